Context: an optimization exercise on an open-source flow, tuned for small area and a short achievable clock period. The choices shown serve that exercise and are no tape-out recipe.
In this exercise RTL edits were held to simulation tests only and were not proved equivalent to the original.
Order is by start time. A run may have started before the one above it ended, and the first run may already hold edits.
Not every run is shown, and edits may drop behaviour that the tests do not exercise.
No activity file was given, so power comes from the tool's default toggle rates.

$ cat design/flow/config.mk
export PLATFORM = sky130hd
export DESIGN_NAME = RISC_V
export DESIGN_NICKNAME = RISC_V
export VERILOG_FILES = /design/flow/design.v
export SDC_FILE = /design/flow/constraint.sdc
export NUM_CORES = 4
export LEC_CHECK = 0
export CAP_MARGIN = 20
export CORE_MARGIN = 2
export CORE_UTILIZATION = 40
export SETUP_SLACK_MARGIN = 0.6
export SLEW_MARGIN = 20
$ cat design/flow/constraint.sdc
create_clock -name core_clock -period 18.0 [get_ports {clock}]
set_input_delay 3.6000 -clock core_clock [delete_from_list [all_inputs] [get_ports {clock}]]
set_output_delay 3.6000 -clock core_clock [all_outputs]
set_load 0.01 [all_outputs]
$ cat design/flow/design.v
module programCounter #(parameter LENGTH = 32)(
	input clock,reset,enable,
	input [LENGTH-1:0]D,
	output reg [LENGTH-1:0]Q
	);
always @(posedge clock, posedge reset) 
	begin
		if(reset) 
            Q <= 'h400000;
        else
			if(enable)
				Q <= D;
				else
					Q <= Q;
	end
endmodule
module ImmediateDecode (
    input [31:0] instruction,
	 input [2:0] sel,
    output reg [31:0] immediate
    );
localparam I_TYPE			= 3'b000;
localparam S_TYPE			= 3'b001;
localparam B_TYPE			= 3'b010;
localparam U_TYPE			= 3'b011;
localparam J_TYPE			= 3'b100;
localparam U_TYPE_SLL	= 3'b101;
    always @*
    begin
        case(sel)
        I_TYPE:
           immediate <= {{20{instruction[31]}},instruction[31:20]};
        S_TYPE:
           immediate <= {20'h0,instruction[31:25],instruction[11:7]};
        B_TYPE:
           immediate <= {{19{instruction[31]}},instruction[31],instruction[7],instruction[30:25],instruction[11:8],1'b0};
        U_TYPE:
           immediate <= {12'h0,instruction[31:12]};
        J_TYPE:
           immediate <= {{11{instruction[31]}},instruction[31],instruction[19:12],instruction[20],instruction[30:21],1'b0};
        U_TYPE_SLL:
           immediate <= ({12'h0,instruction[31:12]} << 'hC);
        default: 
           immediate <= {19'h0,instruction[31],instruction[7],instruction[30:25],instruction[11:8],1'b0} - 3'h4;
        endcase
    end
endmodule
module Adder_param #(parameter LENGTH = 32)(
	input [LENGTH-1:0]A,
	input [LENGTH-1:0]B,
	output reg [LENGTH-1:0]Q
	);
always @*
				Q <= A + B;
endmodule
module Mux_2in_1out #(parameter LENGTH = 32)(
    input clk, rst, enable,
    input [LENGTH-1:0]A, 
    input [LENGTH-1:0]B,
    input sel,
    output reg [LENGTH-1:0]Q
    );
localparam A_TO_OUT = 1'b0;
localparam B_TO_OUT = 1'b1;
always @*
begin
			case (sel)
			A_TO_OUT: Q <= A;
			B_TO_OUT: Q <= B;
			default: Q <= A;
			endcase
end
endmodule
module Mux_4in_1out #(parameter LENGTH = 32)(
input clk, rst, enable,
input [LENGTH-1:0]A, B, C, D,
input [1:0] sel,
output reg [LENGTH-1:0]Q
);
localparam A_TO_OUT = 2'b00;
localparam B_TO_OUT = 2'b01;
localparam C_TO_OUT = 2'b10;
localparam D_TO_OUT = 2'b11;
always @*
begin
			case (sel)
			A_TO_OUT: Q <= A;
			B_TO_OUT: Q <= B;
			C_TO_OUT: Q <= C;
			D_TO_OUT: Q <= D;
			endcase
end
endmodule
module RegisterFile #(parameter DATA_WIDTH=32, parameter ADDR_WIDTH=5)(
	input [(ADDR_WIDTH-1):0] A1, A2, A3,     
	input [(DATA_WIDTH-1):0] WD3,            
	input WE3,                               
	input clk,reset,
	output [(DATA_WIDTH-1):0] RD1,RD2    
	);
	reg [DATA_WIDTH-1:0] ram[2**ADDR_WIDTH-1:0];
	integer i;
always @ (posedge clk)
  begin
	 if(reset)
		for (i = 0; i < 2**ADDR_WIDTH; i = i + 1)
			ram[i] <= (i == 2) ? 'h7FFFEFFC : 'h0;
	 else
    if (WE3) 
        ram[A3] <= WD3;
  end
assign RD1 = ram[A1];
assign RD2 = ram[A2];
endmodule
module ALU_Control (
	input rst,
	input [2:0] ALUOp,
	input [2:0] funct,
	input [6:0] funct7,
	input [6:0] opCode,
	output reg [2:0] ALUControl
);
localparam R_Type = 7'b0110011;
localparam ADD_FN	= 3'b000;
localparam SUB_FN	= 3'b100;
localparam AND_FN	= 3'b111;
localparam OR_FN	= 3'b110;
localparam SLL_FN	= 3'b001;
localparam SRL_FN	= 3'b101;
localparam SLT_FN	= 3'b010;
localparam SLTU_FN = 3'b011;
reg [2:0] ALUFunctions_o;
always @*
    begin
        if(rst)
            ALUFunctions_o <= 3'b000;       
        else
            case (funct)
					ADD_FN:
						if((funct7 == 6'h01) & (opCode == R_Type))
                    ALUFunctions_o <= 3'b101;
						 else
                    ALUFunctions_o <= 3'b010;
					SUB_FN:
                    ALUFunctions_o <= 3'b110;
					AND_FN:
                    ALUFunctions_o <= 3'b000;
					OR_FN:
                    ALUFunctions_o <= 3'b001;
					SLL_FN:
                    ALUFunctions_o <= 3'b111;
					SRL_FN:
                    ALUFunctions_o <= 3'b011;
					SLT_FN:
                    ALUFunctions_o <= 3'b100;
					SLTU_FN:
                    ALUFunctions_o <= 3'b100;
                default: 
                    ALUFunctions_o <= 3'b010;
            endcase
    end
always @*
    begin
        case (ALUOp)
            3'b000:
                ALUControl = 3'b010;
            3'b001:
                ALUControl = 3'b110;
            3'b010:
                ALUControl = ALUFunctions_o;
            3'b011:
                ALUControl = 3'b011;
				default:
					 ALUControl = 3'b010;
        endcase
    end
endmodule
module ALU #(parameter LENGTH = 5)(
input clk,
input signed [LENGTH-1:0] A,B,                  
input [2:0] ALU_Sel,
input [4:0] shamt,
output reg [LENGTH-1:0] ALU_Out,
output reg zero
    );
localparam AND					= 3'b000;
localparam OR					= 3'b001;
localparam ADD					= 3'b010;
localparam SUB					= 3'b110;
localparam SHIFT_LEFT		= 3'b111;
localparam SHIFT_RIGHT		= 3'b011;
localparam SET_LESS_THAN	= 3'b100;
localparam MUL					= 3'b101;
    always @*
    begin
        case(ALU_Sel)
        AND:
           ALU_Out = A & B;
        OR:
           ALU_Out = A | B;
        ADD:
           ALU_Out = A + B;
        SUB:
           ALU_Out = A - B;
        SHIFT_LEFT:
           ALU_Out = A << B[4:0];
        SHIFT_RIGHT:
           ALU_Out = A >> B;
        SET_LESS_THAN:
           ALU_Out = A < B;
        MUL:
           ALU_Out = A * B;
        default: 
           ALU_Out = 'h0; 
        endcase
			zero = (ALU_Out == 0)? 1:0;
    end
endmodule
module ControlUnit (
    input clk, rst,
    input [6:0] opCode,
	 input [2:0] funct,
	 output reg BranchEQ,
	 output reg BranchNE,
	 output reg MemRead,
    output reg MemtoReg,
    output reg MemWrite,
	 output reg ALUSrcA,
	 output reg [1:0] ALUSrcB,
    output reg RegWrite,
	 output reg HADDR_Sel,
	 output reg RegDst,
	 output reg [2:0] immediateSel,
    output reg [2:0] ALUOp,
	 output reg JalFunct,
	 output reg PCMux
);
localparam B_Type = 7'b1100011;
localparam JAL = 7'b1101111;
localparam I_Type = 7'b0010011;
localparam S_Type = 7'b0100011;
localparam R_Type = 7'b0110011;
localparam BEQ = 3'b000;
localparam BNE = 3'b001;
localparam JALR = 7'b1100111;
localparam AUIPC = 7'b0010111;
localparam LW	= 7'b0000011;
localparam SW	=	3'b010;
always @*
	begin
		if (rst) 
					begin
						BranchEQ			=	1'b0;
						BranchNE			=	1'b0;
						MemRead			=	1'b0;
						MemtoReg			=	1'b0;
						MemWrite			=	1'b0;
						ALUSrcA			=	1'b0;
						ALUSrcB			=	2'b00;
						RegWrite			=	1'b0;
						HADDR_Sel		=	1'b0;
						RegDst			=	1'b0;
						immediateSel	=	3'b000;
						ALUOp				=	3'b000;
						JalFunct			=	1'b0;
						PCMux				=	1'b0;
					end
		else 
		case (opCode)
            R_Type:
					begin
						BranchEQ			=	1'b0;
						BranchNE			=	1'b0;
						MemRead			=	1'b0;  
						MemtoReg			=	1'b0;
						MemWrite			=	1'b0;
						ALUSrcA			=	1'b1;	 
						ALUSrcB			=	2'b00;	 
						RegWrite			=	1'b1;
						HADDR_Sel		=	1'b0;
						RegDst			=	1'b1;
						immediateSel	=	3'b000;
						ALUOp				=	3'b010;
						JalFunct			=	1'b0;
						PCMux				=	1'b0;
					end
            I_Type:
					begin
						BranchEQ			=	1'b0;
						BranchNE			=	1'b0;
						MemRead			=	1'b0;  
						MemtoReg			=	1'b0;
						MemWrite			=	1'b0;
						ALUSrcA			=	1'b1;		 
						ALUSrcB			=	2'b01;		 
						RegWrite			=	1'b1;
						HADDR_Sel		=	1'b0;
						RegDst			=	1'b1;
						immediateSel	=	3'b000;	 
						ALUOp				=	3'b010;	 
						JalFunct			=	1'b0;
						PCMux				=	1'b0;
					end
				AUIPC:
					begin
						BranchEQ			=	1'b0;
						BranchNE			=	1'b0;
						MemRead			=	1'b0;	 
						MemtoReg			=	1'b0;
						MemWrite			=	1'b0;
						ALUSrcA			=	1'b0;	 
						ALUSrcB			=	2'b01;	 
						RegWrite			=	1'b1;	 
						HADDR_Sel		=	1'b0;
						RegDst			=	1'b1;	 
						immediateSel	=	3'b101;	 
						ALUOp				=	3'b000;	 
						JalFunct			=	1'b0;
						PCMux				=	1'b0;
					end
				LW:
					begin
						BranchEQ			=	1'b0;
						BranchNE			=	1'b0;
						MemRead			=	1'b0;
						MemtoReg			=	1'b1;	 
						MemWrite			=	1'b0;
						ALUSrcA			=	1'b1;	 
						ALUSrcB			=	2'b01;	 
						RegWrite			=	1'b1;	 
						HADDR_Sel		=	1'b1;	 
						RegDst			=	1'b1;	 
						immediateSel	=	3'b000;	 
						ALUOp				=	3'b000;	 
						JalFunct			=	1'b0;
						PCMux				=	1'b0;
					end
				B_Type:
					if(funct == BEQ)
					begin
						BranchEQ			=	1'b1;	 
						BranchNE			=	1'b0;
						MemRead			=	1'b0;
						MemtoReg			=	1'b0;
						MemWrite			=	1'b0;
						ALUSrcA			=	1'b1;	 
						ALUSrcB			=	2'b00;	 
						RegWrite			=	1'b0;
						HADDR_Sel		=	1'b0;
						RegDst			=	1'b0;
						immediateSel	=	3'b010;	 
						ALUOp				=	3'b001;	 
						JalFunct			=	1'b0;
						PCMux				=	1'b0;
					end
					else if(funct == BNE)
					begin
						BranchEQ			=	1'b0;
						BranchNE			=	1'b1;	 
						MemRead			=	1'b0;
						MemtoReg			=	1'b0;
						MemWrite			=	1'b0;
						ALUSrcA			=	1'b1;	 
						ALUSrcB			=	2'b00;	 
						RegWrite			=	1'b0;
						HADDR_Sel		=	1'b0;
						RegDst			=	1'b0;
						immediateSel	=	3'b010;	 
						ALUOp				=	3'b001;	 
						JalFunct			=	1'b0;
						PCMux				=	1'b0;
					end
					else
					begin
						BranchEQ			=	1'b0;
						BranchNE			=	1'b0;
						MemRead			=	1'b0;
						MemtoReg			=	1'b0;
						MemWrite			=	1'b0;
						ALUSrcA			=	1'b0;
						ALUSrcB			=	2'b00;
						RegWrite			=	1'b0;
						HADDR_Sel		=	1'b0;
						RegDst			=	1'b0;
						immediateSel	=	3'b000;
						ALUOp				=	3'b000;
						JalFunct			=	1'b0;
						PCMux				=	1'b0;
					end
				JAL:
					begin
						BranchEQ			=	1'b0;
						BranchNE			=	1'b0;
						MemRead			=	1'b0;
						MemtoReg			=	1'b0;
						MemWrite			=	1'b0;
						ALUSrcA			=	1'b0;	 
						ALUSrcB			=	2'b10;	 
						RegWrite			=	1'b1;	 
						HADDR_Sel		=	1'b0;
						RegDst			=	1'b1;	 
						immediateSel	=	3'b100;	 
						ALUOp				=	3'b000;	 
						JalFunct			=	1'b1;		 
						PCMux				=	1'b0;
					end
				JALR:
					begin
						BranchEQ			=	1'b0;
						BranchNE			=	1'b0;
						MemRead			=	1'b0;
						MemtoReg			=	1'b0;
						MemWrite			=	1'b0;
						ALUSrcA			=	1'b0;	 
						ALUSrcB			=	2'b10;	 
						RegWrite			=	1'b1;	 
						HADDR_Sel		=	1'b0;
						RegDst			=	1'b1;	 
						immediateSel	=	3'b000;	 
						ALUOp				=	3'b000;	 
						JalFunct			=	1'b0;
						PCMux				=	1'b1;		 
					end
				S_Type:
					begin
						BranchEQ			=	1'b0;
						BranchNE			=	1'b0;
						MemRead			=	1'b0;
						MemtoReg			=	1'b0;
						MemWrite			=	1'b1;	 
						ALUSrcA			=	1'b1;	 
						ALUSrcB			=	2'b01;	 
						RegWrite			=	1'b0;
						HADDR_Sel		=	1'b1;	 
						RegDst			=	1'b0;
						immediateSel	=	3'b001;	 
						ALUOp				=	3'b000;	 
						JalFunct			=	1'b0;
						PCMux				=	1'b0;
					end
				default:
					begin
						BranchEQ			=	1'b0;
						BranchNE			=	1'b0;
						MemRead			=	1'b0;
						MemtoReg			=	1'b0;
						MemWrite			=	1'b0;
						ALUSrcA			=	1'b0;
						ALUSrcB			=	2'b00;
						RegWrite			=	1'b0;
						HADDR_Sel		=	1'b0;
						RegDst			=	1'b0;
						immediateSel	=	3'b000;
						ALUOp				=	3'b000;
						JalFunct			=	1'b0;
						PCMux				=	1'b0;
					end
	endcase	 
	end
endmodule
module RISC_V #(parameter LENGTH = 32)(
    input clock,reset,
	 input [LENGTH-1:0] HRDATA_Instr, HRDATA_Data,
	 output MemWrite,
	 output [LENGTH-1:0] RegisterFile_RD2_w, HADDR,
	 output [LENGTH-1:0] programCounter_Output
    );
wire [LENGTH-1:0] programCounter_Output_mux;
wire [LENGTH-1:0] programCounter_Output_mux2;
wire [LENGTH-1:0] programCounter_Output_normal;
wire [LENGTH-1:0] programCounter_Output_branch;
wire [LENGTH-1:0] programCounter_Output_JALR;
wire [LENGTH-1:0] immediate_w;
wire [LENGTH-1:0] ALU_Out;
wire [LENGTH-1:0] RegisterFile_RD1_w;
wire [LENGTH-1:0] RD2_Imm_mux_w;
wire [LENGTH-1:0] RD1_PC_mux_w;
wire [LENGTH-1:0] ALU_Result;
wire [LENGTH-1:0] ALU_DataMem_mux;
wire [2:0] immediateSel;
wire PCSrc;
wire HADDR_Sel;
wire ALUSrcA;
wire [1:0] ALUSrcB;
wire [2:0] ALUOp;
wire [2:0] ALUControl;
wire zero;
wire MemtoReg;
wire RegDst;
wire [4:0] RegisterFile_A3_w;
wire BranchEQ;
wire BranchNE;
wire MemRead;
wire RegWrite;
wire JalFunct;
wire PCMux;
programCounter  #(.LENGTH(LENGTH)) programCounter_TOP(  
    .clock(clock),
    .reset(reset),
    .enable(1'b1),
    .D(programCounter_Output_mux2),
    .Q(programCounter_Output)
    );
ImmediateDecode ImmediateDecode_TOP(  
    .sel(immediateSel),
    .instruction(HRDATA_Instr),
    .immediate(immediate_w)
    );
Adder_param #(.LENGTH(LENGTH)) Adder_param_PC(  
	.A(programCounter_Output),
	.B('h4),
	.Q(programCounter_Output_normal)
);
Adder_param #(.LENGTH(LENGTH)) Adder_param_Branch(  
	.A(programCounter_Output),
	.B(immediate_w),
	.Q(programCounter_Output_branch)
);
Adder_param #(.LENGTH(LENGTH)) Adder_param_JALR(  
	.A(RegisterFile_RD1_w),
	.B(immediate_w),
	.Q(programCounter_Output_JALR)
);
Mux_2in_1out #(.LENGTH(LENGTH)) Mux_2in_1out_1(        
    .clk(clock),
    .rst(reset),
    .enable(1'b1),
    .A(programCounter_Output_normal),
    .B(programCounter_Output_branch),
    .sel(PCSrc),
    .Q(programCounter_Output_mux)
    );
Mux_2in_1out #(.LENGTH(LENGTH)) Mux_2in_1out_7(        
    .clk(clock),
    .rst(reset),
    .enable(1'b1),
    .A(programCounter_Output_mux),
    .B(programCounter_Output_JALR),
    .sel(PCMux),
    .Q(programCounter_Output_mux2)
    );
Mux_2in_1out #(.LENGTH(LENGTH)) Mux_2in_1out_2(        
    .clk(clock),
    .rst(reset),
    .enable(1'b1),
    .A(programCounter_Output),
    .B(ALU_Result),
    .sel(HADDR_Sel),	 
    .Q(HADDR)
    );
Mux_2in_1out #(.LENGTH(5)) Mux_2in_1out_5(        
    .clk(clock),
    .rst(reset),
    .enable(1'b1),
    .A(HRDATA_Instr[19:15]),
    .B(HRDATA_Instr[11:7]),
    .sel(RegDst),
    .Q(RegisterFile_A3_w)
    );
RegisterFile #(.DATA_WIDTH(LENGTH), .ADDR_WIDTH(5)) RegisterFile_TOP(
    .clk(clock),
    .reset(reset),
    .A1(HRDATA_Instr[19:15]),
    .A2(HRDATA_Instr[24:20]),
    .A3(RegisterFile_A3_w),
    .WD3(ALU_DataMem_mux),				 
    .WE3(RegWrite),	 
    .RD1(RegisterFile_RD1_w),                     
    .RD2(RegisterFile_RD2_w)
    );
Mux_2in_1out #(.LENGTH(LENGTH)) Mux_2in_1out_6(        
    .clk(clock),
    .rst(reset),
    .enable(1'b1),
    .A(programCounter_Output),
    .B(RegisterFile_RD1_w),		 
    .sel(ALUSrcA),	 
    .Q(RD1_PC_mux_w)
    );
Mux_4in_1out #(.LENGTH(LENGTH)) Mux_4in_1out_1(        
    .clk(clock),
    .rst(reset),
    .enable(1'b1),
    .A(RegisterFile_RD2_w),
    .B(immediate_w),		 
	 .C('h4),
    .sel(ALUSrcB),	 
    .Q(RD2_Imm_mux_w)
    );
ALU_Control ALU_Control_TOP(
	.rst(reset),
	.ALUOp(ALUOp),		 
	.funct(HRDATA_Instr[14:12]),
	.funct7(HRDATA_Instr[31:25]),
	.opCode(HRDATA_Instr[6:0]),
	.ALUControl(ALUControl)
    );
ALU #(.LENGTH(LENGTH)) ALU_TOP(       
    .clk(clock),
    .ALU_Sel(ALUControl),
    .A(RD1_PC_mux_w),
    .B(RD2_Imm_mux_w),                         
    .shamt(HRDATA_Instr[10:6]),
    .ALU_Out(ALU_Result),
	 .zero(zero)
    );
Mux_2in_1out #(.LENGTH(LENGTH)) Mux_2in_1out_4(        
    .clk(clock),
    .rst(reset),
    .enable(1'b1),
    .A(ALU_Result),
    .B(HRDATA_Data),		 
    .sel(MemtoReg),	 
    .Q(ALU_DataMem_mux)
    );
ControlUnit ControlUnit(
    .clk(clock),
	 .rst(reset),
    .opCode(HRDATA_Instr[6:0]),
	 .funct(HRDATA_Instr[14:12]),
	 .BranchEQ(BranchEQ),
	 .BranchNE(BranchNE),
	 .MemRead(MemRead),
    .MemtoReg(MemtoReg),
    .MemWrite(MemWrite),
	 .ALUSrcA(ALUSrcA),
	 .ALUSrcB(ALUSrcB),
    .RegWrite(RegWrite),
	 .HADDR_Sel(HADDR_Sel),
	 .RegDst(RegDst),
	 .immediateSel(immediateSel),
    .ALUOp(ALUOp),
	 .JalFunct(JalFunct),
	 .PCMux(PCMux)
);
assign PCSrc = ((zero & BranchEQ) | (~zero & BranchNE)) | JalFunct;
endmodule
$ cat design/flow/run.sh
#!/bin/bash
# synth_recipe.tcl (not shown) runs the flow's synth.tcl, then flattens the netlist and writes it again
# the make line also repeats each setting of config.mk as NAME=value (left out here)
make -C /OpenROAD-flow-scripts/flow DESIGN_CONFIG=/design/flow/config.mk WORK_HOME=/design/flow/orfs CLKGATE_MAP_FILE= SYNTH_SCRIPT=/design/flow/synth_recipe.tcl finish
==> impl_metrics.ini, run 1 <==
[final_layout]
area_delta_synth_final_pct = 18.2
drive_gt1_frac = 0.183
fin_nets = 9384

[drt]
drc = 0
drt-initial-drc-count = 10500
dr.pass1.iters = 12
routed_via_density = 6.43
post_drt_wl_per_cell_um = 37.5
ant_nets = 0
routed-via-count = 73100
drt-total-wl_um = 427000

[floorplan]
rows = 166
die_area_mm2 = 0.210
start_util = 0.403
die_y_um = 458
core_mm2 = 0.205
die_w_um = 458
boundaryPins = 163

[cts]
ctsHoldBuffers = 0
cts.sinks = 1056
cts.path.max_buffers = 3
clk_latency_ns = 0.77
tritoncts = built
cts.clk_slew.worst_paths_ns = 0.06
numCtsBuffers = 107
htree_levels = 3
root_buffer = clkbuf_16

[worst_setup_path]
start_kind = input pin
crit_path_end_kind = primary output
slowest_delay_ns = 0.64
critPathRequiredTime_ns = 14.40
path_class = in -> out
path_max_fanout = 16
arrival_ns = 13.82
critPathSlowestCell = nor2_2
crit_top_cell = buf_4

[sta]
period_needed_ns = 17.42
tightest_slew_ns = 1.30
finalSetupViolations = 0
final_max_slew_viol_count = 0
fin_tns_setup_ns = 0
finClkSkew_ns = 0.0451
fmax_mhz = 57.4
final-hold-violation-count = 0
rsz0062_at_grt = yes
relSlewSlack = 0.136
fin_crit_sh = 0.968

[global_routing]
grt_pass1_vias = 73500
antenna_found_initial = 22
grt_use_total = 0.399
grt_pass1_wl_um = 583000
grt_max_degree = 95
gr-total-overflow = 0

[synth]
synth_edf_count = 1024
synth_ff_type = edfxtp_1
ys_top_cells_by_area = edfxtp_1 37%, mux2i_1 10%, fa_1 10%, nor2_1 7.0%, ha_1 4.7%
synthCells = 8037
avgSynthCellArea_um2 = 10.3
synth_commonest_cells = 1548 x nor2_1, 1024 x edfxtp_1, 842 x mux2i_1, 555 x inv_1, 489 x nand2_1
ys_seq_area_frac = 0.382
yosysUniqueCellTypes = 109
yosysMostFrequentCell = nor2_1
synth_top_cell_area_share = 0.373
yosysTopAreaCell = edfxtp_1
synth-warning-count = 42
ys_ff_latch = 1056
netlist_area_mm2 = 0.0825
async_flop_share = 0.0303

[place]
port_buffers = 162
dp_hpwl_um = 303000
gp_congestion = 1.03

[run_status]
status = no timing/DRC/antenna violations

[job]
cap_violations = 0

[worst_hold_path]
hold_path_class = reg -> reg
[cell type report]
class / instances / area, µm²
antenna: 9 / 22.5
clock buffer: 137 / 2810
clock inverter: 58 / 629
fill: 18900 / 107000
inverter: 573 / 2160
multi-input combinational: 5786 / 47300
sequential: 1056 / 31600
tap: 2688 / 3360
timing repair buffer: 1070 / 9770
[per-stage QoR]
step | hold WS, ns | std cells | area (µm²) | utilization | setup slack [ns]
after detailed placement | 0.651 | 11100 | 93000 | 0.454 | -0.525
after global placement | 0.633 | 11100 | 92900 | 0.453 | -0.648
after CTS | 0.664 | 11300 | 96800 | 0.473 | 0.440
final | 0.672 | 11400 | 97600 | 0.476 | 0.577
after global routing | 0.709 | 11400 | 97500 | 0.476 | 0.316
after floorplan | 0.617 | 8037 | 82500 | - | 0.651
[layer usage]
layer | up-vias | global-route usage | routed length (µm) | part of all wire
li1 | 29600 | - | - | -
met1 | 36400 | 0.463 | 145000 | 0.34
met2 | 5413 | 0.618 | 188000 | 0.44
met3 | 1685 | 0.0873 | 45300 | 0.11
met4 | 22 | 0.364 | 47900 | 0.11
met5 | - | 0 | 132 | 0.00031
[worst paths after layout]
check | slack [ns] | start | depth (start not counted) | end
worst max-delay path | 0.58 | HRDATA_Instr[23] | 42 | HADDR[30]
worst min-delay path | 0.67 | programCounter_TOP.Q[0]$_DFFE_PP0P_ | 2 | programCounter_TOP.Q[0]$_DFFE_PP0P_
worst max register to register | 5.29 | RegisterFile_TOP.ram[6][5]$_SDFFCE_PN0P_ | 44 | programCounter_TOP.Q[17]$_DFF_PP0_
worst min register to register | 0.67 | programCounter_TOP.Q[0]$_DFFE_PP0P_ | 2 | programCounter_TOP.Q[0]$_DFFE_PP0P_
max in group asynchronous | 14.09 | reset | 3 | programCounter_TOP.Q[17]$_DFF_PP0_
min in group asynchronous | 3.41 | reset | 3 | programCounter_TOP.Q[23]$_DFF_PP0_
[cells by family (layout without fill, tap and decap cells)]
group / count (synthesis) / after routing / synth area share
AOI/OAI and AO/OA: 1295 / 1295 / 0.105
adders and majority gates: 724 / 724 / 0.147
DFF: 1056 / 1056 / 0.382
muxes: 1085 / 1085 / 0.158
xor gates and xnor gates: 188 / 188 / 0.0201
other: 0 / 9 / 0
buffers and inverters: 1195 / 1838 / 0.0602
and+or+nand+nor: 2494 / 2494 / 0.127
[state kept, by name, summed over array words and instances, names as in the netlist]
name and count:
RegisterFile_TOP.ram 1024, programCounter_TOP.Q 32
[cell usage in the layout (no fill, tap or decap), types with 84 or more instances in the layout]
master           instances
nor2_1                1528
edfxtp_1              1024
mux2i_1                807
buf_4                  793
inv_1                  549
nand2_1                421
fa_1                   404
a22oi_1                346
a21oi_1                323
ha_1                   301
mux4_2                 165
clkdlybuf4s50_1        144
xnor2_1                140
o21ai_0                115
o22ai_1                109
clkbuf_16              109
nand3_1                 96
buf_12                  84
[repair_timing]
action | in CTS | in global routing
pin swaps | 20 | 42
buffers inserted | 17 | 15
gates resized for setup | 70 | 98
setup endpoints to repair | 18 | 14
[worst max-delay path, delay by kind of cell]
kind,cells,cell delay (ns)
compound gates,10,1.30
fa+ha+maj,9,4.23
simple gates,8,1.79
buf+inv,15,2.86
Power of run 1 is not shown: default switching activity piles up to over one toggle a cycle in this logic, so the estimate is an artifact.
==> run 2, diff against run 1 <==
==> design/flow/design.v (replaced) <==
module add32 (input [31:0] a, input [31:0] b, output [31:0] s);
assign s = a + b;
endmodule
module add32c (input [31:0] a, input [31:0] b, input ci, output [31:0] s);
wire [32:0] t = {a, 1'b1} + {b, ci};
assign s = t[32:1];
endmodule
module rf_read (input [1023:0] q, input [4:0] a, input [31:0] w, input hit, output reg [31:0] d);
wire [31:0] dec = 32'b1 << a;
integer k;
always @* begin
    d = w & {32{hit}};
    for (k = 0; k < 32; k = k + 1)
        d = d | (q[32*k +: 32] & {32{dec[k] & ~hit}});
end
endmodule
module mul_tree (input [31:0] a, input [31:0] b, output [31:0] s, output [31:0] c);
wire pp0_0;
wire pp0_1;
wire pp0_2;
wire pp0_3;
wire pp0_4;
wire pp0_5;
wire pp0_6;
wire pp0_7;
wire pp0_8;
wire pp0_9;
wire pp0_10;
wire pp0_11;
wire pp0_12;
wire pp0_13;
wire pp0_14;
wire pp0_15;
wire pp0_16;
wire pp0_17;
wire pp0_18;
wire pp0_19;
wire pp0_20;
wire pp0_21;
wire pp0_22;
wire pp0_23;
wire pp0_24;
wire pp0_25;
wire pp0_26;
wire pp0_27;
wire pp0_28;
wire pp0_29;
wire pp0_30;
wire pp0_31;
wire pp1_0;
wire pp1_1;
wire pp1_2;
wire pp1_3;
wire pp1_4;
wire pp1_5;
wire pp1_6;
wire pp1_7;
wire pp1_8;
wire pp1_9;
wire pp1_10;
wire pp1_11;
wire pp1_12;
wire pp1_13;
wire pp1_14;
wire pp1_15;
wire pp1_16;
wire pp1_17;
wire pp1_18;
wire pp1_19;
wire pp1_20;
wire pp1_21;
wire pp1_22;
wire pp1_23;
wire pp1_24;
wire pp1_25;
wire pp1_26;
wire pp1_27;
wire pp1_28;
wire pp1_29;
wire pp2_0;
wire pp2_1;
wire pp2_2;
wire pp2_3;
wire pp2_4;
wire pp2_5;
wire pp2_6;
wire pp2_7;
wire pp2_8;
wire pp2_9;
wire pp2_10;
wire pp2_11;
wire pp2_12;
wire pp2_13;
wire pp2_14;
wire pp2_15;
wire pp2_16;
wire pp2_17;
wire pp2_18;
wire pp2_19;
wire pp2_20;
wire pp2_21;
wire pp2_22;
wire pp2_23;
wire pp2_24;
wire pp2_25;
wire pp2_26;
wire pp2_27;
wire pp3_0;
wire pp3_1;
wire pp3_2;
wire pp3_3;
wire pp3_4;
wire pp3_5;
wire pp3_6;
wire pp3_7;
wire pp3_8;
wire pp3_9;
wire pp3_10;
wire pp3_11;
wire pp3_12;
wire pp3_13;
wire pp3_14;
wire pp3_15;
wire pp3_16;
wire pp3_17;
wire pp3_18;
wire pp3_19;
wire pp3_20;
wire pp3_21;
wire pp3_22;
wire pp3_23;
wire pp3_24;
wire pp3_25;
wire pp4_0;
wire pp4_1;
wire pp4_2;
wire pp4_3;
wire pp4_4;
wire pp4_5;
wire pp4_6;
wire pp4_7;
wire pp4_8;
wire pp4_9;
wire pp4_10;
wire pp4_11;
wire pp4_12;
wire pp4_13;
wire pp4_14;
wire pp4_15;
wire pp4_16;
wire pp4_17;
wire pp4_18;
wire pp4_19;
wire pp4_20;
wire pp4_21;
wire pp4_22;
wire pp4_23;
wire pp5_0;
wire pp5_1;
wire pp5_2;
wire pp5_3;
wire pp5_4;
wire pp5_5;
wire pp5_6;
wire pp5_7;
wire pp5_8;
wire pp5_9;
wire pp5_10;
wire pp5_11;
wire pp5_12;
wire pp5_13;
wire pp5_14;
wire pp5_15;
wire pp5_16;
wire pp5_17;
wire pp5_18;
wire pp5_19;
wire pp5_20;
wire pp5_21;
wire pp6_0;
wire pp6_1;
wire pp6_2;
wire pp6_3;
wire pp6_4;
wire pp6_5;
wire pp6_6;
wire pp6_7;
wire pp6_8;
wire pp6_9;
wire pp6_10;
wire pp6_11;
wire pp6_12;
wire pp6_13;
wire pp6_14;
wire pp6_15;
wire pp6_16;
wire pp6_17;
wire pp6_18;
wire pp6_19;
wire pp7_0;
wire pp7_1;
wire pp7_2;
wire pp7_3;
wire pp7_4;
wire pp7_5;
wire pp7_6;
wire pp7_7;
wire pp7_8;
wire pp7_9;
wire pp7_10;
wire pp7_11;
wire pp7_12;
wire pp7_13;
wire pp7_14;
wire pp7_15;
wire pp7_16;
wire pp7_17;
wire pp8_0;
wire pp8_1;
wire pp8_2;
wire pp8_3;
wire pp8_4;
wire pp8_5;
wire pp8_6;
wire pp8_7;
wire pp8_8;
wire pp8_9;
wire pp8_10;
wire pp8_11;
wire pp8_12;
wire pp8_13;
wire pp8_14;
wire pp8_15;
wire pp9_0;
wire pp9_1;
wire pp9_2;
wire pp9_3;
wire pp9_4;
wire pp9_5;
wire pp9_6;
wire pp9_7;
wire pp9_8;
wire pp9_9;
wire pp9_10;
wire pp9_11;
wire pp9_12;
wire pp9_13;
wire pp10_0;
wire pp10_1;
wire pp10_2;
wire pp10_3;
wire pp10_4;
wire pp10_5;
wire pp10_6;
wire pp10_7;
wire pp10_8;
wire pp10_9;
wire pp10_10;
wire pp10_11;
wire pp11_0;
wire pp11_1;
wire pp11_2;
wire pp11_3;
wire pp11_4;
wire pp11_5;
wire pp11_6;
wire pp11_7;
wire pp11_8;
wire pp11_9;
wire pp12_0;
wire pp12_1;
wire pp12_2;
wire pp12_3;
wire pp12_4;
wire pp12_5;
wire pp12_6;
wire pp12_7;
wire pp13_0;
wire pp13_1;
wire pp13_2;
wire pp13_3;
wire pp13_4;
wire pp13_5;
wire pp14_0;
wire pp14_1;
wire pp14_2;
wire pp14_3;
wire pp15_0;
wire pp15_1;
wire s1;
wire c2;
wire s3;
wire c4;
wire s5;
wire c6;
wire s7;
wire c8;
wire s9;
wire c10;
wire s11;
wire c12;
wire s13;
wire c14;
wire s15;
wire c16;
wire s17;
wire c18;
wire s19;
wire c20;
wire s21;
wire c22;
wire s23;
wire c24;
wire s25;
wire c26;
wire s27;
wire c28;
wire s29;
wire c30;
wire s31;
wire c32;
wire s33;
wire s34;
wire s35;
wire s36;
wire s37;
wire c38;
wire s39;
wire c40;
wire s41;
wire c42;
wire s43;
wire c44;
wire s45;
wire c46;
wire s47;
wire c48;
wire s49;
wire c50;
wire s51;
wire c52;
wire s53;
wire c54;
wire s55;
wire c56;
wire s57;
wire c58;
wire s59;
wire c60;
wire s61;
wire c62;
wire s63;
wire c64;
wire s65;
wire c66;
wire s67;
wire c68;
wire s69;
wire c70;
wire s71;
wire c72;
wire s73;
wire c74;
wire s75;
wire c76;
wire s77;
wire c78;
wire s79;
wire c80;
wire s81;
wire c82;
wire s83;
wire c84;
wire s85;
wire c86;
wire s87;
wire c88;
wire s89;
wire c90;
wire s91;
wire c92;
wire s93;
wire c94;
wire s95;
wire c96;
wire s97;
wire c98;
wire s99;
wire c100;
wire s101;
wire c102;
wire s103;
wire c104;
wire s105;
wire c106;
wire s107;
wire c108;
wire s109;
wire c110;
wire s111;
wire c112;
wire s113;
wire c114;
wire s115;
wire c116;
wire s117;
wire c118;
wire s119;
wire c120;
wire s121;
wire c122;
wire s123;
wire c124;
wire s125;
wire c126;
wire s127;
wire c128;
wire s129;
wire c130;
wire s131;
wire c132;
wire s133;
wire s134;
wire s135;
wire s136;
wire s137;
wire c138;
wire s139;
wire c140;
wire s141;
wire c142;
wire s143;
wire c144;
wire s145;
wire c146;
wire s147;
wire c148;
wire s149;
wire c150;
wire s151;
wire c152;
wire s153;
wire c154;
wire s155;
wire c156;
wire s157;
wire c158;
wire s159;
wire c160;
wire s161;
wire c162;
wire s163;
wire c164;
wire s165;
wire c166;
wire s167;
wire c168;
wire s169;
wire c170;
wire s171;
wire c172;
wire s173;
wire c174;
wire s175;
wire c176;
wire s177;
wire c178;
wire s179;
wire c180;
wire s181;
wire c182;
wire s183;
wire c184;
wire s185;
wire c186;
wire s187;
wire c188;
wire s189;
wire c190;
wire s191;
wire c192;
wire s193;
wire c194;
wire s195;
wire c196;
wire s197;
wire c198;
wire s199;
wire c200;
wire s201;
wire c202;
wire s203;
wire c204;
wire s205;
wire c206;
wire s207;
wire c208;
wire s209;
wire c210;
wire s211;
wire c212;
wire s213;
wire c214;
wire s215;
wire c216;
wire s217;
wire c218;
wire s219;
wire c220;
wire s221;
wire c222;
wire s223;
wire c224;
wire s225;
wire c226;
wire s227;
wire c228;
wire s229;
wire c230;
wire s231;
wire c232;
wire s233;
wire c234;
wire s235;
wire c236;
wire s237;
wire c238;
wire s239;
wire c240;
wire s241;
wire c242;
wire s243;
wire c244;
wire s245;
wire c246;
wire s247;
wire c248;
wire s249;
wire c250;
wire s251;
wire s252;
wire s253;
wire s254;
wire c255;
wire s256;
wire c257;
wire s258;
wire c259;
wire s260;
wire c261;
wire s262;
wire c263;
wire s264;
wire c265;
wire s266;
wire c267;
wire s268;
wire c269;
wire s270;
wire c271;
wire s272;
wire c273;
wire s274;
wire c275;
wire s276;
wire c277;
wire s278;
wire c279;
wire s280;
wire c281;
wire s282;
wire c283;
wire s284;
wire c285;
wire s286;
wire c287;
wire s288;
wire c289;
wire s290;
wire c291;
wire s292;
wire c293;
wire s294;
wire c295;
wire s296;
wire c297;
wire s298;
wire c299;
wire s300;
wire c301;
wire s302;
wire c303;
wire s304;
wire c305;
wire s306;
wire c307;
wire s308;
wire c309;
wire s310;
wire c311;
wire s312;
wire c313;
wire s314;
wire c315;
wire s316;
wire c317;
wire s318;
wire c319;
wire s320;
wire c321;
wire s322;
wire c323;
wire s324;
wire c325;
wire s326;
wire c327;
wire s328;
wire c329;
wire s330;
wire c331;
wire s332;
wire c333;
wire s334;
wire c335;
wire s336;
wire c337;
wire s338;
wire c339;
wire s340;
wire c341;
wire s342;
wire c343;
wire s344;
wire c345;
wire s346;
wire c347;
wire s348;
wire c349;
wire s350;
wire s351;
wire s352;
wire c353;
wire s354;
wire c355;
wire s356;
wire c357;
wire s358;
wire c359;
wire s360;
wire c361;
wire s362;
wire c363;
wire s364;
wire c365;
wire s366;
wire c367;
wire s368;
wire c369;
wire s370;
wire c371;
wire s372;
wire c373;
wire s374;
wire c375;
wire s376;
wire c377;
wire s378;
wire c379;
wire s380;
wire c381;
wire s382;
wire c383;
wire s384;
wire c385;
wire s386;
wire c387;
wire s388;
wire c389;
wire s390;
wire c391;
wire s392;
wire c393;
wire s394;
wire c395;
wire s396;
wire c397;
wire s398;
wire c399;
wire s400;
wire c401;
wire s402;
wire c403;
wire s404;
wire c405;
wire s406;
wire s407;
wire c408;
wire s409;
wire c410;
wire s411;
wire c412;
wire s413;
wire c414;
wire s415;
wire c416;
wire s417;
wire c418;
wire s419;
wire c420;
wire s421;
wire c422;
wire s423;
wire c424;
wire s425;
wire c426;
wire s427;
wire c428;
wire s429;
wire c430;
wire s431;
wire c432;
wire s433;
wire c434;
wire s435;
wire c436;
wire s437;
wire c438;
wire s439;
wire c440;
wire s441;
wire c442;
wire s443;
wire c444;
wire s445;
wire c446;
wire s447;
wire c448;
wire s449;
wire c450;
wire s451;
wire c452;
wire s453;
wire c454;
wire s455;
wire c456;
wire s457;
wire c458;
wire s459;
wire c460;
wire s461;
wire c462;
wire s463;
wire c464;
wire s465;
wire one0 = b[0] ^ 1'b0;
wire two0 = (b[1] & ~b[0] & ~1'b0) | (~b[1] & b[0] & 1'b0);
wire neg0 = b[1];
assign pp0_0 = ((one0 & a[0]) | (two0 & 1'b0)) ^ neg0;
assign pp0_1 = ((one0 & a[1]) | (two0 & a[0])) ^ neg0;
assign pp0_2 = ((one0 & a[2]) | (two0 & a[1])) ^ neg0;
assign pp0_3 = ((one0 & a[3]) | (two0 & a[2])) ^ neg0;
assign pp0_4 = ((one0 & a[4]) | (two0 & a[3])) ^ neg0;
assign pp0_5 = ((one0 & a[5]) | (two0 & a[4])) ^ neg0;
assign pp0_6 = ((one0 & a[6]) | (two0 & a[5])) ^ neg0;
assign pp0_7 = ((one0 & a[7]) | (two0 & a[6])) ^ neg0;
assign pp0_8 = ((one0 & a[8]) | (two0 & a[7])) ^ neg0;
assign pp0_9 = ((one0 & a[9]) | (two0 & a[8])) ^ neg0;
assign pp0_10 = ((one0 & a[10]) | (two0 & a[9])) ^ neg0;
assign pp0_11 = ((one0 & a[11]) | (two0 & a[10])) ^ neg0;
assign pp0_12 = ((one0 & a[12]) | (two0 & a[11])) ^ neg0;
assign pp0_13 = ((one0 & a[13]) | (two0 & a[12])) ^ neg0;
assign pp0_14 = ((one0 & a[14]) | (two0 & a[13])) ^ neg0;
assign pp0_15 = ((one0 & a[15]) | (two0 & a[14])) ^ neg0;
assign pp0_16 = ((one0 & a[16]) | (two0 & a[15])) ^ neg0;
assign pp0_17 = ((one0 & a[17]) | (two0 & a[16])) ^ neg0;
assign pp0_18 = ((one0 & a[18]) | (two0 & a[17])) ^ neg0;
assign pp0_19 = ((one0 & a[19]) | (two0 & a[18])) ^ neg0;
assign pp0_20 = ((one0 & a[20]) | (two0 & a[19])) ^ neg0;
assign pp0_21 = ((one0 & a[21]) | (two0 & a[20])) ^ neg0;
assign pp0_22 = ((one0 & a[22]) | (two0 & a[21])) ^ neg0;
assign pp0_23 = ((one0 & a[23]) | (two0 & a[22])) ^ neg0;
assign pp0_24 = ((one0 & a[24]) | (two0 & a[23])) ^ neg0;
assign pp0_25 = ((one0 & a[25]) | (two0 & a[24])) ^ neg0;
assign pp0_26 = ((one0 & a[26]) | (two0 & a[25])) ^ neg0;
assign pp0_27 = ((one0 & a[27]) | (two0 & a[26])) ^ neg0;
assign pp0_28 = ((one0 & a[28]) | (two0 & a[27])) ^ neg0;
assign pp0_29 = ((one0 & a[29]) | (two0 & a[28])) ^ neg0;
assign pp0_30 = ((one0 & a[30]) | (two0 & a[29])) ^ neg0;
assign pp0_31 = ((one0 & a[31]) | (two0 & a[30])) ^ neg0;
wire one1 = b[2] ^ b[1];
wire two1 = (b[3] & ~b[2] & ~b[1]) | (~b[3] & b[2] & b[1]);
wire neg1 = b[3];
assign pp1_0 = ((one1 & a[0]) | (two1 & 1'b0)) ^ neg1;
assign pp1_1 = ((one1 & a[1]) | (two1 & a[0])) ^ neg1;
assign pp1_2 = ((one1 & a[2]) | (two1 & a[1])) ^ neg1;
assign pp1_3 = ((one1 & a[3]) | (two1 & a[2])) ^ neg1;
assign pp1_4 = ((one1 & a[4]) | (two1 & a[3])) ^ neg1;
assign pp1_5 = ((one1 & a[5]) | (two1 & a[4])) ^ neg1;
assign pp1_6 = ((one1 & a[6]) | (two1 & a[5])) ^ neg1;
assign pp1_7 = ((one1 & a[7]) | (two1 & a[6])) ^ neg1;
assign pp1_8 = ((one1 & a[8]) | (two1 & a[7])) ^ neg1;
assign pp1_9 = ((one1 & a[9]) | (two1 & a[8])) ^ neg1;
assign pp1_10 = ((one1 & a[10]) | (two1 & a[9])) ^ neg1;
assign pp1_11 = ((one1 & a[11]) | (two1 & a[10])) ^ neg1;
assign pp1_12 = ((one1 & a[12]) | (two1 & a[11])) ^ neg1;
assign pp1_13 = ((one1 & a[13]) | (two1 & a[12])) ^ neg1;
assign pp1_14 = ((one1 & a[14]) | (two1 & a[13])) ^ neg1;
assign pp1_15 = ((one1 & a[15]) | (two1 & a[14])) ^ neg1;
assign pp1_16 = ((one1 & a[16]) | (two1 & a[15])) ^ neg1;
assign pp1_17 = ((one1 & a[17]) | (two1 & a[16])) ^ neg1;
assign pp1_18 = ((one1 & a[18]) | (two1 & a[17])) ^ neg1;
assign pp1_19 = ((one1 & a[19]) | (two1 & a[18])) ^ neg1;
assign pp1_20 = ((one1 & a[20]) | (two1 & a[19])) ^ neg1;
assign pp1_21 = ((one1 & a[21]) | (two1 & a[20])) ^ neg1;
assign pp1_22 = ((one1 & a[22]) | (two1 & a[21])) ^ neg1;
assign pp1_23 = ((one1 & a[23]) | (two1 & a[22])) ^ neg1;
assign pp1_24 = ((one1 & a[24]) | (two1 & a[23])) ^ neg1;
assign pp1_25 = ((one1 & a[25]) | (two1 & a[24])) ^ neg1;
assign pp1_26 = ((one1 & a[26]) | (two1 & a[25])) ^ neg1;
assign pp1_27 = ((one1 & a[27]) | (two1 & a[26])) ^ neg1;
assign pp1_28 = ((one1 & a[28]) | (two1 & a[27])) ^ neg1;
assign pp1_29 = ((one1 & a[29]) | (two1 & a[28])) ^ neg1;
wire one2 = b[4] ^ b[3];
wire two2 = (b[5] & ~b[4] & ~b[3]) | (~b[5] & b[4] & b[3]);
wire neg2 = b[5];
assign pp2_0 = ((one2 & a[0]) | (two2 & 1'b0)) ^ neg2;
assign pp2_1 = ((one2 & a[1]) | (two2 & a[0])) ^ neg2;
assign pp2_2 = ((one2 & a[2]) | (two2 & a[1])) ^ neg2;
assign pp2_3 = ((one2 & a[3]) | (two2 & a[2])) ^ neg2;
assign pp2_4 = ((one2 & a[4]) | (two2 & a[3])) ^ neg2;
assign pp2_5 = ((one2 & a[5]) | (two2 & a[4])) ^ neg2;
assign pp2_6 = ((one2 & a[6]) | (two2 & a[5])) ^ neg2;
assign pp2_7 = ((one2 & a[7]) | (two2 & a[6])) ^ neg2;
assign pp2_8 = ((one2 & a[8]) | (two2 & a[7])) ^ neg2;
assign pp2_9 = ((one2 & a[9]) | (two2 & a[8])) ^ neg2;
assign pp2_10 = ((one2 & a[10]) | (two2 & a[9])) ^ neg2;
assign pp2_11 = ((one2 & a[11]) | (two2 & a[10])) ^ neg2;
assign pp2_12 = ((one2 & a[12]) | (two2 & a[11])) ^ neg2;
assign pp2_13 = ((one2 & a[13]) | (two2 & a[12])) ^ neg2;
assign pp2_14 = ((one2 & a[14]) | (two2 & a[13])) ^ neg2;
assign pp2_15 = ((one2 & a[15]) | (two2 & a[14])) ^ neg2;
assign pp2_16 = ((one2 & a[16]) | (two2 & a[15])) ^ neg2;
assign pp2_17 = ((one2 & a[17]) | (two2 & a[16])) ^ neg2;
assign pp2_18 = ((one2 & a[18]) | (two2 & a[17])) ^ neg2;
assign pp2_19 = ((one2 & a[19]) | (two2 & a[18])) ^ neg2;
assign pp2_20 = ((one2 & a[20]) | (two2 & a[19])) ^ neg2;
assign pp2_21 = ((one2 & a[21]) | (two2 & a[20])) ^ neg2;
assign pp2_22 = ((one2 & a[22]) | (two2 & a[21])) ^ neg2;
assign pp2_23 = ((one2 & a[23]) | (two2 & a[22])) ^ neg2;
assign pp2_24 = ((one2 & a[24]) | (two2 & a[23])) ^ neg2;
assign pp2_25 = ((one2 & a[25]) | (two2 & a[24])) ^ neg2;
assign pp2_26 = ((one2 & a[26]) | (two2 & a[25])) ^ neg2;
assign pp2_27 = ((one2 & a[27]) | (two2 & a[26])) ^ neg2;
wire one3 = b[6] ^ b[5];
wire two3 = (b[7] & ~b[6] & ~b[5]) | (~b[7] & b[6] & b[5]);
wire neg3 = b[7];
assign pp3_0 = ((one3 & a[0]) | (two3 & 1'b0)) ^ neg3;
assign pp3_1 = ((one3 & a[1]) | (two3 & a[0])) ^ neg3;
assign pp3_2 = ((one3 & a[2]) | (two3 & a[1])) ^ neg3;
assign pp3_3 = ((one3 & a[3]) | (two3 & a[2])) ^ neg3;
assign pp3_4 = ((one3 & a[4]) | (two3 & a[3])) ^ neg3;
assign pp3_5 = ((one3 & a[5]) | (two3 & a[4])) ^ neg3;
assign pp3_6 = ((one3 & a[6]) | (two3 & a[5])) ^ neg3;
assign pp3_7 = ((one3 & a[7]) | (two3 & a[6])) ^ neg3;
assign pp3_8 = ((one3 & a[8]) | (two3 & a[7])) ^ neg3;
assign pp3_9 = ((one3 & a[9]) | (two3 & a[8])) ^ neg3;
assign pp3_10 = ((one3 & a[10]) | (two3 & a[9])) ^ neg3;
assign pp3_11 = ((one3 & a[11]) | (two3 & a[10])) ^ neg3;
assign pp3_12 = ((one3 & a[12]) | (two3 & a[11])) ^ neg3;
assign pp3_13 = ((one3 & a[13]) | (two3 & a[12])) ^ neg3;
assign pp3_14 = ((one3 & a[14]) | (two3 & a[13])) ^ neg3;
assign pp3_15 = ((one3 & a[15]) | (two3 & a[14])) ^ neg3;
assign pp3_16 = ((one3 & a[16]) | (two3 & a[15])) ^ neg3;
assign pp3_17 = ((one3 & a[17]) | (two3 & a[16])) ^ neg3;
assign pp3_18 = ((one3 & a[18]) | (two3 & a[17])) ^ neg3;
assign pp3_19 = ((one3 & a[19]) | (two3 & a[18])) ^ neg3;
assign pp3_20 = ((one3 & a[20]) | (two3 & a[19])) ^ neg3;
assign pp3_21 = ((one3 & a[21]) | (two3 & a[20])) ^ neg3;
assign pp3_22 = ((one3 & a[22]) | (two3 & a[21])) ^ neg3;
assign pp3_23 = ((one3 & a[23]) | (two3 & a[22])) ^ neg3;
assign pp3_24 = ((one3 & a[24]) | (two3 & a[23])) ^ neg3;
assign pp3_25 = ((one3 & a[25]) | (two3 & a[24])) ^ neg3;
wire one4 = b[8] ^ b[7];
wire two4 = (b[9] & ~b[8] & ~b[7]) | (~b[9] & b[8] & b[7]);
wire neg4 = b[9];
assign pp4_0 = ((one4 & a[0]) | (two4 & 1'b0)) ^ neg4;
assign pp4_1 = ((one4 & a[1]) | (two4 & a[0])) ^ neg4;
assign pp4_2 = ((one4 & a[2]) | (two4 & a[1])) ^ neg4;
assign pp4_3 = ((one4 & a[3]) | (two4 & a[2])) ^ neg4;
assign pp4_4 = ((one4 & a[4]) | (two4 & a[3])) ^ neg4;
assign pp4_5 = ((one4 & a[5]) | (two4 & a[4])) ^ neg4;
assign pp4_6 = ((one4 & a[6]) | (two4 & a[5])) ^ neg4;
assign pp4_7 = ((one4 & a[7]) | (two4 & a[6])) ^ neg4;
assign pp4_8 = ((one4 & a[8]) | (two4 & a[7])) ^ neg4;
assign pp4_9 = ((one4 & a[9]) | (two4 & a[8])) ^ neg4;
assign pp4_10 = ((one4 & a[10]) | (two4 & a[9])) ^ neg4;
assign pp4_11 = ((one4 & a[11]) | (two4 & a[10])) ^ neg4;
assign pp4_12 = ((one4 & a[12]) | (two4 & a[11])) ^ neg4;
assign pp4_13 = ((one4 & a[13]) | (two4 & a[12])) ^ neg4;
assign pp4_14 = ((one4 & a[14]) | (two4 & a[13])) ^ neg4;
assign pp4_15 = ((one4 & a[15]) | (two4 & a[14])) ^ neg4;
assign pp4_16 = ((one4 & a[16]) | (two4 & a[15])) ^ neg4;
assign pp4_17 = ((one4 & a[17]) | (two4 & a[16])) ^ neg4;
assign pp4_18 = ((one4 & a[18]) | (two4 & a[17])) ^ neg4;
assign pp4_19 = ((one4 & a[19]) | (two4 & a[18])) ^ neg4;
assign pp4_20 = ((one4 & a[20]) | (two4 & a[19])) ^ neg4;
assign pp4_21 = ((one4 & a[21]) | (two4 & a[20])) ^ neg4;
assign pp4_22 = ((one4 & a[22]) | (two4 & a[21])) ^ neg4;
assign pp4_23 = ((one4 & a[23]) | (two4 & a[22])) ^ neg4;
wire one5 = b[10] ^ b[9];
wire two5 = (b[11] & ~b[10] & ~b[9]) | (~b[11] & b[10] & b[9]);
wire neg5 = b[11];
assign pp5_0 = ((one5 & a[0]) | (two5 & 1'b0)) ^ neg5;
assign pp5_1 = ((one5 & a[1]) | (two5 & a[0])) ^ neg5;
assign pp5_2 = ((one5 & a[2]) | (two5 & a[1])) ^ neg5;
assign pp5_3 = ((one5 & a[3]) | (two5 & a[2])) ^ neg5;
assign pp5_4 = ((one5 & a[4]) | (two5 & a[3])) ^ neg5;
assign pp5_5 = ((one5 & a[5]) | (two5 & a[4])) ^ neg5;
assign pp5_6 = ((one5 & a[6]) | (two5 & a[5])) ^ neg5;
assign pp5_7 = ((one5 & a[7]) | (two5 & a[6])) ^ neg5;
assign pp5_8 = ((one5 & a[8]) | (two5 & a[7])) ^ neg5;
assign pp5_9 = ((one5 & a[9]) | (two5 & a[8])) ^ neg5;
assign pp5_10 = ((one5 & a[10]) | (two5 & a[9])) ^ neg5;
assign pp5_11 = ((one5 & a[11]) | (two5 & a[10])) ^ neg5;
assign pp5_12 = ((one5 & a[12]) | (two5 & a[11])) ^ neg5;
assign pp5_13 = ((one5 & a[13]) | (two5 & a[12])) ^ neg5;
assign pp5_14 = ((one5 & a[14]) | (two5 & a[13])) ^ neg5;
assign pp5_15 = ((one5 & a[15]) | (two5 & a[14])) ^ neg5;
assign pp5_16 = ((one5 & a[16]) | (two5 & a[15])) ^ neg5;
assign pp5_17 = ((one5 & a[17]) | (two5 & a[16])) ^ neg5;
assign pp5_18 = ((one5 & a[18]) | (two5 & a[17])) ^ neg5;
assign pp5_19 = ((one5 & a[19]) | (two5 & a[18])) ^ neg5;
assign pp5_20 = ((one5 & a[20]) | (two5 & a[19])) ^ neg5;
assign pp5_21 = ((one5 & a[21]) | (two5 & a[20])) ^ neg5;
wire one6 = b[12] ^ b[11];
wire two6 = (b[13] & ~b[12] & ~b[11]) | (~b[13] & b[12] & b[11]);
wire neg6 = b[13];
assign pp6_0 = ((one6 & a[0]) | (two6 & 1'b0)) ^ neg6;
assign pp6_1 = ((one6 & a[1]) | (two6 & a[0])) ^ neg6;
assign pp6_2 = ((one6 & a[2]) | (two6 & a[1])) ^ neg6;
assign pp6_3 = ((one6 & a[3]) | (two6 & a[2])) ^ neg6;
assign pp6_4 = ((one6 & a[4]) | (two6 & a[3])) ^ neg6;
assign pp6_5 = ((one6 & a[5]) | (two6 & a[4])) ^ neg6;
assign pp6_6 = ((one6 & a[6]) | (two6 & a[5])) ^ neg6;
assign pp6_7 = ((one6 & a[7]) | (two6 & a[6])) ^ neg6;
assign pp6_8 = ((one6 & a[8]) | (two6 & a[7])) ^ neg6;
assign pp6_9 = ((one6 & a[9]) | (two6 & a[8])) ^ neg6;
assign pp6_10 = ((one6 & a[10]) | (two6 & a[9])) ^ neg6;
assign pp6_11 = ((one6 & a[11]) | (two6 & a[10])) ^ neg6;
assign pp6_12 = ((one6 & a[12]) | (two6 & a[11])) ^ neg6;
assign pp6_13 = ((one6 & a[13]) | (two6 & a[12])) ^ neg6;
assign pp6_14 = ((one6 & a[14]) | (two6 & a[13])) ^ neg6;
assign pp6_15 = ((one6 & a[15]) | (two6 & a[14])) ^ neg6;
assign pp6_16 = ((one6 & a[16]) | (two6 & a[15])) ^ neg6;
assign pp6_17 = ((one6 & a[17]) | (two6 & a[16])) ^ neg6;
assign pp6_18 = ((one6 & a[18]) | (two6 & a[17])) ^ neg6;
assign pp6_19 = ((one6 & a[19]) | (two6 & a[18])) ^ neg6;
wire one7 = b[14] ^ b[13];
wire two7 = (b[15] & ~b[14] & ~b[13]) | (~b[15] & b[14] & b[13]);
wire neg7 = b[15];
assign pp7_0 = ((one7 & a[0]) | (two7 & 1'b0)) ^ neg7;
assign pp7_1 = ((one7 & a[1]) | (two7 & a[0])) ^ neg7;
assign pp7_2 = ((one7 & a[2]) | (two7 & a[1])) ^ neg7;
assign pp7_3 = ((one7 & a[3]) | (two7 & a[2])) ^ neg7;
assign pp7_4 = ((one7 & a[4]) | (two7 & a[3])) ^ neg7;
assign pp7_5 = ((one7 & a[5]) | (two7 & a[4])) ^ neg7;
assign pp7_6 = ((one7 & a[6]) | (two7 & a[5])) ^ neg7;
assign pp7_7 = ((one7 & a[7]) | (two7 & a[6])) ^ neg7;
assign pp7_8 = ((one7 & a[8]) | (two7 & a[7])) ^ neg7;
assign pp7_9 = ((one7 & a[9]) | (two7 & a[8])) ^ neg7;
assign pp7_10 = ((one7 & a[10]) | (two7 & a[9])) ^ neg7;
assign pp7_11 = ((one7 & a[11]) | (two7 & a[10])) ^ neg7;
assign pp7_12 = ((one7 & a[12]) | (two7 & a[11])) ^ neg7;
assign pp7_13 = ((one7 & a[13]) | (two7 & a[12])) ^ neg7;
assign pp7_14 = ((one7 & a[14]) | (two7 & a[13])) ^ neg7;
assign pp7_15 = ((one7 & a[15]) | (two7 & a[14])) ^ neg7;
assign pp7_16 = ((one7 & a[16]) | (two7 & a[15])) ^ neg7;
assign pp7_17 = ((one7 & a[17]) | (two7 & a[16])) ^ neg7;
wire one8 = b[16] ^ b[15];
wire two8 = (b[17] & ~b[16] & ~b[15]) | (~b[17] & b[16] & b[15]);
wire neg8 = b[17];
assign pp8_0 = ((one8 & a[0]) | (two8 & 1'b0)) ^ neg8;
assign pp8_1 = ((one8 & a[1]) | (two8 & a[0])) ^ neg8;
assign pp8_2 = ((one8 & a[2]) | (two8 & a[1])) ^ neg8;
assign pp8_3 = ((one8 & a[3]) | (two8 & a[2])) ^ neg8;
assign pp8_4 = ((one8 & a[4]) | (two8 & a[3])) ^ neg8;
assign pp8_5 = ((one8 & a[5]) | (two8 & a[4])) ^ neg8;
assign pp8_6 = ((one8 & a[6]) | (two8 & a[5])) ^ neg8;
assign pp8_7 = ((one8 & a[7]) | (two8 & a[6])) ^ neg8;
assign pp8_8 = ((one8 & a[8]) | (two8 & a[7])) ^ neg8;
assign pp8_9 = ((one8 & a[9]) | (two8 & a[8])) ^ neg8;
assign pp8_10 = ((one8 & a[10]) | (two8 & a[9])) ^ neg8;
assign pp8_11 = ((one8 & a[11]) | (two8 & a[10])) ^ neg8;
assign pp8_12 = ((one8 & a[12]) | (two8 & a[11])) ^ neg8;
assign pp8_13 = ((one8 & a[13]) | (two8 & a[12])) ^ neg8;
assign pp8_14 = ((one8 & a[14]) | (two8 & a[13])) ^ neg8;
assign pp8_15 = ((one8 & a[15]) | (two8 & a[14])) ^ neg8;
wire one9 = b[18] ^ b[17];
wire two9 = (b[19] & ~b[18] & ~b[17]) | (~b[19] & b[18] & b[17]);
wire neg9 = b[19];
assign pp9_0 = ((one9 & a[0]) | (two9 & 1'b0)) ^ neg9;
assign pp9_1 = ((one9 & a[1]) | (two9 & a[0])) ^ neg9;
assign pp9_2 = ((one9 & a[2]) | (two9 & a[1])) ^ neg9;
assign pp9_3 = ((one9 & a[3]) | (two9 & a[2])) ^ neg9;
assign pp9_4 = ((one9 & a[4]) | (two9 & a[3])) ^ neg9;
assign pp9_5 = ((one9 & a[5]) | (two9 & a[4])) ^ neg9;
assign pp9_6 = ((one9 & a[6]) | (two9 & a[5])) ^ neg9;
assign pp9_7 = ((one9 & a[7]) | (two9 & a[6])) ^ neg9;
assign pp9_8 = ((one9 & a[8]) | (two9 & a[7])) ^ neg9;
assign pp9_9 = ((one9 & a[9]) | (two9 & a[8])) ^ neg9;
assign pp9_10 = ((one9 & a[10]) | (two9 & a[9])) ^ neg9;
assign pp9_11 = ((one9 & a[11]) | (two9 & a[10])) ^ neg9;
assign pp9_12 = ((one9 & a[12]) | (two9 & a[11])) ^ neg9;
assign pp9_13 = ((one9 & a[13]) | (two9 & a[12])) ^ neg9;
wire one10 = b[20] ^ b[19];
wire two10 = (b[21] & ~b[20] & ~b[19]) | (~b[21] & b[20] & b[19]);
wire neg10 = b[21];
assign pp10_0 = ((one10 & a[0]) | (two10 & 1'b0)) ^ neg10;
assign pp10_1 = ((one10 & a[1]) | (two10 & a[0])) ^ neg10;
assign pp10_2 = ((one10 & a[2]) | (two10 & a[1])) ^ neg10;
assign pp10_3 = ((one10 & a[3]) | (two10 & a[2])) ^ neg10;
assign pp10_4 = ((one10 & a[4]) | (two10 & a[3])) ^ neg10;
assign pp10_5 = ((one10 & a[5]) | (two10 & a[4])) ^ neg10;
assign pp10_6 = ((one10 & a[6]) | (two10 & a[5])) ^ neg10;
assign pp10_7 = ((one10 & a[7]) | (two10 & a[6])) ^ neg10;
assign pp10_8 = ((one10 & a[8]) | (two10 & a[7])) ^ neg10;
assign pp10_9 = ((one10 & a[9]) | (two10 & a[8])) ^ neg10;
assign pp10_10 = ((one10 & a[10]) | (two10 & a[9])) ^ neg10;
assign pp10_11 = ((one10 & a[11]) | (two10 & a[10])) ^ neg10;
wire one11 = b[22] ^ b[21];
wire two11 = (b[23] & ~b[22] & ~b[21]) | (~b[23] & b[22] & b[21]);
wire neg11 = b[23];
assign pp11_0 = ((one11 & a[0]) | (two11 & 1'b0)) ^ neg11;
assign pp11_1 = ((one11 & a[1]) | (two11 & a[0])) ^ neg11;
assign pp11_2 = ((one11 & a[2]) | (two11 & a[1])) ^ neg11;
assign pp11_3 = ((one11 & a[3]) | (two11 & a[2])) ^ neg11;
assign pp11_4 = ((one11 & a[4]) | (two11 & a[3])) ^ neg11;
assign pp11_5 = ((one11 & a[5]) | (two11 & a[4])) ^ neg11;
assign pp11_6 = ((one11 & a[6]) | (two11 & a[5])) ^ neg11;
assign pp11_7 = ((one11 & a[7]) | (two11 & a[6])) ^ neg11;
assign pp11_8 = ((one11 & a[8]) | (two11 & a[7])) ^ neg11;
assign pp11_9 = ((one11 & a[9]) | (two11 & a[8])) ^ neg11;
wire one12 = b[24] ^ b[23];
wire two12 = (b[25] & ~b[24] & ~b[23]) | (~b[25] & b[24] & b[23]);
wire neg12 = b[25];
assign pp12_0 = ((one12 & a[0]) | (two12 & 1'b0)) ^ neg12;
assign pp12_1 = ((one12 & a[1]) | (two12 & a[0])) ^ neg12;
assign pp12_2 = ((one12 & a[2]) | (two12 & a[1])) ^ neg12;
assign pp12_3 = ((one12 & a[3]) | (two12 & a[2])) ^ neg12;
assign pp12_4 = ((one12 & a[4]) | (two12 & a[3])) ^ neg12;
assign pp12_5 = ((one12 & a[5]) | (two12 & a[4])) ^ neg12;
assign pp12_6 = ((one12 & a[6]) | (two12 & a[5])) ^ neg12;
assign pp12_7 = ((one12 & a[7]) | (two12 & a[6])) ^ neg12;
wire one13 = b[26] ^ b[25];
wire two13 = (b[27] & ~b[26] & ~b[25]) | (~b[27] & b[26] & b[25]);
wire neg13 = b[27];
assign pp13_0 = ((one13 & a[0]) | (two13 & 1'b0)) ^ neg13;
assign pp13_1 = ((one13 & a[1]) | (two13 & a[0])) ^ neg13;
assign pp13_2 = ((one13 & a[2]) | (two13 & a[1])) ^ neg13;
assign pp13_3 = ((one13 & a[3]) | (two13 & a[2])) ^ neg13;
assign pp13_4 = ((one13 & a[4]) | (two13 & a[3])) ^ neg13;
assign pp13_5 = ((one13 & a[5]) | (two13 & a[4])) ^ neg13;
wire one14 = b[28] ^ b[27];
wire two14 = (b[29] & ~b[28] & ~b[27]) | (~b[29] & b[28] & b[27]);
wire neg14 = b[29];
assign pp14_0 = ((one14 & a[0]) | (two14 & 1'b0)) ^ neg14;
assign pp14_1 = ((one14 & a[1]) | (two14 & a[0])) ^ neg14;
assign pp14_2 = ((one14 & a[2]) | (two14 & a[1])) ^ neg14;
assign pp14_3 = ((one14 & a[3]) | (two14 & a[2])) ^ neg14;
wire one15 = b[30] ^ b[29];
wire two15 = (b[31] & ~b[30] & ~b[29]) | (~b[31] & b[30] & b[29]);
wire neg15 = b[31];
assign pp15_0 = ((one15 & a[0]) | (two15 & 1'b0)) ^ neg15;
assign pp15_1 = ((one15 & a[1]) | (two15 & a[0])) ^ neg15;
mha h2 (.a(pp0_24), .b(pp1_22), .s(s1), .co(c2));
mha h4 (.a(pp0_25), .b(pp1_23), .s(s3), .co(c4));
mfa f6 (.a(pp0_26), .b(pp1_24), .c(pp2_22), .s(s5), .co(c6));
mha h8 (.a(pp3_20), .b(pp4_18), .s(s7), .co(c8));
mfa f10 (.a(pp0_27), .b(pp1_25), .c(pp2_23), .s(s9), .co(c10));
mha h12 (.a(pp3_21), .b(pp4_19), .s(s11), .co(c12));
mfa f14 (.a(pp0_28), .b(pp1_26), .c(pp2_24), .s(s13), .co(c14));
mfa f16 (.a(pp3_22), .b(pp4_20), .c(pp5_18), .s(s15), .co(c16));
mha h18 (.a(pp6_16), .b(pp7_14), .s(s17), .co(c18));
mfa f20 (.a(pp0_29), .b(pp1_27), .c(pp2_25), .s(s19), .co(c20));
mfa f22 (.a(pp3_23), .b(pp4_21), .c(pp5_19), .s(s21), .co(c22));
mha h24 (.a(pp6_17), .b(pp7_15), .s(s23), .co(c24));
mfa f26 (.a(pp0_30), .b(pp1_28), .c(pp2_26), .s(s25), .co(c26));
mfa f28 (.a(pp3_24), .b(pp4_22), .c(pp5_20), .s(s27), .co(c28));
mfa f30 (.a(pp6_18), .b(pp7_16), .c(pp8_14), .s(s29), .co(c30));
mha h32 (.a(pp9_12), .b(pp10_10), .s(s31), .co(c32));
mfa f33 (.a(pp0_31), .b(pp1_29), .c(pp2_27), .s(s33), .co());
mfa f34 (.a(pp3_25), .b(pp4_23), .c(pp5_21), .s(s34), .co());
mfa f35 (.a(pp6_19), .b(pp7_17), .c(pp8_15), .s(s35), .co());
assign s36 = pp9_13 ^ pp10_11;
mha h38 (.a(pp0_16), .b(pp1_14), .s(s37), .co(c38));
mha h40 (.a(pp0_17), .b(pp1_15), .s(s39), .co(c40));
mfa f42 (.a(pp0_18), .b(pp1_16), .c(pp2_14), .s(s41), .co(c42));
mha h44 (.a(pp3_12), .b(pp4_10), .s(s43), .co(c44));
mfa f46 (.a(pp0_19), .b(pp1_17), .c(pp2_15), .s(s45), .co(c46));
mha h48 (.a(pp3_13), .b(pp4_11), .s(s47), .co(c48));
mfa f50 (.a(pp0_20), .b(pp1_18), .c(pp2_16), .s(s49), .co(c50));
mfa f52 (.a(pp3_14), .b(pp4_12), .c(pp5_10), .s(s51), .co(c52));
mha h54 (.a(pp6_8), .b(pp7_6), .s(s53), .co(c54));
mfa f56 (.a(pp0_21), .b(pp1_19), .c(pp2_17), .s(s55), .co(c56));
mfa f58 (.a(pp3_15), .b(pp4_13), .c(pp5_11), .s(s57), .co(c58));
mha h60 (.a(pp6_9), .b(pp7_7), .s(s59), .co(c60));
mfa f62 (.a(pp0_22), .b(pp1_20), .c(pp2_18), .s(s61), .co(c62));
mfa f64 (.a(pp3_16), .b(pp4_14), .c(pp5_12), .s(s63), .co(c64));
mfa f66 (.a(pp6_10), .b(pp7_8), .c(pp8_6), .s(s65), .co(c66));
mha h68 (.a(pp9_4), .b(pp10_2), .s(s67), .co(c68));
mfa f70 (.a(pp0_23), .b(pp1_21), .c(pp2_19), .s(s69), .co(c70));
mfa f72 (.a(pp3_17), .b(pp4_15), .c(pp5_13), .s(s71), .co(c72));
mfa f74 (.a(pp6_11), .b(pp7_9), .c(pp8_7), .s(s73), .co(c74));
mha h76 (.a(pp9_5), .b(pp10_3), .s(s75), .co(c76));
mfa f78 (.a(pp2_20), .b(pp3_18), .c(pp4_16), .s(s77), .co(c78));
mfa f80 (.a(pp5_14), .b(pp6_12), .c(pp7_10), .s(s79), .co(c80));
mfa f82 (.a(pp8_8), .b(pp9_6), .c(pp10_4), .s(s81), .co(c82));
mfa f84 (.a(pp11_2), .b(pp12_0), .c(neg12), .s(s83), .co(c84));
mfa f86 (.a(pp2_21), .b(pp3_19), .c(pp4_17), .s(s85), .co(c86));
mfa f88 (.a(pp5_15), .b(pp6_13), .c(pp7_11), .s(s87), .co(c88));
mfa f90 (.a(pp8_9), .b(pp9_7), .c(pp10_5), .s(s89), .co(c90));
mfa f92 (.a(pp11_3), .b(pp12_1), .c(s3), .s(s91), .co(c92));
mfa f94 (.a(pp5_16), .b(pp6_14), .c(pp7_12), .s(s93), .co(c94));
mfa f96 (.a(pp8_10), .b(pp9_8), .c(pp10_6), .s(s95), .co(c96));
mfa f98 (.a(pp11_4), .b(pp12_2), .c(pp13_0), .s(s97), .co(c98));
mfa f100 (.a(neg13), .b(s5), .c(s7), .s(s99), .co(c100));
mfa f102 (.a(pp5_17), .b(pp6_15), .c(pp7_13), .s(s101), .co(c102));
mfa f104 (.a(pp8_11), .b(pp9_9), .c(pp10_7), .s(s103), .co(c104));
mfa f106 (.a(pp11_5), .b(pp12_3), .c(pp13_1), .s(s105), .co(c106));
mfa f108 (.a(s9), .b(s11), .c(c6), .s(s107), .co(c108));
mfa f110 (.a(pp8_12), .b(pp9_10), .c(pp10_8), .s(s109), .co(c110));
mfa f112 (.a(pp11_6), .b(pp12_4), .c(pp13_2), .s(s111), .co(c112));
mfa f114 (.a(pp14_0), .b(neg14), .c(s13), .s(s113), .co(c114));
mfa f116 (.a(s15), .b(s17), .c(c10), .s(s115), .co(c116));
mfa f118 (.a(pp8_13), .b(pp9_11), .c(pp10_9), .s(s117), .co(c118));
mfa f120 (.a(pp11_7), .b(pp12_5), .c(pp13_3), .s(s119), .co(c120));
mfa f122 (.a(pp14_1), .b(s19), .c(s21), .s(s121), .co(c122));
mfa f124 (.a(s23), .b(c14), .c(c16), .s(s123), .co(c124));
mfa f126 (.a(pp11_8), .b(pp12_6), .c(pp13_4), .s(s125), .co(c126));
mfa f128 (.a(pp14_2), .b(pp15_0), .c(neg15), .s(s127), .co(c128));
mfa f130 (.a(s25), .b(s27), .c(s29), .s(s129), .co(c130));
mfa f132 (.a(s31), .b(c20), .c(c22), .s(s131), .co(c132));
mfa f133 (.a(pp11_9), .b(pp12_7), .c(pp13_5), .s(s133), .co());
mfa f134 (.a(pp14_3), .b(pp15_1), .c(s33), .s(s134), .co());
mfa f135 (.a(s34), .b(s35), .c(s36), .s(s135), .co());
mfa f136 (.a(c26), .b(c28), .c(c30), .s(s136), .co());
mha h138 (.a(pp0_10), .b(pp1_8), .s(s137), .co(c138));
mha h140 (.a(pp0_11), .b(pp1_9), .s(s139), .co(c140));
mfa f142 (.a(pp0_12), .b(pp1_10), .c(pp2_8), .s(s141), .co(c142));
mha h144 (.a(pp3_6), .b(pp4_4), .s(s143), .co(c144));
mfa f146 (.a(pp0_13), .b(pp1_11), .c(pp2_9), .s(s145), .co(c146));
mha h148 (.a(pp3_7), .b(pp4_5), .s(s147), .co(c148));
mfa f150 (.a(pp0_14), .b(pp1_12), .c(pp2_10), .s(s149), .co(c150));
mfa f152 (.a(pp3_8), .b(pp4_6), .c(pp5_4), .s(s151), .co(c152));
mha h154 (.a(pp6_2), .b(pp7_0), .s(s153), .co(c154));
mfa f156 (.a(pp0_15), .b(pp1_13), .c(pp2_11), .s(s155), .co(c156));
mfa f158 (.a(pp3_9), .b(pp4_7), .c(pp5_5), .s(s157), .co(c158));
mha h160 (.a(pp6_3), .b(pp7_1), .s(s159), .co(c160));
mfa f162 (.a(pp2_12), .b(pp3_10), .c(pp4_8), .s(s161), .co(c162));
mfa f164 (.a(pp5_6), .b(pp6_4), .c(pp7_2), .s(s163), .co(c164));
mfa f166 (.a(pp8_0), .b(neg8), .c(s37), .s(s165), .co(c166));
mfa f168 (.a(pp2_13), .b(pp3_11), .c(pp4_9), .s(s167), .co(c168));
mfa f170 (.a(pp5_7), .b(pp6_5), .c(pp7_3), .s(s169), .co(c170));
mfa f172 (.a(pp8_1), .b(s39), .c(c38), .s(s171), .co(c172));
mfa f174 (.a(pp5_8), .b(pp6_6), .c(pp7_4), .s(s173), .co(c174));
mfa f176 (.a(pp8_2), .b(pp9_0), .c(neg9), .s(s175), .co(c176));
mfa f178 (.a(s41), .b(s43), .c(c40), .s(s177), .co(c178));
mfa f180 (.a(pp5_9), .b(pp6_7), .c(pp7_5), .s(s179), .co(c180));
mfa f182 (.a(pp8_3), .b(pp9_1), .c(s45), .s(s181), .co(c182));
mfa f184 (.a(s47), .b(c42), .c(c44), .s(s183), .co(c184));
mfa f186 (.a(pp8_4), .b(pp9_2), .c(pp10_0), .s(s185), .co(c186));
mfa f188 (.a(neg10), .b(s49), .c(s51), .s(s187), .co(c188));
mfa f190 (.a(s53), .b(c46), .c(c48), .s(s189), .co(c190));
mfa f192 (.a(pp8_5), .b(pp9_3), .c(pp10_1), .s(s191), .co(c192));
mfa f194 (.a(s55), .b(s57), .c(s59), .s(s193), .co(c194));
mfa f196 (.a(c50), .b(c52), .c(c54), .s(s195), .co(c196));
mfa f198 (.a(pp11_0), .b(neg11), .c(s61), .s(s197), .co(c198));
mfa f200 (.a(s63), .b(s65), .c(s67), .s(s199), .co(c200));
mfa f202 (.a(c56), .b(c58), .c(c60), .s(s201), .co(c202));
mfa f204 (.a(pp11_1), .b(s69), .c(s71), .s(s203), .co(c204));
mfa f206 (.a(s73), .b(s75), .c(c62), .s(s205), .co(c206));
mfa f208 (.a(c64), .b(c66), .c(c68), .s(s207), .co(c208));
mfa f210 (.a(s1), .b(s77), .c(s79), .s(s209), .co(c210));
mfa f212 (.a(s81), .b(s83), .c(c70), .s(s211), .co(c212));
mfa f214 (.a(c72), .b(c74), .c(c76), .s(s213), .co(c214));
mfa f216 (.a(c2), .b(s85), .c(s87), .s(s215), .co(c216));
mfa f218 (.a(s89), .b(s91), .c(c78), .s(s217), .co(c218));
mfa f220 (.a(c80), .b(c82), .c(c84), .s(s219), .co(c220));
mfa f222 (.a(c4), .b(s93), .c(s95), .s(s221), .co(c222));
mfa f224 (.a(s97), .b(s99), .c(c86), .s(s223), .co(c224));
mfa f226 (.a(c88), .b(c90), .c(c92), .s(s225), .co(c226));
mfa f228 (.a(c8), .b(s101), .c(s103), .s(s227), .co(c228));
mfa f230 (.a(s105), .b(s107), .c(c94), .s(s229), .co(c230));
mfa f232 (.a(c96), .b(c98), .c(c100), .s(s231), .co(c232));
mfa f234 (.a(c12), .b(s109), .c(s111), .s(s233), .co(c234));
mfa f236 (.a(s113), .b(s115), .c(c102), .s(s235), .co(c236));
mfa f238 (.a(c104), .b(c106), .c(c108), .s(s237), .co(c238));
mfa f240 (.a(c18), .b(s117), .c(s119), .s(s239), .co(c240));
mfa f242 (.a(s121), .b(s123), .c(c110), .s(s241), .co(c242));
mfa f244 (.a(c112), .b(c114), .c(c116), .s(s243), .co(c244));
mfa f246 (.a(c24), .b(s125), .c(s127), .s(s245), .co(c246));
mfa f248 (.a(s129), .b(s131), .c(c118), .s(s247), .co(c248));
mfa f250 (.a(c120), .b(c122), .c(c124), .s(s249), .co(c250));
mfa f251 (.a(c32), .b(s133), .c(s134), .s(s251), .co());
mfa f252 (.a(s135), .b(s136), .c(c126), .s(s252), .co());
mfa f253 (.a(c128), .b(c130), .c(c132), .s(s253), .co());
mha h255 (.a(pp0_6), .b(pp1_4), .s(s254), .co(c255));
mha h257 (.a(pp0_7), .b(pp1_5), .s(s256), .co(c257));
mfa f259 (.a(pp0_8), .b(pp1_6), .c(pp2_4), .s(s258), .co(c259));
mha h261 (.a(pp3_2), .b(pp4_0), .s(s260), .co(c261));
mfa f263 (.a(pp0_9), .b(pp1_7), .c(pp2_5), .s(s262), .co(c263));
mha h265 (.a(pp3_3), .b(pp4_1), .s(s264), .co(c265));
mfa f267 (.a(pp2_6), .b(pp3_4), .c(pp4_2), .s(s266), .co(c267));
mfa f269 (.a(pp5_0), .b(neg5), .c(s137), .s(s268), .co(c269));
mfa f271 (.a(pp2_7), .b(pp3_5), .c(pp4_3), .s(s270), .co(c271));
mfa f273 (.a(pp5_1), .b(s139), .c(c138), .s(s272), .co(c273));
mfa f275 (.a(pp5_2), .b(pp6_0), .c(neg6), .s(s274), .co(c275));
mfa f277 (.a(s141), .b(s143), .c(c140), .s(s276), .co(c277));
mfa f279 (.a(pp5_3), .b(pp6_1), .c(s145), .s(s278), .co(c279));
mfa f281 (.a(s147), .b(c142), .c(c144), .s(s280), .co(c281));
mfa f283 (.a(neg7), .b(s149), .c(s151), .s(s282), .co(c283));
mfa f285 (.a(s153), .b(c146), .c(c148), .s(s284), .co(c285));
mfa f287 (.a(s155), .b(s157), .c(s159), .s(s286), .co(c287));
mfa f289 (.a(c150), .b(c152), .c(c154), .s(s288), .co(c289));
mfa f291 (.a(s161), .b(s163), .c(s165), .s(s290), .co(c291));
mfa f293 (.a(c156), .b(c158), .c(c160), .s(s292), .co(c293));
mfa f295 (.a(s167), .b(s169), .c(s171), .s(s294), .co(c295));
mfa f297 (.a(c162), .b(c164), .c(c166), .s(s296), .co(c297));
mfa f299 (.a(s173), .b(s175), .c(s177), .s(s298), .co(c299));
mfa f301 (.a(c168), .b(c170), .c(c172), .s(s300), .co(c301));
mfa f303 (.a(s179), .b(s181), .c(s183), .s(s302), .co(c303));
mfa f305 (.a(c174), .b(c176), .c(c178), .s(s304), .co(c305));
mfa f307 (.a(s185), .b(s187), .c(s189), .s(s306), .co(c307));
mfa f309 (.a(c180), .b(c182), .c(c184), .s(s308), .co(c309));
mfa f311 (.a(s191), .b(s193), .c(s195), .s(s310), .co(c311));
mfa f313 (.a(c186), .b(c188), .c(c190), .s(s312), .co(c313));
mfa f315 (.a(s197), .b(s199), .c(s201), .s(s314), .co(c315));
mfa f317 (.a(c192), .b(c194), .c(c196), .s(s316), .co(c317));
mfa f319 (.a(s203), .b(s205), .c(s207), .s(s318), .co(c319));
mfa f321 (.a(c198), .b(c200), .c(c202), .s(s320), .co(c321));
mfa f323 (.a(s209), .b(s211), .c(s213), .s(s322), .co(c323));
mfa f325 (.a(c204), .b(c206), .c(c208), .s(s324), .co(c325));
mfa f327 (.a(s215), .b(s217), .c(s219), .s(s326), .co(c327));
mfa f329 (.a(c210), .b(c212), .c(c214), .s(s328), .co(c329));
mfa f331 (.a(s221), .b(s223), .c(s225), .s(s330), .co(c331));
mfa f333 (.a(c216), .b(c218), .c(c220), .s(s332), .co(c333));
mfa f335 (.a(s227), .b(s229), .c(s231), .s(s334), .co(c335));
mfa f337 (.a(c222), .b(c224), .c(c226), .s(s336), .co(c337));
mfa f339 (.a(s233), .b(s235), .c(s237), .s(s338), .co(c339));
mfa f341 (.a(c228), .b(c230), .c(c232), .s(s340), .co(c341));
mfa f343 (.a(s239), .b(s241), .c(s243), .s(s342), .co(c343));
mfa f345 (.a(c234), .b(c236), .c(c238), .s(s344), .co(c345));
mfa f347 (.a(s245), .b(s247), .c(s249), .s(s346), .co(c347));
mfa f349 (.a(c240), .b(c242), .c(c244), .s(s348), .co(c349));
mfa f350 (.a(s251), .b(s252), .c(s253), .s(s350), .co());
mfa f351 (.a(c246), .b(c248), .c(c250), .s(s351), .co());
mha h353 (.a(pp0_4), .b(pp1_2), .s(s352), .co(c353));
mha h355 (.a(pp0_5), .b(pp1_3), .s(s354), .co(c355));
mfa f357 (.a(pp2_2), .b(pp3_0), .c(neg3), .s(s356), .co(c357));
mfa f359 (.a(pp2_3), .b(pp3_1), .c(s256), .s(s358), .co(c359));
mfa f361 (.a(neg4), .b(s258), .c(s260), .s(s360), .co(c361));
mfa f363 (.a(s262), .b(s264), .c(c259), .s(s362), .co(c363));
mfa f365 (.a(s266), .b(s268), .c(c263), .s(s364), .co(c365));
mfa f367 (.a(s270), .b(s272), .c(c267), .s(s366), .co(c367));
mfa f369 (.a(s274), .b(s276), .c(c271), .s(s368), .co(c369));
mfa f371 (.a(s278), .b(s280), .c(c275), .s(s370), .co(c371));
mfa f373 (.a(s282), .b(s284), .c(c279), .s(s372), .co(c373));
mfa f375 (.a(s286), .b(s288), .c(c283), .s(s374), .co(c375));
mfa f377 (.a(s290), .b(s292), .c(c287), .s(s376), .co(c377));
mfa f379 (.a(s294), .b(s296), .c(c291), .s(s378), .co(c379));
mfa f381 (.a(s298), .b(s300), .c(c295), .s(s380), .co(c381));
mfa f383 (.a(s302), .b(s304), .c(c299), .s(s382), .co(c383));
mfa f385 (.a(s306), .b(s308), .c(c303), .s(s384), .co(c385));
mfa f387 (.a(s310), .b(s312), .c(c307), .s(s386), .co(c387));
mfa f389 (.a(s314), .b(s316), .c(c311), .s(s388), .co(c389));
mfa f391 (.a(s318), .b(s320), .c(c315), .s(s390), .co(c391));
mfa f393 (.a(s322), .b(s324), .c(c319), .s(s392), .co(c393));
mfa f395 (.a(s326), .b(s328), .c(c323), .s(s394), .co(c395));
mfa f397 (.a(s330), .b(s332), .c(c327), .s(s396), .co(c397));
mfa f399 (.a(s334), .b(s336), .c(c331), .s(s398), .co(c399));
mfa f401 (.a(s338), .b(s340), .c(c335), .s(s400), .co(c401));
mfa f403 (.a(s342), .b(s344), .c(c339), .s(s402), .co(c403));
mfa f405 (.a(s346), .b(s348), .c(c343), .s(s404), .co(c405));
mfa f406 (.a(s350), .b(s351), .c(c347), .s(s406), .co());
mha h408 (.a(pp0_2), .b(pp1_0), .s(s407), .co(c408));
mha h410 (.a(pp0_3), .b(pp1_1), .s(s409), .co(c410));
mfa f412 (.a(pp2_0), .b(neg2), .c(s352), .s(s411), .co(c412));
mfa f414 (.a(pp2_1), .b(s354), .c(c353), .s(s413), .co(c414));
mfa f416 (.a(s254), .b(s356), .c(c355), .s(s415), .co(c416));
mfa f418 (.a(c255), .b(s358), .c(c357), .s(s417), .co(c418));
mfa f420 (.a(c257), .b(s360), .c(c359), .s(s419), .co(c420));
mfa f422 (.a(c261), .b(s362), .c(c361), .s(s421), .co(c422));
mfa f424 (.a(c265), .b(s364), .c(c363), .s(s423), .co(c424));
mfa f426 (.a(c269), .b(s366), .c(c365), .s(s425), .co(c426));
mfa f428 (.a(c273), .b(s368), .c(c367), .s(s427), .co(c428));
mfa f430 (.a(c277), .b(s370), .c(c369), .s(s429), .co(c430));
mfa f432 (.a(c281), .b(s372), .c(c371), .s(s431), .co(c432));
mfa f434 (.a(c285), .b(s374), .c(c373), .s(s433), .co(c434));
mfa f436 (.a(c289), .b(s376), .c(c375), .s(s435), .co(c436));
mfa f438 (.a(c293), .b(s378), .c(c377), .s(s437), .co(c438));
mfa f440 (.a(c297), .b(s380), .c(c379), .s(s439), .co(c440));
mfa f442 (.a(c301), .b(s382), .c(c381), .s(s441), .co(c442));
mfa f444 (.a(c305), .b(s384), .c(c383), .s(s443), .co(c444));
mfa f446 (.a(c309), .b(s386), .c(c385), .s(s445), .co(c446));
mfa f448 (.a(c313), .b(s388), .c(c387), .s(s447), .co(c448));
mfa f450 (.a(c317), .b(s390), .c(c389), .s(s449), .co(c450));
mfa f452 (.a(c321), .b(s392), .c(c391), .s(s451), .co(c452));
mfa f454 (.a(c325), .b(s394), .c(c393), .s(s453), .co(c454));
mfa f456 (.a(c329), .b(s396), .c(c395), .s(s455), .co(c456));
mfa f458 (.a(c333), .b(s398), .c(c397), .s(s457), .co(c458));
mfa f460 (.a(c337), .b(s400), .c(c399), .s(s459), .co(c460));
mfa f462 (.a(c341), .b(s402), .c(c401), .s(s461), .co(c462));
mfa f464 (.a(c345), .b(s404), .c(c403), .s(s463), .co(c464));
mfa f465 (.a(c349), .b(s406), .c(c405), .s(s465), .co());
assign s[0] = pp0_0;
assign c[0] = neg0;
assign s[1] = pp0_1;
assign c[1] = 1'b0;
assign s[2] = neg1;
assign c[2] = s407;
assign s[3] = s409;
assign c[3] = c408;
assign s[4] = s411;
assign c[4] = c410;
assign s[5] = s413;
assign c[5] = c412;
assign s[6] = s415;
assign c[6] = c414;
assign s[7] = s417;
assign c[7] = c416;
assign s[8] = s419;
assign c[8] = c418;
assign s[9] = s421;
assign c[9] = c420;
assign s[10] = s423;
assign c[10] = c422;
assign s[11] = s425;
assign c[11] = c424;
assign s[12] = s427;
assign c[12] = c426;
assign s[13] = s429;
assign c[13] = c428;
assign s[14] = s431;
assign c[14] = c430;
assign s[15] = s433;
assign c[15] = c432;
assign s[16] = s435;
assign c[16] = c434;
assign s[17] = s437;
assign c[17] = c436;
assign s[18] = s439;
assign c[18] = c438;
assign s[19] = s441;
assign c[19] = c440;
assign s[20] = s443;
assign c[20] = c442;
assign s[21] = s445;
assign c[21] = c444;
assign s[22] = s447;
assign c[22] = c446;
assign s[23] = s449;
assign c[23] = c448;
assign s[24] = s451;
assign c[24] = c450;
assign s[25] = s453;
assign c[25] = c452;
assign s[26] = s455;
assign c[26] = c454;
assign s[27] = s457;
assign c[27] = c456;
assign s[28] = s459;
assign c[28] = c458;
assign s[29] = s461;
assign c[29] = c460;
assign s[30] = s463;
assign c[30] = c462;
assign s[31] = s465;
assign c[31] = c464;
endmodule
module mfa (input a, input b, input c, output s, output co);
assign s = a ^ b ^ c;
assign co = (a & b) | (a & c) | (b & c);
endmodule
module mha (input a, input b, output s, output co);
assign s = a ^ b;
assign co = a & b;
endmodule
module RISC_V #(parameter LENGTH = 32)(
    input clock,reset,
    input [LENGTH-1:0] HRDATA_Instr, HRDATA_Data,
    output MemWrite,
    output [LENGTH-1:0] RegisterFile_RD2_w, HADDR,
    output [LENGTH-1:0] programCounter_Output
    );
wire [31:0] ins = HRDATA_Instr;
wire [6:0] op = ins[6:0];
wire [2:0] f3 = ins[14:12];
wire [6:0] f7 = ins[31:25];
wire [4:0] rd  = ins[11:7];
wire [4:0] rs1 = ins[19:15];
wire [4:0] rs2 = ins[24:20];
wire is_r     = (op == 7'b0110011);
wire is_i     = (op == 7'b0010011);
wire is_auipc = (op == 7'b0010111);
wire is_ld    = (op == 7'b0000011);
wire is_st    = (op == 7'b0100011);
wire is_br    = (op == 7'b1100011);
wire is_jal   = (op == 7'b1101111);
wire is_jalr  = (op == 7'b1100111);
wire [31:0] immI = {{20{ins[31]}}, ins[31:20]};
wire [31:0] immS = {20'h0, ins[31:25], ins[11:7]};
wire [31:0] immB = {{19{ins[31]}}, ins[31], ins[7], ins[30:25], ins[11:8], 1'b0};
wire [31:0] immJ = {{11{ins[31]}}, ins[31], ins[19:12], ins[20], ins[30:21], 1'b0};
wire [31:0] immU = {ins[31:12], 12'h0};
reg [31:0] pc;
assign programCounter_Output = pc;
reg [31:0] p_s, p_c;      
reg        p_cin;
reg        p_slt;         
reg        p_we;
reg [4:0]  p_rd;
wire [31:0] p_sum;
add32c u_fin (.a(p_s), .b(p_c), .ci(p_cin), .s(p_sum));
wire p_lt = (p_s[31] == p_c[31]) ? p_s[31] : p_sum[31];
wire [31:0] w = p_slt ? {31'b0, p_lt} : p_sum;
reg [31:0] rf [0:31];
wire [1023:0] rfq;
genvar gq;
generate for (gq = 0; gq < 32; gq = gq + 1) begin : g_q
    assign rfq[32*gq +: 32] = rf[gq];
end endgenerate
wire hit1 = p_we & (p_rd == rs1);
wire hit2 = p_we & (p_rd == rs2);
wire [31:0] rs1v, rs2v;
rf_read u_rd1 (.q(rfq), .a(rs1), .w(w), .hit(hit1), .d(rs1v));
rf_read u_rd2 (.q(rfq), .a(rs2), .w(w), .hit(hit2), .d(rs2v));
assign RegisterFile_RD2_w = rs2v;
wire [31:0] w0 = w & {32{~reset}};
wire [31:0] w2 = (w & ~{32{reset}}) | (32'h7FFFEFFC & {32{reset}});
genvar gi;
generate for (gi = 0; gi < 32; gi = gi + 1) begin : g_rf
    always @(posedge clock)
        if (reset | (p_we & (p_rd == gi)))
            rf[gi] <= (gi == 2) ? w2 : w0;
end endgenerate
wire [31:0] A = rs1v;
wire [31:0] B = is_r ? rs2v : immI;
wire is_mul = is_r & (f7 == 7'b0000001) & (f3 == 3'b000);
wire is_alu = is_r | is_i;
wire [31:0] mul_s, mul_c;
mul_tree u_mul (.a(rs1v), .b(rs2v), .s(mul_s), .c(mul_c));
reg [31:0] x, y;
reg cin, slt;
always @* begin
    x = 32'b0; y = 32'b0; cin = 1'b0; slt = 1'b0;
    if (is_alu) begin
        case (f3)
        3'b000: begin x = A; y = B; end
        3'b100: begin x = A; y = ~B; cin = 1'b1; end
        3'b111: x = A & B;
        3'b110: x = A | B;
        3'b001: x = A << B[4:0];
        3'b101: x = A >> B;
        default: begin x = A; y = ~B; cin = 1'b1; slt = 1'b1; end
        endcase
        if (is_mul) begin x = mul_s; y = mul_c; cin = 1'b0; end
    end else if (is_ld) begin
        x = HRDATA_Data;
    end else if (is_auipc) begin
        x = pc; y = immU;
    end else begin
        x = pc; y = 32'd4;
    end
end
wire we = is_alu | is_ld | is_auipc | is_jal | is_jalr;
always @(posedge clock) begin
    p_s   <= x;
    p_c   <= y;
    p_cin <= cin;
    p_slt <= slt;
    p_rd  <= rd;
    p_we  <= we & ~reset;
end
wire [31:0] pc4  = pc + 32'd4;
wire [31:0] pcim;
add32 u_pcim (.a(pc), .b(is_jal ? immJ : immB), .s(pcim));
wire [31:0] agu;
add32 u_agu (.a(rs1v), .b(is_st ? immS : immI), .s(agu));
wire eq = (rs1v == rs2v);
wire take = is_jal | (is_br & ((f3 == 3'b000) & eq | (f3 == 3'b001) & ~eq));
wire [31:0] npc = is_jalr ? agu : take ? pcim : pc4;
always @(posedge clock, posedge reset)
    if (reset) pc <= 32'h00400000;
    else       pc <= npc;
assign HADDR = (is_ld | is_st) ? agu : pc;
assign MemWrite = is_st & ~reset;
endmodule
--- a/design/flow/config.mk
+++ b/design/flow/config.mk
@@ -12 +12,2 @@
 export SLEW_MARGIN = 20
+export SYNTH_HIERARCHICAL = 1
==> run 2 against run 1 <==
Compared with the run above: routed wire length is 3.1% higher; worst setup slack better by 1.8 ns; via count rose by 2.2%; critical endpoint is now HADDR[27].
==> impl_metrics.ini, run 2 <==
[floorplan]
die_y_um = 443
core_mm2 = 0.192
start_util = 0.401
rows = 161
die_area_mm2 = 0.196
boundaryPins = 163
die_w_um = 443

[cts]
post_cts_resize_count = 0
root_buffer = clkbuf_16
clk_latency_ns = 0.83
cts.sinks = 1128
cts.path.max_buffers = 3
tritoncts = built
htree_levels = 4
numCtsBuffers = 132
cts_setup_buffers = 0
ctsHoldBuffers = 0
cts.clk_slew.worst_paths_ns = 0.05

[global_routing]
grt_use_total = 0.432
antenna_found_initial = 51
grt_pass1_vias = 68600
grt_pass1_wl_um = 588000
gr-total-overflow = 0
grt_max_degree = 79

[place]
dp_hpwl_um = 283000
gp_congestion = 1.04
port_buffers = 162

[worst_setup_path]
arrival_ns = 11.99
critPathRequiredTime_ns = 14.40
path_class = in -> out
start_kind = input pin
crit_path_end_kind = primary output
r2r.worst_path.cells = 25
path_max_fanout = 46
r2r_start = p_rd[0]$_DFF_P_
reg2reg_slack_ns = 6.93
cp-startpoint = HRDATA_Instr[17]
rr_endpoint = p_s[31]$_DFF_P_

[worst_hold_path]
worstHoldPathCells = 2
whs_endpoint = pc[22]$_DFF_PP1_
hold_path_class = reg -> reg
hp-start = pc[22]$_DFF_PP1_

[drt]
ant_nets = 0
post_drt_wl_per_cell_um = 44.5
drc = 0
drt-initial-drc-count = 14700
dr.pass1.iters = 9
routed_via_density = 7.58
routed-via-count = 74800
drt-total-wl_um = 440000

[synth]
synth_ff_type = edfxtp_1
synth_top_cell_area_share = 0.399
synth_commonest_cells = 1024 x edfxtp_1, 703 x a22oi_1, 595 x a21oi_1, 478 x nand2_1, 336 x clkbuf_1
ys_top_cells_by_area = edfxtp_1 40%, a22oi_1 6.8%, fa_1 5.5%, a21oi_1 3.9%, mux2_2 3.0%
synth-warning-count = 9
synthCells = 7330
avgSynthCellArea_um2 = 10.5
netlist_area_mm2 = 0.0772
async_flop_share = 0.0284
yosysUniqueCellTypes = 125
synth_edf_count = 1024
ys_ff_latch = 1128
yosysMostFrequentCell = edfxtp_1
ys_seq_area_frac = 0.428
yosysTopAreaCell = edfxtp_1

[sta]
period_needed_ns = 15.59
relSlewSlack = 0.175
final_max_slew_viol_count = 0
rsz0062_at_grt = no
tightest_slew_ns = 1.24
finalSetupViolations = 0
finClkSkew_ns = 0.0774
final-hold-violation-count = 0
fin_crit_sh = 0.866
fin_tns_setup_ns = 0
fmax_mhz = 64.1

[final_layout]
layout_commonest_cell = edfxtp_1
mostFrequentLayoutCells = 1024 x edfxtp_1, 703 x a22oi_1, 593 x a21oi_1
multi_input_comb_area_mm2 = 0.0409
largest_register_ffs = 1024
fillers = 18000
max_flop_register = rf
area_delta_synth_final_pct = 11.4
drive_gt1_frac = 0.152
seq_area_mm2 = 0.0330
fin_nets = 7621

[job]
cap_violations = 0

[run_status]
status = no timing/DRC/antenna violations
run 2: through the flow:
step	utilization	std cells	setup slack, ns	cell area (µm²)	hold slack [ns]
2_1_floorplan	-	7330	6.51	77200	0.570
3_3_place_gp	0.423	9609	2.44	81400	0.648
3_5_place_dp	0.424	9611	2.44	81400	0.654
4_1_cts	0.447	9846	2.46	85900	0.661
5_1_grt	0.447	9849	2.49	85900	0.677
6_report	0.447	9869	2.41	86000	0.669
run 2: kinds of logic (layout without fill, tap and decap cells):
logic type	count (synthesis)	count (layout)	share of synthesized area
other	2	25	0.0000973
and+or+nand+nor	1955	1955	0.133
DFF	1128	1128	0.428
adders and majority gates	367	367	0.0792
muxes	398	398	0.0569
AOI/OAI and AO/OA	2428	2428	0.224
xor gates and xnor gates	223	223	0.0253
buffers and inverters	829	819	0.0539
run 2: cell type report:
cell class | count | area share
clock inverters | 77 | 0.0116
flip-flops and latches | 1128 | 0.384
well taps | 2526 | 0.0368
repair buffers | 499 | 0.0485
multi-input cells | 5373 | 0.475
clock buffers | 158 | 0.0398
diodes | 23 | 0.000669
inverters | 85 | 0.00374
run 2: worst max path at each step:
stage | end | slack [ns] | depth (start not counted)
finish | HADDR[27] | 2.41 | 23
global route | HADDR[27] | 2.49 | 23
CTS | HADDR[27] | 2.46 | 23
floorplan | HADDR[16] | 6.51 | 20
global placement | HADDR[27] | 2.44 | 23
detailed placement | HADDR[27] | 2.44 | 23
run 2: worst max-delay path, stage by stage:
cell             delay, ns
buf_2                 0.08
buf_4                 0.51
xor2_1                0.21
nor4_1                0.08
and3_2                0.24
buf_4                 0.37
nor4bb_4              0.86
nor2b_2               1.05
buf_4                 0.60
a22oi_1               0.16
nand4_1               0.13
or4_2                 0.22
buf_4                 0.62
ha_1                  0.41
a21oi_1               0.32
and2_1                0.19
o21ai_0               0.08
a21oi_1               0.16
o31a_1                0.41
nor3_1                0.11
nor4_1                0.58
mux2_2                0.27
clkdlybuf4s50_1       0.58
run 2: Yosys stat by module, one instance, submodules excluded:
module / flops+latches / cell area, µm²
rf_read: 0 / 7160
RISC_V: 1128 / 43300
add32: 0 / 1740
mha: 0 / 12.5
add32c: 0 / 1740
mul_tree: 0 / 9730
mfa: 0 / 20.0
run 2: routing by layer:
| metal | routed length, µm | vias up | global-route usage |
|---|---|---|---|
| li1 | - | 28600 | - |
| met1 | 152000 | 36800 | 0.522 |
| met2 | 178000 | 7272 | 0.611 |
| met3 | 65600 | 2061 | 0.174 |
| met4 | 42700 | 42 | 0.330 |
| met5 | 456 | - | 0.00537 |
Power of run 2 is not shown: the default activity estimate is doubtful for this run.
==> run 3, diff against run 2 <==
--- a/design/flow/design.v
+++ b/design/flow/design.v
@@ -3,14 +3,141 @@
 endmodule
-module add32c (input [31:0] a, input [31:0] b, input ci, output [31:0] s);
-wire [32:0] t = {a, 1'b1} + {b, ci};
-assign s = t[32:1];
+module add32bk (input [31:0] a, input [31:0] b, input ci, output [31:0] s);
+wire [31:0] p = a ^ b;
+wire [31:0] g0 = a & b;
+wire gc0 = g0[0] | (p[0] & ci);
+wire G1 = g0[1] | (p[1] & gc0);
+wire G2 = g0[3] | (p[3] & g0[2]);
+wire P2 = p[3] & p[2];
+wire G3 = g0[5] | (p[5] & g0[4]);
+wire P3 = p[5] & p[4];
+wire G4 = g0[7] | (p[7] & g0[6]);
+wire P4 = p[7] & p[6];
+wire G5 = g0[9] | (p[9] & g0[8]);
+wire P5 = p[9] & p[8];
+wire G6 = g0[11] | (p[11] & g0[10]);
+wire P6 = p[11] & p[10];
+wire G7 = g0[13] | (p[13] & g0[12]);
+wire P7 = p[13] & p[12];
+wire G8 = g0[15] | (p[15] & g0[14]);
+wire P8 = p[15] & p[14];
+wire G9 = g0[17] | (p[17] & g0[16]);
+wire P9 = p[17] & p[16];
+wire G10 = g0[19] | (p[19] & g0[18]);
+wire P10 = p[19] & p[18];
+wire G11 = g0[21] | (p[21] & g0[20]);
+wire P11 = p[21] & p[20];
+wire G12 = g0[23] | (p[23] & g0[22]);
+wire P12 = p[23] & p[22];
+wire G13 = g0[25] | (p[25] & g0[24]);
+wire P13 = p[25] & p[24];
+wire G14 = g0[27] | (p[27] & g0[26]);
+wire P14 = p[27] & p[26];
+wire G15 = g0[29] | (p[29] & g0[28]);
+wire P15 = p[29] & p[28];
+wire G16 = g0[31] | (p[31] & g0[30]);
+wire P16 = p[31] & p[30];
+wire G17 = G2 | (P2 & G1);
+wire G18 = G4 | (P4 & G3);
+wire P18 = P4 & P3;
+wire G19 = G6 | (P6 & G5);
+wire P19 = P6 & P5;
+wire G20 = G8 | (P8 & G7);
+wire P20 = P8 & P7;
+wire G21 = G10 | (P10 & G9);
+wire P21 = P10 & P9;
+wire G22 = G12 | (P12 & G11);
+wire P22 = P12 & P11;
+wire G23 = G14 | (P14 & G13);
+wire P23 = P14 & P13;
+wire G24 = G16 | (P16 & G15);
+wire P24 = P16 & P15;
+wire G25 = G18 | (P18 & G17);
+wire G26 = G20 | (P20 & G19);
+wire P26 = P20 & P19;
+wire G27 = G22 | (P22 & G21);
+wire P27 = P22 & P21;
+wire G28 = G24 | (P24 & G23);
+wire P28 = P24 & P23;
+wire G29 = G26 | (P26 & G25);
+wire G30 = G28 | (P28 & G27);
+wire P30 = P28 & P27;
+wire G31 = G30 | (P30 & G29);
+wire G32 = G27 | (P27 & G29);
+wire G33 = G19 | (P19 & G25);
+wire G34 = G21 | (P21 & G29);
+wire G35 = G23 | (P23 & G32);
+wire G36 = G3 | (P3 & G17);
+wire G37 = G5 | (P5 & G25);
+wire G38 = G7 | (P7 & G33);
+wire G39 = G9 | (P9 & G29);
+wire G40 = G11 | (P11 & G34);
+wire G41 = G13 | (P13 & G32);
+wire G42 = G15 | (P15 & G35);
+wire G43 = g0[2] | (p[2] & G1);
+wire G44 = g0[4] | (p[4] & G17);
+wire G45 = g0[6] | (p[6] & G36);
+wire G46 = g0[8] | (p[8] & G25);
+wire G47 = g0[10] | (p[10] & G37);
+wire G48 = g0[12] | (p[12] & G33);
+wire G49 = g0[14] | (p[14] & G38);
+wire G50 = g0[16] | (p[16] & G29);
+wire G51 = g0[18] | (p[18] & G39);
+wire G52 = g0[20] | (p[20] & G34);
+wire G53 = g0[22] | (p[22] & G40);
+wire G54 = g0[24] | (p[24] & G32);
+wire G55 = g0[26] | (p[26] & G41);
+wire G56 = g0[28] | (p[28] & G35);
+wire G57 = g0[30] | (p[30] & G42);
+assign s[0] = p[0] ^ ci;
+assign s[1] = p[1] ^ gc0;
+assign s[2] = p[2] ^ G1;
+assign s[3] = p[3] ^ G43;
+assign s[4] = p[4] ^ G17;
+assign s[5] = p[5] ^ G44;
+assign s[6] = p[6] ^ G36;
+assign s[7] = p[7] ^ G45;
+assign s[8] = p[8] ^ G25;
+assign s[9] = p[9] ^ G46;
+assign s[10] = p[10] ^ G37;
+assign s[11] = p[11] ^ G47;
+assign s[12] = p[12] ^ G33;
+assign s[13] = p[13] ^ G48;
+assign s[14] = p[14] ^ G38;
+assign s[15] = p[15] ^ G49;
+assign s[16] = p[16] ^ G29;
+assign s[17] = p[17] ^ G50;
+assign s[18] = p[18] ^ G39;
+assign s[19] = p[19] ^ G51;
+assign s[20] = p[20] ^ G34;
+assign s[21] = p[21] ^ G52;
+assign s[22] = p[22] ^ G40;
+assign s[23] = p[23] ^ G53;
+assign s[24] = p[24] ^ G32;
+assign s[25] = p[25] ^ G54;
+assign s[26] = p[26] ^ G41;
+assign s[27] = p[27] ^ G55;
+assign s[28] = p[28] ^ G35;
+assign s[29] = p[29] ^ G56;
+assign s[30] = p[30] ^ G42;
+assign s[31] = p[31] ^ G57;
 endmodule
-module rf_read (input [1023:0] q, input [4:0] a, input [31:0] w, input hit, output reg [31:0] d);
+module rf_read (input [1023:0] q, input [4:0] a, input [31:0] w, input hit, output [31:0] d);
 wire [31:0] dec = 32'b1 << a;
-integer k;
-always @* begin
-    d = w & {32{hit}};
-    for (k = 0; k < 32; k = k + 1)
-        d = d | (q[32*k +: 32] & {32{dec[k] & ~hit}});
-end
+wire [32:0] sel = {hit, dec & {32{~hit}}};
+genvar j, g;
+generate for (j = 0; j < 32; j = j + 1) begin : g_bit
+    wire [32:0] v = {w[j], q[j+992], q[j+960], q[j+928], q[j+896], q[j+864], q[j+832], q[j+800],
+                     q[j+768], q[j+736], q[j+704], q[j+672], q[j+640], q[j+608], q[j+576], q[j+544],
+                     q[j+512], q[j+480], q[j+448], q[j+416], q[j+384], q[j+352], q[j+320], q[j+288],
+                     q[j+256], q[j+224], q[j+192], q[j+160], q[j+128], q[j+96], q[j+64], q[j+32], q[j]};
+    wire [10:0] n;
+    for (g = 0; g < 11; g = g + 1) begin : g_grp
+        aoi222 u (.a1(v[3*g]), .b1(sel[3*g]), .a2(v[3*g+1]), .b2(sel[3*g+1]),
+                  .a3(v[3*g+2]), .b3(sel[3*g+2]), .y(n[g]));
+    end
+    assign d[j] = ~&n;
+end endgenerate
+endmodule
+module aoi222 (input a1, input b1, input a2, input b2, input a3, input b3, output y);
+assign y = ~((a1 & b1) | (a2 & b2) | (a3 & b3));
 endmodule
@@ -1419,2 +1546,3 @@
 reg        p_slt;         
+reg        p_rev;         
 reg        p_we;
@@ -1422,5 +1550,10 @@
 wire [31:0] p_sum;
-add32c u_fin (.a(p_s), .b(p_c), .ci(p_cin), .s(p_sum));
+add32bk u_fin (.a(p_s), .b(p_c), .ci(p_cin), .s(p_sum));
 wire p_lt = (p_s[31] == p_c[31]) ? p_s[31] : p_sum[31];
-wire [31:0] w = p_slt ? {31'b0, p_lt} : p_sum;
+wire [31:0] p_sum_r;
+genvar gr;
+generate for (gr = 0; gr < 32; gr = gr + 1) begin : g_rev
+    assign p_sum_r[gr] = p_sum[31-gr];
+end endgenerate
+wire [31:0] w = p_slt ? {31'b0, p_lt} : p_rev ? p_sum_r : p_sum;
 reg [31:0] rf [0:31];
@@ -1449,8 +1582,18 @@
 wire is_alu = is_r | is_i;
+wire is_sll = (f3 == 3'b001);
+wire is_srl = (f3 == 3'b101);
+wire [31:0] rs1r;
+generate for (gr = 0; gr < 32; gr = gr + 1) begin : g_rev1
+    assign rs1r[gr] = rs1v[31-gr];
+end endgenerate
+wire big = is_srl & (|B[31:5]);
+wire [31:0] oh = big ? 32'b0 : (32'b1 << B[4:0]);
+wire [31:0] ma = is_srl ? rs1r : rs1v;
+wire [31:0] mb = (is_sll | is_srl) ? oh : rs2v;
 wire [31:0] mul_s, mul_c;
-mul_tree u_mul (.a(rs1v), .b(rs2v), .s(mul_s), .c(mul_c));
+mul_tree u_mul (.a(ma), .b(mb), .s(mul_s), .c(mul_c));
 reg [31:0] x, y;
-reg cin, slt;
+reg cin, slt, rev;
 always @* begin
-    x = 32'b0; y = 32'b0; cin = 1'b0; slt = 1'b0;
+    x = 32'b0; y = 32'b0; cin = 1'b0; slt = 1'b0; rev = 1'b0;
     if (is_alu) begin
@@ -1461,4 +1604,4 @@
         3'b110: x = A | B;
-        3'b001: x = A << B[4:0];
-        3'b101: x = A >> B;
+        3'b001: begin x = mul_s; y = mul_c; end
+        3'b101: begin x = mul_s; y = mul_c; rev = 1'b1; end
         default: begin x = A; y = ~B; cin = 1'b1; slt = 1'b1; end
@@ -1480,2 +1623,3 @@
     p_slt <= slt;
+    p_rev <= rev;
     p_rd  <= rd;
@@ -1483,5 +1627,3 @@
 end
-wire [31:0] pc4  = pc + 32'd4;
 wire [31:0] pcim;
-add32 u_pcim (.a(pc), .b(is_jal ? immJ : immB), .s(pcim));
 wire [31:0] agu;
@@ -1490,3 +1632,4 @@
 wire take = is_jal | (is_br & ((f3 == 3'b000) & eq | (f3 == 3'b001) & ~eq));
-wire [31:0] npc = is_jalr ? agu : take ? pcim : pc4;
+add32bk u_pcim (.a(pc), .b(is_jal ? immJ : take ? immB : 32'd4), .ci(1'b0), .s(pcim));
+wire [31:0] npc = is_jalr ? agu : pcim;
 always @(posedge clock, posedge reset)
--- a/design/flow/config.mk
+++ b/design/flow/config.mk
@@ -10,2 +10,3 @@
 export CORE_UTILIZATION = 40
+export CTS_BUF_LIST = sky130_fd_sc_hd__clkbuf_8
 export SETUP_SLACK_MARGIN = 0.6
==> run 3 against run 2 <==
Compared with the run above: still clean; maximum frequency grew 4.6%; clock-buffer cell count grew 29; worst setup slack gained 0.69 ns; global-route usage shrank 9.9 points; register-to-register slack lost 1.8 ns; synthesized cell count shrank 26%; via count shrank 24%; routed wire length shrank 32%; critical path type unchanged; largest cell class unchanged.
==> impl_metrics.ini, run 3 <==
[sta]
final_max_slew_viol_count = 0
fmax_mhz = 67.1
tightest_slew_ns = 1.19
fin_tns_setup_ns = 0
relSlewSlack = 0.201
period_needed_ns = 14.90
fin_crit_sh = 0.828
final-hold-violation-count = 0
rsz0062_at_grt = no
finalSetupViolations = 0
finClkSkew_ns = 0.0724

[power]
power.total_w = 0.0153
power_density_mw_per_mm2 = 201
peakVddDrop_v = 0.000673
cellLeakagePower_nw = 27.6

[floorplan]
core_mm2 = 0.169
boundaryPins = 163
rows = 151
die_w_um = 416
die_y_um = 416
start_util = 0.402
die_area_mm2 = 0.173

[synth]
synth-warning-count = 8
netlist_area_mm2 = 0.0679
synthCells = 5409
yosysUniqueCellTypes = 97
avgSynthCellArea_um2 = 12.6
yosysTopAreaCell = edfxtp_1
ys_seq_area_frac = 0.486
async_flop_share = 0.0283
synth_top_cell_area_share = 0.453
ys_ff_latch = 1129
ys_top_cells_by_area = edfxtp_1 45%, a222oi_1 10%, fa_1 7.2%, mux2_2 3.3%, a21oi_1 2.7%
synth_commonest_cells = 1024 x edfxtp_1, 704 x a222oi_1, 363 x a21oi_1, 298 x nand2_1, 245 x fa_1
synth_ff_type = edfxtp_1
synth_edf_count = 1024
yosysMostFrequentCell = edfxtp_1

[final_layout]
layout_commonest_cell = edfxtp_1
final_cells = 7935
fin_nets = 5992
area_delta_synth_final_pct = 11.8
max_flop_register = rf
mostFrequentLayoutCells = 1024 x edfxtp_1, 704 x a222oi_1, 360 x a21oi_1
largest_register_ffs = 1024
drive_gt1_frac = 0.181

[worst_setup_path]
critPathSlowestCell = or3_1
start_kind = input pin
crit_top_cell = buf_4
path_class = in -> out
arrival_ns = 11.30
critPathRequiredTime_ns = 14.40
path_max_fanout = 32
slowest_delay_ns = 0.84
crit_path_end_kind = primary output
path_cells = clkdlybuf4s50_1, buf_4, xor2_1, nor4_1, and3_1, buf_4, nand4bb_1, nor2_2, buf_4, a222oi_1, nand4_1, or3_1, ha_1, nand4_1, nor4_2, and3_1, o21bai_1, or2_1, xor2_1, mux2_2, clkdlybuf4s50_1
reg2reg_slack_ns = 5.17

[worst_hold_path]
hold_path_class = reg -> reg

[place]
gp_congestion = 1.03
dpl.cell_count = 7600
port_buffers = 162
dp_hpwl_um = 197000

[global_routing]
grt_pass1_vias = 53300
grt_max_degree = 72
grt_use_total = 0.332
gr-total-overflow = 0
grt_pass1_wl_um = 410000
antenna_found_initial = 25

[cts]
cts.sinks = 1129
cts.clk_slew.worst_paths_ns = 0.07
htree_levels = 4
post_cts_resize_count = 0
root_buffer = clkbuf_8
cts_setup_buffers = 0
clk_latency_ns = 1.00
tritoncts = built
cts.path.max_buffers = 3
ctsHoldBuffers = 0
numCtsBuffers = 181

[job]
cap_violations = 0

[drt]
post_drt_wl_per_cell_um = 37.7
ant_nets = 0
drc = 0
drt-initial-drc-count = 13200
dr.pass1.iters = 14
drt-total-wl_um = 299000
routed_via_density = 7.16
routed-via-count = 56800

[run_status]
status = no timing/DRC/antenna violations
-- run 3: changes by cell type after synthesis, moves of 80 or more --
cell and delta:
a22oi_1 -693, and3_1 -230, buf_2 -84, mux2i_1 -103, nand3_1 -151, nand2_1 -180, a222oi_1 +677, xnor2_1 -80
clkbuf_1 -195, nor2_1 -81, a21oi_1 -232
-- run 3: cell type report --
cell class,instances,area [µm²]
clock inverter,134,778
fill,15300,93100
clock buffer,187,2570
inverter,71,269
timing repair buffer,400,3400
multi-input combinational,3782,33100
tap,2218,2780
antenna,14,35.0
sequential,1129,33000
-- run 3: path summary, 6_finish.rpt --
check / start / to / cells after the start
max in group asynchronous: reset / pc[25]$_DFF_PP0_ / 4
min reg2reg: p_slt$_SDFF_PP0_ / rf[2][8]$_DFFE_PP_ / 1
max: HRDATA_Instr[17] / HADDR[27] / 21
min: p_slt$_SDFF_PP0_ / rf[2][8]$_DFFE_PP_ / 1
max reg2reg: p_s[0]$_DFF_P_ / p_s[31]$_DFF_P_ / 32
min in group asynchronous: reset / pc[3]$_DFF_PP0_ / 4
-- run 3: layer usage --
layer / global-route usage / wire length, µm / up-vias
met4: 0.207 / 22700 / 14
met3: 0.111 / 41500 / 841
met2: 0.489 / 127000 / 4507
met5: 0 / 86 / -
li1: - / - / 23100
met1: 0.420 / 108000 / 28300
-- run 3: per-module statistics from Yosys (local to each module, per instance) --
module,area [µm²],times used,flops+latches,cells
RISC_V,39400,1,1129,2140
mul_tree,10400,1,0,1429
add32,1750,1,0,243
add32bk,1300,2,0,149
rf_read,1070,2,0,178
mfa,20.0,210,0,1
mha,12.5,29,0,1
aoi222,10.0,704,0,1
-- run 3: cell families (layout without fill, tap and decap cells) --
kind of cell,after synthesis,in the layout,share of synthesized area
xor+xnor,167,167,0.0215
simple gates,1066,1066,0.0797
buf+inv,499,792,0.0385
other cells,2,17,0.000111
compound gates,1845,1845,0.224
fa+ha+maj,390,390,0.0978
mux,311,311,0.0527
flops,1129,1129,0.486
-- run 3: report_power, final --
| group | switching [W] | internal [W] |
|---|---|---|
| clock network | 0.00110 | 0.00103 |
| logic | 0.00597 | 0.00322 |
| registers | 0.000351 | 0.00363 |
-- run 3: metrics by stage --
stage	area (µm²)	setup slack, ns	hold slack [ns]	utilization
3_3_place_gp	72600	3.33	0.688	0.429
6_report	76000	3.10	0.697	0.449
3_5_place_dp	72600	3.30	0.695	0.429
5_1_grt	75900	2.99	0.729	0.449
4_1_cts	75900	3.35	0.692	0.449
2_1_floorplan	67900	5.44	0.607	-
-- run 3: critical path: cells and delay by family --
| family | cells | cell delay [ns] |
|---|---|---|
| simple gates | 10 | 3.56 |
| buf+inv | 5 | 2.19 |
| compound gates | 2 | 0.61 |
| fa+ha+maj | 1 | 0.57 |
| xor+xnor | 2 | 0.45 |
| mux | 1 | 0.23 |
==> run 4, diff against run 3 <==
--- a/design/flow/config.mk
+++ b/design/flow/config.mk
@@ -11,3 +11,3 @@
 export CTS_BUF_LIST = sky130_fd_sc_hd__clkbuf_8
-export SETUP_SLACK_MARGIN = 0.6
+export SETUP_SLACK_MARGIN = 5
 export SLEW_MARGIN = 20
==> run 4 against run 3 <==
Compared with the run above: clock-buffer cell count is the same; non-clock buffer count is 84 higher; synthesized cell count unchanged; die area stayed put; critical endpoint is now HADDR[13]; highest routed layer unchanged.
==> impl_metrics.ini, run 4 <==
[run_status]
status = no timing/DRC/antenna violations

[power]
power_density_mw_per_mm2 = 198
power.share.sequential = 0.258
p_switching_w = 0.00746
power.total_w = 0.0154
pwr-share-clk = 0.139
p_sw_frac = 0.483
cellLeakagePower_nw = 28.5
combPwrFrac = 0.603
peakVddDrop_v = 0.000670
p_int_w = 0.00797

[place]
port_buffers = 162
dp_hpwl_um = 197000
gp_congestion = 1.03
place_area_mm2 = 0.0726
dpl.cell_count = 7600

[drt]
ant_nets = 0
drc = 0
routed_via_density = 7.19
drt-initial-drc-count = 13200
drt-total-wl_um = 306000
routed-via-count = 57700
dr.pass1.iters = 15
post_drt_wl_per_cell_um = 38.1

[synth]
synth_edf_count = 1024
yosysUniqueCellTypes = 97
synth_commonest_cells = 1024 x edfxtp_1, 704 x a222oi_1, 363 x a21oi_1, 298 x nand2_1, 245 x fa_1
avgSynthCellArea_um2 = 12.6
ys_top_cells_by_area = edfxtp_1 45%, a222oi_1 10%, fa_1 7.2%, mux2_2 3.3%, a21oi_1 2.7%
ys_seq_area_frac = 0.486
netlist_area_mm2 = 0.0679
async_flop_share = 0.0283
yosysMostFrequentCell = edfxtp_1
synth_ff_type = edfxtp_1
synthCells = 5409
synth_top_cell_area_share = 0.453
ys_ff_latch = 1129
yosysTopAreaCell = edfxtp_1
synth-warning-count = 8

[final_layout]
fin_nets = 6081
max_flop_register = rf
layout_commonest_cell = edfxtp_1
finalInstanceArea_mm2 = 0.0780
area_delta_synth_final_pct = 14.9
drive_gt1_frac = 0.216
mostFrequentLayoutCells = 1024 x edfxtp_1, 704 x a222oi_1, 354 x a21oi_1
largest_register_ffs = 1024
fillers = 15100
final_cells = 8024

[floorplan]
core_mm2 = 0.169
die_area_mm2 = 0.173
rows = 151
boundaryPins = 163
start_util = 0.402
die_w_um = 416
die_y_um = 416

[worst_hold_path]
hold_path_class = reg -> reg

[sta]
finalSetupViolations = 0
fmax_mhz = 76.4
period_needed_ns = 13.08
tightest_slew_ns = 1.13
fin_crit_sh = 0.727
finClkSkew_ns = 0.0831
fin_tns_setup_ns = 0
rsz0062_at_grt = yes
relSlewSlack = 0.227
final-hold-violation-count = 0
final_max_slew_viol_count = 0

[global_routing]
grt_use_total = 0.339
grt_max_degree = 72
gr-total-overflow = 0
antenna_found_initial = 19
grt_pass1_vias = 54000
grt_pass1_wl_um = 417000

[worst_setup_path]
critPathSlowestCell = or3_4
critPathRequiredTime_ns = 14.40
slowest_delay_ns = 0.56
path_max_fanout = 32
critical_path_buf_inv_count = 5
start_kind = input pin
path_cells = clkdlybuf4s50_1, buf_8, xnor2_1, and3_4, nand4b_1, buf_4, nor2_2, buf_6, a222oi_1, nand4_1, or3_4, ha_4, a211oi_2, nor2_2, o311ai_4, nor2b_2, o21ai_0, xor2_1, mux2_2, clkdlybuf4s50_1
path_class = in -> out
cp_top_family = simple AND/OR/NAND/NOR gates
crit_path_end_kind = primary output
arrival_ns = 9.48

[cts]
cts.path.max_buffers = 3
tritoncts = built
cts.sinks = 1129
numCtsBuffers = 181
root_buffer = clkbuf_8
clk_latency_ns = 0.98
cts.clk_slew.worst_paths_ns = 0.07
ctsHoldBuffers = 0
htree_levels = 4

[job]
cap_violations = 0
## run 4: cell counts after synthesis
Identical to the previous run, type by type.
## run 4: cell families after synthesis
| family | after synthesis | synth area share |
|---|---|---|
| DFF | 1129 | 0.486 |
| other | 2 | 0.000111 |
| adders and majority gates | 390 | 0.0978 |
| muxes | 311 | 0.0527 |
| AOI/OAI and AO/OA | 1845 | 0.224 |
| and+or+nand+nor | 1066 | 0.0797 |
| xor gates and xnor gates | 167 | 0.0215 |
| buffers and inverters | 499 | 0.0385 |
## run 4: tightest hold or removal path, cell delays in order (launching register included)
cell and delay (ns):
dfrtp_1 0.45, nand2_1 0.12, a31oi_1 0.08
## run 4: layer usage
layer	vias to the layer above	GRT usage	share of wire	wire length, µm
met5	-	0	0.00015	47
met4	8	0.213	0.075	22900
met3	919	0.124	0.14	43500
met2	4703	0.496	0.43	130000
met1	28800	0.423	0.36	109000
li1	23300	-	-	-
## run 4: cell type report
cell class              instances  area [µm²]  share of cell area
flip-flops and latches       1129       33000               0.423
clock buffers                 187        2570              0.0330
repair buffers                484        4550              0.0584
multi-input cells            3787       34000               0.436
inverters                      71         269             0.00345
well taps                    2218        2780              0.0356
clock inverters               134         778             0.00997
diodes                         14        35.0            0.000449
## run 4: per-module statistics from Yosys (local to each module, per instance), a selection
| module | copies in the design | area, µm² | flops+latches |
|---|---|---|---|
| aoi222 | 704 | 10.0 | 0 |
| add32 | 1 | 1750 | 0 |
| add32bk | 2 | 1300 | 0 |
| mfa | 210 | 20.0 | 0 |
| mul_tree | 1 | 10400 | 0 |
| mha | 29 | 12.5 | 0 |
| rf_read | 2 | 1070 | 0 |
## run 4: path summary, 6_finish.rpt
kind,endpoint,start,depth (start not counted),slack (ns)
setup / recovery,HADDR[13],HRDATA_Instr[15],20,4.92
hold / removal,p_s[7]$_DFF_P_,pc[7]$_DFF_PP0_,2,0.69
setup reg to reg,p_s[25]$_DFF_P_,p_s[0]$_DFF_P_,33,5.91
hold reg to reg,p_s[7]$_DFF_P_,pc[7]$_DFF_PP0_,2,0.69
max in group asynchronous,pc[28]$_DFF_PP0_,reset,4,14.14
min in group asynchronous,pc[3]$_DFF_PP0_,reset,4,3.43
## run 4: repair_timing
item | 4_1_cts | 5_1_grt
gates cloned | 8 | 4
setup buffers | 61 | 16
setup endpoints to repair | 58 | 54
resized for setup | 203 | 86
pin swaps | 80 | 58
## run 4: power groups by stage
stage	sequential [W]	combinational (W)	clock (W)
6_report	0.00398	0.00931	0.00214
5_1_grt	0.00404	0.00950	0.00225
4_1_cts	0.00397	0.00904	0.00214
3_5_place_dp	0.00402	0.00889	0
3_3_place_gp	0.00399	0.00880	0
2_1_floorplan	0.00392	0.00612	0
## run 4: through the flow
step	hold WS, ns	worst slack [ns]	utilization
6_report	0.687	4.92	0.462
5_1_grt	0.728	4.90	0.461
4_1_cts	0.692	5.00	0.458
3_5_place_dp	0.695	3.30	0.429
3_3_place_gp	0.688	3.33	0.429
2_1_floorplan	0.607	5.44	-
==> run 5, diff against run 4 <==
--- a/design/flow/design.v
+++ b/design/flow/design.v
@@ -123,5 +123,6 @@
 endmodule
-module rf_read (input [1023:0] q, input [4:0] a, input [31:0] w, input hit, output [31:0] d);
+module rf_read (input [1023:0] q, input [4:0] a, input [31:0] w, input hit, input [31:0] npend,
+                output [31:0] d);
 wire [31:0] dec = 32'b1 << a;
-wire [32:0] sel = {hit, dec & {32{~hit}}};
+wire [32:0] sel = {hit, dec & npend};
 genvar j, g;
@@ -1567,4 +1568,5 @@
 wire [31:0] rs1v, rs2v;
-rf_read u_rd1 (.q(rfq), .a(rs1), .w(w), .hit(hit1), .d(rs1v));
-rf_read u_rd2 (.q(rfq), .a(rs2), .w(w), .hit(hit2), .d(rs2v));
+wire [31:0] pend = {31'b0, p_we} << p_rd;
+rf_read u_rd1 (.q(rfq), .a(rs1), .w(w), .hit(hit1), .npend(~pend), .d(rs1v));
+rf_read u_rd2 (.q(rfq), .a(rs2), .w(w), .hit(hit2), .npend(~pend), .d(rs2v));
 assign RegisterFile_RD2_w = rs2v;
@@ -1575,3 +1577,3 @@
     always @(posedge clock)
-        if (reset | (p_we & (p_rd == gi)))
+        if (reset | pend[gi])
             rf[gi] <= (gi == 2) ? w2 : w0;
==> design/flow/flow/run.sh (new file) <==
#!/bin/bash
set -euo pipefail
MARGIN=$(cat flow/margin.txt)
bash standard.sh synth > synth.log 2>&1
bash standard.sh SETUP_SLACK_MARGIN="$MARGIN" finish > layout.log 2>&1
==> design/flow/flow/margin.txt (new file) <==
7.5
==> design/flow/standard.sh (new file) <==
#!/bin/bash
# synth_recipe.tcl (not shown) runs the flow's synth.tcl, then flattens the netlist and writes it again
# the make line also repeats each setting of config.mk as NAME=value (left out here)
make -C /OpenROAD-flow-scripts/flow DESIGN_CONFIG=/design/flow/config.mk WORK_HOME=/design/flow/orfs CLKGATE_MAP_FILE= SYNTH_SCRIPT=/design/flow/synth_recipe.tcl "${@:-finish}"
--- a/design/flow/config.mk
+++ b/design/flow/config.mk
@@ -11,3 +11,3 @@
 export CTS_BUF_LIST = sky130_fd_sc_hd__clkbuf_8
-export SETUP_SLACK_MARGIN = 5
+export SETUP_SLACK_MARGIN = 0.6
 export SLEW_MARGIN = 20
removed: design/flow/run.sh
==> run 5 against run 4 <==
Compared with the run above: register-to-register slack better by 0.90 ns; die area hardly changed; clock power grew 2%; flip-flop and latch count stayed put; total power decreased by 1.2%; combinational power decreased by 2.5%; clock-buffer cell count is 2 higher; global-route usage is 2.8 points higher; worst setup slack improved by 0.97 ns; clock skew shrank 0.0078 ns; core utilization grew 3.2 points; routed wire length up 9.7%; largest power group unchanged.
==> impl_metrics.ini, run 5 <==
[worst_hold_path]
hold_path_class = reg -> reg

[sta]
relSlewSlack = 0.169
tightest_slew_ns = 1.24
final_max_slew_viol_count = 0
final-hold-violation-count = 0
fin_tns_setup_ns = 0
rsz0062_at_grt = yes
setup_slack_ns = 5.89
fin_crit_sh = 0.673
fmax_mhz = 82.6
period_needed_ns = 12.11
finClkSkew_ns = 0.0753
finalSetupViolations = 0

[floorplan]
die_w_um = 416
rows = 151
die_y_um = 416
die_area_mm2 = 0.173
boundaryPins = 163
start_util = 0.402
core_mm2 = 0.169

[final_layout]
final_util = 0.493
finalInstanceArea_mm2 = 0.0834
max_flop_register = rf
area_delta_synth_final_pct = 22.8
fillers = 14500
largest_register_ffs = 1024
layout_commonest_cell = edfxtp_1
drive_gt1_frac = 0.302
mostFrequentLayoutCells = 1024 x edfxtp_1, 723 x a222oi_1, 395 x buf_4
fin_nets = 6286

[global_routing]
gr-total-overflow = 0
grt_use_total = 0.367
antenna_found_initial = 41
grt_pass1_vias = 55800
grt_max_degree = 67
grt_pass1_wl_um = 448000

[worst_setup_path]
path_class = in -> out
crit_path_end_kind = primary output
critPathSlowestCell = or3_4
critPathRequiredTime_ns = 14.40
path_cells = buf_12, buf_12, and3b_2, and3_4, a222oi_1, nand4_1, or3_4, buf_6, fa_2, a211oi_4, o21bai_2, a21oi_2, a21o_4, a211o_1, and3b_2, xnor2_2, mux2_4, buf_6
slowest_delay_ns = 0.76
path_max_fanout = 6
arrival_ns = 8.51
start_kind = input pin

[cts]
htree_levels = 4
cts.path.max_buffers = 3
root_buffer = clkbuf_8
numCtsBuffers = 180
tritoncts = built
cts.sinks = 1129
clk_latency_ns = 0.97
cts.clk_slew.worst_paths_ns = 0.06

[place]
dp_hpwl_um = 196000
port_buffers = 162
gp_congestion = 1.02
pre_cts_ws_ns = 3.63
place_area_mm2 = 0.0721

[synth]
ys_top_cells_by_area = edfxtp_1 45%, a222oi_1 11%, fa_1 7.2%, mux2_2 3.6%, a21oi_1 2.4%
yosysTopAreaCell = edfxtp_1
netlist_area_mm2 = 0.0680
synth_top_cell_area_share = 0.452
synth_edf_count = 1024
ys_seq_area_frac = 0.486
avgSynthCellArea_um2 = 12.7
synthCells = 5341
synth-warning-count = 8
async_flop_share = 0.0283
synth_commonest_cells = 1024 x edfxtp_1, 723 x a222oi_1, 328 x a21oi_1, 281 x nand2_1, 245 x fa_1
yosysMostFrequentCell = edfxtp_1
ys_ff_latch = 1129
yosysUniqueCellTypes = 95
synth_ff_type = edfxtp_1

[power]
cellLeakagePower_nw = 31.0
power_density_mw_per_mm2 = 183
peakVddDrop_v = 0.000389

[drt]
ant_nets = 0
routed_via_density = 7.49
drc = 0
drt-total-wl_um = 335000
routed-via-count = 61800
post_drt_wl_per_cell_um = 40.6
dr.pass1.iters = 22
drt-initial-drc-count = 15500

[job]
cap_violations = 0

[run_status]
status = no timing/DRC/antenna violations
==> run 5: cell count changes in the layout (fill, tap and decap cells not counted), sizes merged, moves of 35 or more <==
cell   previous run  this run
mux2i            59        98
o21ai           234       195
nor2            217       148
a21oi           395       360
and3             20       106
buf             315       554
==> run 5: area by class of cell <==
| class | instances | area (µm²) | area share |
|---|---|---|---|
| Antenna cell | 28 | 70.1 | 0.000840 |
| Clock buffer | 189 | 2600 | 0.0312 |
| Clock inverter | 140 | 841 | 0.0101 |
| Inverter | 86 | 325 | 0.00390 |
| Multi-Input combinational cell | 3754 | 36200 | 0.433 |
| Sequential cell | 1129 | 33000 | 0.396 |
| Tap cell | 2218 | 2780 | 0.0333 |
| Timing Repair Buffer | 708 | 7630 | 0.0915 |
==> run 5: worst max-delay path, delay by kind of cell <==
kind / cells / cell delay (ns)
xor gates and xnor gates: 1 / 0.11
buffers and inverters: 4 / 0.54
adders and majority gates: 1 / 0.41
muxes: 1 / 0.28
AOI/OAI and AO/OA: 6 / 1.29
and+or+nand+nor: 5 / 2.26
==> run 5: kinds of logic (layout without fill, tap and decap cells) <==
logic type | Yosys count | count (layout) | share of synthesized area
compound gates | 1763 | 1765 | 0.217
flops | 1129 | 1129 | 0.486
simple gates | 1022 | 1064 | 0.0780
buf+inv | 503 | 1123 | 0.0388
fa+ha+maj | 390 | 390 | 0.0978
mux | 365 | 365 | 0.0608
xor+xnor | 167 | 167 | 0.0215
other cells | 2 | 31 | 0.000111
==> run 5: Yosys stat by module (local to each module, per instance) <==
module    cells  flip-flops and latches
RISC_V     2091                    1129
add32       243                       0
add32bk     149                       0
aoi222        1                       0
mfa           1                       0
mha           1                       0
mul_tree   1422                       0
rf_read     172                       0
==> run 5: repair_timing <==
item,in CTS,in global routing
hold buffers,0,0
resized for setup,704,254
endpoints found under the setup margin,137,86
pin swaps,259,247
gates cloned,66,12
setup buffers,239,101
==> run 5: path summary, 6_finish.rpt <==
| check | start | to | slack (ns) | cells past startpoint |
|---|---|---|---|---|
| max | HRDATA_Instr[19] | HADDR[18] | 5.89 | 18 |
| min | p_slt$_SDFF_PP0_ | rf[2][19]$_DFFE_PP_ | 0.78 | 1 |
| max reg2reg | p_s[0]$_DFF_P_ | p_s[30]$_DFF_P_ | 6.81 | 38 |
| min reg2reg | p_slt$_SDFF_PP0_ | rf[2][19]$_DFFE_PP_ | 0.78 | 1 |
| max in group asynchronous | reset | pc[22]$_DFF_PP1_ | 13.26 | 5 |
| min in group asynchronous | reset | pc[3]$_DFF_PP0_ | 4.35 | 5 |
==> run 5: per-stage QoR <==
step | total power (W) | hold slack (ns) | std cells
after floorplan | 0.0101 | 0.623 | 5342
after global placement | 0.0115 | 0.754 | 7475
after detailed placement | 0.0117 | 0.763 | 7476
after CTS | 0.0144 | 0.772 | 8110
after global routing | 0.0157 | 0.822 | 8230
final | 0.0152 | 0.784 | 8252
==> run 5: power by group <==
| part | switching (W) | leakage, nW | internal (W) |
|---|---|---|---|
| Combinational | 0.00540 | 17.6 | 0.00368 |
| Clock | 0.00112 | 1.97 | 0.00107 |
| Sequential | 0.000356 | 11.4 | 0.00363 |
==> run 5: per-layer routing <==
metal  vias to the layer above  routed length [µm]  track usage
li1                      23800                   -            -
met1                     30400              117000        0.467
met2                      6191              130000        0.501
met3                      1450               61900        0.183
met4                        38               25700        0.204
met5                         -                 398      0.00556
==> run 6, diff against run 5 <==
--- a/design/flow/design.v
+++ b/design/flow/design.v
@@ -1,3 +1,210 @@
-module add32 (input [31:0] a, input [31:0] b, output [31:0] s);
-assign s = a + b;
+module add32sk (input [31:0] a, input [31:0] b, output [31:0] s);
+wire [31:0] p, g;
+genvar i;
+generate for (i = 0; i < 32; i = i + 1) begin : g_pg
+    pg_ha u (.a(a[i]), .b(b[i]), .p(p[i]), .g(g[i]));
+end endgenerate
+wire G1;
+pg_g u1 (.g1(g[1]), .p1(p[1]), .g0(g[0]), .g(G1));
+wire G2, P2;
+pg_gp u2 (.g1(g[3]), .p1(p[3]), .g0(g[2]), .p0(p[2]), .g(G2), .p(P2));
+wire G3, P3;
+pg_gp u3 (.g1(g[5]), .p1(p[5]), .g0(g[4]), .p0(p[4]), .g(G3), .p(P3));
+wire G4, P4;
+pg_gp u4 (.g1(g[7]), .p1(p[7]), .g0(g[6]), .p0(p[6]), .g(G4), .p(P4));
+wire G5, P5;
+pg_gp u5 (.g1(g[9]), .p1(p[9]), .g0(g[8]), .p0(p[8]), .g(G5), .p(P5));
+wire G6, P6;
+pg_gp u6 (.g1(g[11]), .p1(p[11]), .g0(g[10]), .p0(p[10]), .g(G6), .p(P6));
+wire G7, P7;
+pg_gp u7 (.g1(g[13]), .p1(p[13]), .g0(g[12]), .p0(p[12]), .g(G7), .p(P7));
+wire G8, P8;
+pg_gp u8 (.g1(g[15]), .p1(p[15]), .g0(g[14]), .p0(p[14]), .g(G8), .p(P8));
+wire G9, P9;
+pg_gp u9 (.g1(g[17]), .p1(p[17]), .g0(g[16]), .p0(p[16]), .g(G9), .p(P9));
+wire G10, P10;
+pg_gp u10 (.g1(g[19]), .p1(p[19]), .g0(g[18]), .p0(p[18]), .g(G10), .p(P10));
+wire G11, P11;
+pg_gp u11 (.g1(g[21]), .p1(p[21]), .g0(g[20]), .p0(p[20]), .g(G11), .p(P11));
+wire G12, P12;
+pg_gp u12 (.g1(g[23]), .p1(p[23]), .g0(g[22]), .p0(p[22]), .g(G12), .p(P12));
+wire G13, P13;
+pg_gp u13 (.g1(g[25]), .p1(p[25]), .g0(g[24]), .p0(p[24]), .g(G13), .p(P13));
+wire G14, P14;
+pg_gp u14 (.g1(g[27]), .p1(p[27]), .g0(g[26]), .p0(p[26]), .g(G14), .p(P14));
+wire G15, P15;
+pg_gp u15 (.g1(g[29]), .p1(p[29]), .g0(g[28]), .p0(p[28]), .g(G15), .p(P15));
+wire G16, P16;
+pg_gp u16 (.g1(g[31]), .p1(p[31]), .g0(g[30]), .p0(p[30]), .g(G16), .p(P16));
+wire G17;
+pg_g u17 (.g1(g[2]), .p1(p[2]), .g0(G1), .g(G17));
+wire G18;
+pg_g u18 (.g1(G2), .p1(P2), .g0(G1), .g(G18));
+wire G19, P19;
+pg_gp u19 (.g1(g[6]), .p1(p[6]), .g0(G3), .p0(P3), .g(G19), .p(P19));
+wire G20, P20;
+pg_gp u20 (.g1(G4), .p1(P4), .g0(G3), .p0(P3), .g(G20), .p(P20));
+wire G21, P21;
+pg_gp u21 (.g1(g[10]), .p1(p[10]), .g0(G5), .p0(P5), .g(G21), .p(P21));
+wire G22, P22;
+pg_gp u22 (.g1(G6), .p1(P6), .g0(G5), .p0(P5), .g(G22), .p(P22));
+wire G23, P23;
+pg_gp u23 (.g1(g[14]), .p1(p[14]), .g0(G7), .p0(P7), .g(G23), .p(P23));
+wire G24, P24;
+pg_gp u24 (.g1(G8), .p1(P8), .g0(G7), .p0(P7), .g(G24), .p(P24));
+wire G25, P25;
+pg_gp u25 (.g1(g[18]), .p1(p[18]), .g0(G9), .p0(P9), .g(G25), .p(P25));
+wire G26, P26;
+pg_gp u26 (.g1(G10), .p1(P10), .g0(G9), .p0(P9), .g(G26), .p(P26));
+wire G27, P27;
+pg_gp u27 (.g1(g[22]), .p1(p[22]), .g0(G11), .p0(P11), .g(G27), .p(P27));
+wire G28, P28;
+pg_gp u28 (.g1(G12), .p1(P12), .g0(G11), .p0(P11), .g(G28), .p(P28));
+wire G29, P29;
+pg_gp u29 (.g1(g[26]), .p1(p[26]), .g0(G13), .p0(P13), .g(G29), .p(P29));
+wire G30, P30;
+pg_gp u30 (.g1(G14), .p1(P14), .g0(G13), .p0(P13), .g(G30), .p(P30));
+wire G31, P31;
+pg_gp u31 (.g1(g[30]), .p1(p[30]), .g0(G15), .p0(P15), .g(G31), .p(P31));
+wire G32, P32;
+pg_gp u32 (.g1(G16), .p1(P16), .g0(G15), .p0(P15), .g(G32), .p(P32));
+wire G33;
+pg_g u33 (.g1(g[4]), .p1(p[4]), .g0(G18), .g(G33));
+wire G34;
+pg_g u34 (.g1(G3), .p1(P3), .g0(G18), .g(G34));
+wire G35;
+pg_g u35 (.g1(G19), .p1(P19), .g0(G18), .g(G35));
+wire G36;
+pg_g u36 (.g1(G20), .p1(P20), .g0(G18), .g(G36));
+wire G37, P37;
+pg_gp u37 (.g1(g[12]), .p1(p[12]), .g0(G22), .p0(P22), .g(G37), .p(P37));
+wire G38, P38;
+pg_gp u38 (.g1(G7), .p1(P7), .g0(G22), .p0(P22), .g(G38), .p(P38));
+wire G39, P39;
+pg_gp u39 (.g1(G23), .p1(P23), .g0(G22), .p0(P22), .g(G39), .p(P39));
+wire G40, P40;
+pg_gp u40 (.g1(G24), .p1(P24), .g0(G22), .p0(P22), .g(G40), .p(P40));
+wire G41, P41;
+pg_gp u41 (.g1(g[20]), .p1(p[20]), .g0(G26), .p0(P26), .g(G41), .p(P41));
+wire G42, P42;
+pg_gp u42 (.g1(G11), .p1(P11), .g0(G26), .p0(P26), .g(G42), .p(P42));
+wire G43, P43;
+pg_gp u43 (.g1(G27), .p1(P27), .g0(G26), .p0(P26), .g(G43), .p(P43));
+wire G44, P44;
+pg_gp u44 (.g1(G28), .p1(P28), .g0(G26), .p0(P26), .g(G44), .p(P44));
+wire G45, P45;
+pg_gp u45 (.g1(g[28]), .p1(p[28]), .g0(G30), .p0(P30), .g(G45), .p(P45));
+wire G46, P46;
+pg_gp u46 (.g1(G15), .p1(P15), .g0(G30), .p0(P30), .g(G46), .p(P46));
+wire G47, P47;
+pg_gp u47 (.g1(G31), .p1(P31), .g0(G30), .p0(P30), .g(G47), .p(P47));
+wire G48, P48;
+pg_gp u48 (.g1(G32), .p1(P32), .g0(G30), .p0(P30), .g(G48), .p(P48));
+wire G49;
+pg_g u49 (.g1(g[8]), .p1(p[8]), .g0(G36), .g(G49));
+wire G50;
+pg_g u50 (.g1(G5), .p1(P5), .g0(G36), .g(G50));
+wire G51;
+pg_g u51 (.g1(G21), .p1(P21), .g0(G36), .g(G51));
+wire G52;
+pg_g u52 (.g1(G22), .p1(P22), .g0(G36), .g(G52));
+wire G53;
+pg_g u53 (.g1(G37), .p1(P37), .g0(G36), .g(G53));
+wire G54;
+pg_g u54 (.g1(G38), .p1(P38), .g0(G36), .g(G54));
+wire G55;
+pg_g u55 (.g1(G39), .p1(P39), .g0(G36), .g(G55));
+wire G56;
+pg_g u56 (.g1(G40), .p1(P40), .g0(G36), .g(G56));
+wire G57, P57;
+pg_gp u57 (.g1(g[24]), .p1(p[24]), .g0(G44), .p0(P44), .g(G57), .p(P57));
+wire G58, P58;
+pg_gp u58 (.g1(G13), .p1(P13), .g0(G44), .p0(P44), .g(G58), .p(P58));
+wire G59, P59;
+pg_gp u59 (.g1(G29), .p1(P29), .g0(G44), .p0(P44), .g(G59), .p(P59));
+wire G60, P60;
+pg_gp u60 (.g1(G30), .p1(P30), .g0(G44), .p0(P44), .g(G60), .p(P60));
+wire G61, P61;
+pg_gp u61 (.g1(G45), .p1(P45), .g0(G44), .p0(P44), .g(G61), .p(P61));
+wire G62, P62;
+pg_gp u62 (.g1(G46), .p1(P46), .g0(G44), .p0(P44), .g(G62), .p(P62));
+wire G63, P63;
+pg_gp u63 (.g1(G47), .p1(P47), .g0(G44), .p0(P44), .g(G63), .p(P63));
+wire G64, P64;
+pg_gp u64 (.g1(G48), .p1(P48), .g0(G44), .p0(P44), .g(G64), .p(P64));
+wire G65;
+pg_g u65 (.g1(g[16]), .p1(p[16]), .g0(G56), .g(G65));
+wire G66;
+pg_g u66 (.g1(G9), .p1(P9), .g0(G56), .g(G66));
+wire G67;
+pg_g u67 (.g1(G25), .p1(P25), .g0(G56), .g(G67));
+wire G68;
+pg_g u68 (.g1(G26), .p1(P26), .g0(G56), .g(G68));
+wire G69;
+pg_g u69 (.g1(G41), .p1(P41), .g0(G56), .g(G69));
+wire G70;
+pg_g u70 (.g1(G42), .p1(P42), .g0(G56), .g(G70));
+wire G71;
+pg_g u71 (.g1(G43), .p1(P43), .g0(G56), .g(G71));
+wire G72;
+pg_g u72 (.g1(G44), .p1(P44), .g0(G56), .g(G72));
+wire G73;
+pg_g u73 (.g1(G57), .p1(P57), .g0(G56), .g(G73));
+wire G74;
+pg_g u74 (.g1(G58), .p1(P58), .g0(G56), .g(G74));
+wire G75;
+pg_g u75 (.g1(G59), .p1(P59), .g0(G56), .g(G75));
+wire G76;
+pg_g u76 (.g1(G60), .p1(P60), .g0(G56), .g(G76));
+wire G77;
+pg_g u77 (.g1(G61), .p1(P61), .g0(G56), .g(G77));
+wire G78;
+pg_g u78 (.g1(G62), .p1(P62), .g0(G56), .g(G78));
+wire G79;
+pg_g u79 (.g1(G63), .p1(P63), .g0(G56), .g(G79));
+wire G80;
+pg_g u80 (.g1(G64), .p1(P64), .g0(G56), .g(G80));
+assign s[0] = p[0];
+assign s[1] = p[1] ^ g[0];
+assign s[2] = p[2] ^ G1;
+assign s[3] = p[3] ^ G17;
+assign s[4] = p[4] ^ G18;
+assign s[5] = p[5] ^ G33;
+assign s[6] = p[6] ^ G34;
+assign s[7] = p[7] ^ G35;
+assign s[8] = p[8] ^ G36;
+assign s[9] = p[9] ^ G49;
+assign s[10] = p[10] ^ G50;
+assign s[11] = p[11] ^ G51;
+assign s[12] = p[12] ^ G52;
+assign s[13] = p[13] ^ G53;
+assign s[14] = p[14] ^ G54;
+assign s[15] = p[15] ^ G55;
+assign s[16] = p[16] ^ G56;
+assign s[17] = p[17] ^ G65;
+assign s[18] = p[18] ^ G66;
+assign s[19] = p[19] ^ G67;
+assign s[20] = p[20] ^ G68;
+assign s[21] = p[21] ^ G69;
+assign s[22] = p[22] ^ G70;
+assign s[23] = p[23] ^ G71;
+assign s[24] = p[24] ^ G72;
+assign s[25] = p[25] ^ G73;
+assign s[26] = p[26] ^ G74;
+assign s[27] = p[27] ^ G75;
+assign s[28] = p[28] ^ G76;
+assign s[29] = p[29] ^ G77;
+assign s[30] = p[30] ^ G78;
+assign s[31] = p[31] ^ G79;
+endmodule
+module pg_ha (input a, input b, output p, output g);
+assign p = a ^ b;
+assign g = a & b;
+endmodule
+module pg_gp (input g1, input p1, input g0, input p0, output g, output p);
+assign g = g1 | (p1 & g0);
+assign p = p1 & p0;
+endmodule
+module pg_g (input g1, input p1, input g0, output g);
+assign g = g1 | (p1 & g0);
 endmodule
@@ -144,3 +351,3 @@
 endmodule
-module mul_tree (input [31:0] a, input [31:0] b, output [31:0] s, output [31:0] c);
+module mul_tree (input [31:0] a, input [31:0] b, input sh, input [4:0] n, output [31:0] s, output [31:0] c);
 wire pp0_0;
@@ -882,5 +1089,6 @@
 wire s465;
-wire one0 = b[0] ^ 1'b0;
-wire two0 = (b[1] & ~b[0] & ~1'b0) | (~b[1] & b[0] & 1'b0);
-wire neg0 = b[1];
+wire hn0 = (n[4:1] == 4'd0);
+wire one0 = sh ? (hn0 & ~n[0]) : (b[0] ^ 1'b0);
+wire two0 = sh ? (hn0 & n[0]) : ((b[1] & ~b[0] & ~1'b0) | (~b[1] & b[0] & 1'b0));
+wire neg0 = ~sh & b[1];
 assign pp0_0 = ((one0 & a[0]) | (two0 & 1'b0)) ^ neg0;
@@ -917,5 +1125,6 @@
 assign pp0_31 = ((one0 & a[31]) | (two0 & a[30])) ^ neg0;
-wire one1 = b[2] ^ b[1];
-wire two1 = (b[3] & ~b[2] & ~b[1]) | (~b[3] & b[2] & b[1]);
-wire neg1 = b[3];
+wire hn1 = (n[4:1] == 4'd1);
+wire one1 = sh ? (hn1 & ~n[0]) : (b[2] ^ b[1]);
+wire two1 = sh ? (hn1 & n[0]) : ((b[3] & ~b[2] & ~b[1]) | (~b[3] & b[2] & b[1]));
+wire neg1 = ~sh & b[3];
 assign pp1_0 = ((one1 & a[0]) | (two1 & 1'b0)) ^ neg1;
@@ -950,5 +1159,6 @@
 assign pp1_29 = ((one1 & a[29]) | (two1 & a[28])) ^ neg1;
-wire one2 = b[4] ^ b[3];
-wire two2 = (b[5] & ~b[4] & ~b[3]) | (~b[5] & b[4] & b[3]);
-wire neg2 = b[5];
+wire hn2 = (n[4:1] == 4'd2);
+wire one2 = sh ? (hn2 & ~n[0]) : (b[4] ^ b[3]);
+wire two2 = sh ? (hn2 & n[0]) : ((b[5] & ~b[4] & ~b[3]) | (~b[5] & b[4] & b[3]));
+wire neg2 = ~sh & b[5];
 assign pp2_0 = ((one2 & a[0]) | (two2 & 1'b0)) ^ neg2;
@@ -981,5 +1191,6 @@
 assign pp2_27 = ((one2 & a[27]) | (two2 & a[26])) ^ neg2;
-wire one3 = b[6] ^ b[5];
-wire two3 = (b[7] & ~b[6] & ~b[5]) | (~b[7] & b[6] & b[5]);
-wire neg3 = b[7];
+wire hn3 = (n[4:1] == 4'd3);
+wire one3 = sh ? (hn3 & ~n[0]) : (b[6] ^ b[5]);
+wire two3 = sh ? (hn3 & n[0]) : ((b[7] & ~b[6] & ~b[5]) | (~b[7] & b[6] & b[5]));
+wire neg3 = ~sh & b[7];
 assign pp3_0 = ((one3 & a[0]) | (two3 & 1'b0)) ^ neg3;
@@ -1010,5 +1221,6 @@
 assign pp3_25 = ((one3 & a[25]) | (two3 & a[24])) ^ neg3;
-wire one4 = b[8] ^ b[7];
-wire two4 = (b[9] & ~b[8] & ~b[7]) | (~b[9] & b[8] & b[7]);
-wire neg4 = b[9];
+wire hn4 = (n[4:1] == 4'd4);
+wire one4 = sh ? (hn4 & ~n[0]) : (b[8] ^ b[7]);
+wire two4 = sh ? (hn4 & n[0]) : ((b[9] & ~b[8] & ~b[7]) | (~b[9] & b[8] & b[7]));
+wire neg4 = ~sh & b[9];
 assign pp4_0 = ((one4 & a[0]) | (two4 & 1'b0)) ^ neg4;
@@ -1037,5 +1249,6 @@
 assign pp4_23 = ((one4 & a[23]) | (two4 & a[22])) ^ neg4;
-wire one5 = b[10] ^ b[9];
-wire two5 = (b[11] & ~b[10] & ~b[9]) | (~b[11] & b[10] & b[9]);
-wire neg5 = b[11];
+wire hn5 = (n[4:1] == 4'd5);
+wire one5 = sh ? (hn5 & ~n[0]) : (b[10] ^ b[9]);
+wire two5 = sh ? (hn5 & n[0]) : ((b[11] & ~b[10] & ~b[9]) | (~b[11] & b[10] & b[9]));
+wire neg5 = ~sh & b[11];
 assign pp5_0 = ((one5 & a[0]) | (two5 & 1'b0)) ^ neg5;
@@ -1062,5 +1275,6 @@
 assign pp5_21 = ((one5 & a[21]) | (two5 & a[20])) ^ neg5;
-wire one6 = b[12] ^ b[11];
-wire two6 = (b[13] & ~b[12] & ~b[11]) | (~b[13] & b[12] & b[11]);
-wire neg6 = b[13];
+wire hn6 = (n[4:1] == 4'd6);
+wire one6 = sh ? (hn6 & ~n[0]) : (b[12] ^ b[11]);
+wire two6 = sh ? (hn6 & n[0]) : ((b[13] & ~b[12] & ~b[11]) | (~b[13] & b[12] & b[11]));
+wire neg6 = ~sh & b[13];
 assign pp6_0 = ((one6 & a[0]) | (two6 & 1'b0)) ^ neg6;
@@ -1085,5 +1299,6 @@
 assign pp6_19 = ((one6 & a[19]) | (two6 & a[18])) ^ neg6;
-wire one7 = b[14] ^ b[13];
-wire two7 = (b[15] & ~b[14] & ~b[13]) | (~b[15] & b[14] & b[13]);
-wire neg7 = b[15];
+wire hn7 = (n[4:1] == 4'd7);
+wire one7 = sh ? (hn7 & ~n[0]) : (b[14] ^ b[13]);
+wire two7 = sh ? (hn7 & n[0]) : ((b[15] & ~b[14] & ~b[13]) | (~b[15] & b[14] & b[13]));
+wire neg7 = ~sh & b[15];
 assign pp7_0 = ((one7 & a[0]) | (two7 & 1'b0)) ^ neg7;
@@ -1106,5 +1321,6 @@
 assign pp7_17 = ((one7 & a[17]) | (two7 & a[16])) ^ neg7;
-wire one8 = b[16] ^ b[15];
-wire two8 = (b[17] & ~b[16] & ~b[15]) | (~b[17] & b[16] & b[15]);
-wire neg8 = b[17];
+wire hn8 = (n[4:1] == 4'd8);
+wire one8 = sh ? (hn8 & ~n[0]) : (b[16] ^ b[15]);
+wire two8 = sh ? (hn8 & n[0]) : ((b[17] & ~b[16] & ~b[15]) | (~b[17] & b[16] & b[15]));
+wire neg8 = ~sh & b[17];
 assign pp8_0 = ((one8 & a[0]) | (two8 & 1'b0)) ^ neg8;
@@ -1125,5 +1341,6 @@
 assign pp8_15 = ((one8 & a[15]) | (two8 & a[14])) ^ neg8;
-wire one9 = b[18] ^ b[17];
-wire two9 = (b[19] & ~b[18] & ~b[17]) | (~b[19] & b[18] & b[17]);
-wire neg9 = b[19];
+wire hn9 = (n[4:1] == 4'd9);
+wire one9 = sh ? (hn9 & ~n[0]) : (b[18] ^ b[17]);
+wire two9 = sh ? (hn9 & n[0]) : ((b[19] & ~b[18] & ~b[17]) | (~b[19] & b[18] & b[17]));
+wire neg9 = ~sh & b[19];
 assign pp9_0 = ((one9 & a[0]) | (two9 & 1'b0)) ^ neg9;
@@ -1142,5 +1359,6 @@
 assign pp9_13 = ((one9 & a[13]) | (two9 & a[12])) ^ neg9;
-wire one10 = b[20] ^ b[19];
-wire two10 = (b[21] & ~b[20] & ~b[19]) | (~b[21] & b[20] & b[19]);
-wire neg10 = b[21];
+wire hn10 = (n[4:1] == 4'd10);
+wire one10 = sh ? (hn10 & ~n[0]) : (b[20] ^ b[19]);
+wire two10 = sh ? (hn10 & n[0]) : ((b[21] & ~b[20] & ~b[19]) | (~b[21] & b[20] & b[19]));
+wire neg10 = ~sh & b[21];
 assign pp10_0 = ((one10 & a[0]) | (two10 & 1'b0)) ^ neg10;
@@ -1157,5 +1375,6 @@
 assign pp10_11 = ((one10 & a[11]) | (two10 & a[10])) ^ neg10;
-wire one11 = b[22] ^ b[21];
-wire two11 = (b[23] & ~b[22] & ~b[21]) | (~b[23] & b[22] & b[21]);
-wire neg11 = b[23];
+wire hn11 = (n[4:1] == 4'd11);
+wire one11 = sh ? (hn11 & ~n[0]) : (b[22] ^ b[21]);
+wire two11 = sh ? (hn11 & n[0]) : ((b[23] & ~b[22] & ~b[21]) | (~b[23] & b[22] & b[21]));
+wire neg11 = ~sh & b[23];
 assign pp11_0 = ((one11 & a[0]) | (two11 & 1'b0)) ^ neg11;
@@ -1170,5 +1389,6 @@
 assign pp11_9 = ((one11 & a[9]) | (two11 & a[8])) ^ neg11;
-wire one12 = b[24] ^ b[23];
-wire two12 = (b[25] & ~b[24] & ~b[23]) | (~b[25] & b[24] & b[23]);
-wire neg12 = b[25];
+wire hn12 = (n[4:1] == 4'd12);
+wire one12 = sh ? (hn12 & ~n[0]) : (b[24] ^ b[23]);
+wire two12 = sh ? (hn12 & n[0]) : ((b[25] & ~b[24] & ~b[23]) | (~b[25] & b[24] & b[23]));
+wire neg12 = ~sh & b[25];
 assign pp12_0 = ((one12 & a[0]) | (two12 & 1'b0)) ^ neg12;
@@ -1181,5 +1401,6 @@
 assign pp12_7 = ((one12 & a[7]) | (two12 & a[6])) ^ neg12;
-wire one13 = b[26] ^ b[25];
-wire two13 = (b[27] & ~b[26] & ~b[25]) | (~b[27] & b[26] & b[25]);
-wire neg13 = b[27];
+wire hn13 = (n[4:1] == 4'd13);
+wire one13 = sh ? (hn13 & ~n[0]) : (b[26] ^ b[25]);
+wire two13 = sh ? (hn13 & n[0]) : ((b[27] & ~b[26] & ~b[25]) | (~b[27] & b[26] & b[25]));
+wire neg13 = ~sh & b[27];
 assign pp13_0 = ((one13 & a[0]) | (two13 & 1'b0)) ^ neg13;
@@ -1190,5 +1411,6 @@
 assign pp13_5 = ((one13 & a[5]) | (two13 & a[4])) ^ neg13;
-wire one14 = b[28] ^ b[27];
-wire two14 = (b[29] & ~b[28] & ~b[27]) | (~b[29] & b[28] & b[27]);
-wire neg14 = b[29];
+wire hn14 = (n[4:1] == 4'd14);
+wire one14 = sh ? (hn14 & ~n[0]) : (b[28] ^ b[27]);
+wire two14 = sh ? (hn14 & n[0]) : ((b[29] & ~b[28] & ~b[27]) | (~b[29] & b[28] & b[27]));
+wire neg14 = ~sh & b[29];
 assign pp14_0 = ((one14 & a[0]) | (two14 & 1'b0)) ^ neg14;
@@ -1197,5 +1419,6 @@
 assign pp14_3 = ((one14 & a[3]) | (two14 & a[2])) ^ neg14;
-wire one15 = b[30] ^ b[29];
-wire two15 = (b[31] & ~b[30] & ~b[29]) | (~b[31] & b[30] & b[29]);
-wire neg15 = b[31];
+wire hn15 = (n[4:1] == 4'd15);
+wire one15 = sh ? (hn15 & ~n[0]) : (b[30] ^ b[29]);
+wire two15 = sh ? (hn15 & n[0]) : ((b[31] & ~b[30] & ~b[29]) | (~b[31] & b[30] & b[29]));
+wire neg15 = ~sh & b[31];
 assign pp15_0 = ((one15 & a[0]) | (two15 & 1'b0)) ^ neg15;
@@ -1547,2 +1770,3 @@
 reg        p_slt;         
+reg        p_zero;        
 reg        p_rev;         
@@ -1558,3 +1782,3 @@
 end endgenerate
-wire [31:0] w = p_slt ? {31'b0, p_lt} : p_rev ? p_sum_r : p_sum;
+wire [31:0] w = p_zero ? 32'b0 : p_slt ? {31'b0, p_lt} : p_rev ? p_sum_r : p_sum;
 reg [31:0] rf [0:31];
@@ -1590,8 +1814,6 @@
 end endgenerate
-wire big = is_srl & (|B[31:5]);
-wire [31:0] oh = big ? 32'b0 : (32'b1 << B[4:0]);
+wire big = is_alu & is_srl & (|B[31:5]);
 wire [31:0] ma = is_srl ? rs1r : rs1v;
-wire [31:0] mb = (is_sll | is_srl) ? oh : rs2v;
 wire [31:0] mul_s, mul_c;
-mul_tree u_mul (.a(ma), .b(mb), .s(mul_s), .c(mul_c));
+mul_tree u_mul (.a(ma), .b(rs2v), .sh(is_sll | is_srl), .n(B[4:0]), .s(mul_s), .c(mul_c));
 reg [31:0] x, y;
@@ -1625,2 +1847,3 @@
     p_slt <= slt;
+    p_zero <= big;
     p_rev <= rev;
@@ -1631,3 +1854,3 @@
 wire [31:0] agu;
-add32 u_agu (.a(rs1v), .b(is_st ? immS : immI), .s(agu));
+add32sk u_agu (.a(rs1v), .b(is_st ? immS : immI), .s(agu));
 wire eq = (rs1v == rs2v);
==> design/flow/flow/run.sh (replaced) <==
#!/bin/bash
# Own layout flow: the standard synthesis and layout steps, with the port
# buffers that placement inserts made plain buffers (buf_2) instead of the
# delay cells buffer_ports picks by default. Each step's log is under
# orfs/logs; the two make runs log to synth.log and layout.log here.
set -euo pipefail
bash standard.sh synth > synth.log 2>&1
bash standard.sh "BUFFER_PORTS_ARGS=-buffer_cell sky130_fd_sc_hd__buf_2" finish > layout.log 2>&1
--- a/design/flow/config.mk
+++ b/design/flow/config.mk
@@ -11,3 +11,3 @@
 export CTS_BUF_LIST = sky130_fd_sc_hd__clkbuf_8
-export SETUP_SLACK_MARGIN = 0.6
+export SETUP_SLACK_MARGIN = 5
 export SLEW_MARGIN = 20
removed: design/flow/flow/margin.txt
==> run 6 against run 5 <==
Compared with the run above: sequential share of layout area is 7.2 points higher; maximum frequency fell by 5.7%; clock skew is 0.023 ns higher; clock-buffer cell count shrank 4; via count down 16%; synthesized area down 6.4%; routed wire length decreased by 16%; synthesized cell count fell by 10%; non-clock buffer count shrank 368; core utilization shrank 4.7 points; global-route usage fell by 2.8 points; hold slack worse by 0.12 ns; largest cell class is now flip-flops and latches.
==> impl_metrics.ini, run 6 <==
[sta]
period_needed_ns = 12.84
setup_slack_ns = 5.16
tightest_slew_ns = 1.24
fin_tns_setup_ns = 0
fmax_mhz = 77.9
fin_crit_sh = 0.713
whs_ns = 0.659
relSlewSlack = 0.173
final-hold-violation-count = 0
final_max_slew_viol_count = 0
finClkSkew_ns = 0.0984
finalSetupViolations = 0
rsz0062_at_grt = yes

[drt]
routed_via_density = 7.18
dr.pass1.iters = 15
post_drt_wl_per_cell_um = 39.2
drt-initial-drc-count = 12200
drt-total-wl_um = 283000
drc = 0
ant_nets = 0
routed-via-count = 51900

[synth]
synthCells = 4782
synth_commonest_cells = 1024 x edfxtp_1, 704 x a222oi_1, 303 x xnor2_1, 279 x a22oi_1, 244 x fa_1
ys_top_cells_by_area = edfxtp_1 48%, a222oi_1 11%, fa_1 7.7%, xnor2_1 4.2%, a22oi_1 3.3%
synth_ff_type = edfxtp_1
ys_seq_area_frac = 0.519
synth_top_cell_area_share = 0.483
yosysUniqueCellTypes = 83
ys_ff_latch = 1130
netlist_area_mm2 = 0.0636
yosysMostFrequentCell = edfxtp_1
async_flop_share = 0.0283
synth_edf_count = 1024
synth-warning-count = 8
avgSynthCellArea_um2 = 13.3
yosysTopAreaCell = edfxtp_1

[job]
cap_violations = 0

[worst_setup_path]
path_max_fanout = 16
r2r.worst_path.cells = 31
endpoint = HADDR[19]
start_kind = flip-flop
critPathRequiredTime_ns = 14.40
cp-startpoint = p_s[0]$_DFF_P_
path_class = reg -> out
r2r_start = p_s[0]$_DFF_P_
arrival_ns = 9.24
rr_endpoint = p_s[31]$_DFF_P_
crit_path_end_kind = primary output
reg2reg_slack_ns = 6.33

[floorplan]
boundaryPins = 163
core_mm2 = 0.158
rows = 146
die_area_mm2 = 0.162
start_util = 0.402
die_w_um = 403
die_y_um = 403

[final_layout]
seq_area_mm2 = 0.0330
max_flop_register = rf
fillers = 14500
mostFrequentLayoutCells = 1024 x edfxtp_1, 704 x a222oi_1, 303 x xnor2_1
area_delta_synth_final_pct = 11.0
fin_nets = 5435
multi_input_comb_area_mm2 = 0.0292
drive_gt1_frac = 0.163
layout_commonest_cell = edfxtp_1
largest_register_ffs = 1024

[cts]
post_cts_resize_count = 0
tritoncts = built
cts.clk_slew.worst_paths_ns = 0.07
root_buffer = clkbuf_8
htree_levels = 4
cts.sinks = 1130
ctsHoldBuffers = 0
clk_latency_ns = 0.94
numCtsBuffers = 182
cts_setup_buffers = 0
cts.path.max_buffers = 3

[place]
pre_cts_ws_ns = 5.41
gp_congestion = 1.01
dp_hpwl_um = 184000
port_buffers = 162

[global_routing]
grt_use_total = 0.339
gr-total-overflow = 0
grt_pass1_wl_um = 389000
grt_max_degree = 72
antenna_found_initial = 33
grt_pass1_vias = 49400

[worst_hold_path]
hold_path_class = reg -> reg
worstHoldPathCells = 2

[run_status]
status = no timing/DRC/antenna violations
-- run 6: cell count changes after synthesis, sizes merged, moves of 92 or more --
cell | before | now
a22oi | 11 | 280
xnor2 | 54 | 303
a21oi | 360 | 155
a221oi | 182 | 4
mux2 | 267 | 102
buf | 277 | 178
nand2 | 292 | 200
-- run 6: final cells by class --
class / instances / area share
clock buffer: 185 / 0.0360
sequential: 1130 / 0.468
inverter: 78 / 0.00418
tap: 2072 / 0.0367
clock inverter: 132 / 0.0113
multi-input combinational: 3276 / 0.413
antenna: 13 / 0.000460
timing repair buffer: 340 / 0.0310
-- run 6: kinds of logic (layout without fill, tap and decap cells) --
group                      Yosys count  count (layout)  synth area share
AOI/OAI and AO/OA                 1470            1470             0.194
xor gates and xnor gates           393             393            0.0543
adders and majority gates          362             362            0.0999
buffers and inverters              377             735            0.0292
DFF                               1130            1130             0.519
muxes                              173             173            0.0292
other                                2              16          0.000118
and+or+nand+nor                    875             875            0.0740
-- run 6: layer usage --
layer  track usage  vias to the layer above  part of all wire
met4         0.234                       22             0.084
met2         0.500                     4422              0.43
met1         0.417                    25900              0.35
li1              -                    20600                 -
met3         0.116                      900              0.14
met5             0                        -           0.00045
-- run 6: worst min-delay path by stage --
stage | startpoint | slack [ns] | to
5_1_grt | pc[21]$_DFF_PP0_ | 0.71 | p_s[21]$_DFF_P_
3_3_place_gp | pc[21]$_DFF_PP0_ | 0.65 | p_s[21]$_DFF_P_
2_1_floorplan | pc[13]$_DFF_PP0_ | 0.58 | p_s[13]$_DFF_P_
3_5_place_dp | pc[21]$_DFF_PP0_ | 0.66 | p_s[21]$_DFF_P_
6_report | pc[21]$_DFF_PP0_ | 0.66 | p_s[21]$_DFF_P_
4_1_cts | pc[21]$_DFF_PP0_ | 0.67 | p_s[21]$_DFF_P_
-- run 6: per-stage QoR --
| step | std cells | util | area [µm²] |
|---|---|---|---|
| floorplan | 4783 | - | 63600 |
| global placement | 6893 | 0.425 | 67200 |
| detailed placement | 6894 | 0.425 | 67200 |
| CTS | 7211 | 0.446 | 70600 |
| global route | 7218 | 0.446 | 70600 |
| finish | 7226 | 0.447 | 70700 |
-- run 6: critical path: stages, from the launching register on --
cell and delay [ns]:
dfxtp_1 0.31, inv_1 0.05, fa_1 0.43, fa_1 0.43
nand2b_1 0.18, a21oi_1 0.30, o21ai_1 0.18, a211oi_2 0.30
o31ai_2 0.15, fa_1 0.40, xnor2_1 0.17, mux2i_2 0.68
nor2_1 0.43, a222oi_1 0.50, nand4_1 0.40, or3_1 0.79
ha_1 0.49, and2_1 0.16, and2_1 0.13, a21o_1 0.34
a21o_1 0.53, a21o_1 0.20, xor2_1 0.37, mux2_2 0.28
buf_2 0.13
-- run 6: modules after synthesis, one instance, submodules excluded --
module,copies in the design,cells inside
mfa,210,1
add32bk,2,152
aoi222,704,1
RISC_V,1,2128
mha,29,1
pg_ha,32,1
add32sk,1,32
rf_read,2,172
mul_tree,1,879
pg_gp,45,2
pg_g,30,1
Power of run 6 is not shown: the default activity estimate is doubtful for this run.
==> run 7, diff against run 6 <==
==> design/flow/flow/run.sh (replaced) <==
#!/bin/bash
# Own layout flow: the standard synthesis and layout steps, with the port
# buffers that placement inserts made plain buffers (buf_2) instead of the
# delay cells buffer_ports picks by default, and timing repair aimed at the
# setup margin in flow/margin.txt (the SDC and clock period are unchanged).
# Each step's log is under orfs/logs; the two make runs log to synth.log and
# layout.log here.
set -euo pipefail
MARGIN=$(cat flow/margin.txt)
bash standard.sh synth > synth.log 2>&1
bash standard.sh "BUFFER_PORTS_ARGS=-buffer_cell sky130_fd_sc_hd__buf_2" SETUP_SLACK_MARGIN="$MARGIN" finish > layout.log 2>&1
==> design/flow/flow/margin.txt (new file) <==
6
==> run 7 against run 6 <==
Compared with the run above: clock skew is 0.0077 ns lower; clock-buffer cell count unchanged; via count down 0.18%; synthesized area is the same; core utilization up 0.23 points; routed wire length is essentially flat; worst setup slack better by 0.79 ns; flip-flop and latch count unchanged; first-iteration DRC count is 1.8% lower; register-to-register slack better by 0.06 ns; synthesized cell count is the same; critical path type is now in -> out; largest cell class unchanged.
==> impl_metrics.ini, run 7 <==
[worst_setup_path]
r2r_start = p_s[0]$_DFF_P_
critPathRequiredTime_ns = 14.40
reg2reg_slack_ns = 6.39
start_kind = input pin
rr_endpoint = p_s[31]$_DFF_P_
crit_path_end_kind = primary output
r2r.worst_path.cells = 33
path_max_fanout = 32
arrival_ns = 8.45
path_class = in -> out
cp-startpoint = HRDATA_Instr[19]

[worst_hold_path]
worstHoldPathCells = 2
hold_path_class = reg -> reg
hp-start = pc[21]$_DFF_PP0_
whs_endpoint = p_s[21]$_DFF_P_

[global_routing]
antenna_found_initial = 27
gr-total-overflow = 0
grt_pass1_wl_um = 389000
grt_max_degree = 72
grt_pass1_vias = 49300
grt_use_total = 0.339

[sta]
finalSetupViolations = 0
finClkSkew_ns = 0.0907
fin_tns_setup_ns = 0
tightest_slew_ns = 1.26
final-hold-violation-count = 0
period_needed_ns = 12.05
fmax_mhz = 83.0
setup_slack_ns = 5.95
final_max_slew_viol_count = 0
fin_crit_sh = 0.669
relSlewSlack = 0.160
rsz0062_at_grt = no

[final_layout]
drive_gt1_frac = 0.173
area_delta_synth_final_pct = 11.6
max_flop_register = rf
finalInstanceArea_mm2 = 0.0710
mostFrequentLayoutCells = 1024 x edfxtp_1, 704 x a222oi_1, 303 x xnor2_1
fin_nets = 5440
largest_register_ffs = 1024
final_cells = 7233
layout_commonest_cell = edfxtp_1

[floorplan]
start_util = 0.402
rows = 146
die_w_um = 403
die_y_um = 403
boundaryPins = 163
die_area_mm2 = 0.162
core_mm2 = 0.158

[drt]
drt-total-wl_um = 283000
post_drt_wl_per_cell_um = 39.2
drc = 0
routed-via-count = 51800
drt-initial-drc-count = 11900
routed_via_density = 7.16
ant_nets = 0
dr.pass1.iters = 14

[place]
place_area_mm2 = 0.0672
dp_hpwl_um = 184000
gp_congestion = 1.01
dpl.cell_count = 6894
pre_cts_ws_ns = 5.41
port_buffers = 162

[cts]
cts.sinks = 1130
numCtsBuffers = 182
tritoncts = built
ctsHoldBuffers = 0
cts.path.max_buffers = 3
htree_levels = 4
clk_latency_ns = 0.95
root_buffer = clkbuf_8
cts.clk_slew.worst_paths_ns = 0.07

[synth]
synth_ff_type = edfxtp_1
yosysTopAreaCell = edfxtp_1
async_flop_share = 0.0283
synth_edf_count = 1024
synthCells = 4782
yosysUniqueCellTypes = 83
synth-warning-count = 8
synth_commonest_cells = 1024 x edfxtp_1, 704 x a222oi_1, 303 x xnor2_1, 279 x a22oi_1, 244 x fa_1
ys_top_cells_by_area = edfxtp_1 48%, a222oi_1 11%, fa_1 7.7%, xnor2_1 4.2%, a22oi_1 3.3%
synth_top_cell_area_share = 0.483
ys_seq_area_frac = 0.519
netlist_area_mm2 = 0.0636
ys_ff_latch = 1130
avgSynthCellArea_um2 = 13.3
yosysMostFrequentCell = edfxtp_1

[job]
cap_violations = 0

[run_status]
status = no timing/DRC/antenna violations
==> run 7: timing repair <==
action	CTS	global route
endpoints found under the setup margin	20	24
hold endpoints to repair	0	0
gates resized for setup	32	40
pin swaps	5	16
buffers inserted	2	3
==> run 7: metal layers <==
metal,track usage,wire length (µm)
met1,0.419,99400
met5,0,101
met4,0.235,23200
met2,0.497,121000
met3,0.117,39300
==> run 7: modules after synthesis (local to each module, per instance), excerpt <==
| module | area [µm²] | copies in the design | flip-flops and latches |
|---|---|---|---|
| RISC_V | 39300 | 1 | 1130 |
| mul_tree | 6440 | 1 | 0 |
| add32bk | 1320 | 2 | 0 |
| rf_read | 1060 | 2 | 0 |
| add32sk | 279 | 1 | 0 |
| mfa | 20.0 | 210 | 0 |
| pg_gp | 13.8 | 45 | 0 |
| mha | 12.5 | 29 | 0 |
| aoi222 | 10.0 | 704 | 0 |
| pg_g | 7.51 | 30 | 0 |
==> run 7: metrics by stage <==
stage	hold slack [ns]	util
after floorplan	0.582	-
after global placement	0.650	0.425
after detailed placement	0.663	0.425
after CTS	0.669	0.447
after global routing	0.708	0.449
final	0.660	0.449
==> run 7: area by class of cell <==
class / instances / area (µm²)
well taps: 2072 / 2590
fillers: 14500 / 87200
clock inverters: 132 / 798
inverters: 78 / 295
diodes: 15 / 37.5
repair buffers: 345 / 2270
multi-input cells: 3276 / 29400
clock buffers: 185 / 2550
flip-flops and latches: 1130 / 33000
==> run 7: worst max-delay path by stage <==
stage | end | slack (ns)
after floorplan | HADDR[22] | 7.29
after global placement | p_s[31]$_DFF_P_ | 5.47
after CTS | HADDR[19] | 6.01
after detailed placement | p_s[31]$_DFF_P_ | 5.41
after global routing | HADDR[31] | 6.00
final | HADDR[31] | 5.95
==> run 7: critical path, cell delays in order <==
cell	delay (ns)
clkbuf_4	0.28
and3b_1	0.27
and3_1	0.20
buf_4	0.29
a222oi_1	0.51
nand4_1	0.40
or3_2	0.84
ha_1	0.44
and2_1	0.19
a21o_1	0.21
a21o_1	0.20
a21o_1	0.15
a21o_1	0.16
xor2_1	0.18
mux2_2	0.27
buf_2	0.19
==> run 7: cell families after synthesis <==
kind of cell    share of synthesized area
other cells                      0.000118
simple gates                       0.0740
flops                               0.519
fa+ha+maj                          0.0999
xor+xnor                           0.0543
buf+inv                            0.0292
mux                                0.0292
compound gates                      0.194
Power of run 7 is not shown: the default activity estimate is doubtful for this run.
==> run 8, diff against run 7 <==
--- a/design/flow/design.v
+++ b/design/flow/design.v
@@ -199,2 +199,203 @@
 endmodule
+module add32skc (input [31:0] a, input [31:0] b, input ci, output [31:0] s);
+wire [31:0] p, g;
+genvar i;
+generate for (i = 0; i < 32; i = i + 1) begin : g_pg
+    pg_ha u (.a(a[i]), .b(b[i]), .p(p[i]), .g(g[i]));
+end endgenerate
+wire gc0;
+pg_g u0 (.g1(g[0]), .p1(p[0]), .g0(ci), .g(gc0));
+wire G1;
+pg_g u1 (.g1(g[1]), .p1(p[1]), .g0(gc0), .g(G1));
+wire G2, P2;
+pg_gp u2 (.g1(g[3]), .p1(p[3]), .g0(g[2]), .p0(p[2]), .g(G2), .p(P2));
+wire G3, P3;
+pg_gp u3 (.g1(g[5]), .p1(p[5]), .g0(g[4]), .p0(p[4]), .g(G3), .p(P3));
+wire G4, P4;
+pg_gp u4 (.g1(g[7]), .p1(p[7]), .g0(g[6]), .p0(p[6]), .g(G4), .p(P4));
+wire G5, P5;
+pg_gp u5 (.g1(g[9]), .p1(p[9]), .g0(g[8]), .p0(p[8]), .g(G5), .p(P5));
+wire G6, P6;
+pg_gp u6 (.g1(g[11]), .p1(p[11]), .g0(g[10]), .p0(p[10]), .g(G6), .p(P6));
+wire G7, P7;
+pg_gp u7 (.g1(g[13]), .p1(p[13]), .g0(g[12]), .p0(p[12]), .g(G7), .p(P7));
+wire G8, P8;
+pg_gp u8 (.g1(g[15]), .p1(p[15]), .g0(g[14]), .p0(p[14]), .g(G8), .p(P8));
+wire G9, P9;
+pg_gp u9 (.g1(g[17]), .p1(p[17]), .g0(g[16]), .p0(p[16]), .g(G9), .p(P9));
+wire G10, P10;
+pg_gp u10 (.g1(g[19]), .p1(p[19]), .g0(g[18]), .p0(p[18]), .g(G10), .p(P10));
+wire G11, P11;
+pg_gp u11 (.g1(g[21]), .p1(p[21]), .g0(g[20]), .p0(p[20]), .g(G11), .p(P11));
+wire G12, P12;
+pg_gp u12 (.g1(g[23]), .p1(p[23]), .g0(g[22]), .p0(p[22]), .g(G12), .p(P12));
+wire G13, P13;
+pg_gp u13 (.g1(g[25]), .p1(p[25]), .g0(g[24]), .p0(p[24]), .g(G13), .p(P13));
+wire G14, P14;
+pg_gp u14 (.g1(g[27]), .p1(p[27]), .g0(g[26]), .p0(p[26]), .g(G14), .p(P14));
+wire G15, P15;
+pg_gp u15 (.g1(g[29]), .p1(p[29]), .g0(g[28]), .p0(p[28]), .g(G15), .p(P15));
+wire G16, P16;
+pg_gp u16 (.g1(g[31]), .p1(p[31]), .g0(g[30]), .p0(p[30]), .g(G16), .p(P16));
+wire G17;
+pg_g u17 (.g1(g[2]), .p1(p[2]), .g0(G1), .g(G17));
+wire G18;
+pg_g u18 (.g1(G2), .p1(P2), .g0(G1), .g(G18));
+wire G19, P19;
+pg_gp u19 (.g1(g[6]), .p1(p[6]), .g0(G3), .p0(P3), .g(G19), .p(P19));
+wire G20, P20;
+pg_gp u20 (.g1(G4), .p1(P4), .g0(G3), .p0(P3), .g(G20), .p(P20));
+wire G21, P21;
+pg_gp u21 (.g1(g[10]), .p1(p[10]), .g0(G5), .p0(P5), .g(G21), .p(P21));
+wire G22, P22;
+pg_gp u22 (.g1(G6), .p1(P6), .g0(G5), .p0(P5), .g(G22), .p(P22));
+wire G23, P23;
+pg_gp u23 (.g1(g[14]), .p1(p[14]), .g0(G7), .p0(P7), .g(G23), .p(P23));
+wire G24, P24;
+pg_gp u24 (.g1(G8), .p1(P8), .g0(G7), .p0(P7), .g(G24), .p(P24));
+wire G25, P25;
+pg_gp u25 (.g1(g[18]), .p1(p[18]), .g0(G9), .p0(P9), .g(G25), .p(P25));
+wire G26, P26;
+pg_gp u26 (.g1(G10), .p1(P10), .g0(G9), .p0(P9), .g(G26), .p(P26));
+wire G27, P27;
+pg_gp u27 (.g1(g[22]), .p1(p[22]), .g0(G11), .p0(P11), .g(G27), .p(P27));
+wire G28, P28;
+pg_gp u28 (.g1(G12), .p1(P12), .g0(G11), .p0(P11), .g(G28), .p(P28));
+wire G29, P29;
+pg_gp u29 (.g1(g[26]), .p1(p[26]), .g0(G13), .p0(P13), .g(G29), .p(P29));
+wire G30, P30;
+pg_gp u30 (.g1(G14), .p1(P14), .g0(G13), .p0(P13), .g(G30), .p(P30));
+wire G31, P31;
+pg_gp u31 (.g1(g[30]), .p1(p[30]), .g0(G15), .p0(P15), .g(G31), .p(P31));
+wire G32, P32;
+pg_gp u32 (.g1(G16), .p1(P16), .g0(G15), .p0(P15), .g(G32), .p(P32));
+wire G33;
+pg_g u33 (.g1(g[4]), .p1(p[4]), .g0(G18), .g(G33));
+wire G34;
+pg_g u34 (.g1(G3), .p1(P3), .g0(G18), .g(G34));
+wire G35;
+pg_g u35 (.g1(G19), .p1(P19), .g0(G18), .g(G35));
+wire G36;
+pg_g u36 (.g1(G20), .p1(P20), .g0(G18), .g(G36));
+wire G37, P37;
+pg_gp u37 (.g1(g[12]), .p1(p[12]), .g0(G22), .p0(P22), .g(G37), .p(P37));
+wire G38, P38;
+pg_gp u38 (.g1(G7), .p1(P7), .g0(G22), .p0(P22), .g(G38), .p(P38));
+wire G39, P39;
+pg_gp u39 (.g1(G23), .p1(P23), .g0(G22), .p0(P22), .g(G39), .p(P39));
+wire G40, P40;
+pg_gp u40 (.g1(G24), .p1(P24), .g0(G22), .p0(P22), .g(G40), .p(P40));
+wire G41, P41;
+pg_gp u41 (.g1(g[20]), .p1(p[20]), .g0(G26), .p0(P26), .g(G41), .p(P41));
+wire G42, P42;
+pg_gp u42 (.g1(G11), .p1(P11), .g0(G26), .p0(P26), .g(G42), .p(P42));
+wire G43, P43;
+pg_gp u43 (.g1(G27), .p1(P27), .g0(G26), .p0(P26), .g(G43), .p(P43));
+wire G44, P44;
+pg_gp u44 (.g1(G28), .p1(P28), .g0(G26), .p0(P26), .g(G44), .p(P44));
+wire G45, P45;
+pg_gp u45 (.g1(g[28]), .p1(p[28]), .g0(G30), .p0(P30), .g(G45), .p(P45));
+wire G46, P46;
+pg_gp u46 (.g1(G15), .p1(P15), .g0(G30), .p0(P30), .g(G46), .p(P46));
+wire G47, P47;
+pg_gp u47 (.g1(G31), .p1(P31), .g0(G30), .p0(P30), .g(G47), .p(P47));
+wire G48, P48;
+pg_gp u48 (.g1(G32), .p1(P32), .g0(G30), .p0(P30), .g(G48), .p(P48));
+wire G49;
+pg_g u49 (.g1(g[8]), .p1(p[8]), .g0(G36), .g(G49));
+wire G50;
+pg_g u50 (.g1(G5), .p1(P5), .g0(G36), .g(G50));
+wire G51;
+pg_g u51 (.g1(G21), .p1(P21), .g0(G36), .g(G51));
+wire G52;
+pg_g u52 (.g1(G22), .p1(P22), .g0(G36), .g(G52));
+wire G53;
+pg_g u53 (.g1(G37), .p1(P37), .g0(G36), .g(G53));
+wire G54;
+pg_g u54 (.g1(G38), .p1(P38), .g0(G36), .g(G54));
+wire G55;
+pg_g u55 (.g1(G39), .p1(P39), .g0(G36), .g(G55));
+wire G56;
+pg_g u56 (.g1(G40), .p1(P40), .g0(G36), .g(G56));
+wire G57, P57;
+pg_gp u57 (.g1(g[24]), .p1(p[24]), .g0(G44), .p0(P44), .g(G57), .p(P57));
+wire G58, P58;
+pg_gp u58 (.g1(G13), .p1(P13), .g0(G44), .p0(P44), .g(G58), .p(P58));
+wire G59, P59;
+pg_gp u59 (.g1(G29), .p1(P29), .g0(G44), .p0(P44), .g(G59), .p(P59));
+wire G60, P60;
+pg_gp u60 (.g1(G30), .p1(P30), .g0(G44), .p0(P44), .g(G60), .p(P60));
+wire G61, P61;
+pg_gp u61 (.g1(G45), .p1(P45), .g0(G44), .p0(P44), .g(G61), .p(P61));
+wire G62, P62;
+pg_gp u62 (.g1(G46), .p1(P46), .g0(G44), .p0(P44), .g(G62), .p(P62));
+wire G63, P63;
+pg_gp u63 (.g1(G47), .p1(P47), .g0(G44), .p0(P44), .g(G63), .p(P63));
+wire G64, P64;
+pg_gp u64 (.g1(G48), .p1(P48), .g0(G44), .p0(P44), .g(G64), .p(P64));
+wire G65;
+pg_g u65 (.g1(g[16]), .p1(p[16]), .g0(G56), .g(G65));
+wire G66;
+pg_g u66 (.g1(G9), .p1(P9), .g0(G56), .g(G66));
+wire G67;
+pg_g u67 (.g1(G25), .p1(P25), .g0(G56), .g(G67));
+wire G68;
+pg_g u68 (.g1(G26), .p1(P26), .g0(G56), .g(G68));
+wire G69;
+pg_g u69 (.g1(G41), .p1(P41), .g0(G56), .g(G69));
+wire G70;
+pg_g u70 (.g1(G42), .p1(P42), .g0(G56), .g(G70));
+wire G71;
+pg_g u71 (.g1(G43), .p1(P43), .g0(G56), .g(G71));
+wire G72;
+pg_g u72 (.g1(G44), .p1(P44), .g0(G56), .g(G72));
+wire G73;
+pg_g u73 (.g1(G57), .p1(P57), .g0(G56), .g(G73));
+wire G74;
+pg_g u74 (.g1(G58), .p1(P58), .g0(G56), .g(G74));
+wire G75;
+pg_g u75 (.g1(G59), .p1(P59), .g0(G56), .g(G75));
+wire G76;
+pg_g u76 (.g1(G60), .p1(P60), .g0(G56), .g(G76));
+wire G77;
+pg_g u77 (.g1(G61), .p1(P61), .g0(G56), .g(G77));
+wire G78;
+pg_g u78 (.g1(G62), .p1(P62), .g0(G56), .g(G78));
+wire G79;
+pg_g u79 (.g1(G63), .p1(P63), .g0(G56), .g(G79));
+wire G80;
+pg_g u80 (.g1(G64), .p1(P64), .g0(G56), .g(G80));
+assign s[0] = p[0] ^ ci;
+assign s[1] = p[1] ^ gc0;
+assign s[2] = p[2] ^ G1;
+assign s[3] = p[3] ^ G17;
+assign s[4] = p[4] ^ G18;
+assign s[5] = p[5] ^ G33;
+assign s[6] = p[6] ^ G34;
+assign s[7] = p[7] ^ G35;
+assign s[8] = p[8] ^ G36;
+assign s[9] = p[9] ^ G49;
+assign s[10] = p[10] ^ G50;
+assign s[11] = p[11] ^ G51;
+assign s[12] = p[12] ^ G52;
+assign s[13] = p[13] ^ G53;
+assign s[14] = p[14] ^ G54;
+assign s[15] = p[15] ^ G55;
+assign s[16] = p[16] ^ G56;
+assign s[17] = p[17] ^ G65;
+assign s[18] = p[18] ^ G66;
+assign s[19] = p[19] ^ G67;
+assign s[20] = p[20] ^ G68;
+assign s[21] = p[21] ^ G69;
+assign s[22] = p[22] ^ G70;
+assign s[23] = p[23] ^ G71;
+assign s[24] = p[24] ^ G72;
+assign s[25] = p[25] ^ G73;
+assign s[26] = p[26] ^ G74;
+assign s[27] = p[27] ^ G75;
+assign s[28] = p[28] ^ G76;
+assign s[29] = p[29] ^ G77;
+assign s[30] = p[30] ^ G78;
+assign s[31] = p[31] ^ G79;
+endmodule
 module pg_ha (input a, input b, output p, output g);
@@ -1774,11 +1975,4 @@
 reg [4:0]  p_rd;
-wire [31:0] p_sum;
-add32bk u_fin (.a(p_s), .b(p_c), .ci(p_cin), .s(p_sum));
-wire p_lt = (p_s[31] == p_c[31]) ? p_s[31] : p_sum[31];
-wire [31:0] p_sum_r;
-genvar gr;
-generate for (gr = 0; gr < 32; gr = gr + 1) begin : g_rev
-    assign p_sum_r[gr] = p_sum[31-gr];
-end endgenerate
-wire [31:0] w = p_zero ? 32'b0 : p_slt ? {31'b0, p_lt} : p_rev ? p_sum_r : p_sum;
+wire [31:0] w;
+fin32 u_fin (.s(p_s), .c(p_c), .cin(p_cin), .slt(p_slt), .rev(p_rev), .zero(p_zero), .w(w));
 reg [31:0] rf [0:31];
@@ -1810,2 +2004,3 @@
 wire is_srl = (f3 == 3'b101);
+genvar gr;
 wire [31:0] rs1r;
@@ -1865 +2060,13 @@
 endmodule
+module fin32 (input [31:0] s, input [31:0] c, input cin, input slt, input rev, input zero,
+              output [31:0] w);
+wire [31:0] sum;
+add32skc u_add (.a(s), .b(c), .ci(cin), .s(sum));
+wire lt = (s[31] == c[31]) ? s[31] : sum[31];
+wire [31:0] sum_r;
+genvar i;
+generate for (i = 0; i < 32; i = i + 1) begin : g_rev
+    assign sum_r[i] = sum[31-i];
+end endgenerate
+assign w = zero ? 32'b0 : slt ? {31'b0, lt} : rev ? sum_r : sum;
+endmodule
==> design/flow/flow/margin.txt (replaced) <==
6.5
==> run 8 against run 7 <==
Compared with the run above: still clean; global-route usage shrank 0.82 points; sequential share of layout area shrank 1.1 points; critical path depth grew 2; maximum frequency grew 3.2%; clock skew shrank 0.0080 ns; hold slack lost 0.018 ns; synthesized area grew 0.49%; flip-flop and latch count is the same; highest routed layer unchanged.
==> impl_metrics.ini, run 8 <==
[run_status]
status = no timing/DRC/antenna violations

[sta]
rsz0062_at_grt = yes
fin_tns_setup_ns = 0
finClkSkew_ns = 0.0826
final_max_slew_viol_count = 0
final-hold-violation-count = 0
relSlewSlack = 0.156
tightest_slew_ns = 1.27
period_needed_ns = 11.68
finalSetupViolations = 0
fin_crit_sh = 0.649
fmax_mhz = 85.6

[worst_setup_path]
path_cells = buf_16, and3b_2, and3_4, buf_4, clkbuf_16, a222oi_1, nand4_1, or3_1, buf_6, ha_4, and2_1, and2_1, a21o_4, a21o_1, a21o_1, xor2_2, mux2_4, buf_6
path_max_fanout = 8
arrival_ns = 8.08
rr_endpoint = p_s[31]$_DFF_P_
reg2reg_slack_ns = 7.38
cp_top_family = simple AND/OR/NAND/NOR gates
r2r_start = p_s[0]$_DFF_P_
path_class = in -> out
cp-startpoint = HRDATA_Instr[17]
slowest_delay_ns = 0.55
crit_cells = 18
critPathSlowestCell = nand4_1
start_kind = input pin
crit_path_end_kind = primary output
endpoint = HADDR[31]
r2r.worst_path.cells = 25
critPathRequiredTime_ns = 14.40
critical_path_buf_inv_count = 5

[synth]
ys_seq_area_frac = 0.517
ys_top_cells_by_area = edfxtp_1 48%, a222oi_1 11%, fa_1 7.1%, xnor2_1 4.1%, a22oi_1 3.3%
synth_edf_count = 1024
netlist_area_mm2 = 0.0639
synthCells = 4808
synth-warning-count = 8
async_flop_share = 0.0283
yosysTopAreaCell = edfxtp_1
synth_ff_type = edfxtp_1
synth_commonest_cells = 1024 x edfxtp_1, 704 x a222oi_1, 296 x xnor2_1, 279 x a22oi_1, 227 x fa_1
ys_ff_latch = 1130
yosysUniqueCellTypes = 83
yosysMostFrequentCell = edfxtp_1
synth_top_cell_area_share = 0.481
avgSynthCellArea_um2 = 13.3

[global_routing]
grt_max_degree = 43
grt_pass1_vias = 49800
grt_pass1_wl_um = 382000
antenna_found_initial = 31
gr-total-overflow = 0
grt_use_total = 0.331

[drt]
ant_nets = 0
routed-via-count = 52800
post_drt_wl_per_cell_um = 38.7
dr.pass1.iters = 15
routed_via_density = 7.20
drc = 0
drt-initial-drc-count = 12100
drt-total-wl_um = 284000

[final_layout]
final_cells = 7332
finalInstanceArea_mm2 = 0.0728
drive_gt1_frac = 0.191
area_delta_synth_final_pct = 13.8
fin_nets = 5514
mostFrequentLayoutCells = 1024 x edfxtp_1, 704 x a222oi_1, 296 x xnor2_1
largest_register_ffs = 1024
final_util = 0.459
max_flop_register = rf
layout_commonest_cell = edfxtp_1

[place]
place_area_mm2 = 0.0675
gp_congestion = 1.01
port_buffers = 162
dpl.cell_count = 6929
dp_hpwl_um = 178000

[job]
cap_violations = 0

[floorplan]
die_area_mm2 = 0.163
die_y_um = 404
boundaryPins = 163
start_util = 0.403
die_w_um = 404
core_mm2 = 0.159
rows = 146

[worst_hold_path]
hold_path_class = reg -> reg

[cts]
numCtsBuffers = 181
cts.clk_slew.worst_paths_ns = 0.06
htree_levels = 4
cts.sinks = 1130
tritoncts = built
cts.path.max_buffers = 3
root_buffer = clkbuf_8
clk_latency_ns = 0.98
[run 8: changes by cell type in the layout (fill, tap and decap cells not counted), sizes merged, moves of 16 or more]
cell and delta:
a21o +74, and2 +44, buf +44, o21ai -35, nor3 -32, nor2b +31, or2 +27, xor2 +23
fa -17, a21oi -16
[run 8: worst min-delay path: stages, from the launching register on]
cell     delay [ns]
dfrtp_1        0.42
a21oi_1        0.12
o21ai_1        0.07
[run 8: how the worst min path moves through the flow]
| stage | from | to | slack (ns) | cells after the start |
|---|---|---|---|---|
| after floorplan | pc[13]$_DFF_PP0_ | p_s[13]$_DFF_P_ | 0.58 | 2 |
| after global placement | pc[17]$_DFF_PP0_ | p_s[17]$_DFF_P_ | 0.62 | 2 |
| after detailed placement | pc[17]$_DFF_PP0_ | p_s[17]$_DFF_P_ | 0.62 | 2 |
| after CTS | pc[17]$_DFF_PP0_ | p_s[17]$_DFF_P_ | 0.64 | 2 |
| after global routing | pc[17]$_DFF_PP0_ | p_s[17]$_DFF_P_ | 0.70 | 2 |
| final | pc[17]$_DFF_PP0_ | p_s[17]$_DFF_P_ | 0.64 | 2 |
[run 8: timing repair]
action | CTS | global route
setup buffers | 4 | 43
hold buffers | 0 | 0
cloned | 2 | 8
setup endpoints to repair | 37 | 39
pin swaps | 44 | 88
endpoints found under the hold margin | 0 | 0
gates resized for setup | 102 | 148
[run 8: metal layers]
| layer | wire [µm] | vias up | part of all wire | global-route usage |
|---|---|---|---|---|
| li1 | - | 20900 | - | - |
| met1 | 98300 | 26200 | 0.35 | 0.410 |
| met2 | 120000 | 4730 | 0.42 | 0.485 |
| met3 | 41400 | 915 | 0.15 | 0.110 |
| met4 | 24000 | 24 | 0.084 | 0.234 |
| met5 | 163 | - | 0.00057 | 0 |
[run 8: cell families (layout without fill, tap and decap cells)]
group                      after synthesis  in the layout  share of synthesized area
adders and majority gates              348            348                     0.0948
muxes                                  173            173                     0.0291
buffers and inverters                  344            780                     0.0278
and+or+nand+nor                        919            919                     0.0794
AOI/OAI and AO/OA                     1483           1485                      0.196
other                                    2             16                   0.000117
DFF                                   1130           1130                      0.517
xor gates and xnor gates               409            409                     0.0562
[run 8: per-module statistics from Yosys, one instance, submodules excluded]
module    cells  copies in the design  flops+latches  area, µm²
fin32        76                     1              0        543
add32sk      32                     1              0        279
add32skc     32                     1              0        280
pg_ha         1                    64              0       12.5
mfa           1                   210              0       20.0
mul_tree    879                     1              0       6440
pg_g          1                    61              0       7.51
add32bk     152                     1              0       1320
rf_read     172                     2              0       1060
aoi222        1                   704              0       10.0
pg_gp         2                    90              0       13.8
RISC_V     2045                     1           1130      38800
mha           1                    29              0       12.5
[run 8: per-stage QoR]
step                      worst slack [ns]  hold slack (ns)
after floorplan                       7.29            0.582
after global placement                5.26            0.619
after detailed placement              5.32            0.621
after CTS                             6.48            0.635
after global routing                  6.36            0.697
final                                 6.32            0.643
[run 8: cell type report]
class | count | area, µm²
antenna | 13 | 32.5
clock buffer | 186 | 2560
clock inverter | 144 | 866
fill | 14300 | 85800
inverter | 52 | 196
multi-input combinational | 3337 | 30200
sequential | 1130 | 33000
tap | 2072 | 2590
timing repair buffer | 398 | 3300
Power of run 8 is not shown: the default activity estimate is doubtful for this run.
==> run 9, diff against run 8 <==
--- a/design/flow/config.mk
+++ b/design/flow/config.mk
@@ -11,2 +11,4 @@
 export CTS_BUF_LIST = sky130_fd_sc_hd__clkbuf_8
+export CTS_CLUSTER_DIAMETER = 80
+export CTS_CLUSTER_SIZE = 12
 export SETUP_SLACK_MARGIN = 5
==> run 9 against run 8 <==
Compared with the run above: synthesized cell count unchanged; final cell count down 2.9%; critical endpoint unchanged; critical path depth down 1; worst setup slack worse by 0.081 ns; register-to-register slack worse by 0.13 ns; flip-flop and latch count unchanged; global-route usage down 0.16 points; critical path type unchanged; die area unchanged; non-clock buffer count down 18; sequential share of layout area up 1.2 points.
==> impl_metrics.ini, run 9 <==
[sta]
relSlewSlack = 0.145
final_max_slew_viol_count = 0
finalSetupViolations = 0
finClkSkew_ns = 0.104
period_needed_ns = 11.76
fin_crit_sh = 0.653
tightest_slew_ns = 1.28
rsz0062_at_grt = yes
fmax_mhz = 85.0
fin_tns_setup_ns = 0
final-hold-violation-count = 0

[worst_setup_path]
critical_path_buf_inv_count = 4
critPathRequiredTime_ns = 14.40
cp_top_family = simple AND/OR/NAND/NOR gates
critPathSlowestCell = or3_4
path_max_fanout = 11
crit_path_end_kind = primary output
slowest_delay_ns = 0.66
arrival_ns = 8.16
path_class = in -> out
start_kind = input pin
path_cells = buf_12, and3b_2, and3_4, buf_12, buf_6, a222oi_1, nand4_1, or3_4, ha_4, and2_1, and2_4, a21o_4, a21o_4, a21o_1, xor2_2, mux2_4, buf_6
reg2reg_slack_ns = 7.25

[drt]
wl_met3_um = 39700
routed-via-count = 52000
routed_via_density = 7.31
drt-initial-drc-count = 12400
wl_met2_um = 120000
ant_nets = 0
drt-met1-wl_um = 98700
drc = 0
drt-total-wl_um = 281000
top_layer_used = met5
dr.pass1.iters = 15
post_drt_wl_per_cell_um = 39.5

[synth]
synth_ff_type = edfxtp_1
yosysUniqueCellTypes = 83
yosysMostFrequentCell = edfxtp_1
synth_top_cell_area_share = 0.481
ys_ff_latch = 1130
synth_edf_count = 1024
ys_seq_area_frac = 0.517
synth-warning-count = 8
netlist_area_mm2 = 0.0639
synth_commonest_cells = 1024 x edfxtp_1, 704 x a222oi_1, 296 x xnor2_1, 279 x a22oi_1, 227 x fa_1
ys_top_cells_by_area = edfxtp_1 48%, a222oi_1 11%, fa_1 7.1%, xnor2_1 4.1%, a22oi_1 3.3%
avgSynthCellArea_um2 = 13.3
yosysTopAreaCell = edfxtp_1
synthCells = 4808
async_flop_share = 0.0283

[cts]
cts.path.max_buffers = 3
ctsHoldBuffers = 0
numCtsBuffers = 106
clk_latency_ns = 0.95
cts.clk_slew.worst_paths_ns = 0.10
cts.sinks = 1130
htree_levels = 3
root_buffer = clkbuf_8
tritoncts = built

[run_status]
status = no timing/DRC/antenna violations

[place]
port_buffers = 162
dpl.cell_count = 6929
gp_congestion = 1.01
dp_hpwl_um = 178000

[floorplan]
die_w_um = 404
rows = 146
die_y_um = 404
boundaryPins = 163
start_util = 0.403
die_area_mm2 = 0.163
core_mm2 = 0.159

[final_layout]
mostFrequentLayoutCells = 1024 x edfxtp_1, 704 x a222oi_1, 296 x xnor2_1
largest_register_ffs = 1024
fillers = 14400
multi_input_comb_area_mm2 = 0.0302
seq_area_mm2 = 0.0330
max_flop_register = rf
final_util = 0.447
area_delta_synth_final_pct = 10.8
final_cells = 7118
drive_gt1_frac = 0.174
layout_commonest_cell = edfxtp_1
fin_nets = 5422

[global_routing]
gr-total-overflow = 0
grt_max_degree = 43
grt_use_total = 0.329
antenna_found_initial = 29
grt_pass1_vias = 48900
grt_pass1_wl_um = 381000

[job]
cap_violations = 0

[worst_hold_path]
hold_path_class = reg -> reg
[run 9: metal layers]
metal  global-route usage  vias to the layer above
met5                    0                        -
met4                0.210                       22
met3               0.0987                      893
met2                0.492                     4625
met1                0.416                    26000
li1                     -                    20500
[run 9: per-stage QoR]
| stage | hold WS [ns] | cell area, µm² | setup WS, ns |
|---|---|---|---|
| 4_1_cts | 0.658 | 69900 | 6.50 |
| 5_1_grt | 0.710 | 70800 | 6.32 |
| 3_3_place_gp | 0.619 | 67500 | 5.26 |
| 2_1_floorplan | 0.582 | 63900 | 7.29 |
| 6_report | 0.651 | 70800 | 6.24 |
| 3_5_place_dp | 0.621 | 67500 | 5.32 |
[run 9: worst reg2reg max path, stage by stage (launching register included)]
cell,delay [ns]
dfxtp_1,0.33
ha_1,0.31
a21o_1,0.15
a21o_1,0.18
a21o_1,0.23
a21o_1,0.38
a21o_1,0.60
a21o_1,0.21
xor2_1,0.28
mux2i_1,0.13
nor2_1,0.73
a222oi_1,0.23
nand4_1,0.40
or3_1,1.04
nor2b_2,1.00
buf_4,0.41
xnor2_1,0.15
fa_1,0.51
fa_1,0.59
fa_1,0.60
fa_1,0.45
fa_1,0.52
fa_1,0.68
o21ai_0,0.14
o221a_2,0.32
o21ai_0,0.14
[run 9: final cells by class]
type,instances,share of cell area
Clock inverter,31,0.00410
Antenna cell,9,0.000318
Tap cell,2072,0.0366
Multi-Input combinational cell,3338,0.426
Sequential cell,1130,0.466
Inverter,52,0.00277
Timing Repair Buffer,380,0.0431
Clock buffer,106,0.0206
[run 9: repair_timing]
action | 4_1_cts | 5_1_grt
gates cloned | 4 | 7
buffers inserted | 4 | 25
pin swaps | 50 | 60
endpoints found under the setup margin | 37 | 42
resized for setup | 109 | 107
[run 9: path summary, 6_finish.rpt]
kind                                  start          endpoint  cells past startpoint
setup / recovery           HRDATA_Instr[19]         HADDR[31]                     17
hold / removal             pc[25]$_DFF_PP0_   p_s[25]$_DFF_P_                      2
setup reg to reg             p_s[0]$_DFF_P_   p_s[31]$_DFF_P_                     25
hold reg to reg            pc[25]$_DFF_PP0_   p_s[25]$_DFF_P_                      2
max in group asynchronous             reset  pc[21]$_DFF_PP0_                      3
min in group asynchronous             reset  pc[13]$_DFF_PP0_                      3
[run 9: cell families after synthesis]
logic type,Yosys count,synth area share
XOR/XNOR,409,0.0562
other,2,0.000117
multiplexers,173,0.0291
adder cells (fa/ha/maj),348,0.0948
AND/OR/NAND/NOR,919,0.0794
buffers and inverters,344,0.0278
AO/OA/AOI/OAI,1483,0.196
flip-flops,1130,0.517
[run 9: modules after synthesis (local to each module, per instance)]
| module | cells | cell area, µm² | flops+latches |
|---|---|---|---|
| add32bk | 152 | 1320 | 0 |
| fin32 | 76 | 543 | 0 |
| mfa | 1 | 20.0 | 0 |
| aoi222 | 1 | 10.0 | 0 |
| add32skc | 32 | 280 | 0 |
| pg_gp | 2 | 13.8 | 0 |
| mha | 1 | 12.5 | 0 |
| RISC_V | 2045 | 38800 | 1130 |
| pg_ha | 1 | 12.5 | 0 |
| add32sk | 32 | 279 | 0 |
| mul_tree | 879 | 6440 | 0 |
| pg_g | 1 | 7.51 | 0 |
| rf_read | 172 | 1060 | 0 |
Power of run 9 is not shown: the default activity estimate is doubtful for this run.
==> run 10, diff against run 9 <==
--- a/design/flow/config.mk
+++ b/design/flow/config.mk
@@ -13,2 +13,3 @@
 export CTS_CLUSTER_SIZE = 12
+export PLACE_DENSITY = 0.66
 export SETUP_SLACK_MARGIN = 5
==> run 10 against run 9 <==
Compared with the run above: highest routed layer unchanged; critical endpoint is now HADDR[29]; synthesized area unchanged; routed wire length up 0.35%; still clean on timing, DRC and antenna; critical path type unchanged; largest cell class unchanged; final cell count up 0.11%.
==> impl_metrics.ini, run 10 <==
[worst_setup_path]
slowest_delay_ns = 0.70
crit_path_end_kind = primary output
r2r_start = p_s[0]$_DFF_P_
start_kind = input pin
reg2reg_slack_ns = 7.53
r2r.worst_path.cells = 28
path_max_fanout = 32
critical_path_buf_inv_count = 4
cp_top_family = simple AND/OR/NAND/NOR gates
critPathSlowestCell = nand4_1
path_class = in -> out
critPathRequiredTime_ns = 14.40
rr_endpoint = p_s[31]$_DFF_P_
arrival_ns = 8.21
crit_top_cell = a21o_1
crit_cells = 17
path_cells = buf_8, and3b_1, and3_1, buf_4, a222oi_1, nand4_1, or3_4, buf_12, ha_4, and2_4, a21o_1, a21o_1, a21o_4, a21o_1, xor2_2, mux2_4, buf_6

[global_routing]
grt_use_total = 0.332
grt_pass1_wl_um = 385000
grt_pass1_vias = 49800
antenna_found_initial = 46
gr-total-overflow = 0
grt_max_degree = 58

[synth]
ys_ff_latch = 1130
synthCells = 4808
yosysTopAreaCell = edfxtp_1
yosysUniqueCellTypes = 83
ys_top_cells_by_area = edfxtp_1 48%, a222oi_1 11%, fa_1 7.1%, xnor2_1 4.1%, a22oi_1 3.3%
ys_seq_area_frac = 0.517
synth_ff_type = edfxtp_1
async_flop_share = 0.0283
yosysMostFrequentCell = edfxtp_1
avgSynthCellArea_um2 = 13.3
synth_top_cell_area_share = 0.481
synth_commonest_cells = 1024 x edfxtp_1, 704 x a222oi_1, 296 x xnor2_1, 279 x a22oi_1, 227 x fa_1
netlist_area_mm2 = 0.0639
synth-warning-count = 8
synth_edf_count = 1024

[place]
place_area_mm2 = 0.0676
port_buffers = 162
dp_hpwl_um = 178000
gp_congestion = 1.05

[final_layout]
max_flop_register = rf
multi_input_comb_area_mm2 = 0.0302
final_util = 0.447
layout_commonest_cell = edfxtp_1
fillers = 14200
seq_area_mm2 = 0.0330
largest_register_ffs = 1024
finalInstanceArea_mm2 = 0.0709
drive_gt1_frac = 0.172
fin_nets = 5422
mostFrequentLayoutCells = 1024 x edfxtp_1, 704 x a222oi_1, 296 x xnor2_1
area_delta_synth_final_pct = 10.9

[sta]
fmax_mhz = 84.7
fin_crit_sh = 0.656
fin_tns_setup_ns = 0
finalSetupViolations = 0
rsz0062_at_grt = yes
final-hold-violation-count = 0
finClkSkew_ns = 0.141
tightest_slew_ns = 1.36
relSlewSlack = 0.0949
period_needed_ns = 11.81
final_max_slew_viol_count = 0

[floorplan]
boundaryPins = 163
die_w_um = 404
start_util = 0.403
die_area_mm2 = 0.163
rows = 146
core_mm2 = 0.159
die_y_um = 404

[drt]
drc = 0
routed-via-count = 53400
drt-initial-drc-count = 13900
ant_nets = 0
dr.pass1.iters = 17
drt-total-wl_um = 282000
post_drt_wl_per_cell_um = 39.6
routed_via_density = 7.50

[cts]
clk_latency_ns = 0.91
tritoncts = built
cts.sinks = 1130
cts.path.max_buffers = 3
htree_levels = 3
ctsHoldBuffers = 0
numCtsBuffers = 106
root_buffer = clkbuf_8
cts.clk_slew.worst_paths_ns = 0.09

[worst_hold_path]
hp-start = pc[8]$_DFF_PP0_
whs_endpoint = p_s[8]$_DFF_P_
worstHoldPathCells = 2
hold_path_class = reg -> reg

[job]
cap_violations = 0

[run_status]
status = no timing/DRC/antenna violations
run 10: tightest hold or removal path, cell delays in order (launching register included):
cell and delay [ns]:
dfrtp_1 0.47, inv_1 0.11, a221oi_1 0.08
run 10: area by class of cell:
cell class                 instances  area share
antenna                           17    0.000600
multi-input combinational       3336       0.426
timing repair buffer             382      0.0437
inverter                          52     0.00277
clock inverter                    29     0.00344
tap                             2072      0.0366
clock buffer                     108      0.0210
sequential                      1130       0.466
run 10: metal layers:
layer | track usage | share of wire
met4 | 0.185 | 0.071
met5 | 0.00268 | 0.0020
met2 | 0.465 | 0.41
met3 | 0.156 | 0.18
met1 | 0.418 | 0.34
run 10: worst max path at each step:
| stage | start | to |
|---|---|---|
| after floorplan | HRDATA_Instr[16] | HADDR[22] |
| after global placement | HRDATA_Instr[24] | p_s[31]$_DFF_P_ |
| after detailed placement | HRDATA_Instr[24] | p_s[31]$_DFF_P_ |
| after CTS | HRDATA_Instr[17] | HADDR[31] |
| after global routing | HRDATA_Instr[17] | HADDR[31] |
| final | HRDATA_Instr[18] | HADDR[29] |
run 10: what timing repair did:
item / in CTS / in global routing
cloned: 5 / 3
resized for setup: 124 / 95
endpoints found under the hold margin: 0 / 0
endpoints found under the setup margin: 26 / 28
setup buffers: 13 / 16
pin swaps: 56 / 62
run 10: kinds of logic after synthesis:
| family | after synthesis | synth area share |
|---|---|---|
| multiplexers | 173 | 0.0291 |
| buffers and inverters | 344 | 0.0278 |
| other | 2 | 0.000117 |
| AO/OA/AOI/OAI | 1483 | 0.196 |
| adder cells (fa/ha/maj) | 348 | 0.0948 |
| XOR/XNOR | 409 | 0.0562 |
| AND/OR/NAND/NOR | 919 | 0.0794 |
| flip-flops | 1130 | 0.517 |
run 10: Yosys stat by module, one instance, submodules excluded, a selection:
module,cell area (µm²),times used,flops+latches,cells
RISC_V,38800,1,1130,2045
mul_tree,6440,1,0,879
add32bk,1320,1,0,152
rf_read,1060,2,0,172
add32skc,280,1,0,32
add32sk,279,1,0,32
pg_gp,13.8,90,0,2
pg_ha,12.5,64,0,1
aoi222,10.0,704,0,1
run 10: stage by stage:
stage	instances	worst slack (ns)	hold WS, ns
after global placement	6933	5.55	0.631
after CTS	7089	6.41	0.674
after floorplan	4809	7.29	0.582
final	7126	6.19	0.704
after detailed placement	6934	5.42	0.644
after global routing	7112	6.28	0.731
Power of run 10 is not shown: the default activity estimate is doubtful for this run.
==> run 11, diff against run 10 <==
--- a/design/flow/config.mk
+++ b/design/flow/config.mk
@@ -13,3 +13,2 @@
 export CTS_CLUSTER_SIZE = 12
-export PLACE_DENSITY = 0.66
 export SETUP_SLACK_MARGIN = 5
@@ -17 +16,2 @@
 export SYNTH_HIERARCHICAL = 1
+export TNS_END_PERCENT = 5
==> run 11 against run 10 <==
Compared with the run above: die area unchanged; via count decreased by 2.7%; clock skew decreased by 0.035 ns; largest cell class unchanged; synthesized cell count unchanged; register-to-register slack got worse by 0.26 ns; hold slack got worse by 0.083 ns; core utilization decreased by 0.23 points.
==> impl_metrics.ini, run 11 <==
[run_status]
status = no timing/DRC/antenna violations

[global_routing]
grt_max_degree = 43
grt_use_total = 0.329
gr-total-overflow = 0
antenna_found_initial = 29
grt_pass1_wl_um = 381000
grt_pass1_vias = 48900

[final_layout]
mostFrequentLayoutCells = 1024 x edfxtp_1, 704 x a222oi_1, 296 x xnor2_1
max_flop_register = rf
drive_gt1_frac = 0.169
layout_commonest_cell = edfxtp_1
largest_register_ffs = 1024
area_delta_synth_final_pct = 10.3
fin_nets = 5417

[synth]
ys_top_cells_by_area = edfxtp_1 48%, a222oi_1 11%, fa_1 7.1%, xnor2_1 4.1%, a22oi_1 3.3%
synth_ff_type = edfxtp_1
yosysTopAreaCell = edfxtp_1
synth_commonest_cells = 1024 x edfxtp_1, 704 x a222oi_1, 296 x xnor2_1, 279 x a22oi_1, 227 x fa_1
synth_edf_count = 1024
avgSynthCellArea_um2 = 13.3
synthCells = 4808
yosysMostFrequentCell = edfxtp_1
yosysUniqueCellTypes = 83
ys_seq_area_frac = 0.517
async_flop_share = 0.0283
synth-warning-count = 8
synth_top_cell_area_share = 0.481
ys_ff_latch = 1130
netlist_area_mm2 = 0.0639

[cts]
clk_latency_ns = 0.95
cts.path.max_buffers = 3
htree_levels = 3
tritoncts = built
root_buffer = clkbuf_8
cts.sinks = 1130
cts.clk_slew.worst_paths_ns = 0.10
numCtsBuffers = 106

[drt]
drc = 0
routed_via_density = 7.31
drt-initial-drc-count = 12400
ant_nets = 0
routed-via-count = 52000
drt-total-wl_um = 281000
dr.pass1.iters = 15
post_drt_wl_per_cell_um = 39.6

[floorplan]
die_area_mm2 = 0.163
die_y_um = 404
boundaryPins = 163
die_w_um = 404
core_mm2 = 0.159
rows = 146
start_util = 0.403

[sta]
fin_crit_sh = 0.658
period_needed_ns = 11.84
rsz0062_at_grt = yes
final_max_slew_viol_count = 0
relSlewSlack = 0.138
finalSetupViolations = 0
fmax_mhz = 84.5
finClkSkew_ns = 0.106
final-hold-violation-count = 0
fin_tns_setup_ns = 0
tightest_slew_ns = 1.29

[worst_setup_path]
reg2reg_slack_ns = 7.27
path_max_fanout = 8
r2r_start = p_s[0]$_DFF_P_
path_class = in -> out
slowest_delay_ns = 0.68
arrival_ns = 8.24
endpoint = HADDR[25]
cp-startpoint = HRDATA_Instr[18]
rr_endpoint = p_s[31]$_DFF_P_
critPathRequiredTime_ns = 14.40
crit_path_end_kind = primary output
r2r.worst_path.cells = 25
crit_top_cell = a21o_4
path_cells = buf_16, and3b_2, and3_4, buf_12, buf_6, a222oi_1, nand4_1, or3_4, ha_4, and2_1, and2_4, a21o_4, a21o_4, a21o_1, xor2_2, mux2_2, buf_2
critPathSlowestCell = or3_4
start_kind = input pin

[job]
cap_violations = 0

[place]
port_buffers = 162
gp_congestion = 1.01
dp_hpwl_um = 178000

[worst_hold_path]
hp-start = pc[25]$_DFF_PP0_
hold_path_class = reg -> reg
run 11: cell types whose count changed in the layout (fill, tap and decap cells not counted), sizes merged:
cell	before	now
diode	17	5
buf	375	366
bufbuf	3	1
clkbuf	112	114
clkinv	7	9
a21o	156	157
bufinv	2	1
inv	72	73
o21ai	90	91
run 11: cell type report:
cell class                      count  area (µm²)
Antenna cell                        5        12.5
Inverter                           52         196
Timing Repair Buffer              375        2940
Multi-Input combinational cell   3338       30000
Clock inverter                     31         290
Sequential cell                  1130       33000
Clock buffer                      106        1460
Tap cell                         2072        2590
Fill cell                       14400       88000
run 11: how the worst min path moves through the flow:
| stage | end | slack, ns | depth (start not counted) |
|---|---|---|---|
| after floorplan | p_s[13]$_DFF_P_ | 0.58 | 2 |
| after global placement | p_s[17]$_DFF_P_ | 0.62 | 2 |
| after detailed placement | p_s[17]$_DFF_P_ | 0.62 | 2 |
| after CTS | p_s[17]$_DFF_P_ | 0.66 | 2 |
| after global routing | p_s[13]$_DFF_P_ | 0.71 | 2 |
| final | p_s[25]$_DFF_P_ | 0.62 | 2 |
run 11: Yosys stat by module, one instance, submodules excluded, excerpt:
module / cells / copies in the design / cell area, µm²
mha: 1 / 29 / 12.5
mul_tree: 879 / 1 / 6440
add32skc: 32 / 1 / 280
pg_g: 1 / 61 / 7.51
aoi222: 1 / 704 / 10.0
fin32: 76 / 1 / 543
rf_read: 172 / 2 / 1060
run 11: what timing repair did:
item,in CTS,in global routing
gates cloned,4,7
setup endpoints to repair,37,42
pin swaps,50,37
hold buffers,0,0
gates resized for setup,109,62
setup buffers,4,20
run 11: metal layers:
layer	GRT usage	part of all wire
met1	0.416	0.35
met3	0.0987	0.14
met4	0.210	0.078
met5	0	0.00051
met2	0.492	0.43
run 11: logic make-up after synthesis:
family,Yosys count,share of synthesized area
other cells,2,0.000117
flops,1130,0.517
compound gates,1483,0.196
fa+ha+maj,348,0.0948
mux,173,0.0291
xor+xnor,409,0.0562
simple gates,919,0.0794
buf+inv,344,0.0278
run 11: per-stage QoR:
step / hold WS, ns / area (µm²) / setup WS, ns / utilization / cells
floorplan: 0.582 / 63900 / 7.29 / - / 4809
global placement: 0.619 / 67500 / 5.26 / 0.425 / 6926
detailed placement: 0.621 / 67500 / 5.32 / 0.426 / 6929
CTS: 0.658 / 69900 / 6.50 / 0.441 / 7074
global route: 0.710 / 70500 / 6.32 / 0.445 / 7105
finish: 0.622 / 70600 / 6.16 / 0.445 / 7109
run 11: critical path: cells and delay by family:
kind                       cells  cell delay, ns
AOI/OAI and AO/OA              4            1.15
xor gates and xnor gates       1            0.20
adders and majority gates      1            0.27
buffers and inverters          4            0.59
muxes                          1            0.27
and+or+nand+nor                6            2.11
Power of run 11 is not shown: the default activity estimate is doubtful for this run.
==> run 12, diff against run 11 <==
--- a/design/flow/design.v
+++ b/design/flow/design.v
@@ -546,3 +546,11 @@
     end
-    assign d[j] = ~&n;
+    wire [5:0] t;
+    for (g = 0; g < 5; g = g + 1) begin : g_t
+        nand2m u (.a(n[2*g]), .b(n[2*g+1]), .y(t[g]));
+    end
+    invm u_t5 (.a(n[10]), .y(t[5]));
+    wire u0, u1;
+    nor3m u_u0 (.a(t[0]), .b(t[1]), .c(t[2]), .y(u0));
+    nor3m u_u1 (.a(t[3]), .b(t[4]), .c(t[5]), .y(u1));
+    nand2m u_d (.a(u0), .b(u1), .y(d[j]));
 end endgenerate
@@ -552,2 +560,11 @@
 endmodule
+module nand2m (input a, input b, output y);
+assign y = ~(a & b);
+endmodule
+module nor3m (input a, input b, input c, output y);
+assign y = ~(a | b | c);
+endmodule
+module invm (input a, output y);
+assign y = ~a;
+endmodule
 module mul_tree (input [31:0] a, input [31:0] b, input sh, input [4:0] n, output [31:0] s, output [31:0] c);
==> run 12 against run 11 <==
Compared with the run above: highest routed layer unchanged; synthesized area up 2.2%; first-iteration DRC count down 3.7%; final area rose by 1.7%; non-clock buffer count down 19; die area grew 2.2%; worst setup slack improved by 0.20 ns; synthesized cell count is 6.6% higher; via count increased by 2.3%; still clean on timing, DRC and antenna; sequential share of layout area decreased by 0.79 points; maximum frequency is 1.7% higher; clock skew down 0.033 ns; final cell count rose by 5.6%.
==> impl_metrics.ini, run 12 <==
[run_status]
status = no timing/DRC/antenna violations

[job]
cap_violations = 0

[worst_hold_path]
hold_path_class = reg -> reg

[sta]
tightest_slew_ns = 1.21
fmax_mhz = 85.9
fin_tns_setup_ns = 0
period_needed_ns = 11.64
fin_crit_sh = 0.647
setup_slack_ns = 6.36
rsz0062_at_grt = yes
finClkSkew_ns = 0.0732
final-hold-violation-count = 0
finalSetupViolations = 0
final_max_slew_viol_count = 0
relSlewSlack = 0.190
whs_ns = 0.672

[floorplan]
die_area_mm2 = 0.167
core_mm2 = 0.163
boundaryPins = 163
die_y_um = 408
start_util = 0.402
rows = 148
die_w_um = 408

[drt]
routed_via_density = 7.09
post_drt_wl_per_cell_um = 37.5
ant_nets = 0
dr.pass1.iters = 15
drc = 0
routed-via-count = 53200
drt-initial-drc-count = 11900
drt-total-wl_um = 281000

[global_routing]
gr-total-overflow = 0
antenna_found_initial = 10
busiest_layer = met2
grt_use_met2 = 0.473
grt_max_degree = 65
grt_pass1_wl_um = 385000
use_met3 = 0.108
met1_usage = 0.418
grt_pass1_vias = 50000
grt_use_total = 0.322

[final_layout]
layout_commonest_cell = edfxtp_1
area_delta_synth_final_pct = 9.79
drive_gt1_frac = 0.180
final_cells = 7506
mostFrequentLayoutCells = 1024 x edfxtp_1, 704 x a222oi_1, 482 x nand2_1
largest_register_ffs = 1024
fin_nets = 5717
max_flop_register = rf

[place]
pre_cts_ws_ns = 5.27
port_buffers = 162
gp_congestion = 0.957
dp_hpwl_um = 182000
dpl.cell_count = 7337

[cts]
root_buffer = clkbuf_8
clk_latency_ns = 0.90
tritoncts = built
numCtsBuffers = 106
ctsHoldBuffers = 0
cts.sinks = 1130
cts.path.max_buffers = 3
htree_levels = 3
cts.clk_slew.worst_paths_ns = 0.10

[synth]
yosysMostFrequentCell = edfxtp_1
ys_ff_latch = 1130
ys_top_cells_by_area = edfxtp_1 47%, a222oi_1 11%, fa_1 7.0%, xnor2_1 4.0%, nand2_1 3.3%
synth_commonest_cells = 1024 x edfxtp_1, 704 x a222oi_1, 568 x nand2_1, 296 x xnor2_1, 279 x a22oi_1
synth_top_cell_area_share = 0.470
async_flop_share = 0.0283
yosysUniqueCellTypes = 86
netlist_area_mm2 = 0.0654
synth_ff_type = edfxtp_1
avgSynthCellArea_um2 = 12.8
synth_edf_count = 1024
synth-warning-count = 8
ys_seq_area_frac = 0.505
synthCells = 5127
yosysTopAreaCell = edfxtp_1

[worst_setup_path]
crit_path_end_kind = flip-flop
critPathSlowestCell = o21a_1
start_kind = input pin
critPathRequiredTime_ns = 18.79
path_cells = buf_2, nor3_1, and3_1, buf_4, a222oi_1, nand2_1, nor3_2, nand2_1, xor2_1, nor4_1, nand4_1, nor2_1, mux2i_2, o21a_1, ha_1, a21oi_1, o21ai_0, o31ai_4, o21bai_1, fa_1, xor2_1, mux2_2
critical_path_buf_inv_count = 2
cp_top_family = simple AND/OR/NAND/NOR gates
arrival_ns = 12.43
path_class = in -> reg
path_max_fanout = 32
slowest_delay_ns = 0.80
[run 12: cell type report]
type	count	area [µm²]
Timing Repair Buffer	356	2540
Fill cell	14800	90800
Inverter	115	433
Tap cell	2175	2720
Multi-Input combinational cell	3594	31300
Antenna cell	6	15.0
Sequential cell	1130	33000
Clock inverter	23	208
Clock buffer	107	1470
[run 12: final timing paths]
kind | endpoint | cells after the start | slack [ns] | from
worst max-delay path | pc[27]$_DFF_PP0_ | 22 | 6.36 | HRDATA_Instr[24]
min in group asynchronous | pc[29]$_DFF_PP0_ | 4 | 3.33 | reset
worst max register to register | p_s[31]$_DFF_P_ | 30 | 7.65 | p_s[0]$_DFF_P_
max in group asynchronous | pc[3]$_DFF_PP0_ | 4 | 14.10 | reset
worst min-delay path | p_s[22]$_DFF_P_ | 2 | 0.67 | pc[22]$_DFF_PP1_
worst min register to register | p_s[22]$_DFF_P_ | 2 | 0.67 | pc[22]$_DFF_PP1_
[run 12: metal layers]
| metal | wire (µm) | vias up |
|---|---|---|
| li1 | - | 21100 |
| met1 | 100000 | 26800 |
| met2 | 120000 | 4505 |
| met3 | 42900 | 734 |
| met4 | 18700 | 6 |
| met5 | 39 | - |
[run 12: cells by family (layout without fill, tap and decap cells)]
family | after synthesis | in the layout | share of synthesized area
AOI/OAI and AO/OA | 1481 | 1484 | 0.191
and+or+nand+nor | 1177 | 1177 | 0.0962
DFF | 1130 | 1130 | 0.505
xor gates and xnor gates | 409 | 409 | 0.0550
buffers and inverters | 407 | 601 | 0.0308
adders and majority gates | 348 | 348 | 0.0927
muxes | 173 | 173 | 0.0284
other | 2 | 9 | 0.000115
[run 12: worst register-to-register path, delay by kind of cell, from the launching register on]
| family | cells | cell delay (ns) |
|---|---|---|
| fa+ha+maj | 7 | 3.73 |
| simple gates | 4 | 1.33 |
| mux | 2 | 0.59 |
| flops | 1 | 0.33 |
| xor+xnor | 2 | 0.42 |
| buf+inv | 3 | 0.69 |
| compound gates | 12 | 3.16 |
[run 12: metrics by stage]
step,util,area [µm²]
finish,0.441,71800
global route,0.441,71800
CTS,0.436,70900
detailed placement,0.423,68800
global placement,0.423,68800
floorplan,-,65400
[run 12: modules after synthesis (local to each module, per instance), a selection]
| module | flip-flops and latches | cell area [µm²] | copies in the design | cells inside |
|---|---|---|---|---|
| RISC_V | 1130 | 38800 | 1 | 2045 |
| aoi222 | 0 | 10.0 | 704 | 1 |
| mha | 0 | 12.5 | 29 | 1 |
| nand2m | 0 | 3.75 | 384 | 1 |
| nor3m | 0 | 10.0 | 128 | 1 |
| pg_gp | 0 | 13.8 | 90 | 2 |
[run 12: timing repair]
| action | in CTS | in global routing |
|---|---|---|
| pin swaps | 23 | 65 |
| endpoints found under the setup margin | 33 | 44 |
| resized for setup | 99 | 112 |
| setup buffers | 1 | 24 |
| gates cloned | 1 | 5 |
Power of run 12 is not shown: the default activity estimate is doubtful for this run.

separate check: timing with driven ports:
The results above use ideal ports. As a check the final layouts listed here were re-extracted and re-timed, cells and wires unchanged.
Step 1, drivers: a clkbuf_16 drives clock and a buf_2 each remaining input, both assumed.
Step 2 times the ports against the registers' clock, not the clock port: input delays grow and output delays shrink by t, the midpoint of the rising clock arrivals with the driver on.
Slacks: no drivers / after step 1 / after step 2; pairs: no drivers / after step 1.
run | t, ns | setup slack, ns | worst register clock-pin slew, ns | worst slew at a driven data input, ns
run 1 | 0.828 | 0.577 / 0.524 / 0.524 | 0.07 / 0.07 | 0.12
run 2 | 0.873 | 2.405 / 2.382 / 2.382 | 0.08 / 0.08 | 0.08
run 3 | 1.045 | 3.095 / 3.071 / 2.838 | 0.07 / 0.07 | 0.09
run 4 | 1.018 | 4.917 / 4.880 / 4.039 | 0.07 / 0.07 | 0.09
run 5 | 1.018 | 5.887 / 5.819 / 5.769 | 0.08 / 0.08 | 0.09
run 6 | 0.968 | 5.158 / 5.080 / 5.206 | 0.07 / 0.07 | 0.09
run 7 | 0.984 | 5.952 / 5.894 / 5.194 | 0.07 / 0.07 | 0.09
run 8 | 1.020 | 6.322 / 6.070 / 5.428 | 0.07 / 0.07 | 0.27
run 9 | 0.971 | 6.240 / 5.997 / 5.452 | 0.10 / 0.10 | 0.26
run 10 | 0.918 | 6.187 / 6.134 / 5.693 | 0.10 / 0.10 | 0.09
run 11 | 0.971 | 6.164 / 5.917 / 5.342 | 0.10 / 0.10 | 0.26
run 12 | 0.957 | 6.360 / 6.371 / 5.451 | 0.11 / 0.11 | 0.07
After both steps every run listed still meets setup and hold. For run 12, which loses most, drivers alone change the setup slack by +0.011 ns; drivers and shift together by -0.909 ns.
